Background: an optimization exercise with open tools, aiming at small area and a short achievable clock period. Do not read the settings as production practice.
At most, simulation tests tie the RTL to the original design; equivalence was not proved.
Runs are listed by start time; runs that overlapped did not see each other's results, and the first one shown may already differ from the original design.
Not every run is shown, and edits may drop behaviour that the tests do not exercise.
The RTL of runs 3 to 18 and 24 was laid out without a check of its function.
In runs 15 to 25 the design's own scripts or RTL, not TritonCTS, make the clock network.
The clock port is modelled as an ideal driver, which makes a skipped or thinned clock tree look cheaper than it is; a real chip needs a root buffer or a tree.
Power is estimated from default activity; no workload was simulated.

`design.v`:
```
module flip_flop(Q,clk,D,rst);
input [31:0]Q;
input clk;
input rst;
output reg [31:0]D;
always@(posedge clk)
if(rst == 1)
begin
D <= 'd0;
end
else
begin
D<=Q;
end
endmodule
module fpu (ip1,ip2,result);
    input [31:0]ip1;
    input [31:0]ip2;
    output reg [31:0]result;
     wire sign1,sign2;
     wire [7:0] exp1;
     wire [7:0] exp2;
     reg [7:0] exp1out;
     reg [7:0] exp2out;
     reg [7:0] net_expout;
     reg [7:0] diff;
     reg   [7:0] net_exp;
     wire  [23:0] mantissa1;
     wire  [23:0] mantissa2;
     reg [23:0] new_mantissa;
     reg  [24:0] net_mantissa;
    integer i;
    assign sign1 = ip1[31] ;
    assign sign2 = ip2[31] ;
    assign exp1 = ip1[30:23] ;
    assign exp2 = ip2[30:23] ;
    assign mantissa1 = {1'b1,ip1[22:0]}; 
    assign mantissa2 = {1'b1,ip2[22:0]};
always @(*)
begin
result = 32'b0;
exp1out = 8'b0;
exp2out = 8'b0;
net_expout = 8'b0;
diff = 8'b0;
net_exp = 8'b0;
new_mantissa = 24'b0;
net_mantissa = 25'b0;
if(exp1==exp2) 
begin
    if(sign1 != sign2) 
    begin
        if(mantissa1>mantissa2) 
        begin
        exp1out = exp1;
        net_mantissa = mantissa1 - mantissa2; 
            for(i=0;i<24;i=i+1)     
            begin            
            if(net_mantissa[23] == 0)
            begin
            net_mantissa = net_mantissa<<1;
            exp1out = exp1out - 1'b1;
            end
            end
        result = {sign1,exp1out[7:0],net_mantissa[22:0]};
        end
        else if(mantissa1<mantissa2) 
        begin
        net_mantissa = mantissa2 - mantissa1;    
        exp2out = exp2;        
            for(i=0;i<24;i=i+1)                
            begin
            if(net_mantissa[23] == 0) 
            begin
            net_mantissa = net_mantissa<<1;
            exp2out = exp2out - 1'b1;
            end
            end
        result = {sign2,exp2out[7:0],net_mantissa[22:0]};
        end
        else if (mantissa2==mantissa1) 
        result = 32'b0;
    end
    else if(sign1 == sign2) 
    begin 
    net_mantissa = mantissa1 + mantissa2;
        if(net_mantissa[24] == 0) 
        result = {sign2,exp2[7:0],net_mantissa[22:0]};
        else if(net_mantissa[24] == 1)
        begin
            net_mantissa = net_mantissa>>1;
            exp2out = exp2 + 1'b1;
            result = {sign2,exp2out[7:0],net_mantissa[22:0]};
        end
    end
end
else if (exp2>exp1) 
begin
diff = exp2-exp1;
net_exp = exp2;
new_mantissa = (mantissa1 >> diff);
    if(sign1 == sign2) 
    begin
    net_mantissa = new_mantissa + mantissa2;
        if(net_mantissa[24] == 1) 
        begin
            net_mantissa = net_mantissa>>1;
            net_expout = net_exp+1'b1;
            result = {sign1,net_expout[7:0],net_mantissa[22:0]}; 
        end
        else if(net_mantissa[24] == 0) 
        begin
            net_expout = net_exp;
            result = {sign1,net_expout[7:0],net_mantissa[22:0]}; 
        end
    end
    else if(sign1 != sign2) 
    begin
        if(new_mantissa>mantissa2)
        begin
            net_mantissa = new_mantissa - mantissa2;
            for(i=0;i<24;i=i+1)
            begin
            if(net_mantissa[23] == 0) 
            begin
            net_mantissa = net_mantissa<<1;
            net_exp = net_exp - 1'b1;
            end            
            end
            result = {sign1,net_exp[7:0],net_mantissa[22:0]};
        end 
        else if(mantissa2>new_mantissa)
        begin
            net_mantissa = mantissa2 - new_mantissa ;          
            for(i=0;i<24;i=i+1)
            begin
            if(net_mantissa[23] == 0) 
            begin
            net_mantissa = net_mantissa<<1;
            net_exp = net_exp - 1'b1;
            end
            end
            result = {sign2,net_exp[7:0],net_mantissa[22:0]};
        end 
        else if(mantissa2==new_mantissa)
        begin
             net_mantissa = 25'b0 ;
            result = {sign2,net_exp[7:0],net_mantissa[22:0]};
        end 
    end
end
else if (exp1>exp2) 
begin
diff = exp1-exp2;
net_exp = exp1;
new_mantissa = (mantissa2 >> diff);
    if(sign1 == sign2) 
    begin
    net_mantissa = new_mantissa + mantissa1;
        if(net_mantissa[24] == 1) 
        begin
            net_mantissa = net_mantissa>>1;
            net_expout = net_exp + 1'b1;          
            result = {sign1,net_expout[7:0],net_mantissa[22:0]}; 
        end
        else if(net_mantissa[24] == 0) 
        begin
            net_expout = net_exp;         
            result = {sign1,net_expout[7:0],net_mantissa[22:0]}; 
        end
    end
    else if(sign1 != sign2) 
    begin
        if(mantissa1>new_mantissa)
        begin
            net_mantissa = mantissa1 - new_mantissa;           
            for(i=0;i<24;i=i+1)
            begin
            if(net_mantissa[23] == 0) 
            begin
            net_mantissa = net_mantissa<<1;
            net_exp = net_exp - 1'b1;
            end            
            end
            result = {sign1,net_exp[7:0],net_mantissa[22:0]};
        end 
        else if(new_mantissa>mantissa1)
        begin
            net_mantissa = new_mantissa - mantissa1 ;            
            for(i=0;i<24;i=i+1)
            begin
            if(net_mantissa[23] == 0) 
            begin
            net_mantissa = net_mantissa<<1;
            net_exp = net_exp - 1'b1;
            end        
            end
            result = {sign1,net_exp[7:0],net_mantissa[22:0]};
        end 
        else if(mantissa1==new_mantissa)
        begin
             net_mantissa = 24'b0 ;
            result = {sign1,net_exp[7:0],net_mantissa[22:0]};
        end 
    end
end
end
endmodule
module top_module(ip1,ip2,clk,rst,result);
    input [31:0]ip1;
    input [31:0]ip2;
    input clk;
    input rst;
    output reg [31:0]result;  
    wire [31:0] oop;
    wire [31:0] iip1;
    wire [31:0] iip2;
    wire [31:0] op1;
flip_flop flip_flop1 (ip1,clk,iip1,rst);
flip_flop flip_flop2 (ip2,clk,iip2,rst);
fpu fpu1 (iip1,iip2,oop);
flip_flop flip_flop3 (oop,clk,op1,rst);
always @ (posedge clk) begin 
    result <= op1;
end
endmodule
```
`run.sh`:
```
#!/bin/bash
# synth_recipe.tcl (not shown) runs the flow's synth.tcl, then flattens the netlist and writes it again
# the make line also repeats each setting of config.mk as NAME=value (left out here)
make -C /OpenROAD-flow-scripts/flow DESIGN_CONFIG=/design/flow/config.mk WORK_HOME=/design/flow/orfs CLKGATE_MAP_FILE= SYNTH_SCRIPT=/design/flow/synth_recipe.tcl finish
```
`config.mk`:
```
export PLATFORM = sky130hd
export DESIGN_NAME = top_module
export DESIGN_NICKNAME = top_module
export VERILOG_FILES = /design/flow/design.v
export SDC_FILE = /design/flow/constraint.sdc
export NUM_CORES = 4
export LEC_CHECK = 0
export CAP_MARGIN = 20
export CORE_MARGIN = 2
export CORE_UTILIZATION = 40
export SLEW_MARGIN = 20
```
`constraint.sdc`:
```
create_clock -name core_clock -period 24.0 [get_ports {clk}]
set_input_delay 4.8000 -clock core_clock [delete_from_list [all_inputs] [get_ports {clk}]]
set_output_delay 4.8000 -clock core_clock [all_outputs]
set_load 0.01 [all_outputs]
```
==> qor.yml, run 1 <==
global_route:
  grt_usage_pct: 39.7
  use_met1_pct: 55.6
  grt_antenna_before_repair: 19
  grt_max_degree: 65
  grt_pass1_vias: 75400
  grt_use_met3_pct: 9.22
  gr-total-overflow: 0
  grt.busiest_layer: "met2"
  grt_pass1_wl_um: 514000
  grt.met2_usage_pct: 58.1
logic_synthesis:
  syn_inst: 10100
  ys.flop_type: "dfxtp_1"
  synthArstFlopShare_pct: 0
  synth-edff-count: 0
  netlist.area_leader.share_pct: 7.50
  ys_seq_area_share_pct: 3.87
  synth.top_cells.by_area: "xnor2_1, ha_1, nand2_1, a21oi_1, nor2_1"
  synth_seq_cells: 128
  synth_common_cells: "nand2_1, nor2_1, a21oi_1"
  synth.avg_cell_area_um2: 6.54
  ys_warn_count: 3
  synth_cell_types: 140
  synth_area_leader_cell: "xnor2_1"
  syn_nets: 10600
  yosysMostFrequentCell: "nand2_1"
  syn_area_um2: 66200
power_and_ir_drop:
  internal_power_w: 0.00182
  cellPowerDensity_nw_per_um2: 70.4
  power.share.sequential_pct: 5.3
  combPwrFrac_pct: 88.9
  p_sw_share_pct: 63.2
  p_leak_nw: 26.3
  ir_drop_v: 0.0000653
  switchingPower_w: 0.00312
  clock_power_share_pct: 5.8
worst_setup_path:
  path_max_fanout: 16
  path_class: "reg -> reg"
  crit_required_ns: 24.39
  critPathLaunchType: "register"
  cpMostUsedCell: "ha_1"
  cp.arrival_ns: 23.11
  critPathSlowestCell: "dfxtp_1"
  cpPeakStageDelay_ns: 0.79
  end_kind: "register"
placement:
  place_inst: 12100
  gp_congestion: 1.11
  hpwlAfterDp_um: 287000
  port_buffers: 97
drt:
  via_per_inst: 6.89
  final_antenna_net_count: 0
  num_vias: 83500
  first_pass_iters: 6
  routed_wl_um: 353000
  drtIter0Drc: 12200
  drt-wirelength-per-cell_um: 29.1
  drcViolationCount: 0
die:
  die_width_um: 411
  die_height_um: 411
  core_um2: 165000
  fp-row-count: 149
  die_area_um2: 169000
  initial_core_util_pct: 40.2
  io_pins: 98
job:
  max_cap_violations: 0
clocking:
  cts-resized-gates: 0
  cts_sinks: 128
  clk_latency_ns: 0.54
  cts_buffers: 17
  ctsHoldBuffers: 0
  post_cts_buffers: 0
  clk_pin_slew_ns: 0.09
  cts_root_buf: "clkbuf_16"
  clk_path_buf_depth: 2
  cts_tree: "done"
  h-tree-depth: 4
timing:
  fin_crit_ns: 22.72
  hold_viol: 0
  fin_crit_sh_pct: 94.6
  maxSlewHeadroom_pct: 13.9
  tightest_slew_ns: 1.27
  rsz0062_at_grt: "false"
  slew_viol_final: 0
  finClkSkew_ns: 0.0359
  setup_viol: 0
  max_freq_ghz: 0.0440
  tns_ns: 0
run_status:
  status: "no timing/DRC/antenna violations"
worst_hold_path:
  hold_path.class: "reg -> reg"
final_layout:
  ff_latch_area_um2: 2560
  final_layout_size_suffix_gt1_share_pct: 7.52
  fillers: 17600
  multi_input_comb_area_um2: 60300
  areaGrowthSynthToFinish_pct: 6.08
  nets: 10300
  final_cells: 12100
  final_util_pct: 42.7
[cells in the final DEF (no fill, tap or decap), types with 68 or more instances in the layout]
| cell | count |
|---|---|
| o211ai_1 | 200 |
| o21ai_0 | 655 |
| and2_1 | 121 |
| nand3_1 | 377 |
| o22ai_1 | 111 |
| o21a_1 | 96 |
| nor3_1 | 357 |
| a21o_1 | 103 |
| xnor2_1 | 560 |
| nand4_1 | 171 |
| inv_1 | 297 |
| or3_1 | 92 |
| o21bai_1 | 70 |
| a31oi_1 | 160 |
| and3_1 | 147 |
| nor2_1 | 1045 |
| mux2_2 | 98 |
| dfxtp_1 | 126 |
| clkdlybuf4s50_1 | 96 |
| o31ai_1 | 87 |
| nor4_1 | 104 |
| a211oi_1 | 179 |
| xor2_1 | 186 |
| ha_1 | 358 |
| nand2b_1 | 84 |
| a21oi_1 | 788 |
| nor2b_1 | 115 |
| mux2i_1 | 234 |
| nand2_1 | 1152 |
| a22oi_1 | 68 |
| buf_4 | 256 |
[stage by stage]
stage,area (um2),hold slack [ns],total power [W],setup WS (ns)
final,70200,0.326,0.00494,1.28
after global routing,70200,0.330,0.00522,0.196
after CTS,70200,0.328,0.00477,1.88
after detailed placement,69600,0.314,0.00446,1.98
after global placement,69600,0.310,0.00444,2.09
after floorplan,66200,0.310,0.00315,4.38
[worst max-delay path, delay by kind of cell, from the launching register on]
family | cells | cell delay [ns]
buffers and inverters | 4 | 1.10
muxes | 12 | 2.88
AOI/OAI and AO/OA | 20 | 5.37
xor gates and xnor gates | 4 | 0.98
adders and majority gates | 24 | 7.73
and+or+nand+nor | 31 | 3.69
DFF | 1 | 0.79
[logic make-up (layout without fill, tap and decap cells)]
family	after synthesis	count (layout)	share of synthesized area, %
muxes	354	354	5.86
xor gates and xnor gates	837	837	12.5
adders and majority gates	375	375	7.19
DFF	128	128	3.87
buffers and inverters	907	699	5.53
AOI/OAI and AO/OA	3425	3425	35.0
and+or+nand+nor	4103	4103	30.1
other	0	9	0
[final timing paths]
path | endpoint | startpoint | slack, ns | cells after the start
worst min-delay path | result[17] | flip_flop3.D[17] | 0.33 | 0
worst min register to register | result[17] | flip_flop3.D[17] | 0.33 | 0
worst max-delay path | flip_flop3.D[25] | flip_flop1.D[24] | 1.28 | 95
worst max register to register | flip_flop3.D[25] | flip_flop1.D[24] | 1.28 | 95
[power by group through the flow]
| stage | combinational [W] | sequential [W] | clock, W |
|---|---|---|---|
| CTS | 0.00421 | 0.000260 | 0.000293 |
| global route | 0.00466 | 0.000262 | 0.000300 |
| global placement | 0.00418 | 0.000265 | 0 |
| detailed placement | 0.00419 | 0.000265 | 0 |
| floorplan | 0.00290 | 0.000253 | 0 |
| finish | 0.00439 | 0.000262 | 0.000289 |
[registers in the layout, indices dropped and copies added (netlist names)]
register and count:
result 32, flip_flop3.D 32, flip_flop1.D 32, flip_flop2.D 32
[area by class of cell]
class	count	area share, %
Sequential cell	128	3.65
Inverter	315	1.68
Clock buffer	18	0.611
Tap cell	2189	3.90
Multi-Input combinational cell	9094	85.8
Timing Repair Buffer	352	4.10
Antenna cell	9	0.0321
Clock inverter	14	0.219
[per-layer routing]
layer  share of wire [%]  wire length (um)  up-vias
met5               0.022                76        -
met4                 4.7             16600       12
met3                  11             39400      751
met2                  41            145000     5099
met1                  43            152000    40100
li1                    -                 -    37600
==> run 2: changes to the inputs <==
==> design.v (replaced) <==
module flip_flop #(parameter W = 32) (clk, d, q);
input clk;
input [W-1:0] d;
output reg [W-1:0] q;
always @(posedge clk)
    q <= d;
endmodule
module fpu_align_add (a, b, v, ep1, s);
    input  [31:0] a;
    input  [31:0] b;
    output [24:0] v;     
    output [7:0]  ep1;   
    output        s;     
    wire        swap = b[30:0] > a[30:0];
    wire [7:0]  eB   = swap ? b[30:23] : a[30:23];
    wire [7:0]  eS   = swap ? a[30:23] : b[30:23];
    wire [23:0] mB   = {1'b1, swap ? b[22:0] : a[22:0]};
    wire [23:0] mS   = {1'b1, swap ? a[22:0] : b[22:0]};
    wire [7:0]  d    = eB - eS;
    wire [23:0] mSs  = (d > 8'd23) ? 24'd0 : (mS >> d[4:0]);
    wire        sub  = a[31] ^ b[31];
    assign v   = sub ? ({1'b0, mB} - {1'b0, mSs}) : ({1'b0, mB} + {1'b0, mSs});
    assign ep1 = eB + 8'd1;
    assign s   = swap ? b[31] : a[31];
endmodule
module fpu_normalise (v, ep1, s, kill, set23, r);
    input  [24:0] v;
    input  [7:0]  ep1;
    input         s;
    input         kill;    
    input         set23;   
    output [31:0] r;
    reg [4:0] lz;
    integer i;
    always @(*) begin
        lz = 5'd0;
        for (i = 0; i < 25; i = i + 1)
            if (v[i]) lz = 5'd24 - i[4:0];
    end
    wire [24:0] sh   = v << lz;
    wire [7:0]  e    = ep1 - {3'b0, lz};
    wire        zero = kill | (v == 25'd0);
    assign r = ({s, e, sh[23:1]} & {32{~zero}}) | {8'b0, set23, 23'b0};
endmodule
module top_module(ip1,ip2,clk,rst,result);
    input [31:0]ip1;
    input [31:0]ip2;
    input clk;
    input rst;
    output reg [31:0]result;
    wire [31:0] a, b;
    reg         rst1;
    wire [24:0] v;
    wire [7:0]  ep1;
    wire        s;
    wire [31:0] r;
    flip_flop #(.W(32)) ff_a (.clk(clk), .d(ip1), .q(a));
    flip_flop #(.W(32)) ff_b (.clk(clk), .d(ip2), .q(b));
    always @(posedge clk) rst1 <= rst;
    fpu_align_add u1 (.a(a), .b(b), .v(v), .ep1(ep1), .s(s));
    reg  [24:0] v_q;
    reg  [7:0]  ep1_q;
    reg         s_q, kill_q, set_q;
    always @(posedge clk) begin
        v_q    <= v;
        ep1_q  <= ep1;
        s_q    <= s;
        kill_q <= rst | rst1;
        set_q  <= rst1 & ~rst;
    end
    fpu_normalise u2 (.v(v_q), .ep1(ep1_q), .s(s_q), .kill(kill_q), .set23(set_q), .r(r));
    always @(posedge clk) result <= r;
endmodule
==> qor.yml, run 2 <==
clocking:
  h-tree-depth: 4  # unchanged
  ctsHoldBuffers: 0  # unchanged
  cts_buffers: 17  # unchanged
  cts_root_buf: "clkbuf_16"
  cts_tree: "done"
  cts_sinks: 133  # +3.9%
  cts-resized-gates: 0  # unchanged
  post_cts_buffers: 0  # unchanged
  clk_pin_slew_ns: 0.07  # -0.02 ns
  clk_path_buf_depth: 2  # unchanged
  clk_latency_ns: 0.43  # -0.11 ns
drt:
  drtIter0Drc: 709  # -94%
  drcViolationCount: 0  # unchanged
  final_antenna_net_count: 0  # unchanged
  num_vias: 9065  # -89%
  via_per_inst: 5.64  # -18%
  routed_wl_um: 28700  # -92%
  first_pass_iters: 5  # -1
  drt-wirelength-per-cell_um: 17.9  # -39%
logic_synthesis:
  syn_area_um2: 9900  # -85%
  ys.flop_type: "dfxtp_1"
  yosysMostFrequentCell: "dfxtp_1"
  ys_seq_area_share_pct: 26.9  # +23 points
  synthArstFlopShare_pct: 0  # unchanged
  netlist.area_leader.share_pct: 26.9  # +19 points
  synth.avg_cell_area_um2: 8.24  # +26%
  syn_inst: 1201  # -88%
  synth_area_leader_cell: "dfxtp_1"
  synth-edff-count: 0  # unchanged
  synth_seq_cells: 133  # +3.9%
  synth.top_cells.by_area: "dfxtp_1, mux2i_1, ha_1, nand2_1, a21oi_1"
  syn_nets: 1330  # -87%
  ys_warn_count: 3  # unchanged
  synth_cell_types: 90  # -36%
  synth_common_cells: "dfxtp_1, nand2_1, mux2i_1"
worst_setup_path:
  critPathLaunchType: "register"
  cp.arrival_ns: 10.05  # -13.06 ns
  path_class: "reg -> reg"
  rrSetupSlack_ns: 14.30  # +13.02 ns
  cpPeakStageDelay_ns: 0.54  # -0.25 ns
  critPathSlowestCell: "mux4_2"
  crit_required_ns: 24.35  # -0.04 ns
  path_max_fanout: 40  # +24
  end_kind: "register"
  cpMostUsedCell: "a21oi_1"
final_layout:
  layout_commonest_cell: "dfxtp_1"
  final_layout_size_suffix_gt1_share_pct: 8.42  # +0.90 points
  layout_common_cells: "dfxtp_1, nand2_1, mux2i_1, clkdlybuf4s50_1, a21oi_1"
  finish.instance_area_um2: 11700  # -83%
  final_cells: 1607  # -87%
  antenna_cells: 0  # -9
  fillers: 2381  # -86%
  final_util_pct: 48.2  # +5.6 points
  nets: 1399  # -86%
  top_regs: "ff_a.q: 32 flops, ff_b.q: 32 flops, result: 32 flops"
  areaGrowthSynthToFinish_pct: 18.5
die:
  die_height_um: 161  # -61%
  die_area_um2: 26000  # -85%
  die_width_um: 161  # -61%
  core_um2: 24300  # -85%
  initial_core_util_pct: 40.7  # +0.48 points
  fp-row-count: 57  # -62%
  io_pins: 98  # unchanged
power_and_ir_drop:
  p_leak_nw: 4.86  # -82%
  p_total_w: 0.00131  # -74%
  cellPowerDensity_nw_per_um2: 111  # +58%
  ir_drop_v: 0.0000495  # -24%
global_route:
  grt_max_degree: 61  # -6.2%
  grt_usage_pct: 22.1  # -18 points
  grt_pass1_vias: 8453  # -89%
  gr-total-overflow: 0  # unchanged
  grt_antenna_before_repair: 0  # -19
  grt_pass1_wl_um: 45500  # -91%
timing:
  max_freq_ghz: 0.103  # +130%
  slew_viol_final: 0  # unchanged
  fin_crit_sh_pct: 40.4  # -54 points
  finClkSkew_ns: 0.0140  # -0.0219 ns
  hold_viol: 0  # unchanged
  setup_viol: 0  # unchanged
  fin_crit_ns: 9.70  # -13.02 ns
  tightest_slew_ns: 0.923  # -0.352 ns
  maxSlewHeadroom_pct: 38.3  # +24 points
  rsz0062_at_grt: "false"
  tns_ns: 0  # unchanged
placement:
  hpwlAfterDp_um: 22500  # -92%
  gp_congestion: 0.923  # -17%
  port_buffers: 97  # unchanged
  place_inst: 1575  # -87%
  place_area_um2: 11100  # -84%
job:
  max_cap_violations: 0  # unchanged
run_status:
  status: "no timing/DRC/antenna violations"
worst_hold_path:
  hold_path.class: "reg -> reg"
==> run 2: metal layers <==
metal	share of wire [%]	wire, um	GRT usage [%]	vias to the layer above
met5	0	0	0	-
met4	2.1	594	7.06	0
met3	5.7	1640	4.31	44
met2	47	13500	36.6	295
met1	45	13000	28.9	4213
li1	-	-	-	4513
==> run 2: cell type report <==
class                   instances  area [um2]  share of cell area [%]
well taps                     324         405                    3.46
flip-flops and latches        133        2660                    22.7
multi-input cells             941        6720                    57.3
clock inverters                15         185                    1.58
inverters                      65         244                    2.08
repair buffers                112        1080                    9.24
clock buffers                  17         425                    3.63
==> run 2: final timing paths <==
path | cells past startpoint | end | startpoint
worst max-delay path | 35 | v_q[24] | ff_a.q[23]
worst min-delay path | 2 | result[31] | s_q
worst max register to register | 35 | v_q[24] | ff_a.q[23]
worst min register to register | 2 | result[31] | s_q
==> run 2: logic make-up (layout without fill, tap and decap cells) <==
logic type | after synthesis | count (layout) | share of synthesized area [%]
AOI/OAI and AO/OA | 347 | 347 | 23.6
xor gates and xnor gates | 53 | 53 | 4.69
adders and majority gates | 63 | 63 | 8.12
buffers and inverters | 127 | 209 | 5.46
DFF | 133 | 133 | 26.9
muxes | 123 | 123 | 14.1
and+or+nand+nor | 355 | 355 | 17.2
==> run 2: power breakdown <==
group | leakage, nW | total (W) | switching (W) | internal [W]
Sequential | 1.12 | 0.000320 | 0.0000479 | 0.000272
Clock | 0.293 | 0.000265 | 0.000124 | 0.000141
Combinational | 3.45 | 0.000722 | 0.000418 | 0.000304
Total | 4.86 | 0.00131 | 0.000590 | 0.000717
==> run 2: metrics by stage <==
stage | setup slack (ns) | hold WS [ns]
2_1_floorplan | 15.25 | 0.394
3_3_place_gp | 14.53 | 0.421
3_5_place_dp | 14.43 | 0.423
4_1_cts | 14.30 | 0.422
5_1_grt | 13.38 | 0.447
6_report | 14.30 | 0.420
==> run 2: worst max-delay path, delay by kind of cell (launching register included) <==
kind	cells	cell delay (ns)
adders and majority gates	4	1.09
buffers and inverters	5	1.36
and+or+nand+nor	8	2.12
DFF	1	0.40
AOI/OAI and AO/OA	15	3.43
muxes	2	1.05
xor gates and xnor gates	1	0.15
==> run 3: changes to the inputs <==
--- a/design.v
+++ b/design.v
@@ -6,4 +6,60 @@
     q <= d;
 endmodule
+module cmp_gt #(parameter W = 23) (a, b, gt);
+    input  [W-1:0] a;
+    input  [W-1:0] b;
+    output gt;
+    localparam N = 32;   
+    wire [N-1:0] ax = {{(N-W){1'b0}}, a};
+    wire [N-1:0] bx = {{(N-W){1'b0}}, b};
+    wire [2*N-1:0] g, e;
+    assign g[N-1:0] = ax & ~bx;
+    assign e[N-1:0] = ~(ax ^ bx);
+    genvar k, j;
+    generate
+        for (k = 1; (N >> k) >= 1; k = k + 1) begin : lvl
+            localparam IN  = 2*N - (2*N >> (k - 1));   
+            localparam OUT = 2*N - (2*N >> k);         
+            for (j = 0; j < (N >> k); j = j + 1) begin : node
+                assign g[OUT+j] = g[IN+2*j+1] | (e[IN+2*j+1] & g[IN+2*j]);
+                assign e[OUT+j] = e[IN+2*j+1] & e[IN+2*j];
+            end
+        end
+    endgenerate
+    assign gt = g[2*N-2];
+    assign e[2*N-1] = 1'b0;
+    assign g[2*N-1] = 1'b0;
+endmodule
+module add_pfx #(parameter W = 24) (a, b, cin, s, cout);
+    input  [W-1:0] a;
+    input  [W-1:0] b;
+    input          cin;
+    output [W-1:0] s;
+    output         cout;
+    localparam N = W + 1;   
+    localparam L = $clog2(N);
+    wire [W-1:0] p = a ^ b;
+    wire [N*(L+1)-1:0] G, P;
+    assign G[N-1:0] = {a & b, cin};
+    assign P[N-1:0] = {p, 1'b0};
+    genvar k, i;
+    generate
+        for (k = 0; k < L; k = k + 1) begin : lvl
+            for (i = 0; i < N; i = i + 1) begin : pos
+                if ((i >> k) & 1) begin : comb
+                    localparam J = ((i >> k) << k) - 1;
+                    assign G[(k+1)*N+i] = G[k*N+i] | (P[k*N+i] & G[k*N+J]);
+                    assign P[(k+1)*N+i] = P[k*N+i] & P[k*N+J];
+                end else begin : pass
+                    assign G[(k+1)*N+i] = G[k*N+i];
+                    assign P[(k+1)*N+i] = P[k*N+i];
+                end
+            end
+        end
+    endgenerate
+    wire [N-1:0] c = G[L*N +: N];   
+    assign s    = p ^ c[W-1:0];
+    assign cout = c[W];
+endmodule
 module fpu_align_add (a, b, v, ep1, s);
     input  [31:0] a;
@@ -12,13 +68,24 @@
     output [7:0]  ep1;   
     output        s;     
-    wire        swap = b[30:0] > a[30:0];
-    wire [7:0]  eB   = swap ? b[30:23] : a[30:23];
-    wire [7:0]  eS   = swap ? a[30:23] : b[30:23];
-    wire [23:0] mB   = {1'b1, swap ? b[22:0] : a[22:0]};
-    wire [23:0] mS   = {1'b1, swap ? a[22:0] : b[22:0]};
-    wire [7:0]  d    = eB - eS;
-    wire [23:0] mSs  = (d > 8'd23) ? 24'd0 : (mS >> d[4:0]);
-    wire        sub  = a[31] ^ b[31];
-    assign v   = sub ? ({1'b0, mB} - {1'b0, mSs}) : ({1'b0, mB} + {1'b0, mSs});
+    wire [7:0] ea = a[30:23];
+    wire [7:0] eb = b[30:23];
+    wire [8:0] dab = {1'b0, ea} - {1'b0, eb};
+    wire [7:0] dba = eb - ea;
+    wire       egt = dab[8];             
+    wire       eeq = (ea == eb);
+    wire       mgt;
+    cmp_gt #(23) u_cmp (.a(b[22:0]), .b(a[22:0]), .gt(mgt));
+    wire       swap = egt | (eeq & mgt);
+    wire [7:0]  eB = swap ? eb : ea;
+    wire [22:0] mB = swap ? b[22:0] : a[22:0];
+    wire [22:0] mS = swap ? a[22:0] : b[22:0];
+    wire [7:0]  d  = egt ? dba : dab[7:0];
+    wire        big = d[7] | d[6] | d[5] | (d[4] & d[3]);
+    wire [23:0] mSs = big ? 24'd0 : ({1'b1, mS} >> d[4:0]);
+    wire        sub = a[31] ^ b[31];
+    wire [23:0] sm;
+    wire        co;
+    add_pfx #(24) u_add (.a({1'b1, mB}), .b(mSs ^ {24{sub}}), .cin(sub), .s(sm), .cout(co));
+    assign v   = {co & ~sub, sm};
     assign ep1 = eB + 8'd1;
     assign s   = swap ? b[31] : a[31];
@@ -31,15 +98,18 @@
     input         set23;   
     output [31:0] r;
-    reg [4:0] lz;
-    integer i;
-    always @(*) begin
-        lz = 5'd0;
-        for (i = 0; i < 25; i = i + 1)
-            if (v[i]) lz = 5'd24 - i[4:0];
-    end
-    wire [24:0] sh   = v << lz;
+    wire        z16 = ~|v[24:9];
+    wire [24:0] x1  = z16 ? {v[8:0], 16'd0} : v;
+    wire        z8  = ~|x1[24:17];
+    wire [24:0] x2  = z8 ? {x1[16:0], 8'd0} : x1;
+    wire        z4  = ~|x2[24:21];
+    wire [24:0] x3  = z4 ? {x2[20:0], 4'd0} : x2;
+    wire        z2  = ~|x3[24:23];
+    wire [24:0] x4  = z2 ? {x3[22:0], 2'd0} : x3;
+    wire        z1  = ~x4[24];
+    wire [23:0] x5  = z1 ? x4[22:0] : x4[23:1];
+    wire [4:0]  lz  = {z16, z8, z4, z2, z1};
     wire [7:0]  e    = ep1 - {3'b0, lz};
-    wire        zero = kill | (v == 25'd0);
-    assign r = ({s, e, sh[23:1]} & {32{~zero}}) | {8'b0, set23, 23'b0};
+    wire        zero = kill | ~x4[24] & ~x4[23];
+    assign r = ({s, e, x5[22:0]} & {32{~zero}}) | {8'b0, set23, 23'b0};
 endmodule
 module top_module(ip1,ip2,clk,rst,result);
==> qor.yml, run 3 <==
worst_hold_path:
  min_from: "s_q"
  min_delay_worst_endpoint: "result[31]"
  hold_depth: 2  # unchanged
  hold_path.class: "reg -> reg"
final_layout:
  finish.instance_area_um2: 11000  # -6.4%
  layout_common_cells: "dfxtp_1, a21oi_1, clkdlybuf4s50_1, nor2_1, nand2_1"
  antenna_cells: 0  # unchanged
  areaGrowthSynthToFinish_pct: 18.4  # about the same
  final_layout_size_suffix_gt1_share_pct: 9.15  # +0.73 points
  nets: 1304  # -6.8%
  layout_commonest_cell: "dfxtp_1"
  top_regs: "ff_a.q: 32 flops, ff_b.q: 32 flops, result: 32 flops"
die:
  fp-row-count: 55  # -3.5%
  die_width_um: 156  # -3.1%
  die_height_um: 156  # -3.1%
  initial_core_util_pct: 40.8  # +0.14 points
  core_um2: 22700  # -6.6%
  io_pins: 98  # unchanged
  die_area_um2: 24400  # -6.1%
logic_synthesis:
  synth.top_cells.by_area: "dfxtp_1, ha_1, mux2i_1, a21oi_1, xnor2_1"
  netlist.area_leader.share_pct: 28.7  # +1.8 points
  synth_cell_types: 94  # +4.4%
  synth.avg_cell_area_um2: 8.45  # +2.5%
  synth-edff-count: 0  # unchanged
  ys_warn_count: 2  # -1
  ys_seq_area_share_pct: 28.7  # +1.8 points
  synth_area_leader_cell: "dfxtp_1"
  ys.flop_type: "dfxtp_1"
  yosysMostFrequentCell: "dfxtp_1"
  syn_area_um2: 9280  # -6.3%
  synth_common_cells: "dfxtp_1, a21oi_1, nor2_1"
  synth_seq_cells: 133  # unchanged
  synthArstFlopShare_pct: 0  # unchanged
  syn_inst: 1098  # -8.6%
  syn_nets: 1235  # -7.1%
clocking:
  post_cts_buffers: 0  # unchanged
  clk_pin_slew_ns: 0.06  # about the same
  h-tree-depth: 4  # unchanged
  cts_buffers: 17  # unchanged
  cts_root_buf: "clkbuf_16"
  cts_sinks: 133  # unchanged
  ctsHoldBuffers: 0  # unchanged
  cts_tree: "done"
  clk_latency_ns: 0.43  # about the same
  clk_path_buf_depth: 2  # unchanged
  cts-resized-gates: 0  # unchanged
timing:
  max_freq_ghz: 0.149  # +45%
  finClkSkew_ns: 0.0131  # -0.000947 ns
  hold_viol: 0  # unchanged
  tightest_slew_ns: 1.08  # +0.157 ns
  rsz0062_at_grt: "false"
  maxSlewHeadroom_pct: 27.5  # -11 points
  fin_crit_sh_pct: 27.9  # -12 points
  tns_ns: 0  # unchanged
  setup_viol: 0  # unchanged
  fin_crit_ns: 6.70  # -3.00 ns
  slew_viol_final: 0  # unchanged
drt:
  first_pass_iters: 5  # unchanged
  via_per_inst: 5.63  # -0.22%
  routed_wl_um: 24900  # -13%
  drcViolationCount: 0  # unchanged
  num_vias: 8246  # -9.0%
  final_antenna_net_count: 0  # unchanged
  drtIter0Drc: 711  # +0.28%
  drt-wirelength-per-cell_um: 17.0  # -4.8%
global_route:
  grt_pass1_wl_um: 39800  # -13%
  gr-total-overflow: 0  # unchanged
  grt_pass1_vias: 7580  # -10%
  grt_max_degree: 57  # -6.6%
  grt_antenna_before_repair: 0  # unchanged
  grt_usage_pct: 20.5  # -1.5 points
worst_setup_path:
  end_kind: "register"
  rrSetupSlack_ns: 17.30  # +3.00 ns
  cpMostUsedCell: "inv_1"
  cpPeakStageDelay_ns: 0.88  # +0.34 ns
  path_max_fanout: 35  # -13%
  path_class: "reg -> reg"
  worst_r2r_endpoint: "result[29]"
  critPathLaunchType: "register"
  r2r_start: "v_q[19]"
  r2r_cells: 21  # -40%
  critPathSlowestCell: "nor3_4"
  cp.arrival_ns: 6.97  # -3.08 ns
  crit_required_ns: 24.27  # -0.08 ns
  path_cells: "or4_1 -> or3_1 -> nor2_2 -> a21oi_2 -> inv_1 -> o21ai_0 -> or2_1 -> nor3_4 -> inv_1 -> nor2_1 -> o31a_1 -> buf_4 -> ha_1 -> inv_1 -> fa_1 -> a21o_1 -> a21oi_1 -> nor2b_1 -> nor3_1 -> xnor2_1 -> nor2_1"
placement:
  hpwlAfterDp_um: 19200  # -15%
  gp_congestion: 0.928  # +0.54%
  place_area_um2: 10400  # -6.5%
  port_buffers: 97  # unchanged
job:
  max_cap_violations: 0  # unchanged
power_and_ir_drop:
  p_leak_nw: 4.53  # -6.7%
  ir_drop_v: 0.0000457  # -7.8%
  cellPowerDensity_nw_per_um2: 102  # -8.4%
run_status:
  status: "no timing/DRC/antenna violations"
-- run 3: stage by stage --
| stage | power (W) | utilization (%) | setup WS [ns] | hold WS, ns | std cells |
|---|---|---|---|---|---|
| final | 0.00112 | 48.3 | 17.30 | 0.409 | 1465 |
| after global routing | 0.00120 | 48.3 | 16.64 | 0.418 | 1465 |
| after CTS | 0.00112 | 48.3 | 17.35 | 0.413 | 1465 |
| after detailed placement | 0.000861 | 45.8 | 17.36 | 0.402 | 1433 |
| after global placement | 0.000860 | 45.8 | 17.51 | 0.403 | 1433 |
| after floorplan | 0.000713 | - | 18.50 | 0.394 | 1098 |
-- run 3: area by class of cell --
type	count	area, um2
Inverter	70	263
Timing Repair Buffer	108	1050
Tap cell	285	357
Fill cell	2218	11700
Clock inverter	13	140
Sequential cell	133	2660
Multi-Input combinational cell	837	6060
Clock buffer	19	443
-- run 3: worst max-delay path, delay by kind of cell (launching register included) --
family	cells	cell delay (ns)
adders and majority gates	2	0.65
DFF	1	0.31
xor gates and xnor gates	1	0.14
and+or+nand+nor	9	3.40
buffers and inverters	4	1.18
AOI/OAI and AO/OA	5	0.85
-- run 3: cell families (layout without fill, tap and decap cells) --
family	after synthesis	after routing	synth area share, %
mux	67	67	8.88
simple gates	322	322	17.1
flops	133	133	28.7
fa+ha+maj	71	71	10.1
compound gates	318	318	23.7
xor+xnor	59	59	5.57
buf+inv	128	210	6.03
-- run 3: per-layer routing --
layer,track usage (%),share of wire [%],up-vias
met2,32.7,45,286
met3,3.32,4.8,49
met4,9.35,3.5,0
met5,0,0,-
li1,-,-,4116
met1,27.3,46,3795
-- run 3: how the worst max path moves through the flow --
| stage | to | slack [ns] | from | cells after the start |
|---|---|---|---|---|
| after floorplan | v_q[24] | 18.50 | ff_a.q[23] | 30 |
| after global placement | result[29] | 17.51 | v_q[19] | 21 |
| after detailed placement | result[29] | 17.36 | v_q[19] | 21 |
| after CTS | result[29] | 17.35 | v_q[19] | 21 |
| after global routing | result[29] | 16.64 | v_q[19] | 21 |
| final | result[29] | 17.30 | v_q[19] | 21 |
-- run 3: where the power goes --
group	internal (W)	total [W]	switching, W
Clock	0.000149	0.000257	0.000109
Sequential	0.000271	0.000314	0.0000435
Combinational	0.000237	0.000548	0.000311
Total	0.000656	0.00112	0.000464
==> run 4: changes to the inputs <==
--- a/config.mk
+++ b/config.mk
@@ -6,4 +6,5 @@
 export NUM_CORES = 4
 export LEC_CHECK = 0
+export ABC_AREA = 1
 export CAP_MARGIN = 20
 export CORE_MARGIN = 2
==> qor.yml, run 4 <==
run_status:
  status: "no timing/DRC/antenna violations"
clocking:
  cts_sinks: 133  # unchanged
  clk_pin_slew_ns: 0.06  # about the same
  cts-resized-gates: 0  # unchanged
  post_cts_buffers: 0  # unchanged
  h-tree-depth: 4  # unchanged
  clk_path_buf_depth: 2  # unchanged
  cts_buffers: 17  # unchanged
  cts_tree: "done"
  cts_root_buf: "clkbuf_16"
  ctsHoldBuffers: 0  # unchanged
  clk_latency_ns: 0.43  # about the same
logic_synthesis:
  ys_warn_count: 2  # unchanged
  syn_inst: 1230  # +12%
  ys_seq_area_share_pct: 30.9  # +2.2 points
  synth-edff-count: 0  # unchanged
  syn_area_um2: 8620  # -7.1%
  synth_seq_cells: 133  # unchanged
  ys.flop_type: "dfxtp_1"
  synth_common_cells: "nand2_1, dfxtp_1, nand3_1"
  yosysMostFrequentCell: "nand2_1"
  synth.avg_cell_area_um2: 7.01  # -17%
  syn_nets: 1367  # +11%
  synthArstFlopShare_pct: 0  # unchanged
  netlist.area_leader.share_pct: 30.9  # +2.2 points
  synth_area_leader_cell: "dfxtp_1"
  synth_cell_types: 48  # -49%
  synth.top_cells.by_area: "dfxtp_1, nand2_1, ha_1, nand3_1, o21ai_0"
timing:
  max_freq_ghz: 0.162  # +8.6%
  worst_slack_ns: 17.83  # +0.529 ns
  maxSlewHeadroom_pct: 50.7  # +23 points
  setup_viol: 0  # unchanged
  slew_viol_final: 0  # unchanged
  fin_crit_ns: 6.17  # -0.529 ns
  hold_viol: 0  # unchanged
  tns_ns: 0  # unchanged
  whs_ns: 0.416  # +0.00694 ns
  finClkSkew_ns: 0.0134  # +0.000379 ns
  tightest_slew_ns: 0.740  # -0.340 ns
  rsz0062_at_grt: "false"
  fin_crit_sh_pct: 25.7  # -2.2 points
die:
  die_height_um: 151  # -3.5%
  initial_core_util_pct: 40.9  # about the same
  core_um2: 21100  # -7.1%
  die_area_um2: 22700  # -6.9%
  io_pins: 98  # unchanged
  fp-row-count: 53  # -3.6%
  die_width_um: 151  # -3.5%
power_and_ir_drop:
  p_leak_nw: 4.94  # +8.9%
  ir_drop_v: 0.0000490  # +7.4%
  cellPowerDensity_nw_per_um2: 99.7  # -2.3%
drt:
  drtIter0Drc: 417  # -41%
  first_pass_iters: 5  # unchanged
  drt-wirelength-per-cell_um: 13.5  # -20%
  num_vias: 7899  # -4.2%
  drcViolationCount: 0  # unchanged
  via_per_inst: 4.98  # -12%
  routed_wl_um: 21500  # -14%
  final_antenna_net_count: 0  # unchanged
final_layout:
  ff_latch_area_um2: 2660  # unchanged
  layout_commonest_cell: "nand2_1"
  finish.instance_area_um2: 10300  # -5.8%
  fillers: 2149  # -3.1%
  antenna_cells: 0  # unchanged
  multi_input_comb_area_um2: 5200  # -14%
  final_layout_size_suffix_gt1_share_pct: 6.94  # -2.2 points
  top_regs: "ff_a.q: 32 flops, ff_b.q: 32 flops, result: 32 flops"
  nets: 1436  # +10%
  areaGrowthSynthToFinish_pct: 20.1
  layout_common_cells: "nand2_1, dfxtp_1, nand3_1, inv_1, o21ai_0"
  final_util_pct: 49.1  # +0.72 points
worst_setup_path:
  crit_required_ns: 24.29  # +0.02 ns
  cpPeakStageDelay_ns: 0.55  # -0.33 ns
  cpMostUsedCell: "nor2_1"
  critPathSlowestCell: "nor2_1"
  cp.arrival_ns: 6.46  # -0.51 ns
  path_max_fanout: 29  # -17%
  end_kind: "register"
  path_class: "reg -> reg"
  critPathLaunchType: "register"
job:
  max_cap_violations: 0  # unchanged
global_route:
  grt_usage_pct: 19.6  # -0.96 points
  grt_pass1_wl_um: 35200  # -12%
  grt_antenna_before_repair: 0  # unchanged
  gr-total-overflow: 0  # unchanged
  grt_pass1_vias: 7300  # -3.7%
  grt_max_degree: 89  # +56%
worst_hold_path:
  hold_path.class: "reg -> reg"
placement:
  gp_congestion: 0.926  # -0.14%
  port_buffers: 97  # unchanged
  place_area_um2: 9720  # -6.5%
  hpwlAfterDp_um: 17200  # -10%
  place_worst_setup_slack_ns: 17.94  # +0.572 ns
[run 4: cell families (layout without fill, tap and decap cells)]
| logic type | Yosys count | count (layout) | share of synthesized area (%) |
|---|---|---|---|
| flip-flops | 133 | 133 | 30.9 |
| XOR/XNOR | 50 | 50 | 5.26 |
| multiplexers | 3 | 3 | 0.494 |
| adder cells (fa/ha/maj) | 71 | 71 | 10.8 |
| buffers and inverters | 185 | 266 | 8.92 |
| AO/OA/AOI/OAI | 248 | 248 | 16.5 |
| AND/OR/NAND/NOR | 540 | 540 | 27.1 |
[run 4: area by class of cell]
type,count,share of cell area (%)
well taps,275,3.33
inverters,130,4.72
flip-flops and latches,133,25.7
multi-input cells,912,50.2
clock inverters,14,1.91
clock buffers,17,4.11
repair buffers,105,9.96
[run 4: critical path, delay by kind of cell (launching register included)]
| kind | cells | cell delay, ns |
|---|---|---|
| XOR/XNOR | 2 | 0.32 |
| flip-flops | 1 | 0.35 |
| AND/OR/NAND/NOR | 11 | 1.58 |
| multiplexers | 1 | 0.26 |
| AO/OA/AOI/OAI | 7 | 1.36 |
| buffers and inverters | 8 | 1.17 |
| adder cells (fa/ha/maj) | 3 | 0.97 |
[run 4: stage by stage]
step | total power, W | instances
2_1_floorplan | 0.000626 | 1230
3_3_place_gp | 0.000755 | 1555
3_5_place_dp | 0.000757 | 1555
4_1_cts | 0.00104 | 1586
5_1_grt | 0.00112 | 1586
6_report | 0.00103 | 1586
[run 4: path summary, 6_finish.rpt]
kind,start,end,slack (ns),cells past startpoint
max,ff_a.q[23],v_q[24],17.83,32
min reg2reg,rst1,set_q,0.42,2
min,rst1,set_q,0.42,2
max reg2reg,ff_a.q[23],v_q[24],17.83,32
[run 4: per-layer routing]
layer	part of all wire (%)	up-vias	GRT usage [%]
li1	-	4187	-
met1	47	3507	25.1
met2	47	178	33.2
met3	4.4	27	3.34
met4	2.0	0	6.87
met5	0	-	0
[run 4: power breakdown]
group / total, W / switching [W] / leakage [nW] / internal [W]
clock network: 0.000278 / 0.000103 / 0.306 / 0.000175
registers: 0.000298 / 0.0000266 / 1.12 / 0.000272
logic: 0.000455 / 0.000278 / 3.52 / 0.000177
==> run 5: changes to the inputs <==
==> flow/run.sh (new file) <==
#!/bin/bash
# probe: run the standard flow unchanged
bash standard.sh > standard.log 2>&1
==> standard.sh (new file) <==
#!/bin/bash
# synth_recipe.tcl (not shown) runs the flow's synth.tcl, then flattens the netlist and writes it again
# the make line also repeats each setting of config.mk as NAME=value (left out here)
make -C /OpenROAD-flow-scripts/flow DESIGN_CONFIG=/design/flow/config.mk WORK_HOME=/design/flow/orfs CLKGATE_MAP_FILE= SYNTH_SCRIPT=/design/flow/synth_recipe.tcl "${@:-finish}"
--- a/config.mk
+++ b/config.mk
@@ -6,5 +6,4 @@
 export NUM_CORES = 4
 export LEC_CHECK = 0
-export ABC_AREA = 1
 export CAP_MARGIN = 20
 export CORE_MARGIN = 2
removed: run.sh
==> qor.yml, run 5 <==
run_status:
  status: "no timing/DRC/antenna violations"
power_and_ir_drop:
  ir_drop_v: 0.0000457  # -6.9%
  p_leak_nw: 4.53  # -8.2%
  cellPowerDensity_nw_per_um2: 102  # +2.4%
drt:
  via_per_inst: 5.63  # +13%
  drtIter0Drc: 711  # +71%
  routed_wl_um: 24900  # +16%
  drcViolationCount: 0  # unchanged
  first_pass_iters: 5  # unchanged
  num_vias: 8246  # +4.4%
  drt-wirelength-per-cell_um: 17.0  # +26%
  final_antenna_net_count: 0  # unchanged
timing:
  max_freq_ghz: 0.149  # -7.9%
  hold_viol: 0  # unchanged
  finClkSkew_ns: 0.0131  # -0.000379 ns
  tightest_slew_ns: 1.08  # +0.340 ns
  fin_crit_sh_pct: 27.9  # +2.2 points
  fin_crit_ns: 6.70  # +0.529 ns
  rsz0062_at_grt: "false"
  slew_viol_final: 0  # unchanged
  tns_ns: 0  # unchanged
  setup_viol: 0  # unchanged
  maxSlewHeadroom_pct: 27.5  # -23 points
clocking:
  clk_path_buf_depth: 2  # unchanged
  clk_pin_slew_ns: 0.06  # about the same
  cts_sinks: 133  # unchanged
  ctsHoldBuffers: 0  # unchanged
  h-tree-depth: 4  # unchanged
  post_cts_buffers: 0  # unchanged
  cts-resized-gates: 0  # unchanged
  clk_latency_ns: 0.43  # about the same
  cts_buffers: 17  # unchanged
  cts_tree: "done"
  cts_root_buf: "clkbuf_16"
logic_synthesis:
  netlist.area_leader.share_pct: 28.7  # -2.2 points
  synth.avg_cell_area_um2: 8.45  # +21%
  ys.flop_type: "dfxtp_1"
  synth_area_leader_cell: "dfxtp_1"
  ys_warn_count: 2  # unchanged
  synth_common_cells: "dfxtp_1, a21oi_1, nor2_1"
  yosysMostFrequentCell: "dfxtp_1"
  synthArstFlopShare_pct: 0  # unchanged
  synth_seq_cells: 133  # unchanged
  ys_seq_area_share_pct: 28.7  # -2.2 points
  synth_cell_types: 94  # +96%
  syn_inst: 1098  # -11%
  syn_area_um2: 9280  # +7.6%
  synth-edff-count: 0  # unchanged
  synth.top_cells.by_area: "dfxtp_1, ha_1, mux2i_1, a21oi_1, xnor2_1"
  syn_nets: 1235  # -9.7%
global_route:
  grt_antenna_before_repair: 0  # unchanged
  gr-total-overflow: 0  # unchanged
  grt_usage_pct: 20.5  # +0.96 points
  grt_pass1_wl_um: 39800  # +13%
  grt_max_degree: 57  # -36%
  grt_pass1_vias: 7580  # +3.8%
placement:
  gp_congestion: 0.928  # +0.14%
  hpwlAfterDp_um: 19200  # +12%
  place_inst: 1433  # -7.8%
  port_buffers: 97  # unchanged
worst_setup_path:
  critPathLaunchType: "register"
  end_kind: "register"
  crit_required_ns: 24.27  # -0.02 ns
  path_cells: "or4_1 -> or3_1 -> nor2_2 -> a21oi_2 -> inv_1 -> o21ai_0 -> or2_1 -> nor3_4 -> inv_1 -> nor2_1 -> o31a_1 -> buf_4 -> ha_1 -> inv_1 -> fa_1 -> a21o_1 -> a21oi_1 -> nor2b_1 -> nor3_1 -> xnor2_1 -> nor2_1"
  path_class: "reg -> reg"
  critPathSlowestCell: "nor3_4"
  cpMostUsedCell: "inv_1"
  path_max_fanout: 35  # +21%
  cp.arrival_ns: 6.97  # +0.51 ns
  cpPeakStageDelay_ns: 0.88  # +0.33 ns
die:
  die_area_um2: 24400  # +7.4%
  io_pins: 98  # unchanged
  die_height_um: 156  # +3.6%
  initial_core_util_pct: 40.8  # about the same
  die_width_um: 156  # +3.6%
  core_um2: 22700  # +7.7%
  fp-row-count: 55  # +3.8%
final_layout:
  ff_latch_area_um2: 2660  # unchanged
  top_regs: "ff_a.q: 32 flops, ff_b.q: 32 flops, result: 32 flops"
  layout_common_cells: "dfxtp_1, a21oi_1, clkdlybuf4s50_1, nor2_1, nand2_1"
  fillers: 2218  # +3.2%
  areaGrowthSynthToFinish_pct: 18.4
  final_layout_size_suffix_gt1_share_pct: 9.15  # +2.2 points
  final_cells: 1465  # -7.6%
  nets: 1304  # -9.2%
  multi_input_comb_area_um2: 6060  # +17%
  layout_commonest_cell: "dfxtp_1"
  antenna_cells: 0  # unchanged
job:
  max_cap_violations: 0  # unchanged
worst_hold_path:
  hold_path.class: "reg -> reg"
==> run 5: cell count changes in the layout (fill, tap and decap cells not counted), moves of 12 or more <==
cell,change
a21boi_1,-18
and3_1,+14
o21ai_0,-38
inv_1,-49
xnor2_1,+37
mux2i_1,+51
xor2_1,-26
mux4_2,+12
a21oi_1,+24
a21o_1,+18
nand2_1,-205
nor3_1,+29
nand3_1,-90
==> run 5: per-layer routing <==
layer	up-vias	GRT usage, %	wire length (um)	share of wire (%)
met5	-	0	0	0
met3	49	3.32	1200	4.8
met4	0	9.35	877	3.5
li1	4116	-	-	-
met1	3795	27.3	11500	46
met2	286	32.7	11300	45
==> run 5: logic make-up (layout without fill, tap and decap cells) <==
logic type               count (synthesis)  count (layout)  synth area share [%]
AO/OA/AOI/OAI                          318             318                  23.7
buffers and inverters                  128             210                  6.03
XOR/XNOR                                59              59                  5.57
adder cells (fa/ha/maj)                 71              71                  10.1
flip-flops                             133             133                  28.7
multiplexers                            67              67                  8.88
AND/OR/NAND/NOR                        322             322                  17.1
==> run 5: path summary, 6_finish.rpt <==
path	from	to	slack, ns	depth (start not counted)
worst min register to register	s_q	result[31]	0.41	2
worst min-delay path	s_q	result[31]	0.41	2
worst max-delay path	v_q[19]	result[29]	17.30	21
worst max register to register	v_q[19]	result[29]	17.30	21
==> run 5: cell type report <==
| type | instances | area share [%] |
|---|---|---|
| Timing Repair Buffer | 108 | 9.60 |
| Multi-Input combinational cell | 837 | 55.2 |
| Tap cell | 285 | 3.25 |
| Clock buffer | 19 | 4.03 |
| Inverter | 70 | 2.39 |
| Clock inverter | 13 | 1.28 |
| Sequential cell | 133 | 24.3 |
==> run 5: worst max-delay path, delay by kind of cell (launching register included) <==
kind / cells / cell delay (ns)
compound gates: 5 / 0.85
xor+xnor: 1 / 0.14
fa+ha+maj: 2 / 0.65
buf+inv: 4 / 1.18
flops: 1 / 0.31
simple gates: 9 / 3.40
==> run 5: stage by stage <==
step                      instance area, um2  setup WS, ns  util [%]  power (W)  hold WS [ns]
after floorplan                         9280         18.50         -   0.000713         0.394
after global placement                 10400         17.51      45.8   0.000860         0.403
after detailed placement               10400         17.36      45.8   0.000861         0.402
after CTS                              11000         17.35      48.3    0.00112         0.413
after global routing                   11000         16.64      48.3    0.00120         0.418
final                                  11000         17.30      48.3    0.00112         0.409
==> run 5: where the power goes <==
part	total, W	switching, W	internal (W)
clock	0.000257	0.000109	0.000149
sequential	0.000314	0.0000435	0.000271
combinational	0.000548	0.000311	0.000237
==> run 6: changes to the inputs <==
==> flow/run.sh (replaced) <==
#!/bin/bash
# Standard flow, with timing repair aimed at a 18.5 ns setup margin and
# plain buffers (instead of delay buffers) on the ports.
set -euo pipefail
bash standard.sh SETUP_SLACK_MARGIN=18.5 "BUFFER_PORTS_ARGS=-buffer_cell sky130_fd_sc_hd__buf_2" finish > standard.log 2>&1
--- a/config.mk
+++ b/config.mk
@@ -6,4 +6,5 @@
 export NUM_CORES = 4
 export LEC_CHECK = 0
+export ABC_AREA = 1
 export CAP_MARGIN = 20
 export CORE_MARGIN = 2
==> qor.yml, run 6 <==
worst_setup_path:
  path_class: "reg -> out"
  cp_top_family: "flip-flops"
  critPathBufInv: 1  # -3
  crit_required_ns: 19.20  # -5.07 ns
  cpPeakStageDelay_ns: 0.33  # -0.55 ns
  end_kind: "output port"
  r2r_cells: 30  # +43%
  critPathLaunchType: "register"
  cp.arrival_ns: 0.86  # -6.11 ns
  rrSetupSlack_ns: 18.94  # +1.64 ns
  path_cells: "buf_6"
  path_max_fanout: 1  # -97%
  r2r_start: "ff_a.q[23]"
  critPathSlowestCell: "dfxtp_2"
  worst_r2r_endpoint: "v_q[19]"
logic_synthesis:
  synth_common_cells: "nand2_1, dfxtp_1, nand3_1"
  syn_nets: 1367  # +11%
  ys_seq_area_share_pct: 30.9  # +2.2 points
  ys_warn_count: 2  # unchanged
  synth.avg_cell_area_um2: 7.01  # -17%
  syn_area_um2: 8620  # -7.1%
  synth_cell_types: 48  # -49%
  synth_seq_cells: 133  # unchanged
  netlist.area_leader.share_pct: 30.9  # +2.2 points
  yosysMostFrequentCell: "nand2_1"
  synth.top_cells.by_area: "dfxtp_1, nand2_1, ha_1, nand3_1, o21ai_0"
  synth_area_leader_cell: "dfxtp_1"
  synthArstFlopShare_pct: 0  # unchanged
  syn_inst: 1230  # +12%
  synth-edff-count: 0  # unchanged
  ys.flop_type: "dfxtp_1"
drt:
  dr_wl_met3_um: 1140  # -4.8%
  routed_wl_um: 22400  # -10%
  first_pass_iters: 5  # unchanged
  num_vias: 8071  # -2.1%
  final_antenna_net_count: 0  # unchanged
  via_per_inst: 5.06  # -10%
  drtIter0Drc: 509  # -28%
  routed.top_layer: "met4"
  met1_length_um: 10100  # -12%
  drt-wirelength-per-cell_um: 14.1  # -17%
  wl_met2_um: 10600  # -6.8%
  drcViolationCount: 0  # unchanged
timing:
  tns_ns: 0  # unchanged
  fin_crit_ns: 5.66  # -1.04 ns
  setup_viol: 0  # unchanged
  rsz0062_at_grt: "true"
  max_freq_ghz: 0.177  # +18%
  hold_viol: 0  # unchanged
  fin_crit_sh_pct: 23.6  # -4.3 points
  maxSlewHeadroom_pct: 49.5  # +22 points
  slew_viol_final: 0  # unchanged
  tightest_slew_ns: 0.750  # -0.330 ns
  finClkSkew_ns: 0.0109  # -0.00215 ns
die:
  core_um2: 21100  # -7.1%
  die_height_um: 151  # -3.5%
  io_pins: 98  # unchanged
  die_width_um: 151  # -3.5%
  initial_core_util_pct: 40.9  # about the same
  fp-row-count: 53  # -3.6%
  die_area_um2: 22700  # -6.9%
global_route:
  grt_pass1_wl_um: 36000  # -9.7%
  grt_antenna_before_repair: 0  # unchanged
  grt_pass1_vias: 7320  # -3.4%
  grt_max_degree: 45  # -21%
  grt_usage_pct: 20.0  # -0.50 points
  gr-total-overflow: 0  # unchanged
power_and_ir_drop:
  combPwrFrac_pct: 44.5  # -4.5 points
  power.share.sequential_pct: 29.4  # +1.4 points
  ir_drop_v: 0.0000497  # +8.8%
  switchingPower_w: 0.000424  # -8.5%
  p_sw_share_pct: 41.4  # about the same
  cellPowerDensity_nw_per_um2: 101  # -1.1%
  p_leak_nw: 5.06  # +12%
  clock_power_share_pct: 26.1  # +3.1 points
  internal_power_w: 0.000600  # -8.6%
clocking:
  clk_pin_slew_ns: 0.06  # about the same
  cts_tree: "done"
  h-tree-depth: 4  # unchanged
  clk_path_buf_depth: 2  # unchanged
  clk_latency_ns: 0.43  # about the same
  cts_sinks: 133  # unchanged
  ctsHoldBuffers: 0  # unchanged
  cts_root_buf: "clkbuf_16"
  cts_buffers: 17  # unchanged
final_layout:
  top_regs: "ff_a.q: 32 flops, ff_b.q: 32 flops, result: 32 flops"
  final_cells: 1596  # +8.9%
  final_util_pct: 48.2  # -0.19 points
  ff_latch_area_um2: 2680  # +0.52%
  areaGrowthSynthToFinish_pct: 17.8
  antenna_cells: 0  # unchanged
  final_layout_size_suffix_gt1_share_pct: 16.9  # +7.7 points
  fillers: 2197  # -0.95%
  layout_common_cells: "nand2_1, dfxtp_1, nand3_1, inv_1, o21ai_0"
  nets: 1445  # +11%
  layout_commonest_cell: "nand2_1"
  multi_input_comb_area_um2: 5350  # -12%
  finish.instance_area_um2: 10200  # -7.5%
worst_hold_path:
  hold_path.class: "reg -> reg"
  hold_depth: 2  # unchanged
  min_from: "rst1"
  min_delay_worst_endpoint: "set_q"
placement:
  gp_congestion: 0.913  # -1.5%
  hpwlAfterDp_um: 17000  # -11%
  place_area_um2: 9230  # -11%
  place_inst: 1554  # +8.4%
  port_buffers: 97  # unchanged
job:
  max_cap_violations: 0  # unchanged
run_status:
  status: "no timing/DRC/antenna violations"
[run 6: cells by family after synthesis]
group                    synth area share (%)
AND/OR/NAND/NOR                          27.1
AO/OA/AOI/OAI                            16.5
buffers and inverters                    8.92
flip-flops                               30.9
adder cells (fa/ha/maj)                  10.8
XOR/XNOR                                 5.26
multiplexers                            0.494
[run 6: repair_timing]
item	in CTS	in global routing
pin swaps	1	6
gates resized for setup	12	43
cloned	1	3
hold endpoints to repair	0	0
setup buffers	0	6
setup endpoints to repair	49	51
[run 6: per-stage QoR]
step | setup WS [ns] | total power, W | hold slack [ns]
floorplan | 18.83 | 0.000626 | 0.394
global placement | 18.13 | 0.000727 | 0.406
detailed placement | 18.10 | 0.000729 | 0.407
CTS | 18.32 | 0.00101 | 0.415
global route | 18.31 | 0.00111 | 0.428
finish | 18.34 | 0.00102 | 0.413
[run 6: worst max-delay path by stage]
stage	slack, ns	to	start	cells past startpoint
2_1_floorplan	18.83	kill_q	rst	1
3_3_place_gp	18.13	v_q[19]	ff_a.q[27]	28
3_5_place_dp	18.10	v_q[24]	ff_a.q[23]	30
4_1_cts	18.32	result[25]	result[25]	1
5_1_grt	18.31	result[9]	result[9]	1
6_report	18.34	result[25]	result[25]	1
[run 6: per-layer routing]
metal,vias up,GRT usage (%)
met3,41,4.22
li1,4211,-
met5,-,0
met4,0,6.87
met1,3598,26.0
met2,221,33.1
[run 6: worst min-delay path, delay by kind of cell, from the launching register on]
kind / cells / cell delay, ns
buf+inv: 1 / 0.04
flops: 1 / 0.30
simple gates: 1 / 0.03
[run 6: power groups by stage]
stage / clock network (W) / registers [W] / logic (W)
2_1_floorplan: 0 / 0.000304 / 0.000321
3_3_place_gp: 0 / 0.000302 / 0.000425
3_5_place_dp: 0 / 0.000303 / 0.000426
4_1_cts: 0.000274 / 0.000298 / 0.000434
5_1_grt: 0.000285 / 0.000306 / 0.000520
6_report: 0.000267 / 0.000301 / 0.000456
[run 6: area by class of cell]
type                            instances  share of cell area, %
Inverter                              130                   4.83
Multi-Input combinational cell        916                   52.7
Tap cell                              275                   3.39
Timing Repair Buffer                  110                   6.78
Sequential cell                       133                   26.4
Clock inverter                         14                   1.64
Clock buffer                           18                   4.32
==> run 7: changes to the inputs <==
==> flow/run.sh (replaced) <==
#!/bin/bash
# Standard flow, with timing repair aimed at a 18.0 ns setup margin and
# plain buffers (instead of delay buffers) on the ports.
set -euo pipefail
bash standard.sh SETUP_SLACK_MARGIN=18.0 "BUFFER_PORTS_ARGS=-buffer_cell sky130_fd_sc_hd__buf_2" finish > standard.log 2>&1
==> qor.yml, run 7 <==
logic_synthesis:
  yosysMostFrequentCell: "nand2_1"
  syn_inst: 1230  # unchanged
  ys_warn_count: 2  # unchanged
  synth_seq_cells: 133  # unchanged
  syn_nets: 1367  # unchanged
  synth_common_cells: "nand2_1, dfxtp_1, nand3_1"
  syn_area_um2: 8620  # unchanged
  synthArstFlopShare_pct: 0  # unchanged
  synth.avg_cell_area_um2: 7.01  # unchanged
  netlist.area_leader.share_pct: 30.9  # unchanged
  ys_seq_area_share_pct: 30.9  # unchanged
  synth_area_leader_cell: "dfxtp_1"
  ys.flop_type: "dfxtp_1"
  synth_cell_types: 48  # unchanged
  synth-edff-count: 0  # unchanged
  synth.top_cells.by_area: "dfxtp_1, nand2_1, ha_1, nand3_1, o21ai_0"
timing:
  tightest_slew_ns: 0.755  # +0.00497 ns
  hold_viol: 0  # unchanged
  setup_viol: 0  # unchanged
  finClkSkew_ns: 0.0115  # +0.000555 ns
  tns_ns: 0  # unchanged
  maxSlewHeadroom_pct: 49.1  # -0.34 points
  max_freq_ghz: 0.176  # -0.47%
  slew_viol_final: 0  # unchanged
  rsz0062_at_grt: "false"
  fin_crit_sh_pct: 23.7  # +0.11 points
  fin_crit_ns: 5.69  # +0.0270 ns
worst_setup_path:
  critPathSlowestCell: "dfxtp_1"
  critPathLaunchType: "register"
  path_max_fanout: 1  # unchanged
  cpPeakStageDelay_ns: 0.33  # about the same
  path_class: "reg -> out"
  cp_num_cells: 1  # unchanged
  end_kind: "output port"
  critPathBufInv: 1  # unchanged
  path_cells: "buf_2"
  crit_required_ns: 19.20  # about the same
  cp.arrival_ns: 0.89  # +0.03 ns
  r2r_cells: 33  # +10%
  cp_top_family: "flip-flops"
drt:
  via_per_inst: 5.05  # -0.11%
  drt-wirelength-per-cell_um: 13.8  # -1.6%
  num_vias: 8037  # -0.42%
  routed_wl_um: 22000  # -1.9%
  final_antenna_net_count: 0  # unchanged
  first_pass_iters: 5  # unchanged
  drcViolationCount: 0  # unchanged
  drtIter0Drc: 523  # +2.8%
placement:
  gp_congestion: 0.913  # unchanged
  place_inst: 1554  # unchanged
  place_area_um2: 9230  # unchanged
  port_buffers: 97  # unchanged
  hpwlAfterDp_um: 17000  # unchanged
worst_hold_path:
  hold_path.class: "reg -> reg"
  hold_depth: 2  # unchanged
global_route:
  gr-total-overflow: 0  # unchanged
  grt_max_degree: 89  # +98%
  grt_usage_pct: 19.8  # -0.26 points
  grt_pass1_vias: 7267  # -0.72%
  grt_pass1_wl_um: 35600  # -1.0%
  grt_antenna_before_repair: 0  # unchanged
clocking:
  cts_buffers: 17  # unchanged
  clk_path_buf_depth: 2  # unchanged
  h-tree-depth: 4  # unchanged
  ctsHoldBuffers: 0  # unchanged
  clk_latency_ns: 0.43  # about the same
  cts_sinks: 133  # unchanged
  cts_tree: "done"
  cts_root_buf: "clkbuf_16"
  clk_pin_slew_ns: 0.06  # about the same
power_and_ir_drop:
  ir_drop_v: 0.0000497  # about the same
  p_leak_nw: 5.03  # -0.64%
  cellPowerDensity_nw_per_um2: 101  # -0.13%
die:
  initial_core_util_pct: 40.9  # unchanged
  die_area_um2: 22700  # unchanged
  io_pins: 98  # unchanged
  die_height_um: 151  # unchanged
  die_width_um: 151  # unchanged
  fp-row-count: 53  # unchanged
  core_um2: 21100  # unchanged
job:
  max_cap_violations: 0  # unchanged
final_layout:
  layout_commonest_cell: "nand2_1"
  finish.instance_area_um2: 9960  # -1.9%
  layout_common_cells: "nand2_1, dfxtp_1, nand3_1, inv_1, o21ai_0"
  final_layout_size_suffix_gt1_share_pct: 15.1  # -1.8 points
  multi_input_comb_area_um2: 5280  # -1.2%
  top_regs: "ff_a.q: 32 flops, ff_b.q: 32 flops, result: 32 flops"
  antenna_cells: 0  # unchanged
  fillers: 2217  # +0.91%
  areaGrowthSynthToFinish_pct: 15.6
  final_cells: 1591  # -0.31%
  ff_latch_area_um2: 2660  # -0.51%
  nets: 1440  # -0.35%
run_status:
  status: "no timing/DRC/antenna violations"
==> run 7: cells by family after synthesis <==
| group | count (synthesis) | share of synthesized area, % |
|---|---|---|
| flip-flops | 133 | 30.9 |
| buffers and inverters | 185 | 8.92 |
| adder cells (fa/ha/maj) | 71 | 10.8 |
| XOR/XNOR | 50 | 5.26 |
| AO/OA/AOI/OAI | 248 | 16.5 |
| multiplexers | 3 | 0.494 |
| AND/OR/NAND/NOR | 540 | 27.1 |
==> run 7: power by group <==
part / leakage, nW / internal (W) / switching (W)
sequential: 1.12 / 0.000272 / 0.0000259
clock: 0.294 / 0.000159 / 0.000108
combinational: 3.62 / 0.000155 / 0.000283
total: 5.03 / 0.000586 / 0.000418
==> run 7: stage by stage <==
step                      util [%]  hold slack (ns)  setup WS (ns)  power (W)
after floorplan                  -            0.394          18.83   0.000626
after global placement        43.8            0.406          18.13   0.000727
after detailed placement      43.8            0.407          18.10   0.000729
after CTS                     46.7            0.415          18.05    0.00100
after global routing          47.2            0.428          18.01    0.00109
final                         47.2            0.414          18.31    0.00100
==> run 7: final cells by class <==
class / count / share of cell area (%)
clock inverters: 14 / 1.67
multi-input cells: 914 / 53.1
inverters: 130 / 4.93
well taps: 275 / 3.46
flip-flops and latches: 133 / 26.7
repair buffers: 107 / 5.74
clock buffers: 18 / 4.41
==> run 7: final timing paths <==
path / endpoint / slack, ns / start
worst max-delay path: result[25] / 18.31 / result[25]
worst min-delay path: set_q / 0.41 / rst1
worst max register to register: v_q[24] / 18.61 / ff_a.q[23]
worst min register to register: set_q / 0.41 / rst1
==> run 7: what timing repair did <==
| action | 4_1_cts | 5_1_grt |
|---|---|---|
| endpoints found under the hold margin | 0 | 0 |
| endpoints found under the setup margin | 0 | 18 |
| buffers inserted | 0 | 3 |
| gates resized for setup | 0 | 19 |
==> run 7: layer usage <==
layer  track usage [%]  wire length, um
met5                 0                0
met4              6.12              533
met3              3.64             1100
met2              33.0            10300
met1              26.0            10000
==> run 8: changes to the inputs <==
--- a/config.mk
+++ b/config.mk
@@ -10,3 +10,4 @@
 export CORE_MARGIN = 2
 export CORE_UTILIZATION = 40
+export CTS_BUF_LIST = sky130_fd_sc_hd__clkbuf_8
 export SLEW_MARGIN = 20
==> qor.yml, run 8 <==
run_status:
  status: "no timing/DRC/antenna violations"
drt:
  met1_length_um: 10200  # +1.5%
  wl_met2_um: 10400  # +0.69%
  drt-wirelength-per-cell_um: 13.9  # +0.14%
  routed_wl_um: 22100  # +0.14%
  first_pass_iters: 7  # +2
  via_per_inst: 5.00  # -1.1%
  routed.top_layer: "met4"
  drcViolationCount: 0  # unchanged
  dr_wl_met3_um: 1020  # -7.5%
  num_vias: 7950  # -1.1%
  final_antenna_net_count: 0  # unchanged
  drtIter0Drc: 532  # +1.7%
final_layout:
  final_layout_size_suffix_gt1_share_pct: 15.2  # +0.076 points
  layout_common_cells: "nand2_1, dfxtp_1, nand3_1, inv_1, o21ai_0"
  fillers: 2243  # +1.2%
  layout_commonest_cell: "nand2_1"
  antenna_cells: 0  # unchanged
  multi_input_comb_area_um2: 5290  # about the same
  ff_latch_area_um2: 2660  # unchanged
  top_regs: "ff_a.q: 32 flops, ff_b.q: 32 flops, result: 32 flops"
  nets: 1440  # unchanged
  areaGrowthSynthToFinish_pct: 13.4
logic_synthesis:
  synth_top_family_by_area: "simple AND/OR/NAND/NOR gates"
  synth_xor_area_share_pct: 5.26  # unchanged
  synth_adder_area_share_pct: 10.8  # unchanged
  synth.avg_cell_area_um2: 7.01  # unchanged
  syn_area_um2: 8620  # unchanged
  synth_cell_types: 48  # unchanged
  syn_nets: 1367  # unchanged
  synth_mux_area_share_pct: 0.494  # unchanged
  synth_compound_area_share_pct: 16.5  # unchanged
  synth-edff-count: 0  # unchanged
  synthArstFlopShare_pct: 0  # unchanged
  netlist.area_leader.share_pct: 30.9  # unchanged
  syn_inst: 1230  # unchanged
  synth_area_leader_cell: "dfxtp_1"
  synth_common_cells: "nand2_1, dfxtp_1, nand3_1"
  yosysMostFrequentCell: "nand2_1"
  ys.flop_type: "dfxtp_1"
  ys_seq_area_share_pct: 30.9  # unchanged
  synth.top_cells.by_area: "dfxtp_1, nand2_1, ha_1, nand3_1, o21ai_0"
  ys_warn_count: 2  # unchanged
  synthSimpleGateAreaFrac_pct: 27.1  # unchanged
  synth_seq_cells: 133  # unchanged
die:
  fp-row-count: 53  # unchanged
  die_height_um: 151  # unchanged
  io_pins: 98  # unchanged
  die_width_um: 151  # unchanged
  initial_core_util_pct: 40.9  # unchanged
  die_area_um2: 22700  # unchanged
  core_um2: 21100  # unchanged
clocking:
  cts_tree: "done"
  clk_pin_slew_ns: 0.08  # +0.02 ns
  cts_buffers: 17  # unchanged
  ctsHoldBuffers: 0  # unchanged
  clk_path_buf_depth: 2  # unchanged
  cts_sinks: 133  # unchanged
  clk_latency_ns: 0.46  # +0.03 ns
  cts_root_buf: "clkbuf_8"
  h-tree-depth: 4  # unchanged
worst_setup_path:
  critPathLaunchType: "register"
  cpPeakStageDelay_ns: 0.34  # about the same
  cp_top_family: "flip-flops"
  critPathSlowestCell: "dfxtp_1"
  path_cells: "buf_2"
  path_class: "reg -> out"
  end_kind: "output port"
  critPathBufInv: 1  # unchanged
  path_max_fanout: 1  # unchanged
  crit_required_ns: 19.20  # about the same
  cp.arrival_ns: 0.92  # +0.03 ns
timing:
  hold_viol: 0  # unchanged
  worst_slack_ns: 18.28  # -0.0378 ns
  rsz0062_at_grt: "false"
  max_freq_ghz: 0.175  # -0.66%
  maxSlewHeadroom_pct: 49.4  # +0.24 points
  tightest_slew_ns: 0.751  # -0.00360 ns
  fin_crit_sh_pct: 23.8  # +0.16 points
  slew_viol_final: 0  # unchanged
  fin_crit_ns: 5.72  # +0.0378 ns
  whs_ns: 0.416  # +0.00238 ns
  setup_viol: 0  # unchanged
  tns_ns: 0  # unchanged
  finClkSkew_ns: 0.0166  # +0.00515 ns
global_route:
  gr-total-overflow: 0  # unchanged
  grt_antenna_before_repair: 0  # unchanged
  grt_usage_pct: 19.7  # -0.077 points
  grt_pass1_wl_um: 35500  # -0.27%
  grt_max_degree: 89  # unchanged
  grt_pass1_vias: 7238  # -0.40%
power_and_ir_drop:
  cellPowerDensity_nw_per_um2: 95.6  # -5.1%
  ir_drop_v: 0.0000354  # -29%
  p_leak_nw: 4.94  # -1.8%
job:
  max_cap_violations: 0  # unchanged
worst_hold_path:
  hold_path.class: "reg -> reg"
placement:
  hpwlAfterDp_um: 17000  # unchanged
  port_buffers: 97  # unchanged
  place_worst_setup_slack_ns: 18.10  # unchanged
  gp_congestion: 0.913  # unchanged
run 8: cell counts after synthesis:
Identical to the previous run, type by type.
run 8: layout make-up:
class / count / share of cell area, %
clock buffer: 18 / 2.54
clock inverter: 14 / 1.70
inverter: 130 / 5.02
multi-input combinational: 914 / 54.1
sequential: 133 / 27.3
tap: 275 / 3.52
timing repair buffer: 107 / 5.85
run 8: path summary, 6_finish.rpt:
| check | from | end | slack (ns) | depth (start not counted) |
|---|---|---|---|---|
| setup / recovery | result[25] | result[25] | 18.28 | 1 |
| setup reg to reg | ff_a.q[23] | v_q[24] | 18.60 | 33 |
| hold reg to reg | rst1 | set_q | 0.42 | 2 |
| hold / removal | rst1 | set_q | 0.42 | 2 |
run 8: worst min-delay path: stages (launching register included):
cell and delay, ns:
dfxtp_1 0.31, inv_1 0.04, nor2_1 0.03
run 8: power breakdown:
| part | internal (W) | switching, W | leakage [nW] |
|---|---|---|---|
| combinational | 0.000155 | 0.000283 | 3.62 |
| clock | 0.0000985 | 0.000100 | 0.206 |
| sequential | 0.000271 | 0.0000261 | 1.12 |
| total | 0.000525 | 0.000409 | 4.94 |
run 8: cells by family (layout without fill, tap and decap cells):
kind of cell    after synthesis  after routing
simple gates                540            542
xor+xnor                     50             50
fa+ha+maj                    71             71
buf+inv                     185            269
mux                           3              3
flops                       133            133
compound gates              248            248
run 8: repair_timing:
| action | CTS | global route |
|---|---|---|
| resized for setup | 0 | 18 |
| setup endpoints to repair | 0 | 19 |
| buffers inserted | 0 | 3 |
run 8: stage by stage:
step	instance area [um2]	total power (W)	std cells	utilization, %
2_1_floorplan	8620	0.000626	1230	-
3_5_place_dp	9230	0.000729	1554	43.8
3_3_place_gp	9230	0.000727	1554	43.8
5_1_grt	9770	0.00102	1591	46.3
4_1_cts	9650	0.000931	1586	45.8
6_report	9770	0.000934	1591	46.3
run 8: metal layers:
metal / GRT usage (%) / up-vias
met1: 26.0 / 3532
met4: 6.12 / 0
met2: 32.9 / 200
li1: - / 4189
met5: 0 / -
met3: 3.40 / 29
==> run 9: changes to the inputs <==
==> flow/run.sh (replaced) <==
#!/bin/bash
# Standard flow with: timing repair aimed at a 18.0 ns setup margin, plain
# buffers on the ports, and a clock tree with fewer, larger clusters.
set -euo pipefail
F=$PWD/flow
bash standard.sh SETUP_SLACK_MARGIN=18.0 \
  "BUFFER_PORTS_ARGS=-inputs -buffer_cell sky130_fd_sc_hd__buf_1" POST_GLOBAL_PLACE_TCL=$F/post_gp.tcl \
  "CTS_ARGS=-sink_clustering_enable -repair_clock_nets -dont_use_dummy_load -buf_list sky130_fd_sc_hd__clkbuf_8 -sink_clustering_size 30 -sink_clustering_max_diameter 100" \
  finish > standard.log 2>&1
==> flow/post_gp.tcl (new file) <==
# Output ports get buf_2 buffers (inputs got buf_1 through BUFFER_PORTS_ARGS).
buffer_ports -outputs -buffer_cell sky130_fd_sc_hd__buf_2
--- a/config.mk
+++ b/config.mk
@@ -9,5 +9,4 @@
 export CAP_MARGIN = 20
 export CORE_MARGIN = 2
-export CORE_UTILIZATION = 40
-export CTS_BUF_LIST = sky130_fd_sc_hd__clkbuf_8
+export CORE_UTILIZATION = 60
 export SLEW_MARGIN = 20
==> qor.yml, run 9 <==
run_status:
  status: "no timing/DRC/antenna violations"
drt:
  drtIter0Drc: 608  # +14%
  drt-wirelength-per-cell_um: 14.1  # +1.7%
  first_pass_iters: 6  # -1
  via_per_inst: 5.41  # +8.3%
  final_antenna_net_count: 0  # unchanged
  num_vias: 8006  # +0.70%
  routed_wl_um: 20800  # -5.5%
  drcViolationCount: 0  # unchanged
logic_synthesis:
  synth-edff-count: 0  # unchanged
  synth_area_leader_cell: "dfxtp_1"
  ys_seq_area_share_pct: 30.9  # unchanged
  synth_cell_types: 48  # unchanged
  ys.flop_type: "dfxtp_1"
  synth.avg_cell_area_um2: 7.01  # unchanged
  ys_warn_count: 2  # unchanged
  syn_inst: 1230  # unchanged
  netlist.area_leader.share_pct: 30.9  # unchanged
  yosysMostFrequentCell: "nand2_1"
  syn_nets: 1367  # unchanged
  syn_area_um2: 8620  # unchanged
  synth_seq_cells: 133  # unchanged
  synth.top_cells.by_area: "dfxtp_1, nand2_1, ha_1, nand3_1, o21ai_0"
  synth_common_cells: "nand2_1, dfxtp_1, nand3_1"
  synthArstFlopShare_pct: 0  # unchanged
timing:
  maxSlewHeadroom_pct: 39.0  # -10 points
  tns_ns: 0  # unchanged
  rsz0062_at_grt: "false"
  tightest_slew_ns: 0.914  # +0.163 ns
  max_freq_ghz: 0.175  # +0.39%
  hold_viol: 0  # unchanged
  slew_viol_final: 0  # unchanged
  fin_crit_sh_pct: 23.8  # -0.092 points
  finClkSkew_ns: 0.0231  # +0.00651 ns
  setup_viol: 0  # unchanged
  worst_slack_ns: 18.30  # +0.0220 ns
  fin_crit_ns: 5.70  # -0.0220 ns
  whs_ns: 0.428  # +0.0118 ns
final_layout:
  layout_commonest_cell: "nand2_1"
  antenna_cells: 0  # unchanged
  nets: 1438  # -0.14%
  layout_common_cells: "nand2_1, dfxtp_1, nand3_1, inv_1, o21ai_0"
  areaGrowthSynthToFinish_pct: 8.47
  final_layout_size_suffix_gt1_share_pct: 8.85  # -6.3 points
  fillers: 1318  # -41%
  top_regs: "ff_a.q: 32 flops, ff_b.q: 32 flops, result: 32 flops"
clocking:
  h-tree-depth: 4  # unchanged
  cts_root_buf: "clkbuf_8"
  cts_sinks: 133  # unchanged
  clk_path_buf_depth: 2  # unchanged
  clk_latency_ns: 0.44  # -0.02 ns
  cts_tree: "done"
  clk_pin_slew_ns: 0.07  # about the same
  cts_buffers: 17  # unchanged
worst_setup_path:
  cpPeakStageDelay_ns: 0.33  # about the same
  end_kind: "output port"
  path_max_fanout: 1  # unchanged
  critPathBufInv: 1  # unchanged
  critPathLaunchType: "register"
  critPathSlowestCell: "dfxtp_1"
  cp.arrival_ns: 0.90  # -0.02 ns
  cp_top_family: "flip-flops"
  crit_required_ns: 19.20  # about the same
  path_class: "reg -> out"
  path_cells: "buf_2"
global_route:
  grt.met2_usage_pct: 45.2  # +12 points
  grt_max_degree: 89  # unchanged
  grt_use_met3_pct: 5.49  # +2.1 points
  grt_pass1_vias: 7090  # -2.0%
  grt_usage_pct: 27.7  # +8.0 points
  grt_pass1_wl_um: 32800  # -7.7%
  grt_antenna_before_repair: 0  # unchanged
  gr-total-overflow: 0  # unchanged
  use_met1_pct: 36.0  # +10 points
  grt.busiest_layer: "met2"
power_and_ir_drop:
  power.share.sequential_pct: 34.8  # +2.9 points
  clock_power_share_pct: 15.2  # -6.1 points
  p_sw_share_pct: 43.9  # +0.098 points
  combPwrFrac_pct: 50.0  # +3.1 points
  switchingPower_w: 0.000381  # -6.9%
  ir_drop_v: 0.0000590  # +66%
  p_total_w: 0.000868  # -7.1%
  cellPowerDensity_nw_per_um2: 92.9  # -2.8%
  internal_power_w: 0.000487  # -7.2%
  p_leak_nw: 4.64  # -6.0%
placement:
  place_worst_setup_slack_ns: 17.86  # -0.239 ns
  hpwlAfterDp_um: 16300  # -4.0%
  port_buffers: 97  # unchanged
die:
  die_width_um: 124  # -18%
  core_um2: 13900  # -34%
  die_height_um: 124  # -18%
  fp-row-count: 43  # -19%
  die_area_um2: 15300  # -33%
  initial_core_util_pct: 61.8  # +21 points
  io_pins: 98  # unchanged
job:
  max_cap_violations: 0  # unchanged
worst_hold_path:
  hold_path.class: "reg -> reg"
[run 9: cell counts after synthesis]
No cell type changed its count.
[run 9: layer usage]
layer | wire [um] | up-vias | share of wire [%]
met4 | 580 | 0 | 2.8
met5 | 0 | - | 0
li1 | - | 4166 | -
met3 | 1150 | 38 | 5.5
met2 | 9510 | 224 | 46
met1 | 9600 | 3578 | 46
[run 9: cell families (layout without fill, tap and decap cells)]
| kind of cell | count (synthesis) | after routing | synth area share, % |
|---|---|---|---|
| AO/OA/AOI/OAI | 248 | 249 | 16.5 |
| XOR/XNOR | 50 | 50 | 5.26 |
| adder cells (fa/ha/maj) | 71 | 71 | 10.8 |
| buffers and inverters | 185 | 251 | 8.92 |
| flip-flops | 133 | 133 | 30.9 |
| multiplexers | 3 | 3 | 0.494 |
| AND/OR/NAND/NOR | 540 | 542 | 27.1 |
[run 9: power groups by stage]
stage | sequential (W) | clock, W | combinational (W)
finish | 0.000302 | 0.000132 | 0.000434
CTS | 0.000302 | 0.000137 | 0.000426
global route | 0.000305 | 0.000144 | 0.000494
floorplan | 0.000304 | 0 | 0.000321
detailed placement | 0.000307 | 0 | 0.000424
global placement | 0.000320 | 0 | 0.000390
[run 9: worst paths after layout]
check	slack [ns]	from	cells past startpoint	to
worst min-delay path	0.43	set_q	1	result[23]
worst min register to register	0.43	set_q	1	result[23]
worst max register to register	18.52	ff_a.q[23]	32	v_q[24]
worst max-delay path	18.30	result[10]	1	result[10]
[run 9: area by class of cell]
type / count / area [um2] / area share, %
sequential: 133 / 2660 / 28.5
clock buffer: 17 / 234 / 2.50
tap: 180 / 225 / 2.41
multi-input combinational: 915 / 5270 / 56.4
inverter: 130 / 488 / 5.22
timing repair buffer: 104 / 464 / 4.97
[run 9: timing repair]
item                                    4_1_cts  5_1_grt
resized for setup                             1        8
hold buffers                                  0        0
setup buffers                                 0        1
pin swaps                                     0        3
cloned                                        0        3
endpoints found under the setup margin        9       17
[run 9: through the flow]
step | instance area, um2 | util [%] | std cells
3_5_place_dp | 9030 | 64.8 | 1458
6_report | 9350 | 67.1 | 1479
5_1_grt | 9350 | 67.1 | 1479
3_3_place_gp | 8870 | 63.6 | 1426
4_1_cts | 9260 | 66.5 | 1475
2_1_floorplan | 8620 | - | 1230
==> run 10: changes to the inputs <==
--- a/config.mk
+++ b/config.mk
@@ -9,4 +9,4 @@
 export CAP_MARGIN = 20
 export CORE_MARGIN = 2
-export CORE_UTILIZATION = 60
+export CORE_UTILIZATION = 40
 export SLEW_MARGIN = 20
==> qor.yml, run 10 <==
worst_setup_path:
  end_kind: "output port"
  worst_r2r_endpoint: "v_q[24]"
  cp_top_family: "flip-flops"
  rrSetupSlack_ns: 18.64  # +0.12 ns
  cpPeakStageDelay_ns: 0.35  # +0.02 ns
  path_class: "reg -> out"
  critPathLaunchType: "register"
  path_cells: "buf_2"
  cp.arrival_ns: 0.92  # +0.02 ns
  critPathBufInv: 1  # unchanged
  critPathSlowestCell: "dfxtp_1"
  r2r_start: "ff_a.q[23]"
  r2r_cells: 32  # unchanged
  crit_required_ns: 19.20  # about the same
  path_max_fanout: 1  # unchanged
logic_synthesis:
  syn_area_um2: 8620  # unchanged
  synth_cell_types: 48  # unchanged
  ys.flop_type: "dfxtp_1"
  synth_seq_cells: 133  # unchanged
  synth.avg_cell_area_um2: 7.01  # unchanged
  syn_inst: 1230  # unchanged
  synth_common_cells: "nand2_1, dfxtp_1, nand3_1"
  synth.top_cells.by_area: "dfxtp_1, nand2_1, ha_1, nand3_1, o21ai_0"
  yosysMostFrequentCell: "nand2_1"
  ys_warn_count: 2  # unchanged
  synthArstFlopShare_pct: 0  # unchanged
  netlist.area_leader.share_pct: 30.9  # unchanged
  ys_seq_area_share_pct: 30.9  # unchanged
  synth-edff-count: 0  # unchanged
  syn_nets: 1367  # unchanged
  synth_area_leader_cell: "dfxtp_1"
timing:
  setup_viol: 0  # unchanged
  fin_crit_ns: 5.72  # +0.0232 ns
  finClkSkew_ns: 0.0398  # +0.0167 ns
  tightest_slew_ns: 0.703  # -0.212 ns
  whs_ns: 0.417  # -0.0111 ns
  max_freq_ghz: 0.175  # -0.41%
  maxSlewHeadroom_pct: 52.7  # +14 points
  rsz0062_at_grt: "false"
  fin_crit_sh_pct: 23.9  # +0.097 points
  tns_ns: 0  # unchanged
  hold_viol: 0  # unchanged
  slew_viol_final: 0  # unchanged
die:
  io_pins: 98  # unchanged
  die_width_um: 151  # +22%
  fp-row-count: 53  # +23%
  die_height_um: 151  # +22%
  die_area_um2: 22700  # +48%
  initial_core_util_pct: 40.9  # -21 points
  core_um2: 21100  # +51%
final_layout:
  fillers: 2247  # +70%
  multi_input_comb_area_um2: 5280  # +0.12%
  layout_common_cells: "nand2_1, dfxtp_1, nand3_1, inv_1, o21ai_0"
  ff_latch_area_um2: 2660  # unchanged
  areaGrowthSynthToFinish_pct: 10.1
  final_layout_size_suffix_gt1_share_pct: 9.08  # +0.22 points
  finish.instance_area_um2: 9490  # +1.5%
  nets: 1439  # +0.070%
  final_cells: 1575  # +6.5%
  final_util_pct: 45.0  # -22 points
  top_regs: "ff_a.q: 32 flops, ff_b.q: 32 flops, result: 32 flops"
  antenna_cells: 0  # unchanged
  layout_commonest_cell: "nand2_1"
power_and_ir_drop:
  ir_drop_v: 0.0000378  # -36%
  cellPowerDensity_nw_per_um2: 90.8  # -2.2%
  p_leak_nw: 4.67  # +0.51%
clocking:
  cts_sinks: 133  # unchanged
  clk_pin_slew_ns: 0.06  # about the same
  cts_buffers: 17  # unchanged
  clk_latency_ns: 0.45  # about the same
  cts_tree: "done"
  clk_path_buf_depth: 2  # unchanged
  cts_root_buf: "clkbuf_8"
  ctsHoldBuffers: 0  # unchanged
  h-tree-depth: 4  # unchanged
worst_hold_path:
  hold_depth: 2  # +1
  hold_path.class: "reg -> reg"
  min_from: "rst1"
  min_delay_worst_endpoint: "set_q"
drt:
  drt-wirelength-per-cell_um: 13.4  # -5.2%
  drtIter0Drc: 394  # -35%
  final_antenna_net_count: 0  # unchanged
  routed_wl_um: 21000  # +0.97%
  drcViolationCount: 0  # unchanged
  first_pass_iters: 5  # -1
  num_vias: 7809  # -2.5%
  via_per_inst: 4.96  # -8.4%
placement:
  port_buffers: 97  # unchanged
  place_inst: 1554  # +6.6%
  place_area_um2: 9150  # +1.4%
  hpwlAfterDp_um: 16700  # +2.0%
global_route:
  gr-total-overflow: 0  # unchanged
  grt_max_degree: 89  # unchanged
  grt_pass1_wl_um: 34100  # +4.3%
  grt_antenna_before_repair: 0  # unchanged
  grt_pass1_vias: 7187  # +1.4%
  grt_usage_pct: 19.0  # -8.7 points
run_status:
  status: "no timing/DRC/antenna violations"
job:
  max_cap_violations: 0  # unchanged
==> run 10: logic make-up after synthesis <==
family                   count (synthesis)  synth area share (%)
AO/OA/AOI/OAI                          248                  16.5
XOR/XNOR                                50                  5.26
adder cells (fa/ha/maj)                 71                  10.8
buffers and inverters                  185                  8.92
flip-flops                             133                  30.9
multiplexers                             3                 0.494
AND/OR/NAND/NOR                        540                  27.1
==> run 10: repair_timing <==
action	CTS	global route
setup buffers	0	2
gates resized for setup	0	13
setup endpoints to repair	0	19
==> run 10: layout make-up <==
cell class / count / share of cell area (%)
clock buffers: 17 / 2.47
inverters: 130 / 5.14
multi-input cells: 914 / 55.6
flip-flops and latches: 133 / 28.1
well taps: 275 / 3.63
repair buffers: 106 / 5.09
==> run 10: worst max-delay path by stage <==
| stage | startpoint | endpoint | slack (ns) | depth (start not counted) |
|---|---|---|---|---|
| 6_report | result[25] | result[25] | 18.28 | 1 |
| 4_1_cts | ff_a.q[23] | v_q[24] | 18.05 | 31 |
| 3_3_place_gp | ff_a.q[27] | v_q[19] | 18.12 | 28 |
| 3_5_place_dp | ff_a.q[23] | v_q[24] | 18.11 | 31 |
| 2_1_floorplan | rst | kill_q | 18.83 | 1 |
| 5_1_grt | ff_a.q[23] | v_q[24] | 17.99 | 34 |
==> run 10: power by group <==
part           internal [W]  leakage (nW)  switching [W]
Sequential         0.000272          1.12      0.0000255
Clock             0.0000621         0.122      0.0000726
Combinational      0.000152          3.43       0.000277
Total              0.000486          4.67       0.000375
==> run 10: per-stage QoR <==
stage                     setup slack (ns)  power [W]
final                                18.28   0.000862
after global routing                 17.99   0.000947
after CTS                            18.05   0.000863
after detailed placement             18.11   0.000726
after global placement               18.12   0.000707
after floorplan                      18.83   0.000626
==> run 10: layer usage <==
| metal | GRT usage, % | part of all wire (%) |
|---|---|---|
| met2 | 31.3 | 46 |
| met3 | 2.74 | 3.9 |
| met1 | 25.1 | 48 |
| met4 | 7.38 | 2.5 |
| met5 | 0 | 0 |
==> run 11: changes to the inputs <==
--- a/design.v
+++ b/design.v
@@ -86,5 +86,5 @@
     wire [23:0] sm;
     wire        co;
-    add_pfx #(24) u_add (.a({1'b1, mB}), .b(mSs ^ {24{sub}}), .cin(sub), .s(sm), .cout(co));
+    add_bk #(24) u_add (.a({1'b1, mB}), .b(mSs ^ {24{sub}}), .cin(sub), .s(sm), .cout(co));
     assign v   = {co & ~sub, sm};
     assign ep1 = eB + 8'd1;
@@ -112,4 +112,46 @@
     wire        zero = kill | ~x4[24] & ~x4[23];
     assign r = ({s, e, x5[22:0]} & {32{~zero}}) | {8'b0, set23, 23'b0};
+endmodule
+module add_bk #(parameter W = 24) (a, b, cin, s, cout);
+    input  [W-1:0] a;
+    input  [W-1:0] b;
+    input          cin;
+    output [W-1:0] s;
+    output         cout;
+    localparam N = W + 1;
+    localparam L = $clog2(N);
+    wire [W-1:0] p = a ^ b;
+    wire [N*(2*L+1)-1:0] G, P;
+    assign G[N-1:0] = {a & b, cin};
+    assign P[N-1:0] = {p, 1'b0};
+    genvar k, i;
+    generate
+        for (k = 0; k < L; k = k + 1) begin : up
+            for (i = 0; i < N; i = i + 1) begin : pos
+                if (((i + 1) % (1 << (k + 1))) == 0) begin : comb
+                    assign G[(k+1)*N+i] = G[k*N+i] | (P[k*N+i] & G[k*N+i-(1<<k)]);
+                    assign P[(k+1)*N+i] = P[k*N+i] & P[k*N+i-(1<<k)];
+                end else begin : pass
+                    assign G[(k+1)*N+i] = G[k*N+i];
+                    assign P[(k+1)*N+i] = P[k*N+i];
+                end
+            end
+        end
+        for (k = 0; k < L; k = k + 1) begin : dn
+            for (i = 0; i < N; i = i + 1) begin : pos
+                localparam S = 1 << (L - k - 1);
+                if (i >= 2*S && ((i + 1) % (2*S)) == S) begin : comb
+                    assign G[(L+k+1)*N+i] = G[(L+k)*N+i] | (P[(L+k)*N+i] & G[(L+k)*N+i-S]);
+                    assign P[(L+k+1)*N+i] = P[(L+k)*N+i] & P[(L+k)*N+i-S];
+                end else begin : pass
+                    assign G[(L+k+1)*N+i] = G[(L+k)*N+i];
+                    assign P[(L+k+1)*N+i] = P[(L+k)*N+i];
+                end
+            end
+        end
+    endgenerate
+    wire [N-1:0] c = G[2*L*N +: N];
+    assign s    = p ^ c[W-1:0];
+    assign cout = c[W];
 endmodule
 module top_module(ip1,ip2,clk,rst,result);
==> flow/run.sh (replaced) <==
#!/bin/bash
# Standard flow with: timing repair aimed at a 18.3 ns setup margin, plain
# buffers on the ports, and a clock tree with fewer, larger clusters.
set -euo pipefail
F=$PWD/flow
bash standard.sh SETUP_SLACK_MARGIN=18.3 \
  "BUFFER_PORTS_ARGS=-inputs -buffer_cell sky130_fd_sc_hd__buf_1" POST_GLOBAL_PLACE_TCL=$F/post_gp.tcl \
  "CTS_ARGS=-sink_clustering_enable -repair_clock_nets -dont_use_dummy_load -buf_list sky130_fd_sc_hd__clkbuf_8 -sink_clustering_size 30 -sink_clustering_max_diameter 100" \
  finish > standard.log 2>&1
--- a/config.mk
+++ b/config.mk
@@ -9,4 +9,4 @@
 export CAP_MARGIN = 20
 export CORE_MARGIN = 2
-export CORE_UTILIZATION = 40
+export CORE_UTILIZATION = 70
 export SLEW_MARGIN = 20
==> qor.yml, run 11 <==
run_status:
  status: "no timing/DRC/antenna violations"
timing:
  whs_ns: 0.414  # -0.00261 ns
  setup_viol: 0  # unchanged
  tns_ns: 0  # unchanged
  maxSlewHeadroom_pct: 48.8  # -3.9 points
  tightest_slew_ns: 0.767  # +0.0645 ns
  rsz0062_at_grt: "true"
  finClkSkew_ns: 0.0235  # -0.0163 ns
  max_freq_ghz: 0.175  # +0.18%
  fin_crit_ns: 5.71  # -0.0103 ns
  slew_viol_final: 0  # unchanged
  fin_crit_sh_pct: 23.8  # -0.043 points
  hold_viol: 0  # unchanged
  worst_slack_ns: 18.29  # +0.0103 ns
worst_setup_path:
  critPathLaunchType: "register"
  end_kind: "output port"
  r2r_start: "ff_a.q[23]"
  rrSetupSlack_ns: 18.56  # -0.08 ns
  critPathBufInv: 1  # unchanged
  cp.arrival_ns: 0.91  # about the same
  path_max_fanout: 1  # unchanged
  cpPeakStageDelay_ns: 0.33  # -0.02 ns
  crit_required_ns: 19.20  # about the same
  cp_top_family: "flip-flops"
  r2r_cells: 29  # -9.4%
  critPathSlowestCell: "dfxtp_1"
  path_cells: "buf_2"
  worst_r2r_endpoint: "v_q[22]"
  path_class: "reg -> out"
final_layout:
  fillers: 871  # -61%
  nets: 1391  # -3.3%
  final_layout_size_suffix_gt1_share_pct: 9.81  # +0.74 points
  top_regs: "ff_a.q: 32 flops, ff_b.q: 32 flops, result: 32 flops"
  final_cells: 1390  # -12%
  ff_latch_area_um2: 2670  # +0.42%
  layout_commonest_cell: "nand2_1"
  areaGrowthSynthToFinish_pct: 11.0
  antenna_cells: 0  # unchanged
  multi_input_comb_area_um2: 5220  # -1.1%
  layout_common_cells: "nand2_1, dfxtp_1, inv_1, o21ai_0, nand3_1"
logic_synthesis:
  synthArstFlopShare_pct: 0  # unchanged
  synth_area_leader_cell: "dfxtp_1"
  synth_cell_types: 52  # +8.3%
  synth_seq_cells: 133  # unchanged
  ys_warn_count: 2  # unchanged
  synth_common_cells: "nand2_1, dfxtp_1, inv_1"
  syn_inst: 1164  # -5.4%
  synth-edff-count: 0  # unchanged
  synth.top_cells.by_area: "dfxtp_1, nand2_1, ha_1, o21ai_0, nand3_1"
  syn_nets: 1310  # -4.2%
  synth.avg_cell_area_um2: 7.26  # +3.6%
  syn_area_um2: 8450  # -1.9%
  ys_seq_area_share_pct: 31.5  # +0.61 points
  ys.flop_type: "dfxtp_1"
  netlist.area_leader.share_pct: 31.5  # +0.61 points
  yosysMostFrequentCell: "nand2_1"
placement:
  hpwlAfterDp_um: 15400  # -7.6%
  place_worst_setup_slack_ns: 17.67  # -0.443 ns
  place_inst: 1362  # -12%
  port_buffers: 97  # unchanged
global_route:
  grt_max_degree: 72  # -19%
  grt_pass1_vias: 7084  # -1.4%
  grt_pass1_wl_um: 32300  # -5.5%
  gr-total-overflow: 0  # unchanged
  grt_usage_pct: 31.5  # +13 points
  grt_antenna_before_repair: 0  # unchanged
die:
  core_um2: 11900  # -44%
  fp-row-count: 40  # -25%
  die_width_um: 114  # -24%
  io_pins: 98  # unchanged
  die_area_um2: 13000  # -43%
  die_height_um: 114  # -24%
  initial_core_util_pct: 70.9  # +30 points
drt:
  routed_wl_um: 20700  # -1.8%
  drcViolationCount: 0  # unchanged
  drtIter0Drc: 688  # +75%
  final_antenna_net_count: 0  # unchanged
  drt-wirelength-per-cell_um: 14.9  # +11%
  num_vias: 7870  # +0.78%
  first_pass_iters: 6  # +1
  via_per_inst: 5.66  # +14%
worst_hold_path:
  min_delay_worst_endpoint: "result[31]"
  hold_path.class: "reg -> reg"
  hold_depth: 2  # unchanged
  min_from: "s_q"
clocking:
  cts_buffers: 17  # unchanged
  cts_root_buf: "clkbuf_8"
  clk_path_buf_depth: 2  # unchanged
  clk_pin_slew_ns: 0.08  # +0.02 ns
  ctsHoldBuffers: 0  # unchanged
  cts_sinks: 133  # unchanged
  clk_latency_ns: 0.45  # about the same
  h-tree-depth: 4  # unchanged
  cts_tree: "done"
job:
  max_cap_violations: 0  # unchanged
power_and_ir_drop:
  cellPowerDensity_nw_per_um2: 95.8  # +5.5%
  ir_drop_v: 0.0000459  # +21%
  p_leak_nw: 4.57  # -2.1%
run 11: changes by cell type after synthesis, moves of 5 or more:
cell / change
o21ai_2: -5
nor2_1: -23
o211ai_1: +5
nand2_1: -22
xnor2_1: +6
xor2_1: -6
a21oi_1: -6
nand3_1: -23
fa_1: +8
run 11: routing by layer:
layer / global-route usage, % / vias to the layer above / part of all wire [%]
met5: 0 / - / 0
met4: 14.5 / 0 / 4.2
met3: 6.54 / 75 / 6.4
met2: 54.2 / 325 / 49
met1: 38.0 / 3492 / 41
li1: - / 3978 / -
run 11: kinds of logic after synthesis:
logic type | synth area share, %
compound gates | 16.9
xor+xnor | 5.36
fa+ha+maj | 13.1
buf+inv | 8.62
flops | 31.5
mux | 0.637
simple gates | 23.9
run 11: cell type report:
type	count	area share [%]
repair buffers	107	6.11
well taps	147	1.96
flip-flops and latches	133	28.5
multi-input cells	855	55.7
inverters	131	5.27
clock buffers	17	2.49
run 11: through the flow:
stage / area (um2) / utilization [%] / power (W)
2_1_floorplan: 8450 / - / 0.000629
3_3_place_gp: 8670 / 72.8 / 0.000702
3_5_place_dp: 8830 / 74.1 / 0.000730
4_1_cts: 9170 / 77.0 / 0.000872
5_1_grt: 9380 / 78.8 / 0.000971
6_report: 9380 / 78.8 / 0.000899
run 11: repair_timing:
item / 4_1_cts / 5_1_grt
resized for setup: 14 / 26
buffers inserted: 2 / 4
cloned: 2 / 3
pin swaps: 2 / 3
setup endpoints to repair: 29 / 46
run 11: where the power goes:
group,total [W],switching (W),internal (W)
Sequential,0.000303,0.0000273,0.000276
Combinational,0.000462,0.000295,0.000167
Clock,0.000134,0.0000716,0.0000620
Total,0.000899,0.000394,0.000505
run 11: worst max path at each step:
| stage | from | endpoint | depth (start not counted) | slack, ns |
|---|---|---|---|---|
| finish | result[31] | result[31] | 1 | 18.29 |
| global route | ff_a.q[28] | v_q[22] | 32 | 18.20 |
| CTS | result[30] | result[30] | 1 | 18.28 |
| detailed placement | ff_a.q[28] | v_q[22] | 29 | 17.67 |
| global placement | ff_a.q[28] | v_q[22] | 29 | 17.80 |
| floorplan | rst | kill_q | 1 | 18.83 |
==> run 12: changes to the inputs <==
--- a/config.mk
+++ b/config.mk
@@ -9,4 +9,4 @@
 export CAP_MARGIN = 20
 export CORE_MARGIN = 2
-export CORE_UTILIZATION = 70
+export CORE_UTILIZATION = 60
 export SLEW_MARGIN = 20
==> qor.yml, run 12 <==
run_status:
  status: "no timing/DRC/antenna violations"
clocking:
  ctsHoldBuffers: 0  # unchanged
  h-tree-depth: 4  # unchanged
  cts_root_buf: "clkbuf_8"
  clk_latency_ns: 0.45  # about the same
  clk_path_buf_depth: 2  # unchanged
  cts_sinks: 133  # unchanged
  cts_buffers: 17  # unchanged
  clk_pin_slew_ns: 0.08  # about the same
  cts_tree: "done"
logic_synthesis:
  synth_seq_cells: 133  # unchanged
  synth_cell_types: 52  # unchanged
  synth.top_cells.by_area: "dfxtp_1, nand2_1, ha_1, o21ai_0, nand3_1"
  synth-edff-count: 0  # unchanged
  synth_area_leader_cell: "dfxtp_1"
  synthArstFlopShare_pct: 0  # unchanged
  netlist.area_leader.share_pct: 31.5  # unchanged
  syn_inst: 1164  # unchanged
  syn_area_um2: 8450  # unchanged
  syn_nets: 1310  # unchanged
  synth_common_cells: "nand2_1, dfxtp_1, inv_1"
  yosysMostFrequentCell: "nand2_1"
  synth.avg_cell_area_um2: 7.26  # unchanged
  ys.flop_type: "dfxtp_1"
  ys_seq_area_share_pct: 31.5  # unchanged
  ys_warn_count: 2  # unchanged
worst_setup_path:
  path_max_fanout: 1  # unchanged
  cp_top_family: "flip-flops"
  path_class: "reg -> out"
  critPathBufInv: 1  # unchanged
  end_kind: "output port"
  cpPeakStageDelay_ns: 0.33  # about the same
  crit_required_ns: 19.20  # about the same
  critPathSlowestCell: "dfxtp_1"
  cp.arrival_ns: 0.90  # about the same
  path_cells: "buf_2"
  critPathLaunchType: "register"
timing:
  rsz0062_at_grt: "true"
  tightest_slew_ns: 0.748  # -0.0191 ns
  slew_viol_final: 0  # unchanged
  maxSlewHeadroom_pct: 49.6  # +0.80 points
  tns_ns: 0  # unchanged
  finClkSkew_ns: 0.0345  # +0.0110 ns
  fin_crit_sh_pct: 23.8  # -0.046 points
  setup_viol: 0  # unchanged
  max_freq_ghz: 0.175  # +0.20%
  hold_viol: 0  # unchanged
  fin_crit_ns: 5.70  # -0.0111 ns
drt:
  via_per_inst: 5.41  # -4.5%
  num_vias: 7691  # -2.3%
  drtIter0Drc: 585  # -15%
  first_pass_iters: 7  # +1
  routed_wl_um: 20200  # -2.4%
  final_antenna_net_count: 0  # unchanged
  drt-wirelength-per-cell_um: 14.2  # -4.6%
  drcViolationCount: 0  # unchanged
job:
  max_cap_violations: 0  # unchanged
placement:
  hpwlAfterDp_um: 15700  # +2.0%
  place_area_um2: 8880  # +0.55%
  port_buffers: 97  # unchanged
final_layout:
  top_regs: "ff_a.q: 32 flops, ff_b.q: 32 flops, result: 32 flops"
  antenna_cells: 0  # unchanged
  finish.instance_area_um2: 9450  # +0.72%
  layout_commonest_cell: "nand2_1"
  final_layout_size_suffix_gt1_share_pct: 10.6  # +0.81 points
  areaGrowthSynthToFinish_pct: 11.8
  layout_common_cells: "nand2_1, inv_1, dfxtp_1, o21ai_0, nand3_1"
  fillers: 1219  # +40%
  ff_latch_area_um2: 2680  # +0.33%
  nets: 1390  # -0.072%
  multi_input_comb_area_um2: 5230  # +0.19%
worst_hold_path:
  hold_path.class: "reg -> reg"
die:
  initial_core_util_pct: 61.1  # -9.8 points
  fp-row-count: 43  # +7.5%
  core_um2: 13800  # +16%
  io_pins: 98  # unchanged
  die_width_um: 123  # +7.7%
  die_area_um2: 15000  # +16%
  die_height_um: 123  # +7.7%
power_and_ir_drop:
  p_leak_nw: 4.57  # about the same
  cellPowerDensity_nw_per_um2: 94.8  # -1.1%
  ir_drop_v: 0.0000347  # -24%
global_route:
  gr-total-overflow: 0  # unchanged
  grt_pass1_vias: 6829  # -3.6%
  grt_pass1_wl_um: 32400  # +0.34%
  grt_max_degree: 73  # +1.4%
  grt_usage_pct: 27.7  # -3.8 points
  grt_antenna_before_repair: 0  # unchanged
-- run 12: cell counts after synthesis --
Identical to the previous run, type by type.
-- run 12: cell type report --
class	instances	area share, %
multi-input combinational	854	55.4
sequential	133	28.4
timing repair buffer	107	6.14
inverter	131	5.23
clock buffer	17	2.48
tap	180	2.38
-- run 12: cell families after synthesis --
family | after synthesis | synth area share [%]
compound gates | 249 | 16.9
xor+xnor | 50 | 5.36
fa+ha+maj | 80 | 13.1
buf+inv | 180 | 8.62
flops | 133 | 31.5
mux | 5 | 0.637
simple gates | 467 | 23.9
-- run 12: power breakdown --
part           switching [W]  internal, W  total, W  leakage, nW
Combinational       0.000288     0.000170  0.000457         3.33
Sequential         0.0000285     0.000277  0.000305         1.12
Clock              0.0000710    0.0000620  0.000133        0.122
Total               0.000387     0.000508  0.000895         4.57
-- run 12: per-layer routing --
layer | global-route usage (%) | routed length [um]
met3 | 6.09 | 1030
met5 | 0 | 0
met4 | 12.2 | 727
met2 | 45.8 | 9730
met1 | 34.5 | 8680
-- run 12: metrics by stage --
step | std cells | util, % | setup slack, ns | power [W] | hold slack [ns]
2_1_floorplan | 1164 | - | 18.83 | 0.000629 | 0.394
5_1_grt | 1422 | 68.3 | 18.22 | 0.000977 | 0.440
3_5_place_dp | 1396 | 64.2 | 17.68 | 0.000732 | 0.407
4_1_cts | 1415 | 66.7 | 18.27 | 0.000872 | 0.410
6_report | 1422 | 68.3 | 18.30 | 0.000895 | 0.416
3_3_place_gp | 1364 | 63.0 | 17.78 | 0.000710 | 0.401
-- run 12: path summary, 6_finish.rpt --
check                  start          to  slack, ns  depth (start not counted)
hold reg to reg         rst1       set_q       0.42                          2
setup reg to reg  ff_a.q[28]     v_q[22]      18.57                         31
setup / recovery  result[23]  result[23]      18.30                          1
hold / removal          rst1       set_q       0.42                          2
-- run 12: repair_timing --
item                                    in CTS  in global routing
pin swaps                                    1                  3
gates cloned                                 2                  1
buffers inserted                             0                  6
endpoints found under the hold margin        0                  0
endpoints found under the setup margin      27                 50
resized for setup                           16                 41
==> run 13: changes to the inputs <==
==> flow/run.sh (replaced) <==
#!/bin/bash
# Standard flow with: timing repair aimed at a 18.0 ns setup margin, plain
# buffers on the ports, and a clock tree with fewer, larger clusters.
set -euo pipefail
F=$PWD/flow
bash standard.sh SETUP_SLACK_MARGIN=18.0 \
  "BUFFER_PORTS_ARGS=-inputs -buffer_cell sky130_fd_sc_hd__buf_1" POST_GLOBAL_PLACE_TCL=$F/post_gp.tcl \
  "CTS_ARGS=-sink_clustering_enable -repair_clock_nets -dont_use_dummy_load -buf_list sky130_fd_sc_hd__clkbuf_8 -sink_clustering_size 30 -sink_clustering_max_diameter 100" \
  finish > standard.log 2>&1
==> qor.yml, run 13 <==
logic_synthesis:
  synth_xor_area_share_pct: 5.36  # unchanged
  ys_warn_count: 2  # unchanged
  syn_inst: 1164  # unchanged
  synth_top_family_by_area: "simple AND/OR/NAND/NOR gates"
  synth_common_cells: "nand2_1, dfxtp_1, inv_1"
  synthArstFlopShare_pct: 0  # unchanged
  synth_mux_area_share_pct: 0.637  # unchanged
  synth-edff-count: 0  # unchanged
  synth_compound_area_share_pct: 16.9  # unchanged
  synthSimpleGateAreaFrac_pct: 23.9  # unchanged
  ys_seq_area_share_pct: 31.5  # unchanged
  synth_seq_cells: 133  # unchanged
  yosysMostFrequentCell: "nand2_1"
  synth_area_leader_cell: "dfxtp_1"
  synth.top_cells.by_area: "dfxtp_1, nand2_1, ha_1, o21ai_0, nand3_1"
  netlist.area_leader.share_pct: 31.5  # unchanged
  syn_nets: 1310  # unchanged
  synth_cell_types: 52  # unchanged
  syn_area_um2: 8450  # unchanged
  synth.avg_cell_area_um2: 7.26  # unchanged
  ys.flop_type: "dfxtp_1"
  synth_adder_area_share_pct: 13.1  # unchanged
final_layout:
  fillers: 1248  # +2.4%
  top_regs: "ff_a.q: 32 flops, ff_b.q: 32 flops, result: 32 flops"
  antenna_cells: 0  # unchanged
  final_layout_size_suffix_gt1_share_pct: 8.49  # -2.1 points
  layout_commonest_cell: "nand2_1"
  areaGrowthSynthToFinish_pct: 9.37
  nets: 1385  # -0.36%
  layout_common_cells: "nand2_1, dfxtp_1, inv_1, o21ai_0, nand3_1"
run_status:
  status: "no timing/DRC/antenna violations"
timing:
  maxSlewHeadroom_pct: 49.6  # about the same
  max_freq_ghz: 0.176  # +0.23%
  tns_ns: 0  # unchanged
  rsz0062_at_grt: "false"
  hold_viol: 0  # unchanged
  fin_crit_ns: 5.69  # -0.0132 ns
  finClkSkew_ns: 0.0326  # -0.00189 ns
  worst_slack_ns: 18.31  # +0.0132 ns
  slew_viol_final: 0  # unchanged
  setup_viol: 0  # unchanged
  tightest_slew_ns: 0.748  # +0.000337 ns
  fin_crit_sh_pct: 23.7  # -0.055 points
drt:
  drcViolationCount: 0  # unchanged
  num_vias: 7626  # -0.85%
  final_antenna_net_count: 0  # unchanged
  via_per_inst: 5.38  # -0.50%
  first_pass_iters: 6  # -1
  drt-wirelength-per-cell_um: 13.8  # -2.6%
  routed_wl_um: 19600  # -3.0%
  drtIter0Drc: 516  # -12%
worst_setup_path:
  end_kind: "output port"
  crit_required_ns: 19.20  # about the same
  critPathLaunchType: "register"
  critPathBufInv: 1  # unchanged
  path_max_fanout: 1  # unchanged
  cp_num_cells: 1  # unchanged
  cp.arrival_ns: 0.89  # about the same
  cp_top_family: "flip-flops"
  path_cells: "buf_2"
  worst_r2r_endpoint: "v_q[22]"
  critPathSlowestCell: "dfxtp_1"
  path_class: "reg -> out"
  r2r_start: "ff_a.q[29]"
  r2r_cells: 36  # +16%
  cpPeakStageDelay_ns: 0.32  # about the same
  rrSetupSlack_ns: 18.44  # -0.13 ns
worst_hold_path:
  hold_path.class: "reg -> reg"
  hold_depth: 1  # -1
  min_from: "set_q"
  min_delay_worst_endpoint: "result[23]"
die:
  initial_core_util_pct: 61.1  # unchanged
  die_width_um: 123  # unchanged
  fp-row-count: 43  # unchanged
  die_area_um2: 15000  # unchanged
  core_um2: 13800  # unchanged
  die_height_um: 123  # unchanged
  io_pins: 98  # unchanged
clocking:
  cts_buffers: 17  # unchanged
  ctsHoldBuffers: 0  # unchanged
  cts_sinks: 133  # unchanged
  clk_latency_ns: 0.45  # about the same
  h-tree-depth: 4  # unchanged
  clk_path_buf_depth: 2  # unchanged
  cts_tree: "done"
  cts_root_buf: "clkbuf_8"
  clk_pin_slew_ns: 0.08  # about the same
global_route:
  grt_antenna_before_repair: 0  # unchanged
  gr-total-overflow: 0  # unchanged
  grt_pass1_vias: 6756  # -1.1%
  grt_usage_pct: 27.3  # -0.39 points
  grt_max_degree: 73  # unchanged
  grt_pass1_wl_um: 32000  # -1.2%
power_and_ir_drop:
  cellPowerDensity_nw_per_um2: 94.0  # -0.76%
  ir_drop_v: 0.0000346  # -0.28%
  p_leak_nw: 4.51  # -1.4%
placement:
  hpwlAfterDp_um: 15700  # unchanged
  port_buffers: 97  # unchanged
  place_worst_setup_slack_ns: 17.68  # unchanged
job:
  max_cap_violations: 0  # unchanged
-- run 13: cell counts after synthesis --
Identical to the previous run, type by type.
-- run 13: cell families after synthesis --
| group | after synthesis |
|---|---|
| xor gates and xnor gates | 50 |
| adders and majority gates | 80 |
| buffers and inverters | 180 |
| muxes | 5 |
| and+or+nand+nor | 467 |
| AOI/OAI and AO/OA | 249 |
| DFF | 133 |
-- run 13: what timing repair did --
action	in CTS	in global routing
gates cloned	0	2
pin swaps	0	2
buffers inserted	0	2
setup endpoints to repair	10	20
gates resized for setup	5	13
-- run 13: worst max path at each step --
stage,from,slack [ns],endpoint
finish,result[25],18.31,result[25]
global route,ff_a.q[27],17.99,v_q[22]
global placement,ff_a.q[28],17.78,v_q[22]
detailed placement,ff_a.q[29],17.68,v_q[22]
CTS,ff_a.q[29],18.09,v_q[22]
floorplan,rst,18.83,kill_q
-- run 13: power breakdown --
part | leakage [nW] | switching (W) | total (W) | internal (W)
clock | 0.122 | 0.0000703 | 0.000132 | 0.0000620
combinational | 3.27 | 0.000280 | 0.000437 | 0.000156
sequential | 1.12 | 0.0000260 | 0.000300 | 0.000274
-- run 13: per-stage QoR --
step	cell area, um2	power (W)	utilization (%)	hold slack (ns)	instances
finish	9240	0.000869	66.8	0.412	1417
global route	9240	0.000953	66.8	0.431	1417
CTS	9140	0.000867	66.1	0.410	1413
detailed placement	8880	0.000732	64.2	0.407	1396
global placement	8720	0.000710	63.0	0.401	1364
floorplan	8450	0.000629	-	0.394	1164
-- run 13: layer usage --
layer / routed length (um) / vias to the layer above / track usage (%)
li1: - / 3962 / -
met1: 8460 / 3376 / 34.3
met2: 9250 / 236 / 44.9
met3: 1100 / 52 / 5.72
met4: 762 / 0 / 12.2
met5: 0 / - / 0
-- run 13: final cells by class --
type / instances / area, um2 / area share, %
repair buffers: 103 / 462 / 5.00
clock buffers: 17 / 234 / 2.53
well taps: 180 / 225 / 2.44
multi-input cells: 853 / 5160 / 55.9
flip-flops and latches: 133 / 2660 / 28.8
inverters: 131 / 494 / 5.35
==> run 14: changes to the inputs <==
--- a/design.v
+++ b/design.v
@@ -86,5 +86,5 @@
     wire [23:0] sm;
     wire        co;
-    add_bk #(24) u_add (.a({1'b1, mB}), .b(mSs ^ {24{sub}}), .cin(sub), .s(sm), .cout(co));
+    add_pfx #(24) u_add (.a({1'b1, mB}), .b(mSs ^ {24{sub}}), .cin(sub), .s(sm), .cout(co));
     assign v   = {co & ~sub, sm};
     assign ep1 = eB + 8'd1;
@@ -112,46 +112,4 @@
     wire        zero = kill | ~x4[24] & ~x4[23];
     assign r = ({s, e, x5[22:0]} & {32{~zero}}) | {8'b0, set23, 23'b0};
-endmodule
-module add_bk #(parameter W = 24) (a, b, cin, s, cout);
-    input  [W-1:0] a;
-    input  [W-1:0] b;
-    input          cin;
-    output [W-1:0] s;
-    output         cout;
-    localparam N = W + 1;
-    localparam L = $clog2(N);
-    wire [W-1:0] p = a ^ b;
-    wire [N*(2*L+1)-1:0] G, P;
-    assign G[N-1:0] = {a & b, cin};
-    assign P[N-1:0] = {p, 1'b0};
-    genvar k, i;
-    generate
-        for (k = 0; k < L; k = k + 1) begin : up
-            for (i = 0; i < N; i = i + 1) begin : pos
-                if (((i + 1) % (1 << (k + 1))) == 0) begin : comb
-                    assign G[(k+1)*N+i] = G[k*N+i] | (P[k*N+i] & G[k*N+i-(1<<k)]);
-                    assign P[(k+1)*N+i] = P[k*N+i] & P[k*N+i-(1<<k)];
-                end else begin : pass
-                    assign G[(k+1)*N+i] = G[k*N+i];
-                    assign P[(k+1)*N+i] = P[k*N+i];
-                end
-            end
-        end
-        for (k = 0; k < L; k = k + 1) begin : dn
-            for (i = 0; i < N; i = i + 1) begin : pos
-                localparam S = 1 << (L - k - 1);
-                if (i >= 2*S && ((i + 1) % (2*S)) == S) begin : comb
-                    assign G[(L+k+1)*N+i] = G[(L+k)*N+i] | (P[(L+k)*N+i] & G[(L+k)*N+i-S]);
-                    assign P[(L+k+1)*N+i] = P[(L+k)*N+i] & P[(L+k)*N+i-S];
-                end else begin : pass
-                    assign G[(L+k+1)*N+i] = G[(L+k)*N+i];
-                    assign P[(L+k+1)*N+i] = P[(L+k)*N+i];
-                end
-            end
-        end
-    endgenerate
-    wire [N-1:0] c = G[2*L*N +: N];
-    assign s    = p ^ c[W-1:0];
-    assign cout = c[W];
 endmodule
 module top_module(ip1,ip2,clk,rst,result);
==> flow/run.sh (replaced) <==
#!/bin/bash
# Standard flow with: timing repair aimed at a 17.5 ns setup margin, plain
# buffers on the ports, and a clock tree with fewer, larger clusters.
set -euo pipefail
F=$PWD/flow
bash standard.sh SETUP_SLACK_MARGIN=17.5 \
  "BUFFER_PORTS_ARGS=-inputs -buffer_cell sky130_fd_sc_hd__buf_1" POST_GLOBAL_PLACE_TCL=$F/post_gp.tcl \
  "CTS_ARGS=-sink_clustering_enable -repair_clock_nets -dont_use_dummy_load -buf_list sky130_fd_sc_hd__clkbuf_8 -sink_clustering_size 30 -sink_clustering_max_diameter 100" \
  finish > standard.log 2>&1
==> qor.yml, run 14 <==
placement:
  hpwlAfterDp_um: 16300  # +4.0%
  place_area_um2: 9030  # +1.7%
  place_worst_setup_slack_ns: 17.86  # +0.178 ns
  port_buffers: 97  # unchanged
final_layout:
  antenna_cells: 0  # unchanged
  top_regs: "ff_a.q: 32 flops, ff_b.q: 32 flops, result: 32 flops"
  nets: 1434  # +3.5%
  final_layout_size_suffix_gt1_share_pct: 8.49  # about the same
  layout_common_cells: "nand2_1, dfxtp_1, nand3_1, inv_1, o21ai_0"
  areaGrowthSynthToFinish_pct: 7.72
  layout_commonest_cell: "nand2_1"
  final_util_pct: 66.6  # -0.22 points
  finish.instance_area_um2: 9280  # +0.45%
clocking:
  clk_pin_slew_ns: 0.07  # about the same
  cts_tree: "done"
  clk_path_buf_depth: 2  # unchanged
  clk_latency_ns: 0.44  # about the same
  cts_sinks: 133  # unchanged
  h-tree-depth: 4  # unchanged
  cts_root_buf: "clkbuf_8"
  cts_buffers: 17  # unchanged
power_and_ir_drop:
  switchingPower_w: 0.000378  # +0.27%
  ir_drop_v: 0.0000589  # +70%
  clock_power_share_pct: 15.3  # about the same
  p_sw_share_pct: 43.8  # +0.42 points
  p_leak_nw: 4.62  # +2.5%
  internal_power_w: 0.000485  # -1.4%
  combPwrFrac_pct: 49.7  # -0.5 points
  power.share.sequential_pct: 34.9  # +0.4 points
  cellPowerDensity_nw_per_um2: 93.0  # -1.1%
timing:
  fin_crit_ns: 5.83  # +0.142 ns
  rsz0062_at_grt: "false"
  setup_viol: 0  # unchanged
  maxSlewHeadroom_pct: 40.6  # -9.0 points
  tightest_slew_ns: 0.890  # +0.142 ns
  fin_crit_sh_pct: 24.3  # +0.59 points
  hold_viol: 0  # unchanged
  max_freq_ghz: 0.171  # -2.4%
  worst_slack_ns: 18.17  # -0.142 ns
  finClkSkew_ns: 0.0238  # -0.00883 ns
  slew_viol_final: 0  # unchanged
  tns_ns: 0  # unchanged
global_route:
  grt_usage_pct: 27.7  # +0.41 points
  grt_antenna_before_repair: 0  # unchanged
  grt_max_degree: 89  # +22%
  grt_pass1_wl_um: 32700  # +2.4%
  gr-total-overflow: 0  # unchanged
  grt_pass1_vias: 7097  # +5.0%
logic_synthesis:
  yosysMostFrequentCell: "nand2_1"
  syn_inst: 1230  # +5.7%
  synth_compound_area_share_pct: 16.5  # -0.39 points
  ys_seq_area_share_pct: 30.9  # -0.61 points
  syn_area_um2: 8620  # +2.0%
  synth_xor_area_share_pct: 5.26  # -0.10 points
  syn_nets: 1367  # +4.4%
  synth_cell_types: 48  # -7.7%
  synth_adder_area_share_pct: 10.8  # -2.3 points
  synthArstFlopShare_pct: 0  # unchanged
  ys.flop_type: "dfxtp_1"
  synth.top_cells.by_area: "dfxtp_1, nand2_1, ha_1, nand3_1, o21ai_0"
  ys_warn_count: 2  # unchanged
  synth_seq_cells: 133  # unchanged
  synth-edff-count: 0  # unchanged
  synth_top_family_by_area: "simple AND/OR/NAND/NOR gates"
  synth_common_cells: "nand2_1, dfxtp_1, nand3_1"
  netlist.area_leader.share_pct: 30.9  # -0.61 points
  synth_mux_area_share_pct: 0.494  # -0.14 points
  synthSimpleGateAreaFrac_pct: 27.1  # +3.2 points
  synth_area_leader_cell: "dfxtp_1"
  synth.avg_cell_area_um2: 7.01  # -3.5%
job:
  max_cap_violations: 0  # unchanged
worst_setup_path:
  path_max_fanout: 29  # +28
  startpoint: "ff_a.q[23]"
  critPathSlowestCell: "fa_1"
  end_kind: "register"
  cpPeakStageDelay_ns: 0.44  # +0.12 ns
  endpoint: "v_q[24]"
  rrSetupSlack_ns: 18.17  # -0.27 ns
  r2r_cells: 32  # -11%
  worst_r2r_endpoint: "v_q[24]"
  r2r_start: "ff_a.q[23]"
  cp.arrival_ns: 6.13  # +5.24 ns
  cpMostUsedCell: "nor2_1"
  critPathLaunchType: "register"
  crit_required_ns: 24.30  # +5.10 ns
  path_class: "reg -> reg"
die:
  initial_core_util_pct: 61.8  # +0.73 points
  die_width_um: 124  # +0.95%
  die_height_um: 124  # +0.95%
  core_um2: 13900  # +0.78%
  fp-row-count: 43  # unchanged
  die_area_um2: 15300  # +1.9%
  io_pins: 98  # unchanged
drt:
  drcViolationCount: 0  # unchanged
  met1_length_um: 9410  # +11%
  final_antenna_net_count: 0  # unchanged
  drtIter0Drc: 550  # +6.6%
  num_vias: 7896  # +3.5%
  routed.top_layer: "met4"
  first_pass_iters: 6  # unchanged
  wl_met2_um: 9240  # -0.18%
  routed_wl_um: 20300  # +3.9%
  dr_wl_met3_um: 1100  # +0.27%
  drt-wirelength-per-cell_um: 13.8  # -0.14%
  via_per_inst: 5.35  # -0.53%
worst_hold_path:
  hold_path.class: "reg -> reg"
run_status:
  status: "no timing/DRC/antenna violations"
-- run 14: metal layers --
metal | vias up | global-route usage (%)
met1 | 3510 | 36.0
met5 | - | 0
met4 | 0 | 11.0
met3 | 38 | 5.49
met2 | 196 | 45.1
li1 | 4152 | -
-- run 14: worst min path at each step --
stage	cells after the start	from	to
after floorplan	2	s_q	result[31]
after global placement	2	rst1	set_q
after detailed placement	1	set_q	result[23]
after CTS	1	set_q	result[23]
after global routing	2	s_q	result[31]
final	1	set_q	result[23]
-- run 14: repair_timing --
action	CTS	global route
buffers inserted	0	0
endpoints found under the setup margin	0	7
hold buffers	0	0
gates resized for setup	0	4
-- run 14: power groups by stage --
stage          clock network (W)  logic (W)  registers [W]
2_1_floorplan                  0   0.000321       0.000304
3_3_place_gp                   0   0.000390       0.000320
3_5_place_dp                   0   0.000424       0.000307
4_1_cts                 0.000137   0.000426       0.000302
5_1_grt                 0.000144   0.000490       0.000305
6_report                0.000132   0.000429       0.000302
-- run 14: layout make-up --
class	count	area [um2]
multi-input combinational	912	5220
fill	1331	4650
sequential	133	2660
inverter	130	488
timing repair buffer	103	449
clock buffer	17	234
tap	180	225
-- run 14: per-stage QoR --
stage	power (W)	cells	hold WS, ns
after global routing	0.000940	1475	0.448
after global placement	0.000709	1426	0.412
final	0.000863	1475	0.428
after detailed placement	0.000730	1458	0.416
after CTS	0.000865	1475	0.431
after floorplan	0.000626	1230	0.394
-- run 14: cells by family after synthesis --
family | Yosys count
multiplexers | 3
AO/OA/AOI/OAI | 248
buffers and inverters | 185
XOR/XNOR | 50
adder cells (fa/ha/maj) | 71
AND/OR/NAND/NOR | 540
flip-flops | 133
-- run 14: worst max-delay path, delay by kind of cell (launching register included) --
kind | cells | cell delay (ns)
flops | 1 | 0.35
xor+xnor | 2 | 0.31
simple gates | 11 | 1.30
fa+ha+maj | 3 | 0.95
buf+inv | 8 | 1.06
mux | 1 | 0.31
compound gates | 7 | 1.37
==> run 15: changes to the inputs <==
--- a/design.v
+++ b/design.v
@@ -86,5 +86,5 @@
     wire [23:0] sm;
     wire        co;
-    add_pfx #(24) u_add (.a({1'b1, mB}), .b(mSs ^ {24{sub}}), .cin(sub), .s(sm), .cout(co));
+    add_bk #(24) u_add (.a({1'b1, mB}), .b(mSs ^ {24{sub}}), .cin(sub), .s(sm), .cout(co));
     assign v   = {co & ~sub, sm};
     assign ep1 = eB + 8'd1;
@@ -112,4 +112,46 @@
     wire        zero = kill | ~x4[24] & ~x4[23];
     assign r = ({s, e, x5[22:0]} & {32{~zero}}) | {8'b0, set23, 23'b0};
+endmodule
+module add_bk #(parameter W = 24) (a, b, cin, s, cout);
+    input  [W-1:0] a;
+    input  [W-1:0] b;
+    input          cin;
+    output [W-1:0] s;
+    output         cout;
+    localparam N = W + 1;
+    localparam L = $clog2(N);
+    wire [W-1:0] p = a ^ b;
+    wire [N*(2*L+1)-1:0] G, P;
+    assign G[N-1:0] = {a & b, cin};
+    assign P[N-1:0] = {p, 1'b0};
+    genvar k, i;
+    generate
+        for (k = 0; k < L; k = k + 1) begin : up
+            for (i = 0; i < N; i = i + 1) begin : pos
+                if (((i + 1) % (1 << (k + 1))) == 0) begin : comb
+                    assign G[(k+1)*N+i] = G[k*N+i] | (P[k*N+i] & G[k*N+i-(1<<k)]);
+                    assign P[(k+1)*N+i] = P[k*N+i] & P[k*N+i-(1<<k)];
+                end else begin : pass
+                    assign G[(k+1)*N+i] = G[k*N+i];
+                    assign P[(k+1)*N+i] = P[k*N+i];
+                end
+            end
+        end
+        for (k = 0; k < L; k = k + 1) begin : dn
+            for (i = 0; i < N; i = i + 1) begin : pos
+                localparam S = 1 << (L - k - 1);
+                if (i >= 2*S && ((i + 1) % (2*S)) == S) begin : comb
+                    assign G[(L+k+1)*N+i] = G[(L+k)*N+i] | (P[(L+k)*N+i] & G[(L+k)*N+i-S]);
+                    assign P[(L+k+1)*N+i] = P[(L+k)*N+i] & P[(L+k)*N+i-S];
+                end else begin : pass
+                    assign G[(L+k+1)*N+i] = G[(L+k)*N+i];
+                    assign P[(L+k+1)*N+i] = P[(L+k)*N+i];
+                end
+            end
+        end
+    endgenerate
+    wire [N-1:0] c = G[2*L*N +: N];
+    assign s    = p ^ c[W-1:0];
+    assign cout = c[W];
 endmodule
 module top_module(ip1,ip2,clk,rst,result);
==> flow/run.sh (replaced) <==
#!/bin/bash
# Standard flow (standard synthesis unchanged) with: timing repair aimed at
# a 18.3 ns setup margin, buf_1 on input ports and buf_2 on output ports,
# and a one-level clock tree (flow/pre_cts.tcl) instead of TritonCTS.
set -euo pipefail
F=$PWD/flow
bash standard.sh SETUP_SLACK_MARGIN=18.3 \
  "BUFFER_PORTS_ARGS=-inputs -buffer_cell sky130_fd_sc_hd__buf_1" \
  POST_GLOBAL_PLACE_TCL=$F/post_gp.tcl \
  PRE_CTS_TCL=$F/pre_cts.tcl \
  finish > standard.log 2>&1
==> flow/manual_cts.tcl (new file) <==
# Build a one-level clock tree: the clock port drives N clkbuf_16 buffers,
# each of which drives the clock pins of one cluster of flip-flops
# (clusters: the flip-flops split into equal halves by x, then by y).
proc manual_cts {nbuf master_name} {
  set block [ord::get_db_block]
  set db [ord::get_db]
  set master [$db findMaster $master_name]
  set clk [$block findNet clk]
  set sinks {}
  foreach it [$clk getITerms] {
    set inst [$it getInst]
    set bb [$inst getBBox]
    lappend sinks [list $it [expr {([$bb xMin]+[$bb xMax])/2}] [expr {([$bb yMin]+[$bb yMax])/2}]]
  }
  # recursive bisection into nbuf groups (nbuf a power of two)
  set groups [list $sinks]
  set axis 0
  while {[llength $groups] < $nbuf} {
    set ng {}
    foreach g $groups {
      set s [lsort -integer -index [expr {$axis + 1}] $g]
      set h [expr {[llength $s] / 2}]
      lappend ng [lrange $s 0 [expr {$h - 1}]] [lrange $s $h end]
    }
    set groups $ng
    set axis [expr {1 - $axis}]
  }
  set k 0
  foreach g $groups {
    set net [odb::dbNet_create $block "clknet_m$k"]
    $net setSigType CLOCK
    set buf [odb::dbInst_create $block $master "clkbuf_m$k"]
    set sx 0; set sy 0
    foreach s $g {
      set it [lindex $s 0]
      $it disconnect
      $it connect $net
      incr sx [lindex $s 1]; incr sy [lindex $s 2]
    }
    set n [llength $g]
    [$buf findITerm A] connect $clk
    [$buf findITerm X] connect $net
    $buf setLocation [expr {$sx / $n}] [expr {$sy / $n}]
    $buf setPlacementStatus PLACED
    incr k
  }
}
==> flow/pre_cts.tcl (new file) <==
# Replace TritonCTS with a one-level clock tree: the clock port drives four
# clkbuf_16 buffers, each driving the clock pins of a quarter of the
# flip-flops (split by position).
source [file join [file dirname [info script]] manual_cts.tcl]
manual_cts 4 sky130_fd_sc_hd__clkbuf_16
set_propagated_clock [all_clocks]
rename clock_tree_synthesis triton_cts_unused
proc clock_tree_synthesis {args} { puts "clock tree built by flow/manual_cts.tcl" }
==> qor.yml, run 15 <==
final_layout:
  layout_commonest_cell: "nand2_1"
  layout_common_cells: "nand2_1, dfxtp_1, inv_1, o21ai_0, nand3_1"
  nets: 1378  # -3.9%
  areaGrowthSynthToFinish_pct: 9.34
  fillers: 1243  # -6.6%
  antenna_cells: 0  # unchanged
  final_cells: 1410  # -4.4%
  top_regs: "ff_a.q: 32 flops, ff_b.q: 32 flops, result: 32 flops"
  final_layout_size_suffix_gt1_share_pct: 8.46  # -0.039 points
drt:
  final_antenna_net_count: 0  # unchanged
  via_per_inst: 5.37  # +0.25%
  num_vias: 7567  # -4.2%
  first_pass_iters: 6  # unchanged
  routed_wl_um: 19800  # -2.8%
  drtIter0Drc: 597  # +8.5%
  drcViolationCount: 0  # unchanged
  drt-wirelength-per-cell_um: 14.0  # +1.7%
logic_synthesis:
  synth-edff-count: 0  # unchanged
  ys.flop_type: "dfxtp_1"
  synth_area_leader_cell: "dfxtp_1"
  syn_nets: 1310  # -4.2%
  synth.top_cells.by_area: "dfxtp_1, nand2_1, ha_1, o21ai_0, nand3_1"
  syn_area_um2: 8450  # -1.9%
  syn_inst: 1164  # -5.4%
  netlist.area_leader.share_pct: 31.5  # +0.61 points
  synth_common_cells: "nand2_1, dfxtp_1, inv_1"
  synth_cell_types: 52  # +8.3%
  ys_warn_count: 2  # unchanged
  synth_seq_cells: 133  # unchanged
  yosysMostFrequentCell: "nand2_1"
  synth.avg_cell_area_um2: 7.26  # +3.6%
  ys_seq_area_share_pct: 31.5  # +0.61 points
  synthArstFlopShare_pct: 0  # unchanged
placement:
  port_buffers: 97  # unchanged
  hpwlAfterDp_um: 15700  # -3.8%
  place_inst: 1396  # -4.3%
worst_setup_path:
  end_kind: "output port"
  rrSetupSlack_ns: 18.60  # +0.43 ns
  path_max_fanout: 1  # -97%
  critPathLaunchType: "register"
  worst_r2r_endpoint: "v_q[22]"
  path_class: "reg -> out"
  cp.arrival_ns: 0.63  # -5.50 ns
  r2r_cells: 31  # -3.1%
  cp_top_family: "flip-flops"
  r2r_start: "ff_a.q[28]"
  crit_required_ns: 19.20  # -5.10 ns
  critPathBufInv: 1  # -7
  path_cells: "buf_2"
  critPathSlowestCell: "dfxtp_1"
  cpPeakStageDelay_ns: 0.33  # -0.11 ns
worst_hold_path:
  hold_depth: 2  # +1
  min_from: "rst1"
  min_delay_worst_endpoint: "set_q"
  hold_path.class: "reg -> reg"
job:
  max_cap_violations: 0  # unchanged
power_and_ir_drop:
  p_leak_nw: 4.49  # -2.8%
  p_sw_share_pct: 43.9  # +0.12 points
  clock_power_share_pct: 10.0  # -5.3 points
  switchingPower_w: 0.000365  # -3.5%
  combPwrFrac_pct: 53.9  # +4.2 points
  ir_drop_v: 0.0000463  # -21%
  internal_power_w: 0.000466  # -4.0%
  cellPowerDensity_nw_per_um2: 89.9  # -3.3%
  power.share.sequential_pct: 36.1  # +1.2 points
die:
  io_pins: 98  # unchanged
  die_width_um: 123  # -0.94%
  core_um2: 13800  # -0.77%
  die_height_um: 123  # -0.94%
  fp-row-count: 43  # unchanged
  die_area_um2: 15000  # -1.9%
  initial_core_util_pct: 61.1  # -0.73 points
timing:
  maxSlewHeadroom_pct: 48.9  # +8.3 points
  rsz0062_at_grt: "true"
  whs_ns: 0.423  # -0.00467 ns
  tns_ns: 0  # unchanged
  tightest_slew_ns: 0.766  # -0.124 ns
  setup_viol: 0  # unchanged
  fin_crit_sh_pct: 22.6  # -1.7 points
  fin_crit_ns: 5.43  # -0.407 ns
  max_freq_ghz: 0.184  # +7.5%
  slew_viol_final: 0  # unchanged
  hold_viol: 0  # unchanged
  finClkSkew_ns: 0.0148  # -0.00893 ns
run_status:
  status: "no timing/DRC/antenna violations"
global_route:
  grt_usage_pct: 26.2  # -1.5 points
  grt.busiest_layer: "met2"
  grt_pass1_vias: 6719  # -5.3%
  grt_use_met3_pct: 1.81  # -3.7 points
  grt_antenna_before_repair: 0  # unchanged
  grt_pass1_wl_um: 32000  # -2.4%
  use_met1_pct: 34.4  # -1.7 points
  gr-total-overflow: 0  # unchanged
  grt.met2_usage_pct: 46.0  # +0.91 points
  grt_max_degree: 73  # -18%
clocking:
  clk_pin_slew_ns: 0.11  # +0.04 ns
  clk_latency_ns: 0.18  # -0.26 ns
  ctsHoldBuffers: 0  # unchanged
## run 15: worst max-delay path by stage
stage	from	to	slack, ns	cells after the start
global placement	ff_a.q[28]	v_q[22]	17.78	29
detailed placement	ff_a.q[29]	v_q[22]	17.68	29
floorplan	rst	kill_q	18.83	1
CTS	ff_a.q[27]	v_q[22]	18.31	36
finish	result[19]	result[19]	18.57	1
global route	ff_a.q[27]	v_q[22]	18.24	35
## run 15: kinds of logic after synthesis
family,after synthesis,synth area share [%]
and+or+nand+nor,467,23.9
AOI/OAI and AO/OA,249,16.9
buffers and inverters,180,8.62
DFF,133,31.5
adders and majority gates,80,13.1
xor gates and xnor gates,50,5.36
muxes,5,0.637
## run 15: final cells by class
class | instances | area (um2) | share of cell area, %
Inverter | 131 | 494 | 5.35
Buffer | 4 | 100 | 1.08
Multi-Input combinational cell | 854 | 5230 | 56.6
Tap cell | 180 | 225 | 2.44
Sequential cell | 133 | 2660 | 28.8
Timing Repair Buffer | 108 | 524 | 5.67
## run 15: layer usage
metal | up-vias | part of all wire, %
li1 | 3943 | -
met5 | - | 0
met1 | 3381 | 43
met2 | 198 | 49
met4 | 0 | 3.7
met3 | 45 | 4.4
## run 15: worst register-to-register path, delay by kind of cell (launching register included)
kind | cells | cell delay (ns)
AO/OA/AOI/OAI | 7 | 1.41
multiplexers | 1 | 0.27
flip-flops | 1 | 0.37
AND/OR/NAND/NOR | 14 | 1.40
XOR/XNOR | 2 | 0.37
buffers and inverters | 4 | 0.35
adder cells (fa/ha/maj) | 3 | 1.13
## run 15: timing repair
item,in CTS,in global routing
setup buffers,0,6
pin swaps,1,3
endpoints found under the setup margin,20,21
gates cloned,2,2
gates resized for setup,15,13
## run 15: stage by stage
stage	utilization [%]	power [W]	setup slack [ns]	cell area [um2]
final	66.8	0.000831	18.57	9240
after global placement	63.0	0.000710	17.78	8720
after detailed placement	64.2	0.000732	17.68	8880
after CTS	65.7	0.000822	18.31	9080
after global routing	66.8	0.000911	18.24	9240
after floorplan	-	0.000629	18.83	8450
## run 15: power groups by stage
stage               Combinational, W  Clock [W]  Sequential, W
floorplan                   0.000320          0       0.000308
global placement            0.000391          0       0.000319
detailed placement          0.000427          0       0.000305
CTS                         0.000435  0.0000871       0.000300
global route                0.000513  0.0000925       0.000306
finish                      0.000448  0.0000832       0.000300
==> run 16: changes to the inputs <==
==> flow/run.sh (replaced) <==
#!/bin/bash
# Standard flow (standard synthesis unchanged) with: timing repair aimed at
# a 18.5 ns setup margin, buf_1 on input ports and buf_2 on output ports,
# and a one-level clock tree (flow/pre_cts.tcl) instead of TritonCTS.
set -euo pipefail
F=$PWD/flow
bash standard.sh SETUP_SLACK_MARGIN=18.5 \
  "BUFFER_PORTS_ARGS=-inputs -buffer_cell sky130_fd_sc_hd__buf_1" \
  POST_GLOBAL_PLACE_TCL=$F/post_gp.tcl \
  PRE_CTS_TCL=$F/pre_cts.tcl \
  finish > standard.log 2>&1
==> qor.yml, run 16 <==
run_status:
  status: "no timing/DRC/antenna violations"
power_and_ir_drop:
  cellPowerDensity_nw_per_um2: 89.3  # -0.72%
  p_sw_share_pct: 43.9  # about the same
  power.share.sequential_pct: 35.7  # -0.4 points
  internal_power_w: 0.000471  # +1.1%
  combPwrFrac_pct: 54.4  # +0.5 points
  switchingPower_w: 0.000369  # +1.2%
  ir_drop_v: 0.0000499  # +7.7%
  clock_power_share_pct: 9.9  # about the same
  p_leak_nw: 4.58  # +2.0%
die:
  initial_core_util_pct: 61.1  # unchanged
  fp-row-count: 43  # unchanged
  die_area_um2: 15000  # unchanged
  die_height_um: 123  # unchanged
  core_um2: 13800  # unchanged
  io_pins: 98  # unchanged
  die_width_um: 123  # unchanged
final_layout:
  layout_common_cells: "nand2_1, dfxtp_1, inv_1, o21ai_0, nand3_1"
  areaGrowthSynthToFinish_pct: 11.4
  final_util_pct: 68.0  # +1.2 points
  final_layout_size_suffix_gt1_share_pct: 9.59  # +1.1 points
  nets: 1389  # +0.80%
  finish.instance_area_um2: 9410  # +1.8%
  antenna_cells: 0  # unchanged
  top_regs: "ff_a.q: 32 flops, ff_b.q: 32 flops, result: 32 flops"
  layout_commonest_cell: "nand2_1"
job:
  max_cap_violations: 0  # unchanged
global_route:
  grt_antenna_before_repair: 0  # unchanged
  grt_usage_pct: 26.3  # +0.18 points
  gr-total-overflow: 0  # unchanged
  grt_pass1_wl_um: 32200  # +0.67%
  grt_pass1_vias: 6751  # +0.48%
  grt_max_degree: 73  # unchanged
drt:
  drt-wirelength-per-cell_um: 14.2  # +1.2%
  via_per_inst: 5.40  # +0.71%
  final_antenna_net_count: 0  # unchanged
  first_pass_iters: 6  # unchanged
  drtIter0Drc: 579  # -3.0%
  routed_wl_um: 20200  # +1.9%
  num_vias: 7680  # +1.5%
  drcViolationCount: 0  # unchanged
timing:
  worst_slack_ns: 18.57  # -0.00180 ns
  setup_viol: 0  # unchanged
  maxSlewHeadroom_pct: 48.9  # +0.063 points
  hold_viol: 0  # unchanged
  max_freq_ghz: 0.184  # about the same
  fin_crit_ns: 5.43  # +0.00180 ns
  tightest_slew_ns: 0.758  # -0.00811 ns
  rsz0062_at_grt: "true"
  tns_ns: 0  # unchanged
  slew_viol_final: 0  # unchanged
  finClkSkew_ns: 0.0158  # +0.00102 ns
  fin_crit_sh_pct: 22.6  # about the same
logic_synthesis:
  syn_nets: 1310  # unchanged
  ys_warn_count: 2  # unchanged
  ys_seq_area_share_pct: 31.5  # unchanged
  synth_common_cells: "nand2_1, dfxtp_1, inv_1"
  netlist.area_leader.share_pct: 31.5  # unchanged
  syn_area_um2: 8450  # unchanged
  synth.top_cells.by_area: "dfxtp_1, nand2_1, ha_1, o21ai_0, nand3_1"
  ys.flop_type: "dfxtp_1"
  synth.avg_cell_area_um2: 7.26  # unchanged
  yosysMostFrequentCell: "nand2_1"
  syn_inst: 1164  # unchanged
  synth_area_leader_cell: "dfxtp_1"
  synth-edff-count: 0  # unchanged
  synth_cell_types: 52  # unchanged
  synthArstFlopShare_pct: 0  # unchanged
  synth_seq_cells: 133  # unchanged
worst_setup_path:
  critPathSlowestCell: "dfxtp_1"
  r2r_cells: 30  # -3.2%
  cp_top_family: "flip-flops"
  crit_required_ns: 19.20  # about the same
  critPathLaunchType: "register"
  path_cells: "buf_2"
  startpoint: "result[19]"
  rrSetupSlack_ns: 18.77  # +0.17 ns
  cpPeakStageDelay_ns: 0.33  # about the same
  path_max_fanout: 1  # unchanged
  end_kind: "output port"
  worst_r2r_endpoint: "v_q[22]"
  r2r_start: "ff_a.q[23]"
  cp.arrival_ns: 0.63  # about the same
  path_class: "reg -> out"
  critPathBufInv: 1  # unchanged
clocking:
  ctsHoldBuffers: 0  # unchanged
  clk_latency_ns: 0.18  # about the same
  clk_pin_slew_ns: 0.12  # about the same
worst_hold_path:
  hold_depth: 2  # unchanged
  min_delay_worst_endpoint: "set_q"
  hold_path.class: "reg -> reg"
  min_from: "rst1"
placement:
  port_buffers: 97  # unchanged
  place_area_um2: 8880  # unchanged
  place_worst_setup_slack_ns: 17.68  # unchanged
  hpwlAfterDp_um: 15700  # unchanged
-- run 16: repair_timing --
item                                    CTS  global route
endpoints found under the setup margin   22            21
hold endpoints to repair                  0             0
gates resized for setup                  18            29
pin swaps                                 2             9
gates cloned                              2             4
buffers inserted                          3            12
-- run 16: stage by stage --
step / total power, W / instances / hold WS, ns
after global routing: 0.000919 / 1421 / 0.458
after floorplan: 0.000629 / 1164 / 0.394
after CTS: 0.000825 / 1405 / 0.424
after global placement: 0.000710 / 1364 / 0.401
final: 0.000840 / 1421 / 0.423
after detailed placement: 0.000732 / 1396 / 0.407
-- run 16: layout make-up --
cell class / instances / area (um2)
multi-input combinational: 855 / 5300
fill: 1208 / 4420
sequential: 133 / 2660
timing repair buffer: 118 / 624
inverter: 131 / 497
tap: 180 / 225
buffer: 4 / 100
-- run 16: worst max-delay path by stage --
stage / end / slack (ns) / cells after the start
2_1_floorplan: kill_q / 18.83 / 1
3_3_place_gp: v_q[22] / 17.78 / 29
3_5_place_dp: v_q[22] / 17.68 / 29
4_1_cts: v_q[22] / 18.52 / 36
5_1_grt: v_q[22] / 18.43 / 40
6_report: result[19] / 18.57 / 1
-- run 16: cell families (layout without fill, tap and decap cells) --
family | after synthesis | in the layout | synth area share (%)
simple gates | 467 | 469 | 23.9
compound gates | 249 | 250 | 16.9
buf+inv | 180 | 253 | 8.62
flops | 133 | 133 | 31.5
fa+ha+maj | 80 | 80 | 13.1
xor+xnor | 50 | 51 | 5.36
mux | 5 | 5 | 0.637
-- run 16: metal layers --
layer,global-route usage [%],wire length (um),vias to the layer above
met5,0,0,-
met4,7.54,692,0
met3,1.86,968,42
met2,46.5,9870,241
met1,34.5,8630,3428
li1,-,-,3969
-- run 16: power groups by stage --
stage,logic [W],registers (W),clock network (W)
2_1_floorplan,0.000320,0.000308,0
3_3_place_gp,0.000391,0.000319,0
3_5_place_dp,0.000427,0.000305,0
4_1_cts,0.000438,0.000300,0.0000871
5_1_grt,0.000521,0.000306,0.0000925
6_report,0.000457,0.000300,0.0000835
==> run 17: changes to the inputs <==
==> flow/run.sh (replaced) <==
#!/bin/bash
# Standard flow (standard synthesis unchanged) with: timing repair aimed at
# a 18.3 ns setup margin, buf_1 on input ports and buf_2 on output ports,
# and a one-level clock tree (flow/pre_cts.tcl) instead of TritonCTS.
set -euo pipefail
F=$PWD/flow
bash standard.sh SETUP_SLACK_MARGIN=18.3 \
  "BUFFER_PORTS_ARGS=-inputs -buffer_cell sky130_fd_sc_hd__buf_1" \
  POST_GLOBAL_PLACE_TCL=$F/post_gp.tcl \
  PRE_CTS_TCL=$F/pre_cts.tcl \
  finish > standard.log 2>&1
--- a/config.mk
+++ b/config.mk
@@ -9,4 +9,4 @@
 export CAP_MARGIN = 20
 export CORE_MARGIN = 2
-export CORE_UTILIZATION = 60
+export CORE_UTILIZATION = 70
 export SLEW_MARGIN = 20
==> qor.yml, run 17 <==
die:
  core_um2: 11900  # -14%
  initial_core_util_pct: 70.9  # +9.8 points
  die_height_um: 114  # -7.2%
  die_width_um: 114  # -7.2%
  io_pins: 98  # unchanged
  fp-row-count: 40  # -7.0%
  die_area_um2: 13000  # -14%
clocking:
  clk_latency_ns: 0.18  # about the same
  clk_pin_slew_ns: 0.11  # about the same
logic_synthesis:
  synth_area_leader_cell: "dfxtp_1"
  synth.top_cells.by_area: "dfxtp_1, nand2_1, ha_1, o21ai_0, nand3_1"
  ys.flop_type: "dfxtp_1"
  synth_common_cells: "nand2_1, dfxtp_1, inv_1"
  ys_warn_count: 2  # unchanged
  ys_seq_area_share_pct: 31.5  # unchanged
  synthArstFlopShare_pct: 0  # unchanged
  yosysMostFrequentCell: "nand2_1"
  synth_seq_cells: 133  # unchanged
  netlist.area_leader.share_pct: 31.5  # unchanged
  syn_inst: 1164  # unchanged
  synth_cell_types: 52  # unchanged
  synth.avg_cell_area_um2: 7.26  # unchanged
  syn_area_um2: 8450  # unchanged
  syn_nets: 1310  # unchanged
  synth-edff-count: 0  # unchanged
global_route:
  grt_pass1_wl_um: 31500  # -2.2%
  grt_antenna_before_repair: 0  # unchanged
  grt_max_degree: 72  # -1.4%
  grt_usage_pct: 29.2  # +2.9 points
  gr-total-overflow: 0  # unchanged
  grt_pass1_vias: 6966  # +3.2%
worst_setup_path:
  cp.arrival_ns: 0.65  # +0.02 ns
  critPathSlowestCell: "dfxtp_1"
  cp_top_family: "flip-flops"
  crit_required_ns: 19.20  # about the same
  path_max_fanout: 1  # unchanged
  cpPeakStageDelay_ns: 0.34  # about the same
  path_cells: "buf_2"
  critPathLaunchType: "register"
  rrSetupSlack_ns: 18.58  # -0.19 ns
  path_class: "reg -> out"
  critPathBufInv: 1  # unchanged
  end_kind: "output port"
drt:
  final_antenna_net_count: 0  # unchanged
  drcViolationCount: 0  # unchanged
  drt-wirelength-per-cell_um: 14.4  # +1.6%
  first_pass_iters: 6  # unchanged
  routed_wl_um: 19900  # -1.4%
  num_vias: 7756  # +0.99%
  via_per_inst: 5.63  # +4.1%
  drtIter0Drc: 597  # +3.1%
power_and_ir_drop:
  p_leak_nw: 4.49  # -2.1%
  cellPowerDensity_nw_per_um2: 90.9  # +1.8%
  ir_drop_v: 0.0000459  # -7.9%
placement:
  place_worst_setup_slack_ns: 17.67  # -0.0124 ns
  place_area_um2: 8830  # -0.55%
  hpwlAfterDp_um: 15400  # -2.0%
  place_inst: 1362  # -2.4%
  port_buffers: 97  # unchanged
final_layout:
  layout_commonest_cell: "nand2_1"
  multi_input_comb_area_um2: 5230  # -1.4%
  areaGrowthSynthToFinish_pct: 8.78
  nets: 1379  # -0.72%
  fillers: 912  # -25%
  finish.instance_area_um2: 9190  # -2.3%
  layout_common_cells: "nand2_1, dfxtp_1, inv_1, o21ai_0, nand3_1"
  ff_latch_area_um2: 2660  # about the same
  final_cells: 1378  # -3.0%
  top_regs: "ff_a.q: 32 flops, ff_b.q: 32 flops, result: 32 flops"
  final_layout_size_suffix_gt1_share_pct: 8.29  # -1.3 points
  antenna_cells: 0  # unchanged
run_status:
  status: "no timing/DRC/antenna violations"
timing:
  hold_viol: 0  # unchanged
  finClkSkew_ns: 0.0144  # -0.00148 ns
  slew_viol_final: 0  # unchanged
  worst_slack_ns: 18.55  # -0.0188 ns
  max_freq_ghz: 0.184  # -0.35%
  tns_ns: 0  # unchanged
  whs_ns: 0.431  # +0.00780 ns
  fin_crit_sh_pct: 22.7  # +0.078 points
  tightest_slew_ns: 0.766  # +0.00797 ns
  setup_viol: 0  # unchanged
  rsz0062_at_grt: "true"
  fin_crit_ns: 5.45  # +0.0188 ns
  maxSlewHeadroom_pct: 48.9  # -0.054 points
worst_hold_path:
  hold_path.class: "reg -> reg"
job:
  max_cap_violations: 0  # unchanged
==> run 17: cell count changes in the layout (fill, tap and decap cells not counted), sizes merged <==
cell	previous run	this run
buf	116	107
xor2	42	43
nand2	282	281
clkbuf	6	5
==> run 17: cell families after synthesis <==
| kind of cell | share of synthesized area [%] |
|---|---|
| AO/OA/AOI/OAI | 16.9 |
| XOR/XNOR | 5.36 |
| adder cells (fa/ha/maj) | 13.1 |
| buffers and inverters | 8.62 |
| flip-flops | 31.5 |
| multiplexers | 0.637 |
| AND/OR/NAND/NOR | 23.9 |
==> run 17: power by group <==
part	leakage [nW]	switching [W]	internal [W]
Combinational	3.32	0.000292	0.000161
Clock	0.0493	0.0000518	0.0000311
Sequential	1.12	0.0000253	0.000274
==> run 17: routing by layer <==
metal  routed length [um]  part of all wire [%]  track usage [%]
met2                 9770                    49             52.7
met3                 1050                   5.3             2.39
met1                 8340                    42             37.3
met5                    0                     0                0
met4                  708                   3.6             8.86
==> run 17: worst paths after layout <==
check             cells past startpoint         end  startpoint
hold reg to reg                       2  result[31]         s_q
setup reg to reg                     31     v_q[22]  ff_a.q[28]
hold / removal                        2  result[31]         s_q
setup / recovery                      1  result[20]  result[20]
==> run 17: final cells by class <==
type / instances / share of cell area [%]
Multi-Input combinational cell: 855 / 56.9
Sequential cell: 133 / 29.0
Buffer: 4 / 1.09
Timing Repair Buffer: 108 / 5.70
Tap cell: 147 / 2.00
Inverter: 131 / 5.38
==> run 17: per-stage QoR <==
stage	util, %	total power (W)
2_1_floorplan	-	0.000629
3_3_place_gp	72.8	0.000702
3_5_place_dp	74.1	0.000730
4_1_cts	75.9	0.000820
5_1_grt	77.2	0.000906
6_report	77.2	0.000835
==> run 17: repair_timing <==
| item | in CTS | in global routing |
|---|---|---|
| resized for setup | 13 | 11 |
| pin swaps | 2 | 3 |
| hold buffers | 0 | 0 |
| setup endpoints to repair | 18 | 20 |
| setup buffers | 2 | 5 |
| gates cloned | 2 | 3 |
==> run 18: changes to the inputs <==
--- a/config.mk
+++ b/config.mk
@@ -9,4 +9,4 @@
 export CAP_MARGIN = 20
 export CORE_MARGIN = 2
-export CORE_UTILIZATION = 70
+export CORE_UTILIZATION = 80
 export SLEW_MARGIN = 20
==> qor.yml, run 18 <==
die:
  core_um2: 10300  # -14%
  die_height_um: 107  # -6.2%
  die_area_um2: 11400  # -12%
  fp-row-count: 37  # -7.5%
  die_width_um: 107  # -6.2%
  initial_core_util_pct: 82.2  # +11 points
  io_pins: 98  # unchanged
power_and_ir_drop:
  ir_drop_v: 0.0000754  # +64%
  p_leak_nw: 4.52  # +0.71%
  cellPowerDensity_nw_per_um2: 93.8  # +3.2%
worst_hold_path:
  hold_depth: 2  # unchanged
  min_from: "s_q"
  min_delay_worst_endpoint: "result[31]"
  hold_path.class: "reg -> reg"
timing:
  fin_crit_ns: 5.60  # +0.157 ns
  setup_viol: 0  # unchanged
  tns_ns: 0  # unchanged
  worst_slack_ns: 18.40  # -0.157 ns
  rsz0062_at_grt: "true"
  max_freq_ghz: 0.178  # -2.8%
  maxSlewHeadroom_pct: 49.0  # +0.091 points
  tightest_slew_ns: 0.765  # -0.00137 ns
  slew_viol_final: 0  # unchanged
  finClkSkew_ns: 0.0149  # +0.000504 ns
  whs_ns: 0.456  # +0.0256 ns
  hold_viol: 0  # unchanged
  fin_crit_sh_pct: 23.3  # +0.65 points
worst_setup_path:
  critPathLaunchType: "register"
  cp_num_cells: 31  # +30
  cpPeakStageDelay_ns: 0.44  # +0.10 ns
  r2r_start: "ff_a.q[28]"
  end_kind: "register"
  rrSetupSlack_ns: 18.40  # -0.18 ns
  critPathBufInv: 4  # +3
  cpMostUsedCell: "nand2_1"
  crit_required_ns: 24.07  # +4.87 ns
  worst_r2r_endpoint: "v_q[22]"
  r2r_cells: 31  # unchanged
  cp_top_family: "compound AO/OA/AOI/OAI gates"
  critPathSlowestCell: "fa_1"
  path_max_fanout: 12  # +11
  path_class: "reg -> reg"
  cp.arrival_ns: 5.67  # +5.02 ns
clocking:
  clk_pin_slew_ns: 0.12  # about the same
  clk_latency_ns: 0.18  # about the same
final_layout:
  fillers: 507  # -44%
  nets: 1381  # +0.15%
  antenna_cells: 0  # unchanged
  top_regs: "ff_a.q: 32 flops, ff_b.q: 32 flops, result: 32 flops"
  ff_latch_area_um2: 2660  # unchanged
  final_layout_size_suffix_gt1_share_pct: 8.68  # +0.39 points
  layout_common_cells: "nand2_1, dfxtp_1, inv_1, o21ai_0, nand3_1"
  multi_input_comb_area_um2: 5290  # +1.1%
  finish.instance_area_um2: 9230  # +0.45%
  areaGrowthSynthToFinish_pct: 9.27
  layout_commonest_cell: "nand2_1"
logic_synthesis:
  synth_top_family_by_area: "simple AND/OR/NAND/NOR gates"
  ys.flop_type: "dfxtp_1"
  synth_area_leader_cell: "dfxtp_1"
  synthArstFlopShare_pct: 0  # unchanged
  synth-edff-count: 0  # unchanged
  yosysMostFrequentCell: "nand2_1"
  synth.top_cells.by_area: "dfxtp_1, nand2_1, ha_1, o21ai_0, nand3_1"
  synth_cell_types: 52  # unchanged
  ys_seq_area_share_pct: 31.5  # unchanged
  syn_nets: 1310  # unchanged
  synth_adder_area_share_pct: 13.1  # unchanged
  syn_area_um2: 8450  # unchanged
  netlist.area_leader.share_pct: 31.5  # unchanged
  synth.avg_cell_area_um2: 7.26  # unchanged
  syn_inst: 1164  # unchanged
  synthSimpleGateAreaFrac_pct: 23.9  # unchanged
  synth_mux_area_share_pct: 0.637  # unchanged
  synth_common_cells: "nand2_1, dfxtp_1, inv_1"
  synth_xor_area_share_pct: 5.36  # unchanged
  synth_compound_area_share_pct: 16.9  # unchanged
  ys_warn_count: 2  # unchanged
  synth_seq_cells: 133  # unchanged
drt:
  final_antenna_net_count: 0  # unchanged
  first_pass_iters: 6  # unchanged
  drtIter0Drc: 969  # +62%
  num_vias: 8610  # +11%
  routed_wl_um: 23600  # +19%
  via_per_inst: 6.29  # +12%
  drcViolationCount: 0  # unchanged
  drt-wirelength-per-cell_um: 17.3  # +20%
run_status:
  status: "no timing/DRC/antenna violations"
global_route:
  grt_max_degree: 67  # -6.9%
  grt_antenna_before_repair: 0  # unchanged
  grt_pass1_wl_um: 35300  # +12%
  grt_pass1_vias: 7845  # +13%
  gr-total-overflow: 0  # unchanged
  grt_usage_pct: 37.7  # +8.5 points
placement:
  hpwlAfterDp_um: 16800  # +8.9%
  place_worst_setup_slack_ns: 17.56  # -0.102 ns
  port_buffers: 97  # unchanged
  place_area_um2: 8810  # -0.24%
job:
  max_cap_violations: 0  # unchanged
## run 18: power breakdown
part	switching (W)	leakage (nW)	internal (W)
Clock	0.0000545	0.0493	0.0000312
Sequential	0.0000272	1.12	0.000274
Combinational	0.000317	3.35	0.000162
## run 18: worst max-delay path by stage
stage / from / end / slack (ns)
6_report: ff_a.q[28] / v_q[22] / 18.40
5_1_grt: ff_a.q[23] / v_q[22] / 18.15
4_1_cts: ff_a.q[26] / v_q[22] / 18.31
3_3_place_gp: ff_a.q[23] / v_q[22] / 17.81
2_1_floorplan: rst / kill_q / 18.83
3_5_place_dp: ff_a.q[23] / v_q[22] / 17.56
## run 18: cell type report
cell class,count,share of cell area [%]
well taps,136,1.84
repair buffers,107,5.60
plain buffers,4,1.08
flip-flops and latches,133,28.8
inverters,131,5.38
multi-input cells,858,57.3
## run 18: worst register-to-register path: cells and delay by family (launching register included)
family / cells / cell delay, ns
DFF: 1 / 0.37
muxes: 1 / 0.22
and+or+nand+nor: 14 / 1.46
adders and majority gates: 3 / 1.13
buffers and inverters: 4 / 0.41
AOI/OAI and AO/OA: 7 / 1.57
xor gates and xnor gates: 2 / 0.35
## run 18: cells by family after synthesis
kind of cell | after synthesis
simple gates | 467
compound gates | 249
buf+inv | 180
flops | 133
fa+ha+maj | 80
xor+xnor | 50
mux | 5
## run 18: timing repair
action                     CTS  global route
setup endpoints to repair   20            22
hold buffers                 0             0
gates resized for setup     13            19
pin swaps                    2             5
cloned                       2             6
setup buffers                2             5
## run 18: per-layer routing
layer | GRT usage (%) | part of all wire [%]
met3 | 2.43 | 7.6
met1 | 43.5 | 36
met4 | 16.1 | 6.6
met2 | 71.4 | 49
met5 | 0 | 0
## run 18: stage by stage
step	util [%]	instances	total power, W
2_1_floorplan	-	1164	0.000629
3_3_place_gp	84.1	1318	0.000696
3_5_place_dp	85.7	1350	0.000738
4_1_cts	87.8	1358	0.000830
5_1_grt	89.8	1369	0.000918
6_report	89.8	1369	0.000866
==> run 19: changes to the inputs <==
--- a/design.v
+++ b/design.v
@@ -38,5 +38,5 @@
     output         cout;
     localparam N = W + 1;   
-    localparam L = $clog2(N);
+    localparam L = (N > 32) ? 6 : (N > 16) ? 5 : (N > 8) ? 4 : (N > 4) ? 3 : (N > 2) ? 2 : 1;   
     wire [W-1:0] p = a ^ b;
     wire [N*(L+1)-1:0] G, P;
@@ -120,5 +120,5 @@
     output         cout;
     localparam N = W + 1;
-    localparam L = $clog2(N);
+    localparam L = (N > 32) ? 6 : (N > 16) ? 5 : (N > 8) ? 4 : (N > 4) ? 3 : (N > 2) ? 2 : 1;   
     wire [W-1:0] p = a ^ b;
     wire [N*(2*L+1)-1:0] G, P;
--- a/config.mk
+++ b/config.mk
@@ -9,4 +9,4 @@
 export CAP_MARGIN = 20
 export CORE_MARGIN = 2
-export CORE_UTILIZATION = 80
+export CORE_UTILIZATION = 60
 export SLEW_MARGIN = 20
==> qor.yml, run 19 <==
drt:
  first_pass_iters: 6  # unchanged
  num_vias: 7567  # -12%
  routed_wl_um: 19800  # -16%
  drcViolationCount: 0  # unchanged
  drtIter0Drc: 597  # -38%
  drt-wirelength-per-cell_um: 14.0  # -19%
  via_per_inst: 5.37  # -15%
  final_antenna_net_count: 0  # unchanged
logic_synthesis:
  synth_common_cells: "nand2_1, dfxtp_1, inv_1"
  ys_seq_area_share_pct: 31.5  # unchanged
  syn_area_um2: 8450  # unchanged
  synth_seq_cells: 133  # unchanged
  syn_nets: 1310  # unchanged
  synth_mux_area_share_pct: 0.637  # unchanged
  ys_warn_count: 2  # unchanged
  synth.top_cells.by_area: "dfxtp_1, nand2_1, ha_1, o21ai_0, nand3_1"
  synthArstFlopShare_pct: 0  # unchanged
  synth-edff-count: 0  # unchanged
  synth_xor_area_share_pct: 5.36  # unchanged
  ys.flop_type: "dfxtp_1"
  synth_adder_area_share_pct: 13.1  # unchanged
  synth_top_family_by_area: "simple AND/OR/NAND/NOR gates"
  synth_area_leader_cell: "dfxtp_1"
  synth.avg_cell_area_um2: 7.26  # unchanged
  syn_inst: 1164  # unchanged
  yosysMostFrequentCell: "nand2_1"
  synthSimpleGateAreaFrac_pct: 23.9  # unchanged
  netlist.area_leader.share_pct: 31.5  # unchanged
  synth_compound_area_share_pct: 16.9  # unchanged
  synth_cell_types: 52  # unchanged
worst_setup_path:
  r2r_start: "ff_a.q[28]"
  path_max_fanout: 1  # -11
  cp_top_family: "flip-flops"
  cp.arrival_ns: 0.63  # -5.04 ns
  worst_r2r_endpoint: "v_q[22]"
  cpPeakStageDelay_ns: 0.33  # -0.11 ns
  r2r_cells: 31  # unchanged
  critPathLaunchType: "register"
  end_kind: "output port"
  path_class: "reg -> out"
  critPathBufInv: 1  # -3
  path_cells: "buf_2"
  rrSetupSlack_ns: 18.60  # +0.20 ns
  critPathSlowestCell: "dfxtp_1"
  crit_required_ns: 19.20  # -4.87 ns
timing:
  rsz0062_at_grt: "true"
  tightest_slew_ns: 0.766  # +0.00151 ns
  slew_viol_final: 0  # unchanged
  maxSlewHeadroom_pct: 48.9  # -0.10 points
  worst_slack_ns: 18.57  # +0.177 ns
  tns_ns: 0  # unchanged
  fin_crit_sh_pct: 22.6  # -0.74 points
  setup_viol: 0  # unchanged
  fin_crit_ns: 5.43  # -0.177 ns
  max_freq_ghz: 0.184  # +3.3%
  finClkSkew_ns: 0.0148  # -0.0000420 ns
  hold_viol: 0  # unchanged
global_route:
  grt_pass1_vias: 6719  # -14%
  grt_usage_pct: 26.2  # -12 points
  grt_pass1_wl_um: 32000  # -9.6%
  gr-total-overflow: 0  # unchanged
  grt_max_degree: 73  # +9.0%
  grt_antenna_before_repair: 0  # unchanged
die:
  initial_core_util_pct: 61.1  # -21 points
  fp-row-count: 43  # +16%
  die_area_um2: 15000  # +32%
  io_pins: 98  # unchanged
  core_um2: 13800  # +35%
  die_width_um: 123  # +15%
  die_height_um: 123  # +15%
worst_hold_path:
  min_from: "rst1"
  hold_depth: 2  # unchanged
  min_delay_worst_endpoint: "set_q"
  hold_path.class: "reg -> reg"
final_layout:
  ff_latch_area_um2: 2660  # unchanged
  areaGrowthSynthToFinish_pct: 9.34  # about the same
  top_regs: "ff_a.q: 32 flops, ff_b.q: 32 flops, result: 32 flops"
  fillers: 1243  # +150%
  multi_input_comb_area_um2: 5230  # -1.0%
  nets: 1378  # -0.22%
  antenna_cells: 0  # unchanged
  final_layout_size_suffix_gt1_share_pct: 8.46  # -0.22 points
  layout_commonest_cell: "nand2_1"
  layout_common_cells: "nand2_1, dfxtp_1, inv_1, o21ai_0, nand3_1"
job:
  max_cap_violations: 0  # unchanged
power_and_ir_drop:
  p_sw_share_pct: 43.9  # -2.2 points
  switchingPower_w: 0.000365  # -8.6%
  clock_power_share_pct: 10.0  # about the same
  cellPowerDensity_nw_per_um2: 89.9  # -4.1%
  p_leak_nw: 4.49  # -0.58%
  combPwrFrac_pct: 53.9  # -1.4 points
  internal_power_w: 0.000466  # -0.13%
  power.share.sequential_pct: 36.1  # +1.3 points
  ir_drop_v: 0.0000463  # -39%
clocking:
  clk_pin_slew_ns: 0.11  # about the same
  clk_latency_ns: 0.18  # about the same
placement:
  port_buffers: 97  # unchanged
  place_worst_setup_slack_ns: 17.68  # +0.115 ns
  hpwlAfterDp_um: 15700  # -6.4%
run_status:
  status: "no timing/DRC/antenna violations"
run 19: cell counts after synthesis:
Identical to the previous run, type by type.
run 19: area by class of cell:
class | count | share of cell area (%)
multi-input cells | 854 | 56.6
flip-flops and latches | 133 | 28.8
repair buffers | 108 | 5.67
inverters | 131 | 5.35
well taps | 180 | 2.44
plain buffers | 4 | 1.08
run 19: power groups by stage:
stage / logic [W] / registers [W] / clock network, W
CTS: 0.000435 / 0.000300 / 0.0000871
global placement: 0.000391 / 0.000319 / 0
global route: 0.000513 / 0.000306 / 0.0000925
detailed placement: 0.000427 / 0.000305 / 0
floorplan: 0.000320 / 0.000308 / 0
finish: 0.000448 / 0.000300 / 0.0000832
run 19: what timing repair did:
action / 4_1_cts / 5_1_grt
pin swaps: 1 / 3
buffers inserted: 0 / 6
hold buffers: 0 / 0
gates resized for setup: 15 / 13
setup endpoints to repair: 20 / 21
cloned: 2 / 2
run 19: kinds of logic after synthesis:
logic type               after synthesis
AND/OR/NAND/NOR                      467
adder cells (fa/ha/maj)               80
buffers and inverters                180
multiplexers                           5
XOR/XNOR                              50
AO/OA/AOI/OAI                        249
flip-flops                           133
run 19: how the worst max path moves through the flow:
stage                     startpoint         end  slack, ns  cells after the start
after global placement    ff_a.q[28]     v_q[22]      17.78                     29
final                     result[19]  result[19]      18.57                      1
after global routing      ff_a.q[27]     v_q[22]      18.24                     35
after detailed placement  ff_a.q[29]     v_q[22]      17.68                     29
after floorplan                  rst      kill_q      18.83                      1
after CTS                 ff_a.q[27]     v_q[22]      18.31                     36
run 19: worst register-to-register path: cells and delay by family, from the launching register on:
kind                     cells  cell delay, ns
AO/OA/AOI/OAI                7            1.41
AND/OR/NAND/NOR             14            1.40
adder cells (fa/ha/maj)      3            1.13
flip-flops                   1            0.37
XOR/XNOR                     2            0.37
buffers and inverters        4            0.35
multiplexers                 1            0.27
run 19: through the flow:
| stage | std cells | hold slack (ns) | total power (W) | util (%) | area [um2] |
|---|---|---|---|---|---|
| finish | 1410 | 0.423 | 0.000831 | 66.8 | 9240 |
| detailed placement | 1396 | 0.407 | 0.000732 | 64.2 | 8880 |
| CTS | 1402 | 0.424 | 0.000822 | 65.7 | 9080 |
| global route | 1410 | 0.458 | 0.000911 | 66.8 | 9240 |
| global placement | 1364 | 0.401 | 0.000710 | 63.0 | 8720 |
| floorplan | 1164 | 0.394 | 0.000629 | - | 8450 |
run 19: metal layers:
layer	vias to the layer above	wire (um)	global-route usage, %
li1	3943	-	-
met3	45	872	1.81
met1	3381	8570	34.4
met2	198	9600	46.0
met4	0	731	7.54
met5	-	0	0
==> run 20: changes to the inputs <==
--- a/design.v
+++ b/design.v
@@ -30,35 +30,4 @@
     assign e[2*N-1] = 1'b0;
     assign g[2*N-1] = 1'b0;
-endmodule
-module add_pfx #(parameter W = 24) (a, b, cin, s, cout);
-    input  [W-1:0] a;
-    input  [W-1:0] b;
-    input          cin;
-    output [W-1:0] s;
-    output         cout;
-    localparam N = W + 1;   
-    localparam L = (N > 32) ? 6 : (N > 16) ? 5 : (N > 8) ? 4 : (N > 4) ? 3 : (N > 2) ? 2 : 1;   
-    wire [W-1:0] p = a ^ b;
-    wire [N*(L+1)-1:0] G, P;
-    assign G[N-1:0] = {a & b, cin};
-    assign P[N-1:0] = {p, 1'b0};
-    genvar k, i;
-    generate
-        for (k = 0; k < L; k = k + 1) begin : lvl
-            for (i = 0; i < N; i = i + 1) begin : pos
-                if ((i >> k) & 1) begin : comb
-                    localparam J = ((i >> k) << k) - 1;
-                    assign G[(k+1)*N+i] = G[k*N+i] | (P[k*N+i] & G[k*N+J]);
-                    assign P[(k+1)*N+i] = P[k*N+i] & P[k*N+J];
-                end else begin : pass
-                    assign G[(k+1)*N+i] = G[k*N+i];
-                    assign P[(k+1)*N+i] = P[k*N+i];
-                end
-            end
-        end
-    endgenerate
-    wire [N-1:0] c = G[L*N +: N];   
-    assign s    = p ^ c[W-1:0];
-    assign cout = c[W];
 endmodule
 module fpu_align_add (a, b, v, ep1, s);
--- a/flow/run.sh
+++ b/flow/run.sh
@@ -1,5 +1,5 @@
 #!/bin/bash
 # Standard flow (standard synthesis unchanged) with: timing repair aimed at
-# a 18.3 ns setup margin, buf_1 on input ports and buf_2 on output ports,
+# a 18.3 ns setup margin, buf_1 on all ports,
 # and a one-level clock tree (flow/pre_cts.tcl) instead of TritonCTS.
 set -euo pipefail
==> flow/post_gp.tcl (replaced) <==
# Output ports get buf_1 buffers (inputs got buf_1 through BUFFER_PORTS_ARGS).
buffer_ports -outputs -buffer_cell sky130_fd_sc_hd__buf_1
--- a/config.mk
+++ b/config.mk
@@ -11,2 +11,3 @@
 export CORE_UTILIZATION = 60
 export SLEW_MARGIN = 20
+export TNS_END_PERCENT = 10
==> qor.yml, run 20 <==
drt:
  routed_wl_um: 19700  # -0.34%
  via_per_inst: 5.39  # +0.36%
  drt-wirelength-per-cell_um: 13.9  # -0.62%
  drtIter0Drc: 508  # -15%
  drcViolationCount: 0  # unchanged
  num_vias: 7616  # +0.65%
  first_pass_iters: 6  # unchanged
  final_antenna_net_count: 0  # unchanged
job:
  max_cap_violations: 0  # unchanged
power_and_ir_drop:
  internal_power_w: 0.000461  # -1.0%
  combPwrFrac_pct: 53.6  # -0.3 points
  p_leak_nw: 4.38  # -2.5%
  p_total_w: 0.000826  # -0.60%
  switchingPower_w: 0.000364  # about the same
  ir_drop_v: 0.0000447  # -3.5%
  power.share.sequential_pct: 36.4  # +0.3 points
  clock_power_share_pct: 10.1  # about the same
  p_sw_share_pct: 44.1  # +0.25 points
  cellPowerDensity_nw_per_um2: 89.4  # -0.53%
logic_synthesis:
  synth_top_family_by_area: "simple AND/OR/NAND/NOR gates"
  ys.flop_type: "dfxtp_1"
  ys_warn_count: 2  # unchanged
  synth_xor_area_share_pct: 5.36  # unchanged
  netlist.area_leader.share_pct: 31.5  # unchanged
  synth.avg_cell_area_um2: 7.26  # unchanged
  synth.top_cells.by_area: "dfxtp_1, nand2_1, ha_1, o21ai_0, nand3_1"
  synth_compound_area_share_pct: 16.9  # unchanged
  synth_area_leader_cell: "dfxtp_1"
  synth-edff-count: 0  # unchanged
  synth_adder_area_share_pct: 13.1  # unchanged
  syn_nets: 1310  # unchanged
  synth_common_cells: "nand2_1, dfxtp_1, inv_1"
  synthSimpleGateAreaFrac_pct: 23.9  # unchanged
  synth_seq_cells: 133  # unchanged
  synth_mux_area_share_pct: 0.637  # unchanged
  syn_area_um2: 8450  # unchanged
  synth_cell_types: 52  # unchanged
  syn_inst: 1164  # unchanged
  ys_seq_area_share_pct: 31.5  # unchanged
  synthArstFlopShare_pct: 0  # unchanged
  yosysMostFrequentCell: "nand2_1"
run_status:
  status: "no timing/DRC/antenna violations"
final_layout:
  multi_input_comb_area_um2: 5230  # about the same
  ff_latch_area_um2: 2660  # unchanged
  final_layout_size_suffix_gt1_share_pct: 6.16  # -2.3 points
  layout_commonest_cell: "nand2_1"
  finish.instance_area_um2: 9230  # about the same
  top_regs: "ff_a.q: 32 flops, ff_b.q: 32 flops, result: 32 flops"
  nets: 1382  # +0.29%
  fillers: 1259  # +1.3%
  areaGrowthSynthToFinish_pct: 9.27  # about the same
  layout_common_cells: "nand2_1, dfxtp_1, inv_1, o21ai_0, nand3_1"
  final_util_pct: 66.8  # about the same
  antenna_cells: 0  # unchanged
timing:
  fin_crit_sh_pct: 22.8  # +0.14 points
  maxSlewHeadroom_pct: 47.5  # -1.3 points
  tightest_slew_ns: 0.779  # +0.0128 ns
  slew_viol_final: 0  # unchanged
  setup_viol: 0  # unchanged
  max_freq_ghz: 0.183  # -0.63%
  finClkSkew_ns: 0.0119  # -0.00297 ns
  whs_ns: 0.431  # +0.00765 ns
  fin_crit_ns: 5.46  # +0.0345 ns
  rsz0062_at_grt: "true"
  hold_viol: 0  # unchanged
  tns_ns: 0  # unchanged
die:
  initial_core_util_pct: 61.1  # unchanged
  die_height_um: 123  # unchanged
  die_width_um: 123  # unchanged
  die_area_um2: 15000  # unchanged
  io_pins: 98  # unchanged
  fp-row-count: 43  # unchanged
  core_um2: 13800  # unchanged
global_route:
  gr-total-overflow: 0  # unchanged
  grt_usage_pct: 25.9  # -0.26 points
  grt_pass1_wl_um: 31800  # -0.63%
  grt_max_degree: 73  # unchanged
  grt_antenna_before_repair: 0  # unchanged
  grt_pass1_vias: 6749  # +0.45%
worst_setup_path:
  critPathSlowestCell: "dfxtp_1"
  path_cells: "buf_1"
  path_class: "reg -> out"
  startpoint: "result[25]"
  crit_required_ns: 19.20  # about the same
  critPathLaunchType: "register"
  critPathBufInv: 1  # unchanged
  end_kind: "output port"
  cp.arrival_ns: 0.66  # +0.03 ns
  cp_top_family: "flip-flops"
  path_max_fanout: 1  # unchanged
  cpPeakStageDelay_ns: 0.33  # about the same
  r2r_start: "ff_a.q[23]"
worst_hold_path:
  hold_path.class: "reg -> reg"
  min_from: "s_q"
clocking:
  clk_latency_ns: 0.18  # about the same
  clk_pin_slew_ns: 0.11  # about the same
placement:
  hpwlAfterDp_um: 15800  # +0.51%
  port_buffers: 97  # unchanged
  place_area_um2: 8840  # -0.45%
==> run 20: cell counts after synthesis <==
No cell type changed its count.
==> run 20: cells by family (layout without fill, tap and decap cells) <==
logic type / Yosys count / in the layout
adder cells (fa/ha/maj): 80 / 80
AO/OA/AOI/OAI: 249 / 250
flip-flops: 133 / 133
XOR/XNOR: 50 / 51
multiplexers: 5 / 5
AND/OR/NAND/NOR: 467 / 468
buffers and inverters: 180 / 247
==> run 20: final cells by class <==
type	count	area share (%)
plain buffers	4	1.08
inverters	131	5.38
multi-input cells	854	56.7
flip-flops and latches	133	28.8
well taps	180	2.44
repair buffers	112	5.57
==> run 20: power groups by stage <==
stage | registers, W | logic, W | clock network, W
after floorplan | 0.000308 | 0.000320 | 0
after global placement | 0.000319 | 0.000391 | 0
after detailed placement | 0.000306 | 0.000421 | 0
after CTS | 0.000301 | 0.000428 | 0.0000861
after global routing | 0.000306 | 0.000509 | 0.0000924
final | 0.000300 | 0.000442 | 0.0000831
==> run 20: metrics by stage <==
stage / setup WS [ns] / std cells
floorplan: 18.83 / 1164
global placement: 17.78 / 1364
detailed placement: 17.66 / 1396
CTS: 18.36 / 1402
global route: 18.26 / 1414
finish: 18.54 / 1414
==> run 20: timing repair <==
item | CTS | global route
pin swaps | 1 | 4
resized for setup | 13 | 18
hold endpoints to repair | 0 | 0
buffers inserted | 0 | 10
hold buffers | 0 | 0
setup endpoints to repair | 17 | 18
gates cloned | 2 | 2
==> run 20: final timing paths <==
kind,endpoint,depth (start not counted),slack (ns)
worst max-delay path,result[25],1,18.54
worst min-delay path,result[31],2,0.43
worst max register to register,v_q[22],31,18.67
worst min register to register,result[31],2,0.43
==> run 20: metal layers <==
layer  wire length, um  track usage [%]
met5                 0                0
met4               808             8.69
met3               944             1.63
met2              9420             45.0
met1              8530             34.2
==> run 21: changes to the inputs <==
--- a/config.mk
+++ b/config.mk
@@ -9,5 +9,4 @@
 export CAP_MARGIN = 20
 export CORE_MARGIN = 2
-export CORE_UTILIZATION = 60
+export CORE_UTILIZATION = 70
 export SLEW_MARGIN = 20
-export TNS_END_PERCENT = 10
==> qor.yml, run 21 <==
logic_synthesis:
  synth-edff-count: 0  # unchanged
  ys.flop_type: "dfxtp_1"
  synth_top_family_by_area: "simple AND/OR/NAND/NOR gates"
  ys_seq_area_share_pct: 31.5  # unchanged
  synth_cell_types: 52  # unchanged
  synth_xor_area_share_pct: 5.36  # unchanged
  synthSimpleGateAreaFrac_pct: 23.9  # unchanged
  netlist.area_leader.share_pct: 31.5  # unchanged
  yosysMostFrequentCell: "nand2_1"
  synthArstFlopShare_pct: 0  # unchanged
  synth_area_leader_cell: "dfxtp_1"
  synth_mux_area_share_pct: 0.637  # unchanged
  ys_warn_count: 2  # unchanged
  synth_adder_area_share_pct: 13.1  # unchanged
  synth_seq_cells: 133  # unchanged
  syn_inst: 1164  # unchanged
  synth.top_cells.by_area: "dfxtp_1, nand2_1, ha_1, o21ai_0, nand3_1"
  syn_area_um2: 8450  # unchanged
  synth_common_cells: "nand2_1, dfxtp_1, inv_1"
  synth.avg_cell_area_um2: 7.26  # unchanged
  synth_compound_area_share_pct: 16.9  # unchanged
  syn_nets: 1310  # unchanged
timing:
  slew_viol_final: 0  # unchanged
  hold_viol: 0  # unchanged
  setup_viol: 0  # unchanged
  maxSlewHeadroom_pct: 50.2  # +2.6 points
  tns_ns: 0  # unchanged
  tightest_slew_ns: 0.747  # -0.0322 ns
  fin_crit_sh_pct: 23.0  # +0.27 points
  fin_crit_ns: 5.52  # +0.0638 ns
  rsz0062_at_grt: "true"
  max_freq_ghz: 0.181  # -1.2%
  finClkSkew_ns: 0.0151  # +0.00328 ns
drt:
  num_vias: 7863  # +3.2%
  drtIter0Drc: 714  # +41%
  drt-wirelength-per-cell_um: 14.4  # +3.2%
  via_per_inst: 5.70  # +5.9%
  first_pass_iters: 6  # unchanged
  final_antenna_net_count: 0  # unchanged
  wl_met2_um: 9660  # +2.5%
  met1_length_um: 8290  # -2.9%
  routed_wl_um: 19800  # +0.64%
  routed.top_layer: "met4"
  dr_wl_met3_um: 1150  # +22%
  drcViolationCount: 0  # unchanged
die:
  die_area_um2: 13000  # -14%
  io_pins: 98  # unchanged
  die_width_um: 114  # -7.2%
  fp-row-count: 40  # -7.0%
  core_um2: 11900  # -14%
  die_height_um: 114  # -7.2%
  initial_core_util_pct: 70.9  # +9.8 points
global_route:
  grt_usage_pct: 28.9  # +2.9 points
  gr-total-overflow: 0  # unchanged
  grt_antenna_before_repair: 0  # unchanged
  grt_pass1_vias: 6926  # +2.6%
  grt_max_degree: 72  # -1.4%
  grt_pass1_wl_um: 31100  # -2.2%
worst_setup_path:
  crit_required_ns: 24.07  # +4.87 ns
  critPathSlowestCell: "fa_1"
  cpMostUsedCell: "nand2_1"
  path_max_fanout: 23  # +22
  cpPeakStageDelay_ns: 0.44  # +0.11 ns
  path_class: "reg -> reg"
  end_kind: "register"
  critPathLaunchType: "register"
  rrSetupSlack_ns: 18.48  # -0.19 ns
  cp.arrival_ns: 5.59  # +4.93 ns
power_and_ir_drop:
  ir_drop_v: 0.0000467  # +4.5%
  p_total_w: 0.000832  # +0.81%
  cellPowerDensity_nw_per_um2: 90.5  # +1.2%
  p_leak_nw: 4.38  # unchanged
final_layout:
  nets: 1380  # -0.14%
  antenna_cells: 0  # unchanged
  areaGrowthSynthToFinish_pct: 8.81
  layout_common_cells: "nand2_1, dfxtp_1, inv_1, o21ai_0, nand3_1"
  ff_latch_area_um2: 2660  # unchanged
  fillers: 896  # -29%
  final_layout_size_suffix_gt1_share_pct: 5.93  # -0.23 points
  top_regs: "ff_a.q: 32 flops, ff_b.q: 32 flops, result: 32 flops"
  layout_commonest_cell: "nand2_1"
  multi_input_comb_area_um2: 5260  # +0.48%
placement:
  hpwlAfterDp_um: 15300  # -3.2%
  port_buffers: 97  # unchanged
job:
  max_cap_violations: 0  # unchanged
run_status:
  status: "no timing/DRC/antenna violations"
clocking:
  clk_pin_slew_ns: 0.12  # about the same
  clk_latency_ns: 0.18  # about the same
  ctsHoldBuffers: 0  # unchanged
worst_hold_path:
  hold_path.class: "reg -> reg"
## run 21: cell count changes in the layout (fill, tap and decap cells not counted), sizes merged
cell	previous run	this run
buf	111	108
xor2	42	43
## run 21: final timing paths
path,start,end,depth (start not counted)
worst min register to register,s_q,result[31],2
worst max-delay path,ff_a.q[23],v_q[22],29
worst min-delay path,s_q,result[31],2
worst max register to register,ff_a.q[23],v_q[22],29
## run 21: critical path: cells and delay by family, from the launching register on
kind	cells	cell delay, ns
compound gates	4	0.77
fa+ha+maj	4	1.38
flops	1	0.35
simple gates	14	1.61
xor+xnor	3	0.60
buf+inv	3	0.29
mux	1	0.40
## run 21: cell type report
type | instances | area share (%)
Inverter | 131 | 5.40
Timing Repair Buffer | 109 | 5.35
Multi-Input combinational cell | 855 | 57.2
Tap cell | 147 | 2.00
Sequential cell | 133 | 29.0
Buffer | 4 | 1.09
## run 21: timing repair
| action | CTS | global route |
|---|---|---|
| gates cloned | 2 | 3 |
| setup buffers | 0 | 8 |
| setup endpoints to repair | 18 | 21 |
| pin swaps | 1 | 4 |
| resized for setup | 15 | 16 |
## run 21: cell families after synthesis
group           count (synthesis)
mux                             5
flops                         133
simple gates                  467
xor+xnor                       50
buf+inv                       180
fa+ha+maj                      80
compound gates                249
## run 21: per-stage QoR
stage	worst slack [ns]	cells	cell area [um2]	utilization [%]	hold slack, ns
after floorplan	18.83	1164	8450	-	0.394
after global placement	17.80	1330	8670	72.8	0.399
after detailed placement	17.67	1362	8790	73.8	0.407
after CTS	18.34	1368	9000	75.5	0.428
after global routing	18.13	1379	9190	77.2	0.455
final	18.48	1379	9190	77.2	0.430
## run 21: report_power, final
part	internal, W	total (W)	switching (W)
registers	0.000274	0.000299	0.0000254
logic	0.000157	0.000450	0.000293
clock network	0.0000311	0.0000832	0.0000521
total	0.000462	0.000832	0.000371
## run 21: layer usage
layer / vias to the layer above / GRT usage (%)
met5: - / 0
met2: 334 / 51.9
met1: 3503 / 37.0
met4: 0 / 9.11
met3: 62 / 2.13
li1: 3964 / -
==> run 22: changes to the inputs <==
--- a/config.mk
+++ b/config.mk
@@ -9,4 +9,4 @@
 export CAP_MARGIN = 20
 export CORE_MARGIN = 2
-export CORE_UTILIZATION = 70
+export CORE_UTILIZATION = 50
 export SLEW_MARGIN = 20
==> qor.yml, run 22 <==
run_status:
  status: "no timing/DRC/antenna violations"
logic_synthesis:
  synth_common_cells: "nand2_1, dfxtp_1, inv_1"
  synthArstFlopShare_pct: 0  # unchanged
  syn_inst: 1164  # unchanged
  netlist.area_leader.share_pct: 31.5  # unchanged
  synth_seq_cells: 133  # unchanged
  synth_cell_types: 52  # unchanged
  syn_nets: 1310  # unchanged
  synth.avg_cell_area_um2: 7.26  # unchanged
  ys_seq_area_share_pct: 31.5  # unchanged
  ys_warn_count: 2  # unchanged
  synth_area_leader_cell: "dfxtp_1"
  synth-edff-count: 0  # unchanged
  syn_area_um2: 8450  # unchanged
  synth.top_cells.by_area: "dfxtp_1, nand2_1, ha_1, o21ai_0, nand3_1"
  yosysMostFrequentCell: "nand2_1"
  ys.flop_type: "dfxtp_1"
worst_setup_path:
  r2r_start: "ff_a.q[23]"
  r2r_cells: 27  # -6.9%
  worst_r2r_endpoint: "v_q[22]"
  critPathLaunchType: "register"
  path_class: "reg -> out"
  path_cells: "buf_1"
  end_kind: "output port"
  cp_num_cells: 1  # -97%
  critPathBufInv: 1  # -2
  rrSetupSlack_ns: 18.68  # +0.20 ns
  critPathSlowestCell: "dfxtp_1"
  cpPeakStageDelay_ns: 0.33  # -0.11 ns
  cp.arrival_ns: 0.64  # -4.95 ns
  crit_required_ns: 19.20  # -4.87 ns
  cp_top_family: "flip-flops"
  path_max_fanout: 1  # -96%
worst_hold_path:
  min_from: "rst1"
  hold_path.class: "reg -> reg"
  hold_depth: 2  # unchanged
  min_delay_worst_endpoint: "set_q"
final_layout:
  areaGrowthSynthToFinish_pct: 10.5
  antenna_cells: 0  # unchanged
  final_layout_size_suffix_gt1_share_pct: 6.62  # +0.70 points
  top_regs: "ff_a.q: 32 flops, ff_b.q: 32 flops, result: 32 flops"
  fillers: 1675  # +87%
  layout_common_cells: "nand2_1, dfxtp_1, inv_1, o21ai_0, nand3_1"
  final_util_pct: 56.5  # -21 points
  nets: 1386  # +0.43%
  layout_commonest_cell: "nand2_1"
  finish.instance_area_um2: 9340  # +1.6%
  final_cells: 1458  # +5.7%
die:
  die_width_um: 134  # +18%
  io_pins: 98  # unchanged
  initial_core_util_pct: 51.1  # -20 points
  core_um2: 16500  # +39%
  die_area_um2: 18000  # +38%
  fp-row-count: 47  # +18%
  die_height_um: 134  # +18%
drt:
  num_vias: 7511  # -4.5%
  first_pass_iters: 5  # -1
  drcViolationCount: 0  # unchanged
  drt-wirelength-per-cell_um: 14.0  # -2.5%
  via_per_inst: 5.15  # -9.7%
  final_antenna_net_count: 0  # unchanged
  routed_wl_um: 20500  # +3.1%
  drtIter0Drc: 499  # -30%
global_route:
  grt_usage_pct: 21.9  # -6.9 points
  gr-total-overflow: 0  # unchanged
  grt_pass1_vias: 6825  # -1.5%
  grt_antenna_before_repair: 0  # unchanged
  grt_pass1_wl_um: 32600  # +5.1%
  grt_max_degree: 66  # -8.3%
placement:
  port_buffers: 97  # unchanged
  hpwlAfterDp_um: 16200  # +6.0%
  place_area_um2: 8880  # +1.0%
  place_inst: 1435  # +5.4%
job:
  max_cap_violations: 0  # unchanged
timing:
  tightest_slew_ns: 0.734  # -0.0131 ns
  fin_crit_sh_pct: 22.7  # -0.33 points
  finClkSkew_ns: 0.0139  # -0.00122 ns
  slew_viol_final: 0  # unchanged
  rsz0062_at_grt: "true"
  max_freq_ghz: 0.184  # +1.5%
  tns_ns: 0  # unchanged
  hold_viol: 0  # unchanged
  maxSlewHeadroom_pct: 51.0  # +0.88 points
  setup_viol: 0  # unchanged
  fin_crit_ns: 5.44  # -0.0793 ns
clocking:
  clk_pin_slew_ns: 0.11  # about the same
  clk_latency_ns: 0.18  # about the same
power_and_ir_drop:
  p_total_w: 0.000829  # -0.36%
  p_leak_nw: 4.40  # +0.43%
  cellPowerDensity_nw_per_um2: 88.8  # -1.9%
  ir_drop_v: 0.0000499  # +7.0%
run 22: cells by family (layout without fill, tap and decap cells):
| logic type | count (synthesis) | in the layout | synth area share, % |
|---|---|---|---|
| adder cells (fa/ha/maj) | 80 | 80 | 13.1 |
| buffers and inverters | 180 | 249 | 8.62 |
| flip-flops | 133 | 133 | 31.5 |
| multiplexers | 5 | 5 | 0.637 |
| XOR/XNOR | 50 | 51 | 5.36 |
| AND/OR/NAND/NOR | 467 | 469 | 23.9 |
| AO/OA/AOI/OAI | 249 | 251 | 16.9 |
run 22: worst max path at each step:
stage / slack [ns] / start / end
2_1_floorplan: 18.83 / rst / kill_q
6_report: 18.56 / result[19] / result[19]
3_3_place_gp: 17.68 / ff_a.q[23] / v_q[22]
4_1_cts: 18.33 / ff_a.q[23] / v_q[22]
5_1_grt: 18.23 / ff_a.q[23] / v_q[22]
3_5_place_dp: 17.53 / ff_a.q[23] / v_q[22]
run 22: metrics by stage:
step	hold WS (ns)	setup slack, ns
3_3_place_gp	0.408	17.68
6_report	0.424	18.56
5_1_grt	0.435	18.23
3_5_place_dp	0.408	17.53
2_1_floorplan	0.394	18.83
4_1_cts	0.426	18.33
run 22: layout make-up:
| type | count | area, um2 | area share (%) |
|---|---|---|---|
| Buffer | 4 | 100 | 1.07 |
| Inverter | 131 | 497 | 5.32 |
| Timing Repair Buffer | 114 | 533 | 5.71 |
| Sequential cell | 133 | 2660 | 28.5 |
| Tap cell | 220 | 275 | 2.95 |
| Multi-Input combinational cell | 856 | 5270 | 56.5 |
run 22: per-layer routing:
layer | global-route usage, % | share of wire, % | up-vias | wire [um]
met5 | 0 | 0 | - | 0
met4 | 4.91 | 3.1 | 0 | 627
met3 | 0.794 | 3.2 | 33 | 645
met2 | 39.9 | 49 | 180 | 9980
met1 | 29.0 | 45 | 3329 | 9200
li1 | - | - | 3969 | -
run 22: where the power goes:
part,total [W],switching [W],leakage (nW),internal (W)
clock,0.0000837,0.0000525,0.0493,0.0000312
sequential,0.000299,0.0000256,1.12,0.000274
combinational,0.000446,0.000289,3.23,0.000157
total,0.000829,0.000368,4.40,0.000462
run 22: repair_timing:
action / CTS / global route
hold buffers: 0 / 0
resized for setup: 17 / 20
gates cloned: 2 / 4
endpoints found under the setup margin: 20 / 20
buffers inserted: 0 / 13
pin swaps: 1 / 9
==> run 23: changes to the inputs <==
--- a/config.mk
+++ b/config.mk
@@ -9,4 +9,4 @@
 export CAP_MARGIN = 20
 export CORE_MARGIN = 2
-export CORE_UTILIZATION = 50
+export CORE_UTILIZATION = 60
 export SLEW_MARGIN = 20
==> qor.yml, run 23 <==
run_status:
  status: "no timing/DRC/antenna violations"
timing:
  rsz0062_at_grt: "true"
  hold_viol: 0  # unchanged
  setup_viol: 0  # unchanged
  whs_ns: 0.431  # +0.00624 ns
  fin_crit_ns: 5.46  # +0.0155 ns
  tightest_slew_ns: 0.779  # +0.0453 ns
  maxSlewHeadroom_pct: 47.5  # -3.5 points
  tns_ns: 0  # unchanged
  slew_viol_final: 0  # unchanged
  finClkSkew_ns: 0.0119  # -0.00206 ns
  fin_crit_sh_pct: 22.8  # +0.065 points
  max_freq_ghz: 0.183  # -0.28%
logic_synthesis:
  synth_area_leader_cell: "dfxtp_1"
  ys.flop_type: "dfxtp_1"
  netlist.area_leader.share_pct: 31.5  # unchanged
  yosysMostFrequentCell: "nand2_1"
  ys_warn_count: 2  # unchanged
  synthArstFlopShare_pct: 0  # unchanged
  syn_nets: 1310  # unchanged
  synth-edff-count: 0  # unchanged
  ys_seq_area_share_pct: 31.5  # unchanged
  synth_common_cells: "nand2_1, dfxtp_1, inv_1"
  syn_inst: 1164  # unchanged
  synth.top_cells.by_area: "dfxtp_1, nand2_1, ha_1, o21ai_0, nand3_1"
  synth_seq_cells: 133  # unchanged
  syn_area_um2: 8450  # unchanged
  synth.avg_cell_area_um2: 7.26  # unchanged
  synth_cell_types: 52  # unchanged
clocking:
  clk_pin_slew_ns: 0.11  # about the same
  clk_latency_ns: 0.18  # about the same
  ctsHoldBuffers: 0  # unchanged
power_and_ir_drop:
  p_leak_nw: 4.38  # -0.42%
  ir_drop_v: 0.0000447  # -11%
  p_total_w: 0.000826  # -0.45%
  cellPowerDensity_nw_per_um2: 89.4  # +0.71%
worst_hold_path:
  min_delay_worst_endpoint: "result[31]"
  hold_path.class: "reg -> reg"
  hold_depth: 2  # unchanged
  min_from: "s_q"
worst_setup_path:
  r2r_start: "ff_a.q[23]"
  worst_r2r_endpoint: "v_q[22]"
  r2r_cells: 31  # +15%
  path_cells: "buf_1"
  critPathSlowestCell: "dfxtp_1"
  startpoint: "result[25]"
  crit_required_ns: 19.20  # about the same
  critPathBufInv: 1  # unchanged
  rrSetupSlack_ns: 18.67  # about the same
  cpPeakStageDelay_ns: 0.33  # about the same
  path_max_fanout: 1  # unchanged
  cp_top_family: "flip-flops"
  cp.arrival_ns: 0.66  # +0.02 ns
  end_kind: "output port"
  critPathLaunchType: "register"
  path_class: "reg -> out"
placement:
  port_buffers: 97  # unchanged
  place_area_um2: 8840  # -0.48%
  hpwlAfterDp_um: 15800  # -2.6%
final_layout:
  layout_common_cells: "nand2_1, dfxtp_1, inv_1, o21ai_0, nand3_1"
  ff_latch_area_um2: 2660  # unchanged
  antenna_cells: 0  # unchanged
  final_layout_size_suffix_gt1_share_pct: 6.16  # -0.46 points
  fillers: 1259  # -25%
  multi_input_comb_area_um2: 5230  # -0.74%
  finish.instance_area_um2: 9230  # -1.2%
  areaGrowthSynthToFinish_pct: 9.27
  top_regs: "ff_a.q: 32 flops, ff_b.q: 32 flops, result: 32 flops"
  nets: 1382  # -0.29%
  layout_commonest_cell: "nand2_1"
  final_util_pct: 66.8  # +10 points
drt:
  num_vias: 7616  # +1.4%
  drtIter0Drc: 508  # +1.8%
  via_per_inst: 5.39  # +4.6%
  drcViolationCount: 0  # unchanged
  first_pass_iters: 6  # +1
  drt-wirelength-per-cell_um: 13.9  # -0.62%
  final_antenna_net_count: 0  # unchanged
  routed_wl_um: 19700  # -3.6%
global_route:
  grt_pass1_vias: 6749  # -1.1%
  grt_pass1_wl_um: 31800  # -2.7%
  grt_max_degree: 73  # +11%
  grt_usage_pct: 25.9  # +4.0 points
  grt_antenna_before_repair: 0  # unchanged
  gr-total-overflow: 0  # unchanged
die:
  die_area_um2: 15000  # -16%
  io_pins: 98  # unchanged
  initial_core_util_pct: 61.1  # +10 points
  die_height_um: 123  # -8.5%
  die_width_um: 123  # -8.5%
  fp-row-count: 43  # -8.5%
  core_um2: 13800  # -16%
job:
  max_cap_violations: 0  # unchanged
==> run 23: cell counts after synthesis <==
Identical to the previous run, type by type.
==> run 23: power breakdown <==
group / leakage, nW / switching (W) / internal [W]
sequential: 1.12 / 0.0000263 / 0.000274
combinational: 3.21 / 0.000286 / 0.000156
clock: 0.0493 / 0.0000520 / 0.0000311
total: 4.38 / 0.000364 / 0.000461
==> run 23: worst min-delay path, cell delays in order, from the launching register on <==
cell and delay, ns:
dfxtp_1 0.32, inv_1 0.04, nor2_1 0.04
==> run 23: logic make-up after synthesis <==
logic type,synth area share [%]
flip-flops,31.5
AO/OA/AOI/OAI,16.9
multiplexers,0.637
adder cells (fa/ha/maj),13.1
AND/OR/NAND/NOR,23.9
XOR/XNOR,5.36
buffers and inverters,8.62
==> run 23: routing by layer <==
layer / wire (um) / part of all wire [%] / global-route usage (%)
met2: 9420 / 48 / 45.0
met1: 8530 / 43 / 34.2
met5: 0 / 0 / 0
met4: 808 / 4.1 / 8.69
met3: 944 / 4.8 / 1.63
==> run 23: worst max path at each step <==
| stage | endpoint | slack, ns | cells past startpoint |
|---|---|---|---|
| after CTS | v_q[22] | 18.36 | 36 |
| after floorplan | kill_q | 18.83 | 1 |
| after global placement | v_q[22] | 17.78 | 29 |
| after detailed placement | v_q[22] | 17.66 | 29 |
| after global routing | v_q[22] | 18.26 | 30 |
| final | result[25] | 18.54 | 1 |
==> run 23: what timing repair did <==
| item | CTS | global route |
|---|---|---|
| pin swaps | 1 | 4 |
| gates cloned | 2 | 2 |
| setup endpoints to repair | 17 | 18 |
| setup buffers | 0 | 10 |
| resized for setup | 13 | 18 |
==> run 23: final cells by class <==
cell class,count,share of cell area (%)
multi-input cells,854,56.7
repair buffers,112,5.57
flip-flops and latches,133,28.8
inverters,131,5.38
well taps,180,2.44
plain buffers,4,1.08
==> run 23: stage by stage <==
stage / instances / setup WS (ns)
after floorplan: 1164 / 18.83
final: 1414 / 18.54
after global placement: 1364 / 17.78
after global routing: 1414 / 18.26
after CTS: 1402 / 18.36
after detailed placement: 1396 / 17.66
==> run 24: changes to the inputs <==
--- a/design.v
+++ b/design.v
@@ -31,4 +31,35 @@
     assign g[2*N-1] = 1'b0;
 endmodule
+module add_pfx #(parameter W = 24) (a, b, cin, s, cout);
+    input  [W-1:0] a;
+    input  [W-1:0] b;
+    input          cin;
+    output [W-1:0] s;
+    output         cout;
+    localparam N = W + 1;   
+    localparam L = (N > 32) ? 6 : (N > 16) ? 5 : (N > 8) ? 4 : (N > 4) ? 3 : (N > 2) ? 2 : 1;   
+    wire [W-1:0] p = a ^ b;
+    wire [N*(L+1)-1:0] G, P;
+    assign G[N-1:0] = {a & b, cin};
+    assign P[N-1:0] = {p, 1'b0};
+    genvar k, i;
+    generate
+        for (k = 0; k < L; k = k + 1) begin : lvl
+            for (i = 0; i < N; i = i + 1) begin : pos
+                if ((i >> k) & 1) begin : comb
+                    localparam J = ((i >> k) << k) - 1;
+                    assign G[(k+1)*N+i] = G[k*N+i] | (P[k*N+i] & G[k*N+J]);
+                    assign P[(k+1)*N+i] = P[k*N+i] & P[k*N+J];
+                end else begin : pass
+                    assign G[(k+1)*N+i] = G[k*N+i];
+                    assign P[(k+1)*N+i] = P[k*N+i];
+                end
+            end
+        end
+    endgenerate
+    wire [N-1:0] c = G[L*N +: N];   
+    assign s    = p ^ c[W-1:0];
+    assign cout = c[W];
+endmodule
 module fpu_align_add (a, b, v, ep1, s);
     input  [31:0] a;
@@ -55,5 +86,5 @@
     wire [23:0] sm;
     wire        co;
-    add_bk #(24) u_add (.a({1'b1, mB}), .b(mSs ^ {24{sub}}), .cin(sub), .s(sm), .cout(co));
+    add_pfx #(24) u_add (.a({1'b1, mB}), .b(mSs ^ {24{sub}}), .cin(sub), .s(sm), .cout(co));
     assign v   = {co & ~sub, sm};
     assign ep1 = eB + 8'd1;
@@ -81,46 +112,4 @@
     wire        zero = kill | ~x4[24] & ~x4[23];
     assign r = ({s, e, x5[22:0]} & {32{~zero}}) | {8'b0, set23, 23'b0};
-endmodule
-module add_bk #(parameter W = 24) (a, b, cin, s, cout);
-    input  [W-1:0] a;
-    input  [W-1:0] b;
-    input          cin;
-    output [W-1:0] s;
-    output         cout;
-    localparam N = W + 1;
-    localparam L = (N > 32) ? 6 : (N > 16) ? 5 : (N > 8) ? 4 : (N > 4) ? 3 : (N > 2) ? 2 : 1;   
-    wire [W-1:0] p = a ^ b;
-    wire [N*(2*L+1)-1:0] G, P;
-    assign G[N-1:0] = {a & b, cin};
-    assign P[N-1:0] = {p, 1'b0};
-    genvar k, i;
-    generate
-        for (k = 0; k < L; k = k + 1) begin : up
-            for (i = 0; i < N; i = i + 1) begin : pos
-                if (((i + 1) % (1 << (k + 1))) == 0) begin : comb
-                    assign G[(k+1)*N+i] = G[k*N+i] | (P[k*N+i] & G[k*N+i-(1<<k)]);
-                    assign P[(k+1)*N+i] = P[k*N+i] & P[k*N+i-(1<<k)];
-                end else begin : pass
-                    assign G[(k+1)*N+i] = G[k*N+i];
-                    assign P[(k+1)*N+i] = P[k*N+i];
-                end
-            end
-        end
-        for (k = 0; k < L; k = k + 1) begin : dn
-            for (i = 0; i < N; i = i + 1) begin : pos
-                localparam S = 1 << (L - k - 1);
-                if (i >= 2*S && ((i + 1) % (2*S)) == S) begin : comb
-                    assign G[(L+k+1)*N+i] = G[(L+k)*N+i] | (P[(L+k)*N+i] & G[(L+k)*N+i-S]);
-                    assign P[(L+k+1)*N+i] = P[(L+k)*N+i] & P[(L+k)*N+i-S];
-                end else begin : pass
-                    assign G[(L+k+1)*N+i] = G[(L+k)*N+i];
-                    assign P[(L+k+1)*N+i] = P[(L+k)*N+i];
-                end
-            end
-        end
-    endgenerate
-    wire [N-1:0] c = G[2*L*N +: N];
-    assign s    = p ^ c[W-1:0];
-    assign cout = c[W];
 endmodule
 module top_module(ip1,ip2,clk,rst,result);
==> qor.yml, run 24 <==
run_status:
  status: "no timing/DRC/antenna violations"
power_and_ir_drop:
  clock_power_share_pct: 10.1  # about the same
  ir_drop_v: 0.0000562  # +26%
  switchingPower_w: 0.000364  # about the same
  p_total_w: 0.000818  # -0.88%
  combPwrFrac_pct: 53.1  # -0.5 points
  power.share.sequential_pct: 36.8  # +0.4 points
  internal_power_w: 0.000454  # -1.6%
  cellPowerDensity_nw_per_um2: 88.0  # -1.6%
  p_sw_share_pct: 44.5  # +0.39 points
  p_leak_nw: 4.50  # +2.8%
logic_synthesis:
  synth_mux_area_share_pct: 0.494  # -0.14 points
  ys_seq_area_share_pct: 30.9  # -0.61 points
  syn_inst: 1230  # +5.7%
  ys.flop_type: "dfxtp_1"
  synth_adder_area_share_pct: 10.8  # -2.3 points
  synth.avg_cell_area_um2: 7.01  # -3.5%
  synthArstFlopShare_pct: 0  # unchanged
  synth.top_cells.by_area: "dfxtp_1, nand2_1, ha_1, nand3_1, o21ai_0"
  netlist.area_leader.share_pct: 30.9  # -0.61 points
  synth_area_leader_cell: "dfxtp_1"
  synth_seq_cells: 133  # unchanged
  yosysMostFrequentCell: "nand2_1"
  synth-edff-count: 0  # unchanged
  synth_top_family_by_area: "simple AND/OR/NAND/NOR gates"
  syn_nets: 1367  # +4.4%
  ys_warn_count: 2  # unchanged
  synth_cell_types: 48  # -7.7%
  syn_area_um2: 8620  # +2.0%
  synth_xor_area_share_pct: 5.26  # -0.10 points
  synthSimpleGateAreaFrac_pct: 27.1  # +3.2 points
  synth_common_cells: "nand2_1, dfxtp_1, nand3_1"
  synth_compound_area_share_pct: 16.5  # -0.39 points
worst_setup_path:
  cp.arrival_ns: 0.68  # +0.02 ns
  critPathLaunchType: "register"
  crit_required_ns: 19.20  # about the same
  critPathSlowestCell: "dfxtp_1"
  cpPeakStageDelay_ns: 0.35  # +0.02 ns
  critPathBufInv: 1  # unchanged
  path_max_fanout: 1  # unchanged
  cp_top_family: "flip-flops"
  end_kind: "output port"
  r2r_cells: 31  # unchanged
  path_class: "reg -> out"
  r2r_start: "ff_a.q[23]"
  worst_r2r_endpoint: "v_q[24]"
  rrSetupSlack_ns: 18.77  # +0.10 ns
  path_cells: "buf_1"
die:
  core_um2: 13900  # +0.78%
  die_width_um: 124  # +0.95%
  fp-row-count: 43  # unchanged
  die_height_um: 124  # +0.95%
  die_area_um2: 15300  # +1.9%
  io_pins: 98  # unchanged
  initial_core_util_pct: 61.8  # +0.73 points
clocking:
  clk_pin_slew_ns: 0.11  # about the same
  ctsHoldBuffers: 0  # unchanged
  clk_latency_ns: 0.19  # about the same
global_route:
  grt_max_degree: 89  # +22%
  gr-total-overflow: 0  # unchanged
  grt_pass1_wl_um: 32400  # +1.9%
  grt_pass1_vias: 6896  # +2.2%
  grt_usage_pct: 26.2  # +0.26 points
  grt_antenna_before_repair: 0  # unchanged
timing:
  tns_ns: 0  # unchanged
  slew_viol_final: 0  # unchanged
  worst_slack_ns: 18.52  # -0.0192 ns
  max_freq_ghz: 0.182  # -0.35%
  finClkSkew_ns: 0.0237  # +0.0119 ns
  rsz0062_at_grt: "false"
  hold_viol: 0  # unchanged
  setup_viol: 0  # unchanged
  fin_crit_ns: 5.48  # +0.0192 ns
  tightest_slew_ns: 0.914  # +0.136 ns
  maxSlewHeadroom_pct: 39.0  # -8.6 points
  fin_crit_sh_pct: 22.8  # +0.080 points
drt:
  drt-wirelength-per-cell_um: 14.0  # +0.74%
  via_per_inst: 5.42  # +0.60%
  drtIter0Drc: 586  # +15%
  routed_wl_um: 20700  # +5.1%
  num_vias: 7992  # +4.9%
  drcViolationCount: 0  # unchanged
  first_pass_iters: 5  # -1
  final_antenna_net_count: 0  # unchanged
worst_hold_path:
  min_delay_worst_endpoint: "set_q"
  hold_path.class: "reg -> reg"
  hold_depth: 2  # unchanged
  min_from: "rst1"
final_layout:
  ff_latch_area_um2: 2660  # unchanged
  layout_common_cells: "nand2_1, dfxtp_1, nand3_1, inv_1, o21ai_0"
  fillers: 1324  # +5.2%
  multi_input_comb_area_um2: 5330  # +1.9%
  nets: 1434  # +3.8%
  top_regs: "ff_a.q: 32 flops, ff_b.q: 32 flops, result: 32 flops"
  final_layout_size_suffix_gt1_share_pct: 6.56  # +0.40 points
  antenna_cells: 0  # unchanged
  layout_commonest_cell: "nand2_1"
  areaGrowthSynthToFinish_pct: 7.97
job:
  max_cap_violations: 0  # unchanged
placement:
  hpwlAfterDp_um: 16300  # +3.0%
  place_worst_setup_slack_ns: 17.85  # +0.190 ns
  port_buffers: 97  # unchanged
## run 24: cell count changes after synthesis, sizes merged, moves of 5 or more
| cell | previous run | this run |
|---|---|---|
| buf | 23 | 29 |
| o211ai | 17 | 12 |
| nand3 | 99 | 121 |
| fa | 14 | 6 |
| nand2 | 280 | 306 |
| nor2 | 59 | 80 |
| a21oi | 72 | 78 |
| xnor2 | 9 | 3 |
| xor2 | 41 | 47 |
## run 24: cell type report
cell class,count,share of cell area (%)
multi-input combinational,916,57.3
sequential,133,28.6
timing repair buffer,112,5.29
inverter,130,5.27
tap,180,2.42
buffer,4,1.08
## run 24: logic make-up after synthesis
group / after synthesis
AO/OA/AOI/OAI: 248
XOR/XNOR: 50
adder cells (fa/ha/maj): 71
buffers and inverters: 185
flip-flops: 133
multiplexers: 3
AND/OR/NAND/NOR: 540
## run 24: per-stage QoR
| stage | hold WS [ns] | cell area (um2) | util [%] | cells |
|---|---|---|---|---|
| after floorplan | 0.394 | 8620 | - | 1230 |
| after CTS | 0.437 | 9100 | 65.3 | 1462 |
| after global routing | 0.448 | 9300 | 66.8 | 1475 |
| after detailed placement | 0.414 | 8990 | 64.5 | 1458 |
| final | 0.435 | 9300 | 66.8 | 1475 |
| after global placement | 0.412 | 8870 | 63.6 | 1426 |
## run 24: repair_timing
action                                  CTS  global route
cloned                                    0             4
endpoints found under the setup margin   10            21
pin swaps                                 0             4
gates resized for setup                   4            19
buffers inserted                          0             9
## run 24: power by group through the flow
stage	clock network, W	logic (W)	registers (W)
global route	0.0000930	0.000497	0.000305
finish	0.0000828	0.000435	0.000301
global placement	0	0.000390	0.000320
floorplan	0	0.000321	0.000304
CTS	0.0000856	0.000421	0.000302
detailed placement	0	0.000418	0.000307
## run 24: worst max path at each step
stage                          start   endpoint  cells after the start
after detailed placement  ff_a.q[23]    v_q[24]                     32
after global routing      ff_a.q[23]    v_q[24]                     31
after global placement    ff_a.q[23]    v_q[24]                     32
final                      result[1]  result[1]                      1
after CTS                  ff_a.q[9]    v_q[19]                     34
after floorplan                  rst     kill_q                      1
## run 24: per-layer routing
metal	GRT usage [%]	share of wire, %	vias up
met3	2.75	5.1	28
li1	-	-	4169
met1	36.2	46	3585
met5	0	0	-
met4	3.98	2.3	0
met2	45.0	47	210
## run 24: worst reg2reg max path, delay by kind of cell, from the launching register on
kind / cells / cell delay [ns]
and+or+nand+nor: 11 / 1.15
buffers and inverters: 7 / 0.61
xor gates and xnor gates: 2 / 0.58
AOI/OAI and AO/OA: 7 / 1.22
DFF: 1 / 0.37
muxes: 1 / 0.28
adders and majority gates: 3 / 0.91
==> run 25: changes to the inputs <==
==> design.v: back to that of run 20 <==
==> flow/run.sh (replaced) <==
#!/bin/bash
# Standard flow (standard synthesis unchanged) with: timing repair aimed at
# a 18.45 ns setup margin, buf_1 on all ports,
# and a one-level clock tree (flow/pre_cts.tcl) instead of TritonCTS.
set -euo pipefail
F=$PWD/flow
bash standard.sh SETUP_SLACK_MARGIN=18.45 \
  "BUFFER_PORTS_ARGS=-inputs -buffer_cell sky130_fd_sc_hd__buf_1" \
  POST_GLOBAL_PLACE_TCL=$F/post_gp.tcl \
  PRE_CTS_TCL=$F/pre_cts.tcl \
  finish > standard.log 2>&1
==> qor.yml, run 25 <==
run_status:
  status: "no timing/DRC/antenna violations"
drt:
  num_vias: 7611  # -4.8%
  final_antenna_net_count: 0  # unchanged
  drt-wirelength-per-cell_um: 14.0  # -0.14%
  routed_wl_um: 19900  # -4.1%
  drtIter0Drc: 536  # -8.5%
  first_pass_iters: 5  # unchanged
  drcViolationCount: 0  # unchanged
  via_per_inst: 5.38  # -0.80%
final_layout:
  top_regs: "ff_a.q: 32 flops, ff_b.q: 32 flops, result: 32 flops"
  layout_common_cells: "nand2_1, dfxtp_1, inv_1, o21ai_0, nand3_1"
  areaGrowthSynthToFinish_pct: 9.71
  nets: 1384  # -3.5%
  finish.instance_area_um2: 9270  # -0.36%
  layout_commonest_cell: "nand2_1"
  antenna_cells: 0  # unchanged
  final_layout_size_suffix_gt1_share_pct: 6.39  # -0.17 points
logic_synthesis:
  syn_inst: 1164  # -5.4%
  synth_area_leader_cell: "dfxtp_1"
  ys_seq_area_share_pct: 31.5  # +0.61 points
  syn_nets: 1310  # -4.2%
  synth_seq_cells: 133  # unchanged
  ys.flop_type: "dfxtp_1"
  syn_area_um2: 8450  # -1.9%
  synth-edff-count: 0  # unchanged
  yosysMostFrequentCell: "nand2_1"
  synthArstFlopShare_pct: 0  # unchanged
  synth.top_cells.by_area: "dfxtp_1, nand2_1, ha_1, o21ai_0, nand3_1"
  ys_warn_count: 2  # unchanged
  synth_cell_types: 52  # +8.3%
  synth.avg_cell_area_um2: 7.26  # +3.6%
  synth_common_cells: "nand2_1, dfxtp_1, inv_1"
  netlist.area_leader.share_pct: 31.5  # +0.61 points
timing:
  tightest_slew_ns: 0.764  # -0.150 ns
  setup_viol: 0  # unchanged
  slew_viol_final: 0  # unchanged
  worst_slack_ns: 18.54  # +0.0225 ns
  finClkSkew_ns: 0.0143  # -0.00938 ns
  tns_ns: 0  # unchanged
  fin_crit_sh_pct: 22.7  # -0.094 points
  rsz0062_at_grt: "true"
  maxSlewHeadroom_pct: 48.5  # +9.5 points
  hold_viol: 0  # unchanged
  max_freq_ghz: 0.183  # +0.41%
  fin_crit_ns: 5.46  # -0.0225 ns
power_and_ir_drop:
  power.share.sequential_pct: 36.3  # -0.5 points
  internal_power_w: 0.000462  # +1.7%
  switchingPower_w: 0.000365  # +0.29%
  clock_power_share_pct: 10.0  # about the same
  combPwrFrac_pct: 53.7  # +0.6 points
  p_leak_nw: 4.40  # -2.2%
  cellPowerDensity_nw_per_um2: 89.2  # +1.4%
  p_sw_share_pct: 44.2  # -0.35 points
  ir_drop_v: 0.0000447  # -20%
worst_hold_path:
  hold_path.class: "reg -> reg"
  hold_depth: 2  # unchanged
die:
  die_width_um: 123  # -0.94%
  die_area_um2: 15000  # -1.9%
  io_pins: 98  # unchanged
  initial_core_util_pct: 61.1  # -0.73 points
  fp-row-count: 43  # unchanged
  core_um2: 13800  # -0.77%
  die_height_um: 123  # -0.94%
clocking:
  ctsHoldBuffers: 0  # unchanged
  clk_pin_slew_ns: 0.11  # about the same
  clk_latency_ns: 0.18  # about the same
global_route:
  grt_pass1_wl_um: 31900  # -1.6%
  gr-total-overflow: 0  # unchanged
  grt_pass1_vias: 6776  # -1.7%
  grt_max_degree: 73  # -18%
  grt_antenna_before_repair: 0  # unchanged
  grt_usage_pct: 26.0  # -0.21 points
worst_setup_path:
  critPathBufInv: 1  # unchanged
  path_cells: "buf_1"
  cpPeakStageDelay_ns: 0.33  # -0.02 ns
  crit_required_ns: 19.20  # about the same
  r2r_cells: 29  # -6.5%
  path_class: "reg -> out"
  critPathSlowestCell: "dfxtp_1"
  cp_num_cells: 1  # unchanged
  path_max_fanout: 1  # unchanged
  end_kind: "output port"
  critPathLaunchType: "register"
  cp_top_family: "flip-flops"
  cp.arrival_ns: 0.66  # -0.02 ns
placement:
  place_area_um2: 8840  # -1.7%
  hpwlAfterDp_um: 15800  # -3.0%
  place_worst_setup_slack_ns: 17.66  # -0.190 ns
  port_buffers: 97  # unchanged
job:
  max_cap_violations: 0  # unchanged
-- run 25: cell types whose count changed after synthesis, moves of 5 or more --
cell,delta
a21oi_1,-6
fa_1,+8
nand2_1,-22
nand3_1,-23
nor2_1,-23
o211ai_1,+5
o21ai_2,-5
xnor2_1,+6
xor2_1,-6
-- run 25: cells by family after synthesis --
logic type | synth area share, %
simple gates | 23.9
compound gates | 16.9
buf+inv | 8.62
flops | 31.5
fa+ha+maj | 13.1
xor+xnor | 5.36
mux | 0.637
-- run 25: metal layers --
metal	wire length [um]	share of wire [%]	vias up	global-route usage, %
li1	-	-	3959	-
met1	8650	44	3385	34.2
met2	9560	48	225	45.4
met3	886	4.5	42	1.53
met4	760	3.8	0	8.26
met5	0	0	-	0
-- run 25: area by class of cell --
cell class              count  area [um2]
multi-input cells         854        5250
fillers                  1249        4560
flip-flops and latches    133        2660
repair buffers            114         533
inverters                 131         497
well taps                 180         225
plain buffers               4         100
-- run 25: power by group through the flow --
stage	combinational, W	sequential, W	clock, W
CTS	0.000431	0.000301	0.0000861
detailed placement	0.000421	0.000306	0
global route	0.000510	0.000306	0.0000924
floorplan	0.000320	0.000308	0
global placement	0.000391	0.000319	0
finish	0.000444	0.000300	0.0000830
-- run 25: final timing paths --
| kind | from | to | slack (ns) |
|---|---|---|---|
| worst max-delay path | result[25] | result[25] | 18.54 |
| worst min register to register | s_q | result[31] | 0.43 |
| worst max register to register | ff_a.q[23] | v_q[22] | 18.70 |
| worst min-delay path | s_q | result[31] | 0.43 |
-- run 25: what timing repair did --
item                       in CTS  in global routing
setup endpoints to repair      20                 22
setup buffers                   3                  9
hold endpoints to repair        0                  0
gates cloned                    2                  2
pin swaps                       1                  5
resized for setup              16                 21
-- run 25: metrics by stage --
stage          utilization [%]  cells  power (W)  hold slack [ns]
6_report                  67.0   1416   0.000827            0.434
5_1_grt                   67.0   1416   0.000908            0.460
4_1_cts                   65.6   1405   0.000817            0.431
3_5_place_dp              63.9   1396   0.000727            0.408
3_3_place_gp              63.0   1364   0.000710            0.401
2_1_floorplan                -   1164   0.000629            0.394

==> separate check: timing with driven ports <==
The results above use ideal ports. As a check the final layouts listed here were re-extracted and re-timed, cells and wires unchanged.
Step 1 assumes that a clkbuf_16 drives the clock port and a buf_2 every other input.
Step 2 adds t to the input delays and takes it off the output delays; t is the mean of the earliest and latest rising clock arrival at the registers after step 1. Input paths then give back, and output paths get back, about the clock's delay inside the block.
Three values: ideal, step 1, step 2; two values: the first two.
| run | t, ns | setup slack, ns | worst setup path at the end | worst register clock-pin slew, ns | worst slew at a driven data input, ns |
|---|---|---|---|---|---|
| run 1 | 0.589 | 1.285 / 1.285 / 1.285 | register to register | 0.09 / 0.09 | 0.17 |
| run 2 | 0.474 | 14.303 / 14.303 / 14.303 | register to register | 0.07 / 0.07 | 0.04 |
| run 3 | 0.469 | 17.300 / 17.300 / 17.300 | register to register | 0.07 / 0.07 | 0.04 |
| run 4 | 0.471 | 17.830 / 17.830 / 17.830 | register to register | 0.07 / 0.07 | 0.04 |
| run 5 | 0.469 | 17.300 / 17.300 / 17.300 | register to register | 0.07 / 0.07 | 0.04 |
| run 6 | 0.469 | 18.341 / 18.293 / 18.691 | input to register | 0.07 / 0.07 | 0.03 |
| run 7 | 0.470 | 18.314 / 18.268 / 18.614 | register to register | 0.07 / 0.07 | 0.03 |
| run 8 | 0.491 | 18.276 / 18.234 / 18.605 | register to register | 0.10 / 0.10 | 0.03 |
| run 9 | 0.466 | 18.298 / 18.259 / 18.519 | register to register | 0.07 / 0.07 | 0.03 |
| run 10 | 0.478 | 18.275 / 18.232 / 18.640 | register to register | 0.08 / 0.08 | 0.04 |
| run 11 | 0.480 | 18.286 / 18.249 / 18.557 | register to register | 0.08 / 0.08 | 0.04 |
| run 12 | 0.477 | 18.297 / 18.256 / 18.573 | register to register | 0.08 / 0.08 | 0.04 |
| run 13 | 0.471 | 18.310 / 18.272 / 18.440 | register to register | 0.08 / 0.08 | 0.03 |
| run 14 | 0.464 | 18.168 / 18.168 / 18.168 | register to register | 0.07 / 0.07 | 0.03 |
| run 15 | 0.270 | 18.574 / 18.476 / 18.602 | register to register | 0.12 / 0.12 | 0.03 |
| run 16 | 0.270 | 18.572 / 18.475 / 18.710 | input to register | 0.12 / 0.12 | 0.03 |
| run 17 | 0.266 | 18.554 / 18.460 / 18.578 | register to register | 0.12 / 0.12 | 0.04 |
| run 18 | 0.273 | 18.397 / 18.397 / 18.397 | register to register | 0.13 / 0.13 | 0.05 |
| run 19 | 0.270 | 18.574 / 18.476 / 18.602 | register to register | 0.12 / 0.12 | 0.03 |
| run 20 | 0.272 | 18.540 / 18.439 / 18.666 | register to register | 0.12 / 0.12 | 0.03 |
| run 21 | 0.268 | 18.476 / 18.438 / 18.476 | register to register | 0.12 / 0.12 | 0.03 |
| run 22 | 0.272 | 18.555 / 18.456 / 18.680 | register to register | 0.12 / 0.12 | 0.03 |
| run 23 | 0.272 | 18.540 / 18.439 / 18.666 | register to register | 0.12 / 0.12 | 0.03 |
| run 24 | 0.274 | 18.521 / 18.421 / 18.676 | input to register | 0.13 / 0.13 | 0.03 |
| run 25 | 0.270 | 18.543 / 18.444 / 18.699 | input to register | 0.12 / 0.12 | 0.03 |
After both steps setup and hold are still met in every run listed.
